Source: an optimization exercise on an open RTL-to-GDS flow (aim: small area and a short achievable clock period). Production flows keep margins and buffers that such runs may drop.
Function was checked by simulation only, so behaviour that the tests miss may differ from the original.
Runs are listed by start time; runs that overlapped did not see each other's results, and the first one shown may already differ from the original design.
Some runs may be left out. An edit can pass the tests and still lose a function that they never use.

===== flow/config.mk =====
export PLATFORM = sky130hd
export DESIGN_NAME = TopProcessor
export DESIGN_NICKNAME = TopProcessor
export VERILOG_FILES = /design/flow/design.v
export SDC_FILE = /design/flow/constraint.sdc
export NUM_CORES = 4
export LEC_CHECK = 0
export CAP_MARGIN = 20
export CORE_MARGIN = 2
export CORE_UTILIZATION = 40
export SETUP_SLACK_MARGIN = 1.0
export SLEW_MARGIN = 20

===== flow/constraint.sdc =====
create_clock -name core_clock -period 24.0 [get_ports {Clk}]
set_input_delay 4.8000 -clock core_clock [delete_from_list [all_inputs] [get_ports {Clk}]]
set_output_delay 4.8000 -clock core_clock [all_outputs]
set_load 0.01 [all_outputs]

===== flow/design.v =====
`timescale 1ns / 1ps
module Controller(Instruction, ALUOp, ALUSrc, MemRead, MemWrite, MemtoReg, RegWrite, PCSrc, ALUSrc2, ReadReg1, ReadReg2, WriteReg, SEInstruction, Shmt);
	input [31:0] Instruction;
	output reg ALUSrc, MemRead, MemWrite, MemtoReg, RegWrite, PCSrc, ALUSrc2;
	output reg [3:0] ALUOp;
	output reg [4:0] ReadReg1, ReadReg2, WriteReg;
	output reg [15:0] SEInstruction;
	output reg [31:0] Shmt;
	always @(Instruction) begin
		SEInstruction <= Instruction[15:0];
		Shmt <= {27'd0, Instruction[10:6]};
		MemRead <= 0;
		MemWrite <= 0;
		MemtoReg <= 0;
		PCSrc <= 0;
		ALUSrc <= 0;
		ALUSrc2 <= 0;
		ALUOp <= 0;
		RegWrite <= 1;
		ReadReg1 <= Instruction[25:21]; 
		WriteReg <= Instruction[15:11];
		ReadReg2 <= Instruction[20:16]; 
		case (Instruction[31:26])
			6'd0: begin
				case (Instruction[5:0])
					6'b100000: begin
						ALUOp <= 0;
					end
					6'b100010: begin
						ALUOp <= 1;
					end
					6'b100100: begin
						ALUOp <= 3;
					end
					6'b100101: begin
						ALUOp <= 4;
					end
					6'b101010: begin
						ALUOp <= 5;
					end
					6'd0: begin
						ReadReg1 <= Instruction[20:16];
						ALUOp <= 8;
						ALUSrc2 <= 1;
					end
					6'd2: begin
						ReadReg1 <= Instruction[20:16];
						ALUOp <= 9;
						ALUSrc2 <= 1;
					end
					6'd6: begin
						ReadReg1 <= Instruction[20:16];
						ReadReg2 <= Instruction[25:21];
						ALUOp <= 10;
					end
					default: begin
						ALUOp <= 0;
					end
				endcase
			end
			6'd28: begin
				case (Instruction[5:0])
					6'b100001: begin
						ALUOp <= 11;
					end
					6'b100000: begin
						ALUOp <= 12;
					end
					6'b00010: begin
						ALUOp <= 2;
					end
					default: begin
						ALUOp <= 11;
					end
				endcase
			end
			6'd8: begin
				WriteReg <= Instruction[20:16];
				ALUSrc <= 1;
				ALUOp <= 0;
				ALUSrc2 <= 0;
			end
			6'd13: begin
				WriteReg <= Instruction[20:16];
				ALUSrc <= 1;
				ALUOp <= 4;
			end
			6'd35: begin
				WriteReg <= Instruction[20:16];
				ALUOp <= 0;
				ALUSrc <= 1;
				MemRead <= 1;
				MemtoReg <= 1;
			end
			6'd43: begin
				RegWrite <= 0;
				ALUOp <= 0;
				MemWrite <= 1;
				MemtoReg <= 1;
				ALUSrc <= 1;
			end
			6'd5: begin
				RegWrite <= 0;
				PCSrc <= 1;
				ALUOp <= 6;
			end
			default: begin
				ALUOp <= 0;
			end
		endcase
	end
endmodule
`timescale 1ns / 1ps
module ProgramCounter(Address, PCResult, Reset, Clk);
	input [31:0] Address;
	input Reset, Clk;
	output reg [31:0] PCResult;
	always @(posedge Clk) begin
		if (Reset == 1)
			PCResult <= 32'h0;
		else
			PCResult <= Address;
	end
endmodule
`timescale 1ns / 1ps
module PCAdder(PCResult, PCAddResult);
    input [31:0] PCResult;
    output reg [31:0] PCAddResult;
    always @(PCResult) begin
        PCAddResult <= PCResult + 4;
    end
endmodule
`timescale 1ns / 1ps
module SignExtension(in, out);
    input [15:0] in;
    output reg [31:0] out;    
    always @(in) begin
        if (in[15])
            out <= {16'b1111111111111111, in};
        else
            out <= {16'b0, in};
    end
endmodule
`timescale 1ns / 1ps
module Mux32Bit2To1(out, inA, inB, sel);
    output reg [31:0] out;
    input [31:0] inA;
    input [31:0] inB;
    input sel;
    always @(inA, inB, sel) begin
        if (sel)
            out <= inA;
        else
            out <= inB;
    end
endmodule
`timescale 1ns / 1ps
module ALU32Bit(ALUControl, A, B, ALUResult, Zero);
	input [3:0] ALUControl;  
	input [31:0] A, B;	     
	output reg [31:0] ALUResult;	 
	output Zero;	     
	reg [31:0] X;
	reg [4:0] lkIdx;
	reg [5:0] lkVal;
	always @(*) begin
		case (lkIdx)
			5'd0: lkVal = 6'd0;
			5'd1: lkVal = 6'd31;
			5'd2: lkVal = 6'd9;
			5'd3: lkVal = 6'd30;
			5'd4: lkVal = 6'd3;
			5'd5: lkVal = 6'd8;
			5'd6: lkVal = 6'd13;
			5'd7: lkVal = 6'd29;
			5'd8: lkVal = 6'd2;
			5'd9: lkVal = 6'd5;
			5'd10: lkVal = 6'd7;
			5'd11: lkVal = 6'd21;
			5'd12: lkVal = 6'd12;
			5'd13: lkVal = 6'd24;
			5'd14: lkVal = 6'd28;
			5'd15: lkVal = 6'd19;
			5'd16: lkVal = 6'd1;
			5'd17: lkVal = 6'd10;
			5'd18: lkVal = 6'd4;
			5'd19: lkVal = 6'd14;
			5'd20: lkVal = 6'd6;
			5'd21: lkVal = 6'd22;
			5'd22: lkVal = 6'd25;
			5'd23: lkVal = 6'd20;
			5'd24: lkVal = 6'd11;
			5'd25: lkVal = 6'd15;
			5'd26: lkVal = 6'd23;
			5'd27: lkVal = 6'd26;
			5'd28: lkVal = 6'd16;
			5'd29: lkVal = 6'd27;
			5'd30: lkVal = 6'd17;
			5'd31: lkVal = 6'd18;
			default: lkVal = 6'd0;
		endcase
	end
	always @(*) begin
		X = 32'h0;
		lkIdx = 5'd0;
		case (ALUControl)
			0: begin
				ALUResult = A + B;
			end
			1: begin
				ALUResult = A - B;
			end
			2: begin
				ALUResult = (A * B); 
			end
			3: begin
				ALUResult = A & B;
			end
			4: begin
				ALUResult = A | B;
			end
			5: begin
				ALUResult = (A < B)? 32'h1 : 32'h0;  
			end
			6: begin
				ALUResult = (A == B);
			end
			7: begin
				ALUResult = (A != B);
			end
			8: begin
				ALUResult = (A << B);
			end
			9: begin
				ALUResult = (A >> B);
			end
			10: begin
				ALUResult = ((A >> B) | (A << (32-B)));
			end
			11: begin
			    X = ~A;
			    X = X | (X >> 1);
			    X = X | (X >> 2);
			    X = X | (X >> 4);
			    X = X | (X >> 8);
			    X = X | (X >> 16);
			    X = X + 1;
			    X = X * 32'h076BE629;
			    lkIdx = X[31:27];
			    if ( A == 32'hFFFFFFFF) begin
			        ALUResult = 32;
			    end
			    else begin
			        ALUResult = {26'd0, lkVal};
			    end
			end
			12: begin
			    X = A;
			    X = X | (X >> 1);
			    X = X | (X >> 2);
			    X = X | (X >> 4);
			    X = X | (X >> 8);
			    X = X | (X >> 16);
			    X = X + 1;
			    X = X * 32'h076BE629;
			    lkIdx = X[31:27];
			    if ( A == 0) begin
			        ALUResult = 32;
			    end
			    else begin
			        ALUResult = {26'd0, lkVal};
			    end
			end
			default: begin
				ALUResult = 32'h0;
			end
		endcase
	end
	assign Zero = (ALUResult == 0);
endmodule
`timescale 1ns / 1ps
module RegisterFile(ReadRegister1, ReadRegister2, WriteRegister, WriteData, RegWrite, Clk, ReadData1, ReadData2);
	input RegWrite, Clk;
	input [4:0] ReadRegister1, ReadRegister2, WriteRegister;
	input [31:0] WriteData;
	output reg [31:0] ReadData1, ReadData2;
	reg [31:0] regFile [1:31];
	always @(posedge Clk) begin
		if (RegWrite && WriteRegister != 5'd0) begin
			regFile[WriteRegister] <= WriteData;
		end
	end
	always @(*) begin
		ReadData1 = (ReadRegister1 == 5'd0) ? 32'h0 : regFile[ReadRegister1];
		ReadData2 = (ReadRegister2 == 5'd0) ? 32'h0 : regFile[ReadRegister2];
	end
endmodule
`timescale 1ns / 1ps
module Datapath(Clk, Reset, ALUOp, ALUSrc, MemRead, MemWrite, MemtoReg, RegWrite, PCSrc, ReadReg1, ReadReg2, WriteReg, SEInstruction, Shmt, ALUSrc2, InstrAddr, DataAddr, DataWData, DataRData, WriteData);
	input Clk, Reset, ALUSrc, MemWrite, MemRead, MemtoReg, RegWrite, PCSrc, ALUSrc2;
	input [3:0] ALUOp;
	input [4:0] ReadReg1, ReadReg2, WriteReg;
	input [15:0] SEInstruction;
	input [31:0] Shmt;
	input [31:0] DataRData;
	output [31:0] InstrAddr, DataAddr, DataWData, WriteData;
	wire [31:0] ReadData1, ReadData2, ALUResult, ReadDataDM, PCount, PCnt4;
	wire [31:0] ALUMux1, ALUMux2, PCMux, DMMux, SE, SESL2, SESL2Add;
	wire ALUZero, PCALUZero, PCALUZero2, PCSrcandALUZ;
	ALU32Bit alu(ALUOp, ReadData1, ALUMux2, ALUResult, ALUZero);
	RegisterFile regFile(ReadReg1, ReadReg2, WriteReg, DMMux, RegWrite, Clk, ReadData1, ReadData2);
	assign DataAddr = ALUResult;
	assign DataWData = ReadData2;
	assign ReadDataDM = MemRead ? DataRData : 32'h0;
	Mux32Bit2To1 dmux(DMMux, ReadDataDM, ALUResult, MemtoReg);
	ProgramCounter pc(PCMux, PCount, Reset, Clk);
	PCAdder pcadd(PCount, PCnt4);
	assign InstrAddr = PCount;
	SignExtension se(SEInstruction, SE);
	Mux32Bit2To1 muxalu(ALUMux1, SE, ReadData2, ALUSrc);
	Mux32Bit2To1 muxalu2(ALUMux2, Shmt, ALUMux1, ALUSrc2);  
	assign SESL2 = { SE[29:0] , 2'b00 };
	assign SESL2Add = PCnt4 + SESL2;
	assign PCSrcandALUZ = PCSrc & ALUZero;
	Mux32Bit2To1 pcmux(PCMux, SESL2Add, PCnt4, PCSrcandALUZ);
	assign WriteData = DMMux;
endmodule
`timescale 1ns / 1ps
module TopProcessor(Clk, Reset, InstrAddr, Instruction, DataAddr, DataWData, MemWrite, MemRead, DataRData, WriteData);
	input Clk, Reset;
	input [31:0] Instruction;
	input [31:0] DataRData;
	output [31:0] InstrAddr, DataAddr, DataWData;
	output MemWrite, MemRead;
	output [31:0] WriteData;
	wire [3:0] ALUOp;
	wire ALUSrc, ALUSrc2, MemtoReg, RegWrite, PCSrc;
	wire [4:0] ReadReg1, ReadReg2, WriteReg;
	wire [15:0] SEInstruction;
	wire [31:0] Shmt;
	Controller controller(Instruction, ALUOp, ALUSrc, MemRead, MemWrite, MemtoReg, RegWrite, PCSrc, ALUSrc2, ReadReg1, ReadReg2, WriteReg, SEInstruction, Shmt);
	Datapath datapath(Clk, Reset, ALUOp, ALUSrc, MemRead, MemWrite, MemtoReg, RegWrite, PCSrc, ReadReg1, ReadReg2, WriteReg, SEInstruction, Shmt, ALUSrc2, InstrAddr, DataAddr, DataWData, DataRData, WriteData);
endmodule

===== flow/run.sh =====
#!/bin/bash
# synth_recipe.tcl (not shown) runs the flow's synth.tcl, then flattens the netlist and writes it again
# the make line also repeats each setting of config.mk as NAME=value (left out here)
make -C /OpenROAD-flow-scripts/flow DESIGN_CONFIG=/design/flow/config.mk WORK_HOME=/design/flow/orfs CLKGATE_MAP_FILE= SYNTH_SCRIPT=/design/flow/synth_recipe.tcl finish

==> results of run 1 <==
[cell usage in the layout (no fill, tap or decap), types with 51 or more instances in the layout]
| cell | n |
|---|---|
| clkbuf_16 | 105 |
| ha_1 | 618 |
| clkdlybuf4s50_1 | 184 |
| nand2_1 | 1513 |
| a31oi_1 | 110 |
| and3_1 | 111 |
| buf_12 | 61 |
| a21o_1 | 65 |
| fa_1 | 748 |
| nand3_1 | 351 |
| buf_4 | 710 |
| edfxtp_1 | 992 |
| xor2_1 | 51 |
| inv_1 | 1241 |
| nand4_1 | 89 |
| o21ai_0 | 216 |
| mux2i_1 | 625 |
| a21oi_1 | 345 |
| a32oi_1 | 83 |
| xnor2_1 | 177 |
| nor2_1 | 582 |
| a211oi_1 | 97 |
| nor3_1 | 105 |
| o22ai_1 | 69 |
[through the flow]
stage	util	hold slack, ps
5_1_grt	0.469	686
6_report	0.469	608
2_1_floorplan	-	589
3_3_place_gp	0.445	584
4_1_cts	0.464	608
3_5_place_dp	0.445	597
[worst max-delay path by stage]
stage	slack [ps]	startpoint	to
3_5_place_dp	-930	Instruction[31]	WriteData[1]
3_3_place_gp	-790	Instruction[26]	WriteData[1]
5_1_grt	830	Instruction[31]	WriteData[1]
6_report	1190	Instruction[1]	WriteData[31]
4_1_cts	980	Instruction[27]	WriteData[1]
2_1_floorplan	1120	Instruction[30]	WriteData[1]
[area by class of cell]
class	instances	area [um2]	area share
Clock inverter	62	798	0.00726
Tap cell	3150	3940	0.0358
Clock buffer	119	2550	0.0232
Antenna cell	15	37.5	0.000341
Timing Repair Buffer	1010	9260	0.0842
Sequential cell	1022	30400	0.276
Inverter	1267	4770	0.0433
Multi-Input combinational cell	6972	58300	0.530
[layer usage]
layer  global-route usage  vias to the layer above
li1                     -                    35100
met1                0.464                    42200
met2                0.586                     5711
met3               0.0872                     1578
met4                0.274                       20
met5                    0                        -
[sequential cells by signal, summed over array words and instances, names as in the netlist]
register and flops:
datapath.regFile.regFile 992, datapath.pc.PCResult 30
[worst max-delay path: cells and delay by family]
family	cells	cell delay, ps
fa+ha+maj	10	4290
buf+inv	14	3560
xor+xnor	1	190
mux	1	350
compound gates	11	2830
simple gates	7	1870
[timing repair]
action,in CTS,in global routing
resized for setup,136,117
endpoints found under the setup margin,20,16
gates cloned,4,5
pin swaps,29,40
hold buffers,0,0
setup buffers,49,36
[cells by family after synthesis]
family,after synthesis,synth area share
AND/OR/NAND/NOR,3097,0.144
buffers and inverters,1825,0.0770
AO/OA/AOI/OAI,1556,0.114
adder cells (fa/ha/maj),1377,0.243
flip-flops,1022,0.323
multiplexers,696,0.0775
XOR/XNOR,238,0.0223
other,2,0.0000798
==> flow_summary_export.csv, run 1 <==
group,metric,value,unit
synthesis,synth_largest_area_cell,"edfxtp_1",
sta,fin_crit,22810,ps
route,vias_per_cell,6.21,
placement,place_congestion,1.01,
global_routing,track_usage,0.379,
sta,final_max_slew_viol_count,0,
floorplan,fp.coreArea,235000,um2
synthesis,synth_ff_type,"edfxtp_1",
final_layout,area_growth,16.9,%
final_layout,fillCellCount,22000,
final_layout,stdcell_count,13600,
sta,layout_worst_path_cycle_share,0.950,
run_status,status,"complete, no violations",
sta,setup_tns,0,ps
clock_network,cts_buffers,99,
global_routing,grt_pass1_wl,640000,um
route,via_count,84600,
min_path,min_path_type,"reg2reg",
route,drtAntennaViolNets,0,
clock_network,clock_path_buffers,3,
placement,placed_area,104000,um2
synthesis,synth_seq_cells,1022,
worst_setup_path,rr_worst_depth,50,
clock_network,clk_latency,740,ps
synthesis,yosysTopAreaCellShare,0.316,
synthesis,synth_most_common_cell,"nand2_1",
min_path,hold_depth,3,
clock_network,htree_num_levels,3,
floorplan,rows,178,
sta,hold_violations,0,
route,drt-pass1-iter-count,7,
synthesis,syn_avg_cell_area,9.59,um2
final_layout,stdcell_area,110000,um2
clock_network,clock-sinks,1022,
placement,dp_hpwl,336000,um
placement,port_buffers,193,
worst_setup_path,worstPathArrival,18010,ps
synthesis,ys_warn_count,7,
worst_setup_path,max_stage_delay,630,ps
final_layout,layout.nets,11800,
min_path,min_to,"datapath.pc.PCResult[31]",
route,drtIter0Drc,11100,
worst_setup_path,crit_path_frequent_cell,"fa_1",
worst_setup_path,worstReg2RegEnd,"datapath.regFile.regFile[8][0]",
floorplan,initial_utilization,0.401,
worst_setup_path,r2r_setup_slack,12290,ps
sta,fmax,43.8,MHz
job,drv_cap,0,
synthesis,synth-edff-count,992,
worst_setup_path,worst-path-max-fanout,63,
route,top_layer,"met5",
route,wl_met2,203000,um
floorplan,ios,196,
route,wl_met3,50600,um
sta,slew_headroom,0.235,
route,routedWlPerCell,34.0,um
route,drc,0,
sta,rsz0062_at_grt,"true",
worst_setup_path,timing.rr.start,"datapath.regFile.regFile[2][28]",
global_routing,grt_pass1_vias,83700,
worst_setup_path,path_class,"in2out",
sta,fin_skew,34.6,ps
floorplan,dieArea,239000,um2
worst_setup_path,cp_slowest_cell,"clkdlybuf4s50_1",
floorplan,die_h,489,um
sta,setup_slack,1190,ps
worst_setup_path,worst_ep_required_time,19200,ps
floorplan,die_w,489,um
placement,dp_slack,-932,ps
global_routing,grt_max_degree,98,
global_routing,grt_antenna_before_repair,22,
synthesis,async_flop_share,0,
min_path,worstHoldStart,"datapath.pc.PCResult[31]",
synthesis,synthCells,9813,
global_routing,overflow,0,
clock_network,clk_pin_slew,60,ps
synthesis,synth_commonest_cells,"nand2_1, inv_1, edfxtp_1, fa_1, nor2_1",
sta,setup_viol,0,
route,drt_wl_total,463000,um
synthesis,ys_types,113,
worst_setup_path,cp-start-kind,"input pin",
route,met1_length,168000,um
worst_setup_path,crit_path_end_kind,"output pin",
synthesis,synth_area_leaders,"edfxtp_1, fa_1, ha_1, mux2i_1, nand2_1",
sta,tightest_slew,1140,ps
clock_network,cts_tree,"built",
synthesis,ys_seq_area_frac,0.323,
placement,dpl.cell_count,13300,
final_layout,drive_gt1_frac,0.128,
synthesis,mappedNetlistArea,94100,um2
clock_network,clockRootBuffer,"clkbuf_16",
Power of run 1 is not shown: the default activity estimate is doubtful for this run.
## Run 2: large edit since run 1, in outline
flow/design.v: 343 -> 3004 lines; modules unchanged: 0
  g_inv: new, 5 lines
  g_nand2: new, 5 lines
  g_nand3: new, 5 lines
  g_nand4: new, 5 lines
  g_nor2: new, 5 lines
  g_or3: new, 5 lines
  g_nor3: new, 5 lines
  g_o22ai: new, 5 lines
  g_and2: new, 5 lines
  g_xor2: new, 5 lines
  g_xnor2: new, 5 lines
  g_a21oi: new, 5 lines
  g_o21ai: new, 5 lines
  g_a21o: new, 5 lines
  g_a22oi: new, 5 lines
  g_a222oi: new, 5 lines
  g_fa: new, 5 lines
  g_ha: new, 5 lines
  ALU32Bit: edited, 123 -> 74 lines
  RFReadBit: new, 33 lines
  BoothMul32: new, 2713 lines, shown in part
  TopProcessor: edited, 15 -> 89 lines
  removed: Controller, ProgramCounter, PCAdder, SignExtension, Mux32Bit2To1, RegisterFile, Datapath
  code outside the modules changed too, not shown
==> module g_inv as of run 2 <==
module g_inv(A, Y);
	input A;
	output Y;
	assign Y = ~A;
endmodule
==> module g_nand2 as of run 2 <==
module g_nand2(A, B, Y);
	input A, B;
	output Y;
	assign Y = ~(A & B);
endmodule
==> module g_nand3 as of run 2 <==
module g_nand3(A, B, C, Y);
	input A, B, C;
	output Y;
	assign Y = ~(A & B & C);
endmodule
==> module g_nand4 as of run 2 <==
module g_nand4(A, B, C, D, Y);
	input A, B, C, D;
	output Y;
	assign Y = ~(A & B & C & D);
endmodule
==> module g_nor2 as of run 2 <==
module g_nor2(A, B, Y);
	input A, B;
	output Y;
	assign Y = ~(A | B);
endmodule
==> module g_or3 as of run 2 <==
module g_or3(A, B, C, Y);
	input A, B, C;
	output Y;
	assign Y = A | B | C;
endmodule
==> module g_nor3 as of run 2 <==
module g_nor3(A, B, C, Y);
	input A, B, C;
	output Y;
	assign Y = ~(A | B | C);
endmodule
==> module g_o22ai as of run 2 <==
module g_o22ai(A1, A2, B1, B2, Y);
	input A1, A2, B1, B2;
	output Y;
	assign Y = ~((A1 | A2) & (B1 | B2));
endmodule
==> module g_and2 as of run 2 <==
module g_and2(A, B, Y);
	input A, B;
	output Y;
	assign Y = A & B;
endmodule
==> module g_xor2 as of run 2 <==
module g_xor2(A, B, Y);
	input A, B;
	output Y;
	assign Y = A ^ B;
endmodule
==> module g_xnor2 as of run 2 <==
module g_xnor2(A, B, Y);
	input A, B;
	output Y;
	assign Y = ~(A ^ B);
endmodule
==> module g_a21oi as of run 2 <==
module g_a21oi(A1, A2, B1, Y);
	input A1, A2, B1;
	output Y;
	assign Y = ~((A1 & A2) | B1);
endmodule
==> module g_o21ai as of run 2 <==
module g_o21ai(A1, A2, B1, Y);
	input A1, A2, B1;
	output Y;
	assign Y = ~((A1 | A2) & B1);
endmodule
==> module g_a21o as of run 2 <==
module g_a21o(A1, A2, B1, Y);
	input A1, A2, B1;
	output Y;
	assign Y = (A1 & A2) | B1;
endmodule
==> module g_a22oi as of run 2 <==
module g_a22oi(A1, A2, B1, B2, Y);
	input A1, A2, B1, B2;
	output Y;
	assign Y = ~((A1 & A2) | (B1 & B2));
endmodule
==> module g_a222oi as of run 2 <==
module g_a222oi(A1, A2, B1, B2, C1, C2, Y);
	input A1, A2, B1, B2, C1, C2;
	output Y;
	assign Y = ~((A1 & A2) | (B1 & B2) | (C1 & C2));
endmodule
==> module g_fa as of run 2 <==
module g_fa(A, B, CI, S, CO);
	input A, B, CI;
	output S, CO;
	assign {CO, S} = A + B + CI;
endmodule
==> module g_ha as of run 2 <==
module g_ha(A, B, S, CO);
	input A, B;
	output S, CO;
	assign {CO, S} = A + B;
endmodule
==> module ALU32Bit as of run 2 <==
module ALU32Bit(NA, NB, Imm, Sh, UseImm, Sub, SelAdd, SelAnd, SelOr, SelSlt,
                SelShift, ShLeft, ShRot, SelCnt, CntOnes,
                ALUResult, Sum, NotEqual);
	input [31:0] NA, NB;         
	input [31:0] Imm;            
	input [4:0] Sh;              
	input UseImm;                
	input Sub;                   
	input SelAdd, SelAnd, SelOr, SelSlt, SelShift, SelCnt;
	input ShLeft;                
	input ShRot;                 
	input CntOnes;               
	output [31:0] ALUResult;
	output [31:0] Sum;           
	output NotEqual;             
	wire [31:0] A = ~NA;
	wire [31:0] B = ~NB;
	wire [31:0] Y = UseImm ? Imm : B;
	wire [32:0] AddOut = {1'b0, A} + {1'b0, Y ^ {32{Sub}}} + {32'd0, Sub};
	assign Sum = AddOut[31:0];
	wire Less = ~AddOut[32];     
	assign NotEqual = |AddOut[31:0];
	wire [31:0] AndOut = A & Y;
	wire [31:0] OrOut = A | Y;
	wire [4:0] ShNeg = 5'd0 - Sh;
	wire [4:0] Amt = ShRot ? A[4:0] : (ShLeft ? ShNeg : Sh);
	wire [63:0] BB = {B, B};
	wire [31:0] Rot = BB >> Amt;
	wire RotBig = (|A[31:6]) | (A[5] & (|A[4:0]));
	reg [31:0] Mask;
	integer k;
	always @(*) begin
		for (k = 0; k < 32; k = k + 1) begin
			if (ShRot)
				Mask[k] = ~RotBig;
			else if (ShLeft)
				Mask[k] = (k >= Sh);
			else
				Mask[k] = (k + Sh < 32);
		end
	end
	wire [31:0] ShOut = Rot & Mask;
	wire [31:0] C = A ^ {32{CntOnes}};
	wire [15:0] z1; wire [15:0] c1;
	genvar g;
	generate for (g = 0; g < 16; g = g + 1) begin : l1
		assign z1[g] = ~(C[2*g+1] | C[2*g]);
		assign c1[g] = ~C[2*g+1];
	end endgenerate
	wire [7:0] z2; wire [15:0] c2;
	generate for (g = 0; g < 8; g = g + 1) begin : l2
		assign z2[g] = z1[2*g+1] & z1[2*g];
		assign c2[2*g+1:2*g] = z1[2*g+1] ? {1'b1, c1[2*g]} : {1'b0, c1[2*g+1]};
	end endgenerate
	wire [3:0] z3; wire [11:0] c3;
	generate for (g = 0; g < 4; g = g + 1) begin : l3
		assign z3[g] = z2[2*g+1] & z2[2*g];
		assign c3[3*g+2:3*g] = z2[2*g+1] ? {1'b1, c2[4*g+1:4*g]} : {1'b0, c2[4*g+3:4*g+2]};
	end endgenerate
	wire [1:0] z4; wire [7:0] c4;
	generate for (g = 0; g < 2; g = g + 1) begin : l4
		assign z4[g] = z3[2*g+1] & z3[2*g];
		assign c4[4*g+3:4*g] = z3[2*g+1] ? {1'b1, c3[6*g+2:6*g]} : {1'b0, c3[6*g+5:6*g+3]};
	end endgenerate
	wire z5 = z4[1] & z4[0];
	wire [4:0] c5 = z4[1] ? {1'b1, c4[3:0]} : {1'b0, c4[7:4]};
	wire [5:0] CntOut = z5 ? 6'd32 : {1'b0, c5};
	assign ALUResult = ({32{SelAdd}} & Sum)
	                 | ({32{SelAnd}} & AndOut)
	                 | ({32{SelOr}} & OrOut)
	                 | {31'd0, SelSlt & Less}
	                 | ({32{SelShift}} & ShOut)
	                 | {26'd0, {6{SelCnt}} & CntOut};
endmodule
==> module RFReadBit as of run 2 <==
module RFReadBit(S, D, YN);
	input [30:0] S, D;
	output YN;
	wire n1;
	g_a222oi u1 (.A1(S[0]), .A2(D[0]), .B1(S[1]), .B2(D[1]), .C1(S[2]), .C2(D[2]), .Y(n1));
	wire n2;
	g_a222oi u2 (.A1(S[3]), .A2(D[3]), .B1(S[4]), .B2(D[4]), .C1(S[5]), .C2(D[5]), .Y(n2));
	wire n3;
	g_a222oi u3 (.A1(S[6]), .A2(D[6]), .B1(S[7]), .B2(D[7]), .C1(S[8]), .C2(D[8]), .Y(n3));
	wire n4;
	g_a222oi u4 (.A1(S[9]), .A2(D[9]), .B1(S[10]), .B2(D[10]), .C1(S[11]), .C2(D[11]), .Y(n4));
	wire n5;
	g_a222oi u5 (.A1(S[12]), .A2(D[12]), .B1(S[13]), .B2(D[13]), .C1(S[14]), .C2(D[14]), .Y(n5));
	wire n6;
	g_a222oi u6 (.A1(S[15]), .A2(D[15]), .B1(S[16]), .B2(D[16]), .C1(S[17]), .C2(D[17]), .Y(n6));
	wire n7;
	g_a222oi u7 (.A1(S[18]), .A2(D[18]), .B1(S[19]), .B2(D[19]), .C1(S[20]), .C2(D[20]), .Y(n7));
	wire n8;
	g_a222oi u8 (.A1(S[21]), .A2(D[21]), .B1(S[22]), .B2(D[22]), .C1(S[23]), .C2(D[23]), .Y(n8));
	wire n9;
	g_a222oi u9 (.A1(S[24]), .A2(D[24]), .B1(S[25]), .B2(D[25]), .C1(S[26]), .C2(D[26]), .Y(n9));
	wire n10;
	g_a222oi u10 (.A1(S[27]), .A2(D[27]), .B1(S[28]), .B2(D[28]), .C1(S[29]), .C2(D[29]), .Y(n10));
	wire n11;
	g_nand2 u11 (.A(S[30]), .B(D[30]), .Y(n11));
	wire n12;
	g_nand4 u12 (.A(n1), .B(n2), .C(n3), .D(n4), .Y(n12));
	wire n13;
	g_nand4 u13 (.A(n5), .B(n6), .C(n7), .D(n8), .Y(n13));
	wire n14;
	g_nand3 u14 (.A(n9), .B(n10), .C(n11), .Y(n14));
	g_nor3 uo (.A(n12), .B(n13), .C(n14), .Y(YN));
endmodule
==> module BoothMul32 as of run 2, first 66 of 2713 lines <==
module BoothMul32(NA, NB, P);
	input [31:0] NA, NB;
	output [31:0] P;
	wire n1;
	g_inv u1 (.A(NB[1]), .Y(n1));
	wire n2;
	g_nand2 u2 (.A(NB[0]), .B(n1), .Y(n2));
	wire n3;
	g_xnor2 u3 (.A(NB[2]), .B(NB[1]), .Y(n3));
	wire n4;
	g_xor2 u4 (.A(NB[3]), .B(NB[2]), .Y(n4));
	wire n5;
	g_nand2 u5 (.A(n3), .B(n4), .Y(n5));
	wire n6;
	g_xnor2 u6 (.A(NB[4]), .B(NB[3]), .Y(n6));
	wire n7;
	g_xor2 u7 (.A(NB[5]), .B(NB[4]), .Y(n7));
	wire n8;
	g_nand2 u8 (.A(n6), .B(n7), .Y(n8));
	wire n9;
	g_xnor2 u9 (.A(NB[6]), .B(NB[5]), .Y(n9));
	wire n10;
	g_xor2 u10 (.A(NB[7]), .B(NB[6]), .Y(n10));
	wire n11;
	g_nand2 u11 (.A(n9), .B(n10), .Y(n11));
	wire n12;
	g_xnor2 u12 (.A(NB[8]), .B(NB[7]), .Y(n12));
	wire n13;
	g_xor2 u13 (.A(NB[9]), .B(NB[8]), .Y(n13));
	wire n14;
	g_nand2 u14 (.A(n12), .B(n13), .Y(n14));
	wire n15;
	g_xnor2 u15 (.A(NB[10]), .B(NB[9]), .Y(n15));
	wire n16;
	g_xor2 u16 (.A(NB[11]), .B(NB[10]), .Y(n16));
	wire n17;
	g_nand2 u17 (.A(n15), .B(n16), .Y(n17));
	wire n18;
	g_xnor2 u18 (.A(NB[12]), .B(NB[11]), .Y(n18));
	wire n19;
	g_xor2 u19 (.A(NB[13]), .B(NB[12]), .Y(n19));
	wire n20;
	g_nand2 u20 (.A(n18), .B(n19), .Y(n20));
	wire n21;
	g_xnor2 u21 (.A(NB[14]), .B(NB[13]), .Y(n21));
	wire n22;
	g_xor2 u22 (.A(NB[15]), .B(NB[14]), .Y(n22));
	wire n23;
	g_nand2 u23 (.A(n21), .B(n22), .Y(n23));
	wire n24;
	g_xnor2 u24 (.A(NB[16]), .B(NB[15]), .Y(n24));
	wire n25;
	g_xor2 u25 (.A(NB[17]), .B(NB[16]), .Y(n25));
	wire n26;
	g_nand2 u26 (.A(n24), .B(n25), .Y(n26));
	wire n27;
	g_xnor2 u27 (.A(NB[18]), .B(NB[17]), .Y(n27));
	wire n28;
	g_xor2 u28 (.A(NB[19]), .B(NB[18]), .Y(n28));
	wire n29;
	g_nand2 u29 (.A(n27), .B(n28), .Y(n29));
	wire n30;
	g_xnor2 u30 (.A(NB[20]), .B(NB[19]), .Y(n30));
	wire n31;
	g_xor2 u31 (.A(NB[21]), .B(NB[20]), .Y(n31));
	wire n32;
==> module TopProcessor as of run 2 <==
module TopProcessor(Clk, Reset, InstrAddr, Instruction, DataAddr, DataWData, MemWrite, MemRead, DataRData, WriteData);
	input Clk, Reset;
	input [31:0] Instruction;
	input [31:0] DataRData;
	output [31:0] InstrAddr, DataAddr, DataWData;
	output MemWrite, MemRead;
	output [31:0] WriteData;
	wire [5:0] op = Instruction[31:26];
	wire [4:0] rs = Instruction[25:21];
	wire [4:0] rt = Instruction[20:16];
	wire [4:0] rd = Instruction[15:11];
	wire [4:0] sh = Instruction[10:6];
	wire [5:0] fn = Instruction[5:0];
	wire [31:0] imm = {{16{Instruction[15]}}, Instruction[15:0]};
	wire isR    = (op == 6'd0);
	wire isS    = (op == 6'd28);
	wire isAddi = (op == 6'd8);
	wire isOri  = (op == 6'd13);
	wire isLw   = (op == 6'd35);
	wire isSw   = (op == 6'd43);
	wire isBne  = (op == 6'd5);
	wire fSub = isR & (fn == 6'h22);
	wire fAnd = isR & (fn == 6'h24);
	wire fOr  = isR & (fn == 6'h25);
	wire fSlt = isR & (fn == 6'h2a);
	wire fSll = isR & (fn == 6'h00);
	wire fSrl = isR & (fn == 6'h02);
	wire fRot = isR & (fn == 6'h06);
	wire fMul = isS & (fn == 6'h02);
	wire fClz = isS & (fn == 6'h20);
	wire fCnt = isS & ~fMul;
	wire useImm = isAddi | isOri | isLw | isSw;
	wire selAnd = fAnd;
	wire selOr  = fOr | isOri;
	wire selSlt = fSlt;
	wire selShift = fSll | fSrl | fRot;
	wire selAdd = ~(selAnd | selOr | selSlt | selShift | isS);
	wire doSub = fSub | fSlt | isBne;
	wire regWrite = ~(isSw | isBne);
	wire [4:0] wreg = (isAddi | isOri | isLw) ? rt : rd;
	assign MemRead = isLw;
	assign MemWrite = isSw;
	reg [991:0] RF;
	integer i;
	always @(posedge Clk) begin
		for (i = 1; i < 32; i = i + 1)
			if (regWrite && wreg == i)
				RF[32*(i-1) +: 32] <= WriteData;
	end
	wire [30:0] sel1, sel2;
	genvar g, k;
	generate for (g = 1; g < 32; g = g + 1) begin : dec
		assign sel1[g-1] = (rs == g);
		assign sel2[g-1] = (rt == g);
	end endgenerate
	wire [31:0] NRA, NRB;        
	generate for (k = 0; k < 32; k = k + 1) begin : rd_port
		wire [30:0] col;
		for (g = 0; g < 31; g = g + 1) begin : c
			assign col[g] = RF[32*g + k];
		end
		RFReadBit p1 (.S(sel1), .D(col), .YN(NRA[k]));
		RFReadBit p2 (.S(sel2), .D(col), .YN(NRB[k]));
	end endgenerate
	wire [31:0] ALUOther, Sum, MulOut;
	wire NotEqual;
	ALU32Bit alu(.NA(NRA), .NB(NRB), .Imm(imm), .Sh(sh), .UseImm(useImm), .Sub(doSub),
	             .SelAdd(selAdd), .SelAnd(selAnd), .SelOr(selOr), .SelSlt(selSlt),
	             .SelShift(selShift), .ShLeft(fSll), .ShRot(fRot),
	             .SelCnt(fCnt), .CntOnes(~fClz),
	             .ALUResult(ALUOther), .Sum(Sum), .NotEqual(NotEqual));
	BoothMul32 mul(.NA(NRA), .NB(NRB), .P(MulOut));
	assign DataAddr = Sum;
	assign DataWData = ~NRB;
	wire [31:0] OtherW = isLw ? DataRData : ALUOther;
	generate for (k = 0; k < 32; k = k + 1) begin : wb
		g_a21o m (.A1(fMul), .A2(MulOut[k]), .B1(OtherW[k]), .Y(WriteData[k]));
	end endgenerate
	reg [31:2] PC;
	wire taken = isBne & NotEqual;
	wire [31:2] PCNext = PC + (taken ? imm[29:0] : 30'd0) + 30'd1;
	always @(posedge Clk) begin
		if (Reset)
			PC <= 30'd0;
		else
			PC <= PCNext;
	end
	assign InstrAddr = {PC, 2'b00};
endmodule
--- a/flow/config.mk
+++ b/flow/config.mk
@@ -8,5 +8,6 @@
 export CAP_MARGIN = 20
 export CORE_MARGIN = 2
 export CORE_UTILIZATION = 40
-export SETUP_SLACK_MARGIN = 1.0
+export SETUP_SLACK_MARGIN = 5
 export SLEW_MARGIN = 20
+export SYNTH_HIERARCHICAL = 1
==> flow_summary_export.csv, run 2 <==
group,metric,value,unit
global_routing,grt_antenna_before_repair,12,
sta,fin_crit,18780,ps
worst_setup_path,crit_end,"WriteData[31]",
placement,place_congestion,0.995,
final_layout,layout.nets,5728,
min_path,min_path_type,"reg2reg",
route,vias_per_cell,7.02,
route,drt-pass1-iter-count,13,
worst_setup_path,cp-start-kind,"input pin",
global_routing,grt_pass1_wl,365000,um
worst_setup_path,worst_ep_required_time,19200,ps
sta,setup_tns,0,ps
min_path,worstHoldStart,"PC[24]",
worst_setup_path,path_class,"in2out",
global_routing,grt_max_degree,59,
sta,setup_slack,5220,ps
worst_setup_path,worst-path-max-fanout,35,
synthesis,yosysTopAreaCellShare,0.487,
route,routedWlPerCell,35.2,um
synthesis,synth_most_common_cell,"edfxtp_1",
floorplan,die_h,395,um
floorplan,die_w,395,um
clock_network,clockRootBuffer,"clkbuf_16",
final_layout,fillCellCount,13500,
final_layout,final_cell_mix,"edfxtp_1, a222oi_1, nand2_1",
synthesis,ys_warn_count,8,
worst_setup_path,cp_slowest_cell,"buf_4",
worst_setup_path,timing.rr.start,"RF[485]",
worst_setup_path,r2r_setup_slack,14150,ps
route,via_count,52600,
placement,port_buffers,193,
synthesis,synth_commonest_cells,"edfxtp_1, a222oi_1, nand2_1, xnor2_1, o22ai_1",
sta,fin_skew,74.4,ps
clock_network,clock_path_buffers,3,
worst_setup_path,crit_path_end_kind,"output pin",
synthesis,synth-edff-count,992,
synthesis,synth_area_leaders,"edfxtp_1, a222oi_1, fa_1, xnor2_1, o22ai_1",
floorplan,ios,196,
floorplan,dieArea,156000,um2
worst_setup_path,worstReg2RegEnd,"PC[28]",
floorplan,fp.coreArea,152000,um2
worst_setup_path,crit_path_start,"Instruction[16]",
clock_network,clock-sinks,1022,
sta,slew_headroom,0.299,
final_layout,reg_top3,"RF (992), PC (30)",
run_status,status,"complete, no violations",
clock_network,cts_tree,"built",
worst_setup_path,crit_path_frequent_cell,"fa_1",
floorplan,rows,143,
synthesis,mappedNetlistArea,61100,um2
synthesis,ys_types,93,
clock_network,clk_pin_slew,60,ps
placement,dp_slack,3720,ps
global_routing,overflow,0,
final_layout,drive_gt1_frac,0.140,
sta,rsz0062_at_grt,"false",
synthesis,synth_largest_area_cell,"edfxtp_1",
synthesis,synthCells,4946,
clock_network,htree_num_levels,3,
job,drv_cap,0,
global_routing,track_usage,0.323,
route,drt_wl_total,263000,um
worst_setup_path,worstPathArrival,13980,ps
sta,layout_worst_path_cycle_share,0.783,
worst_setup_path,max_stage_delay,640,ps
final_layout,final_common_cell,"edfxtp_1",
sta,tightest_slew,1050,ps
clock_network,clk_latency,750,ps
synthesis,ys_seq_area_frac,0.497,
route,drtIter0Drc,9986,
sta,hold_violations,0,
sta,hold_slack,542,ps
sta,setup_viol,0,
placement,dp_hpwl,166000,um
final_layout,largest_reg_flops,992,
final_layout,top_register,"RF",
final_layout,area_growth,17.1,%
clock_network,cts_buffers,101,
worst_setup_path,rr_worst_depth,33,
route,drtAntennaViolNets,0,
sta,final_max_slew_viol_count,0,
sta,fmax,53.2,MHz
synthesis,syn_avg_cell_area,12.4,um2
floorplan,initial_utilization,0.402,
global_routing,grt_pass1_vias,50400,
route,drc,0,
synthesis,async_flop_share,0,
synthesis,synth_seq_cells,1022,
synthesis,synth_ff_type,"edfxtp_1",
## run 2: changes by cell type after synthesis, sizes merged, moves of 254 or more
cell,delta
nand2,-1173
inv,-1041
a222oi,+631
ha,-546
fa,-539
mux2i,-488
nor2,-408
nand3,-254
## run 2: cell type report
type                       instances  area, um2  share of cell area
clock inverter                    59        492             0.00687
sequential                      1022      30400               0.425
clock buffer                     119       2590              0.0363
inverter                         215        807              0.0113
timing repair buffer             458       4150              0.0579
tap                             2030       2540              0.0355
multi-input combinational       3572      30600               0.427
antenna                           11       27.5            0.000385
## run 2: critical path: cells and delay by family
family / cells / cell delay [ps]
simple gates: 8 / 1490
fa+ha+maj: 6 / 2840
buf+inv: 10 / 3150
compound gates: 3 / 810
xor+xnor: 3 / 780
## run 2: layer usage
metal  GRT usage  share of wire
met1       0.418           0.36
met5           0        0.00013
met2       0.466           0.42
met4       0.201          0.069
met3       0.108           0.15
## run 2: kinds of logic (layout without fill, tap and decap cells)
family	Yosys count	after routing	synth area share
other cells	1	13	0.0000614
mux	209	209	0.0390
flops	1022	1022	0.497
xor+xnor	437	438	0.0626
fa+ha+maj	292	292	0.0858
buf+inv	355	851	0.0246
compound gates	1512	1512	0.197
simple gates	1118	1119	0.0931
## run 2: per-stage QoR
step | util | instances | cell area (um2)
after floorplan | - | 4947 | 61200
after global placement | 0.446 | 7267 | 67700
final | 0.471 | 7486 | 71600
after CTS | 0.468 | 7461 | 71200
after detailed placement | 0.446 | 7267 | 67700
after global routing | 0.471 | 7477 | 71500
## run 2: how the worst min path moves through the flow
stage / slack (ps) / depth (start not counted) / end
2_1_floorplan: 540 / 2 / PC[24]
3_3_place_gp: 540 / 2 / PC[24]
3_5_place_dp: 530 / 2 / PC[24]
4_1_cts: 550 / 2 / PC[24]
5_1_grt: 570 / 2 / PC[24]
6_report: 540 / 2 / PC[24]
## run 2: modules after synthesis (local to each module, per instance), excerpt
module | area (um2) | cells inside | times used | flops+latches
g_o21ai | 5.00 | 1 | 71 | 0
g_o22ai | 6.26 | 1 | 256 | 0
g_inv | 3.75 | 1 | 83 | 0
g_nand3 | 5.00 | 1 | 64 | 0
g_a21o | 7.51 | 1 | 32 | 0
ALU32Bit | 7260 | 1100 | 1 | 0
g_nand4 | 6.26 | 1 | 128 | 0
g_a222oi | 10.0 | 1 | 640 | 0
g_nor2 | 3.75 | 1 | 39 | 0
## run 2: what timing repair did
action,4_1_cts,5_1_grt
setup endpoints to repair,21,16
setup buffers,15,11
pin swaps,17,27
gates cloned,1,3
hold buffers,0,0
resized for setup,56,62
Power of run 2 is not shown: default switching activity piles up to over one toggle a cycle in this logic, so the estimate is an artifact.
==> run 3: changes to the inputs <==
==> flow/flow/run.sh (new file) <==
#!/bin/bash
# Own layout flow: the standard synthesis unchanged, then ORFS from
# floorplan to finish with three knobs the flow settings cannot reach:
#  - a larger setup margin for the timing repair steps,
#  - repair of the worst path only (no total-negative-slack repair),
#  - buf_2 cells as the port buffers.
# Each step's full output goes to its own log in this folder.
set -euo pipefail
MARGIN=8
bash standard.sh synth > synth.log 2>&1
sed -e "s|\"\${@:-finish}\"|SETUP_SLACK_MARGIN=$MARGIN TNS_END_PERCENT=0 BUFFER_PORTS_ARGS='-buffer_cell sky130_fd_sc_hd__buf_2' \"\${@:-finish}\"|" standard.sh > layout.sh
bash layout.sh > layout.log 2>&1
==> flow/standard.sh (new file) <==
#!/bin/bash
# synth_recipe.tcl (not shown) runs the flow's synth.tcl, then flattens the netlist and writes it again
# the make line also repeats each setting of config.mk as NAME=value (left out here)
make -C /OpenROAD-flow-scripts/flow DESIGN_CONFIG=/design/flow/config.mk WORK_HOME=/design/flow/orfs CLKGATE_MAP_FILE= SYNTH_SCRIPT=/design/flow/synth_recipe.tcl "${@:-finish}"
--- a/flow/config.mk
+++ b/flow/config.mk
@@ -7,7 +7,7 @@
 export LEC_CHECK = 0
 export CAP_MARGIN = 20
 export CORE_MARGIN = 2
-export CORE_UTILIZATION = 40
+export CORE_UTILIZATION = 55
 export SETUP_SLACK_MARGIN = 5
 export SLEW_MARGIN = 20
 export SYNTH_HIERARCHICAL = 1
removed: flow/run.sh
==> flow_summary_export.csv, run 3 <==
group,metric,value,unit
run_status,status,"complete, no violations",
min_path,min_path_type,"reg2reg",
synthesis,synth_seq_cells,1022,
synthesis,ys_warn_count,8,
clock_network,clock_path_buffers,3,
clock_network,clockRootBuffer,"clkbuf_16",
worst_setup_path,cp_slowest_cell,"fa_2",
clock_network,cts_tree,"built",
route,vias_per_cell,7.69,
synthesis,synth-edff-count,992,
sta,fmax,58.5,MHz
worst_setup_path,cp-start-kind,"input pin",
worst_setup_path,path_class,"in2out",
worst_setup_path,r2r_setup_slack,14240,ps
route,drt_wl_total,272000,um
placement,dp_slack,4840,ps
worst_setup_path,worstPathArrival,12290,ps
route,via_count,54600,
synthesis,synthCells,4946,
synthesis,syn_avg_cell_area,12.4,um2
final_layout,largest_reg_flops,992,
floorplan,fp.coreArea,110000,um2
sta,fin_skew,49.6,ps
floorplan,rows,122,
synthesis,async_flop_share,0,
clock_network,clock-sinks,1022,
final_layout,drive_gt1_frac,0.219,
final_layout,reg_top3,"RF (992), PC (30)",
route,drc,0,
floorplan,die_w,337,um
placement,port_buffers,193,
sta,tightest_slew,1210,ps
final_layout,layout.nets,5865,
route,drtAntennaViolNets,0,
worst_setup_path,max_stage_delay,660,ps
synthesis,mappedNetlistArea,61100,um2
synthesis,synth_ff_type,"edfxtp_1",
job,drv_cap,0,
synthesis,synth_most_common_cell,"edfxtp_1",
global_routing,grt_max_degree,59,
sta,fin_crit,17090,ps
floorplan,ios,196,
final_layout,area_growth,20.5,%
clock_network,cts_buffers,104,
placement,place_congestion,0.983,
final_layout,fillCellCount,8208,
worst_setup_path,rr_worst_depth,32,
final_layout,final_common_cell,"edfxtp_1",
final_layout,utilization,0.667,
final_layout,final_cell_mix,"edfxtp_1, a222oi_1, nand2_1",
clock_network,holdBufCountCts,0,
sta,setup_slack,6910,ps
worst_setup_path,crit_path_start,"Instruction[19]",
route,drt-pass1-iter-count,13,
route,drtIter0Drc,11500,
sta,layout_worst_path_cycle_share,0.712,
global_routing,overflow,0,
placement,dp_hpwl,163000,um
worst_setup_path,crit_path_end_kind,"output pin",
worst_setup_path,worst-path-max-fanout,16,
sta,setup_viol,0,
worst_setup_path,worst_ep_required_time,19200,ps
synthesis,synth_area_leaders,"edfxtp_1, a222oi_1, fa_1, xnor2_1, o22ai_1",
floorplan,initial_utilization,0.554,
route,routedWlPerCell,38.3,um
synthesis,ys_types,93,
synthesis,ys_seq_area_frac,0.497,
clock_network,htree_num_levels,3,
floorplan,dieArea,114000,um2
floorplan,die_h,337,um
sta,rsz0062_at_grt,"true",
synthesis,synth_commonest_cells,"edfxtp_1, a222oi_1, nand2_1, xnor2_1, o22ai_1",
final_layout,stdcell_area,73600,um2
worst_setup_path,worstReg2RegEnd,"PC[28]",
placement,placed_area,66000,um2
worst_setup_path,crit_end,"WriteData[31]",
clock_network,clk_pin_slew,60,ps
synthesis,synth_largest_area_cell,"edfxtp_1",
clock_network,clk_latency,720,ps
sta,setup_tns,0,ps
sta,slew_headroom,0.188,
global_routing,grt_antenna_before_repair,14,
worst_setup_path,crit_path_frequent_cell,"buf_6",
global_routing,grt_pass1_wl,376000,um
final_layout,top_register,"RF",
global_routing,track_usage,0.470,
sta,final_max_slew_viol_count,0,
global_routing,grt_pass1_vias,51300,
worst_setup_path,timing.rr.start,"RF[301]",
synthesis,yosysTopAreaCellShare,0.487,
sta,hold_violations,0,
## run 3: cell count changes in the layout (fill, tap and decap cells not counted), sizes merged, moves of 6 or more
cell,previous run,this run
bufbuf,0,18
clkdlybuf4s50,187,0
clkinv,52,46
a21o,48,55
bufinv,3,15
buf,259,559
## run 3: how the worst min path moves through the flow
stage / start / end / cells after the start
5_1_grt: PC[24] / PC[24] / 2
2_1_floorplan: PC[24] / PC[24] / 2
4_1_cts: PC[24] / PC[24] / 2
6_report: PC[2] / PC[2] / 3
3_3_place_gp: PC[24] / PC[24] / 2
3_5_place_dp: PC[24] / PC[24] / 2
## run 3: what timing repair did
| action | 4_1_cts | 5_1_grt |
|---|---|---|
| resized for setup | 333 | 63 |
| setup buffers | 122 | 28 |
| pin swaps | 151 | 63 |
| cloned | 30 | 6 |
| setup endpoints to repair | 38 | 30 |
## run 3: worst max-delay path, delay by kind of cell
family          cells  cell delay [ps]
fa+ha+maj           5             2780
buf+inv            11             1450
compound gates      8             1260
simple gates        5             1210
xor+xnor            4              740
## run 3: cells by family (layout without fill, tap and decap cells)
logic type | count (synthesis) | in the layout | share of synthesized area
mux | 209 | 209 | 0.0390
buf+inv | 355 | 990 | 0.0246
flops | 1022 | 1022 | 0.497
xor+xnor | 437 | 439 | 0.0626
other cells | 1 | 12 | 0.0000614
compound gates | 1512 | 1519 | 0.197
simple gates | 1118 | 1122 | 0.0931
fa+ha+maj | 292 | 292 | 0.0858
## run 3: through the flow
stage                     cells  hold slack [ps]
after floorplan            4947              544
after detailed placement   6703              551
after CTS                  7049              563
final                      7093              567
after global routing       7083              578
after global placement     6702              545
## run 3: final cells by class
| cell class | instances | area, um2 | area share |
|---|---|---|---|
| Antenna cell | 10 | 25.0 | 0.000340 |
| Tap cell | 1488 | 1860 | 0.0253 |
| Timing Repair Buffer | 581 | 5390 | 0.0732 |
| Multi-Input combinational cell | 3583 | 31600 | 0.429 |
| Clock inverter | 67 | 851 | 0.0116 |
| Sequential cell | 1022 | 30400 | 0.413 |
| Inverter | 215 | 815 | 0.0111 |
| Clock buffer | 127 | 2730 | 0.0371 |
## run 3: per-layer routing
layer	share of wire	global-route usage	vias to the layer above	wire length, um
li1	-	-	21800	-
met1	0.33	0.580	26400	88700
met2	0.42	0.673	5153	113000
met3	0.16	0.159	1185	43000
met5	0.00028	0	-	76
met4	0.10	0.376	12	27300
## run 3: modules after synthesis, one instance, submodules excluded, excerpt
module   cells  cell area (um2)  times used  flops+latches
g_nor3       1             10.0          64              0
g_o22ai      1             6.26         256              0
g_nor2       1             3.75          39              0
g_fa         1             20.0         210              0
g_xor2       1             8.76          66              0
g_nand4      1             6.26         128              0
g_a21o       1             7.51          32              0
Power of run 3 is left out for the same reason.
==> run 4: changes to the inputs <==
--- a/flow/design.v
+++ b/flow/design.v
@@ -1,4 +1,459 @@
 `timescale 1ns / 1ps
+module AluAdder(A, B, CI, S, CO, NG, P);
+	input [31:0] A, B;
+	input CI;
+	output [31:0] S, NG, P;
+	output CO;
+	wire n1;
+	g_nand2 u1 (.A(A[0]), .B(B[0]), .Y(n1));
+	wire n2;
+	g_nand2 u2 (.A(A[1]), .B(B[1]), .Y(n2));
+	wire n3;
+	g_nand2 u3 (.A(A[2]), .B(B[2]), .Y(n3));
+	wire n4;
+	g_nand2 u4 (.A(A[3]), .B(B[3]), .Y(n4));
+	wire n5;
+	g_nand2 u5 (.A(A[4]), .B(B[4]), .Y(n5));
+	wire n6;
+	g_nand2 u6 (.A(A[5]), .B(B[5]), .Y(n6));
+	wire n7;
+	g_nand2 u7 (.A(A[6]), .B(B[6]), .Y(n7));
+	wire n8;
+	g_nand2 u8 (.A(A[7]), .B(B[7]), .Y(n8));
+	wire n9;
+	g_nand2 u9 (.A(A[8]), .B(B[8]), .Y(n9));
+	wire n10;
+	g_nand2 u10 (.A(A[9]), .B(B[9]), .Y(n10));
+	wire n11;
+	g_nand2 u11 (.A(A[10]), .B(B[10]), .Y(n11));
+	wire n12;
+	g_nand2 u12 (.A(A[11]), .B(B[11]), .Y(n12));
+	wire n13;
+	g_nand2 u13 (.A(A[12]), .B(B[12]), .Y(n13));
+	wire n14;
+	g_nand2 u14 (.A(A[13]), .B(B[13]), .Y(n14));
+	wire n15;
+	g_nand2 u15 (.A(A[14]), .B(B[14]), .Y(n15));
+	wire n16;
+	g_nand2 u16 (.A(A[15]), .B(B[15]), .Y(n16));
+	wire n17;
+	g_nand2 u17 (.A(A[16]), .B(B[16]), .Y(n17));
+	wire n18;
+	g_nand2 u18 (.A(A[17]), .B(B[17]), .Y(n18));
+	wire n19;
+	g_nand2 u19 (.A(A[18]), .B(B[18]), .Y(n19));
+	wire n20;
+	g_nand2 u20 (.A(A[19]), .B(B[19]), .Y(n20));
+	wire n21;
+	g_nand2 u21 (.A(A[20]), .B(B[20]), .Y(n21));
+	wire n22;
+	g_nand2 u22 (.A(A[21]), .B(B[21]), .Y(n22));
+	wire n23;
+	g_nand2 u23 (.A(A[22]), .B(B[22]), .Y(n23));
+	wire n24;
+	g_nand2 u24 (.A(A[23]), .B(B[23]), .Y(n24));
+	wire n25;
+	g_nand2 u25 (.A(A[24]), .B(B[24]), .Y(n25));
+	wire n26;
+	g_nand2 u26 (.A(A[25]), .B(B[25]), .Y(n26));
+	wire n27;
+	g_nand2 u27 (.A(A[26]), .B(B[26]), .Y(n27));
+	wire n28;
+	g_nand2 u28 (.A(A[27]), .B(B[27]), .Y(n28));
+	wire n29;
+	g_nand2 u29 (.A(A[28]), .B(B[28]), .Y(n29));
+	wire n30;
+	g_nand2 u30 (.A(A[29]), .B(B[29]), .Y(n30));
+	wire n31;
+	g_nand2 u31 (.A(A[30]), .B(B[30]), .Y(n31));
+	wire n32;
+	g_nand2 u32 (.A(A[31]), .B(B[31]), .Y(n32));
+	wire n33;
+	g_xor2 u33 (.A(A[0]), .B(B[0]), .Y(n33));
+	wire n34;
+	g_xor2 u34 (.A(A[1]), .B(B[1]), .Y(n34));
+	wire n35;
+	g_xor2 u35 (.A(A[2]), .B(B[2]), .Y(n35));
+	wire n36;
+	g_xor2 u36 (.A(A[3]), .B(B[3]), .Y(n36));
+	wire n37;
+	g_xor2 u37 (.A(A[4]), .B(B[4]), .Y(n37));
+	wire n38;
+	g_xor2 u38 (.A(A[5]), .B(B[5]), .Y(n38));
+	wire n39;
+	g_xor2 u39 (.A(A[6]), .B(B[6]), .Y(n39));
+	wire n40;
+	g_xor2 u40 (.A(A[7]), .B(B[7]), .Y(n40));
+	wire n41;
+	g_xor2 u41 (.A(A[8]), .B(B[8]), .Y(n41));
+	wire n42;
+	g_xor2 u42 (.A(A[9]), .B(B[9]), .Y(n42));
+	wire n43;
+	g_xor2 u43 (.A(A[10]), .B(B[10]), .Y(n43));
+	wire n44;
+	g_xor2 u44 (.A(A[11]), .B(B[11]), .Y(n44));
+	wire n45;
+	g_xor2 u45 (.A(A[12]), .B(B[12]), .Y(n45));
+	wire n46;
+	g_xor2 u46 (.A(A[13]), .B(B[13]), .Y(n46));
+	wire n47;
+	g_xor2 u47 (.A(A[14]), .B(B[14]), .Y(n47));
+	wire n48;
+	g_xor2 u48 (.A(A[15]), .B(B[15]), .Y(n48));
+	wire n49;
+	g_xor2 u49 (.A(A[16]), .B(B[16]), .Y(n49));
+	wire n50;
+	g_xor2 u50 (.A(A[17]), .B(B[17]), .Y(n50));
+	wire n51;
+	g_xor2 u51 (.A(A[18]), .B(B[18]), .Y(n51));
+	wire n52;
+	g_xor2 u52 (.A(A[19]), .B(B[19]), .Y(n52));
+	wire n53;
+	g_xor2 u53 (.A(A[20]), .B(B[20]), .Y(n53));
+	wire n54;
+	g_xor2 u54 (.A(A[21]), .B(B[21]), .Y(n54));
+	wire n55;
+	g_xor2 u55 (.A(A[22]), .B(B[22]), .Y(n55));
+	wire n56;
+	g_xor2 u56 (.A(A[23]), .B(B[23]), .Y(n56));
+	wire n57;
+	g_xor2 u57 (.A(A[24]), .B(B[24]), .Y(n57));
+	wire n58;
+	g_xor2 u58 (.A(A[25]), .B(B[25]), .Y(n58));
+	wire n59;
+	g_xor2 u59 (.A(A[26]), .B(B[26]), .Y(n59));
+	wire n60;
+	g_xor2 u60 (.A(A[27]), .B(B[27]), .Y(n60));
+	wire n61;
+	g_xor2 u61 (.A(A[28]), .B(B[28]), .Y(n61));
+	wire n62;
+	g_xor2 u62 (.A(A[29]), .B(B[29]), .Y(n62));
+	wire n63;
+	g_xor2 u63 (.A(A[30]), .B(B[30]), .Y(n63));
+	wire n64;
+	g_xor2 u64 (.A(A[31]), .B(B[31]), .Y(n64));
+	wire n65;
+	g_inv u65 (.A(n33), .Y(n65));
+	wire n66;
+	g_inv u66 (.A(CI), .Y(n66));
+	wire n67;
+	g_o21ai u67 (.A1(n65), .A2(n66), .B1(n1), .Y(n67));
+	wire n68;
+	g_inv u68 (.A(n34), .Y(n68));
+	wire n69;
+	g_inv u69 (.A(n67), .Y(n69));
+	wire n70;
+	g_o21ai u70 (.A1(n68), .A2(n69), .B1(n2), .Y(n70));
+	wire n71;
+	g_inv u71 (.A(n36), .Y(n71));
+	wire n72;
+	g_o21ai u72 (.A1(n71), .A2(n3), .B1(n4), .Y(n72));
+	wire n73;
+	g_inv u73 (.A(n35), .Y(n73));
+	wire n74;
+	g_nor2 u74 (.A(n71), .B(n73), .Y(n74));
+	wire n75;
+	g_inv u75 (.A(n38), .Y(n75));
+	wire n76;
+	g_o21ai u76 (.A1(n75), .A2(n5), .B1(n6), .Y(n76));
+	wire n77;
+	g_inv u77 (.A(n37), .Y(n77));
+	wire n78;
+	g_nor2 u78 (.A(n75), .B(n77), .Y(n78));
+	wire n79;
+	g_inv u79 (.A(n40), .Y(n79));
+	wire n80;
+	g_o21ai u80 (.A1(n79), .A2(n7), .B1(n8), .Y(n80));
+	wire n81;
+	g_inv u81 (.A(n39), .Y(n81));
+	wire n82;
+	g_nor2 u82 (.A(n79), .B(n81), .Y(n82));
+	wire n83;
+	g_inv u83 (.A(n42), .Y(n83));
+	wire n84;
+	g_o21ai u84 (.A1(n83), .A2(n9), .B1(n10), .Y(n84));
+	wire n85;
+	g_inv u85 (.A(n41), .Y(n85));
+	wire n86;
+	g_nor2 u86 (.A(n83), .B(n85), .Y(n86));
+	wire n87;
+	g_inv u87 (.A(n44), .Y(n87));
+	wire n88;
+	g_o21ai u88 (.A1(n87), .A2(n11), .B1(n12), .Y(n88));
+	wire n89;
+	g_inv u89 (.A(n43), .Y(n89));
+	wire n90;
+	g_nor2 u90 (.A(n87), .B(n89), .Y(n90));
+	wire n91;
+	g_inv u91 (.A(n46), .Y(n91));
+	wire n92;
+	g_o21ai u92 (.A1(n91), .A2(n13), .B1(n14), .Y(n92));
+	wire n93;
+	g_inv u93 (.A(n45), .Y(n93));
+	wire n94;
+	g_nor2 u94 (.A(n91), .B(n93), .Y(n94));
+	wire n95;
+	g_inv u95 (.A(n48), .Y(n95));
+	wire n96;
+	g_o21ai u96 (.A1(n95), .A2(n15), .B1(n16), .Y(n96));
+	wire n97;
+	g_inv u97 (.A(n47), .Y(n97));
+	wire n98;
+	g_nor2 u98 (.A(n95), .B(n97), .Y(n98));
+	wire n99;
+	g_inv u99 (.A(n50), .Y(n99));
+	wire n100;
+	g_o21ai u100 (.A1(n99), .A2(n17), .B1(n18), .Y(n100));
+	wire n101;
+	g_inv u101 (.A(n49), .Y(n101));
+	wire n102;
+	g_nor2 u102 (.A(n99), .B(n101), .Y(n102));
+	wire n103;
+	g_inv u103 (.A(n52), .Y(n103));
+	wire n104;
+	g_o21ai u104 (.A1(n103), .A2(n19), .B1(n20), .Y(n104));
+	wire n105;
+	g_inv u105 (.A(n51), .Y(n105));
+	wire n106;
+	g_nor2 u106 (.A(n103), .B(n105), .Y(n106));
+	wire n107;
+	g_inv u107 (.A(n54), .Y(n107));
+	wire n108;
+	g_o21ai u108 (.A1(n107), .A2(n21), .B1(n22), .Y(n108));
+	wire n109;
+	g_inv u109 (.A(n53), .Y(n109));
+	wire n110;
+	g_nor2 u110 (.A(n107), .B(n109), .Y(n110));
+	wire n111;
+	g_inv u111 (.A(n56), .Y(n111));
+	wire n112;
+	g_o21ai u112 (.A1(n111), .A2(n23), .B1(n24), .Y(n112));
+	wire n113;
+	g_inv u113 (.A(n55), .Y(n113));
+	wire n114;
+	g_nor2 u114 (.A(n111), .B(n113), .Y(n114));
+	wire n115;
+	g_inv u115 (.A(n58), .Y(n115));
+	wire n116;
+	g_o21ai u116 (.A1(n115), .A2(n25), .B1(n26), .Y(n116));
+	wire n117;
+	g_inv u117 (.A(n57), .Y(n117));
+	wire n118;
+	g_nor2 u118 (.A(n115), .B(n117), .Y(n118));
+	wire n119;
+	g_inv u119 (.A(n60), .Y(n119));
+	wire n120;
+	g_o21ai u120 (.A1(n119), .A2(n27), .B1(n28), .Y(n120));
+	wire n121;
+	g_inv u121 (.A(n59), .Y(n121));
+	wire n122;
+	g_nor2 u122 (.A(n119), .B(n121), .Y(n122));
+	wire n123;
+	g_inv u123 (.A(n62), .Y(n123));
+	wire n124;
+	g_o21ai u124 (.A1(n123), .A2(n29), .B1(n30), .Y(n124));
+	wire n125;
+	g_inv u125 (.A(n61), .Y(n125));
+	wire n126;
+	g_nor2 u126 (.A(n123), .B(n125), .Y(n126));
+	wire n127;
+	g_inv u127 (.A(n64), .Y(n127));
+	wire n128;
+	g_o21ai u128 (.A1(n127), .A2(n31), .B1(n32), .Y(n128));
+	wire n129;
+	g_inv u129 (.A(n63), .Y(n129));
+	wire n130;
+	g_nor2 u130 (.A(n127), .B(n129), .Y(n130));
+	wire n131;
+	g_a21oi u131 (.A1(n74), .A2(n70), .B1(n72), .Y(n131));
+	wire n132;
+	g_a21oi u132 (.A1(n82), .A2(n76), .B1(n80), .Y(n132));
+	wire n133;
+	g_nand2 u133 (.A(n82), .B(n78), .Y(n133));
+	wire n134;
+	g_a21oi u134 (.A1(n90), .A2(n84), .B1(n88), .Y(n134));
+	wire n135;
+	g_nand2 u135 (.A(n90), .B(n86), .Y(n135));
+	wire n136;
+	g_a21oi u136 (.A1(n98), .A2(n92), .B1(n96), .Y(n136));
+	wire n137;
+	g_nand2 u137 (.A(n98), .B(n94), .Y(n137));
+	wire n138;
+	g_a21oi u138 (.A1(n106), .A2(n100), .B1(n104), .Y(n138));
+	wire n139;
+	g_nand2 u139 (.A(n106), .B(n102), .Y(n139));
+	wire n140;
+	g_a21oi u140 (.A1(n114), .A2(n108), .B1(n112), .Y(n140));
+	wire n141;
+	g_nand2 u141 (.A(n114), .B(n110), .Y(n141));
+	wire n142;
+	g_a21oi u142 (.A1(n122), .A2(n116), .B1(n120), .Y(n142));
+	wire n143;
+	g_nand2 u143 (.A(n122), .B(n118), .Y(n143));
+	wire n144;
+	g_a21oi u144 (.A1(n130), .A2(n124), .B1(n128), .Y(n144));
+	wire n145;
+	g_nand2 u145 (.A(n130), .B(n126), .Y(n145));
+	wire n146;
+	g_o21ai u146 (.A1(n133), .A2(n131), .B1(n132), .Y(n146));
+	wire n147;
+	g_o21ai u147 (.A1(n137), .A2(n134), .B1(n136), .Y(n147));
+	wire n148;
+	g_nor2 u148 (.A(n137), .B(n135), .Y(n148));
+	wire n149;
+	g_o21ai u149 (.A1(n141), .A2(n138), .B1(n140), .Y(n149));
+	wire n150;
+	g_nor2 u150 (.A(n141), .B(n139), .Y(n150));
+	wire n151;
+	g_o21ai u151 (.A1(n145), .A2(n142), .B1(n144), .Y(n151));
+	wire n152;
+	g_nor2 u152 (.A(n145), .B(n143), .Y(n152));
+	wire n153;
+	g_a21oi u153 (.A1(n148), .A2(n146), .B1(n147), .Y(n153));
+	wire n154;
+	g_a21oi u154 (.A1(n152), .A2(n149), .B1(n151), .Y(n154));
+	wire n155;
+	g_nand2 u155 (.A(n152), .B(n150), .Y(n155));
+	wire n156;
+	g_o21ai u156 (.A1(n155), .A2(n153), .B1(n154), .Y(n156));
+	wire n157;
+	g_inv u157 (.A(n153), .Y(n157));
+	wire n158;
+	g_a21oi u158 (.A1(n150), .A2(n157), .B1(n149), .Y(n158));
+	wire n159;
+	g_inv u159 (.A(n146), .Y(n159));
+	wire n160;
+	g_o21ai u160 (.A1(n135), .A2(n159), .B1(n134), .Y(n160));
+	wire n161;
+	g_o21ai u161 (.A1(n139), .A2(n153), .B1(n138), .Y(n161));
+	wire n162;
+	g_o21ai u162 (.A1(n143), .A2(n158), .B1(n142), .Y(n162));
+	wire n163;
+	g_inv u163 (.A(n131), .Y(n163));
+	wire n164;
+	g_a21oi u164 (.A1(n78), .A2(n163), .B1(n76), .Y(n164));
+	wire n165;
+	g_a21oi u165 (.A1(n86), .A2(n146), .B1(n84), .Y(n165));
+	wire n166;
+	g_a21oi u166 (.A1(n94), .A2(n160), .B1(n92), .Y(n166));
+	wire n167;
+	g_a21oi u167 (.A1(n102), .A2(n157), .B1(n100), .Y(n167));
+	wire n168;
+	g_a21oi u168 (.A1(n110), .A2(n161), .B1(n108), .Y(n168));
+	wire n169;
+	g_inv u169 (.A(n158), .Y(n169));
+	wire n170;
+	g_a21oi u170 (.A1(n118), .A2(n169), .B1(n116), .Y(n170));
+	wire n171;
+	g_a21oi u171 (.A1(n126), .A2(n162), .B1(n124), .Y(n171));
+	wire n172;
+	g_inv u172 (.A(n70), .Y(n172));
+	wire n173;
+	g_o21ai u173 (.A1(n73), .A2(n172), .B1(n3), .Y(n173));
+	wire n174;
+	g_o21ai u174 (.A1(n77), .A2(n131), .B1(n5), .Y(n174));
+	wire n175;
+	g_o21ai u175 (.A1(n81), .A2(n164), .B1(n7), .Y(n175));
+	wire n176;
+	g_o21ai u176 (.A1(n85), .A2(n159), .B1(n9), .Y(n176));
+	wire n177;
+	g_o21ai u177 (.A1(n89), .A2(n165), .B1(n11), .Y(n177));
+	wire n178;
+	g_inv u178 (.A(n160), .Y(n178));
+	wire n179;
+	g_o21ai u179 (.A1(n93), .A2(n178), .B1(n13), .Y(n179));
+	wire n180;
+	g_o21ai u180 (.A1(n97), .A2(n166), .B1(n15), .Y(n180));
+	wire n181;
+	g_o21ai u181 (.A1(n101), .A2(n153), .B1(n17), .Y(n181));
+	wire n182;
+	g_o21ai u182 (.A1(n105), .A2(n167), .B1(n19), .Y(n182));
+	wire n183;
+	g_inv u183 (.A(n161), .Y(n183));
+	wire n184;
+	g_o21ai u184 (.A1(n109), .A2(n183), .B1(n21), .Y(n184));
+	wire n185;
+	g_o21ai u185 (.A1(n113), .A2(n168), .B1(n23), .Y(n185));
+	wire n186;
+	g_o21ai u186 (.A1(n117), .A2(n158), .B1(n25), .Y(n186));
+	wire n187;
+	g_o21ai u187 (.A1(n121), .A2(n170), .B1(n27), .Y(n187));
+	wire n188;
+	g_inv u188 (.A(n162), .Y(n188));
+	wire n189;
+	g_o21ai u189 (.A1(n125), .A2(n188), .B1(n29), .Y(n189));
+	wire n190;
+	g_o21ai u190 (.A1(n129), .A2(n171), .B1(n31), .Y(n190));
+	wire n191;
+	g_xor2 u191 (.A(n33), .B(CI), .Y(n191));
+	wire n192;
+	g_xor2 u192 (.A(n34), .B(n67), .Y(n192));
+	wire n193;
+	g_xor2 u193 (.A(n35), .B(n70), .Y(n193));
+	wire n194;
+	g_xor2 u194 (.A(n36), .B(n173), .Y(n194));
+	wire n195;
+	g_xnor2 u195 (.A(n37), .B(n131), .Y(n195));
+	wire n196;
+	g_xor2 u196 (.A(n38), .B(n174), .Y(n196));
+	wire n197;
+	g_xnor2 u197 (.A(n39), .B(n164), .Y(n197));
+	wire n198;
+	g_xor2 u198 (.A(n40), .B(n175), .Y(n198));
+	wire n199;
+	g_xor2 u199 (.A(n41), .B(n146), .Y(n199));
+	wire n200;
+	g_xor2 u200 (.A(n42), .B(n176), .Y(n200));
+	wire n201;
+	g_xnor2 u201 (.A(n43), .B(n165), .Y(n201));
+	wire n202;
+	g_xor2 u202 (.A(n44), .B(n177), .Y(n202));
+	wire n203;
+	g_xor2 u203 (.A(n45), .B(n160), .Y(n203));
+	wire n204;
+	g_xor2 u204 (.A(n46), .B(n179), .Y(n204));
+	wire n205;
+	g_xnor2 u205 (.A(n47), .B(n166), .Y(n205));
+	wire n206;
+	g_xor2 u206 (.A(n48), .B(n180), .Y(n206));
+	wire n207;
+	g_xnor2 u207 (.A(n49), .B(n153), .Y(n207));
+	wire n208;
+	g_xor2 u208 (.A(n50), .B(n181), .Y(n208));
+	wire n209;
+	g_xnor2 u209 (.A(n51), .B(n167), .Y(n209));
+	wire n210;
+	g_xor2 u210 (.A(n52), .B(n182), .Y(n210));
+	wire n211;
+	g_xor2 u211 (.A(n53), .B(n161), .Y(n211));
+	wire n212;
+	g_xor2 u212 (.A(n54), .B(n184), .Y(n212));
+	wire n213;
+	g_xnor2 u213 (.A(n55), .B(n168), .Y(n213));
+	wire n214;
+	g_xor2 u214 (.A(n56), .B(n185), .Y(n214));
+	wire n215;
+	g_xnor2 u215 (.A(n57), .B(n158), .Y(n215));
+	wire n216;
+	g_xor2 u216 (.A(n58), .B(n186), .Y(n216));
+	wire n217;
+	g_xnor2 u217 (.A(n59), .B(n170), .Y(n217));
+	wire n218;
+	g_xor2 u218 (.A(n60), .B(n187), .Y(n218));
+	wire n219;
+	g_xor2 u219 (.A(n61), .B(n162), .Y(n219));
+	wire n220;
+	g_xor2 u220 (.A(n62), .B(n189), .Y(n220));
+	wire n221;
+	g_xnor2 u221 (.A(n63), .B(n171), .Y(n221));
+	wire n222;
+	g_xor2 u222 (.A(n64), .B(n190), .Y(n222));
+	assign S = {n222, n221, n220, n219, n218, n217, n216, n215, n214, n213, n212, n211, n210, n209, n208, n207, n206, n205, n204, n203, n202, n201, n200, n199, n198, n197, n196, n195, n194, n193, n192, n191};
+	assign CO = n156;
+	assign NG = {n32, n31, n30, n29, n28, n27, n26, n25, n24, n23, n22, n21, n20, n19, n18, n17, n16, n15, n14, n13, n12, n11, n10, n9, n8, n7, n6, n5, n4, n3, n2, n1};
+	assign P = {n64, n63, n62, n61, n60, n59, n58, n57, n56, n55, n54, n53, n52, n51, n50, n49, n48, n47, n46, n45, n44, n43, n42, n41, n40, n39, n38, n37, n36, n35, n34, n33};
+endmodule
+`timescale 1ns / 1ps
 module g_inv(A, Y);
 	input A;
 	output Y;
@@ -107,13 +562,14 @@
 	output NotEqual;             
 	wire [31:0] A = ~NA;
 	wire [31:0] B = ~NB;
-	wire [31:0] Y = UseImm ? Imm : B;
-	wire [32:0] AddOut = {1'b0, A} + {1'b0, Y ^ {32{Sub}}} + {32'd0, Sub};
-	assign Sum = AddOut[31:0];
-	wire Less = ~AddOut[32];     
-	assign NotEqual = |AddOut[31:0];
-	wire [31:0] AndOut = A & Y;
-	wire [31:0] OrOut = A | Y;
+	wire [31:0] Yx = UseImm ? Imm : (B ^ {32{Sub}});
+	wire [31:0] AddNG, AddP;
+	wire AddCO;
+	AluAdder add(.A(A), .B(Yx), .CI(Sub), .S(Sum), .CO(AddCO), .NG(AddNG), .P(AddP));
+	wire Less = ~AddCO;          
+	assign NotEqual = ~&AddP;    
+	wire [31:0] AndOut = ~AddNG;
+	wire [31:0] OrOut = ~AddNG | AddP;
 	wire [4:0] ShNeg = 5'd0 - Sh;
 	wire [4:0] Amt = ShRot ? A[4:0] : (ShLeft ? ShNeg : Sh);
 	wire [63:0] BB = {B, B};
@@ -2139,778 +2595,668 @@
 	wire n1088;
 	g_nand2 u1088 (.A(n112), .B(n49), .Y(n1088));
 	wire n1089;
-	g_xor2 u1089 (.A(n112), .B(n49), .Y(n1089));
+	g_xnor2 u1089 (.A(n112), .B(n49), .Y(n1089));
 	wire n1090;
 	g_nand2 u1090 (.A(s1028), .B(n114), .Y(n1090));
 	wire n1091;
-	g_xor2 u1091 (.A(s1028), .B(n114), .Y(n1091));
+	g_xnor2 u1091 (.A(s1028), .B(n114), .Y(n1091));
 	wire n1092;
 	g_nand2 u1092 (.A(s1030), .B(c1029), .Y(n1092));
 	wire n1093;
-	g_xor2 u1093 (.A(s1030), .B(c1029), .Y(n1093));
+	g_xnor2 u1093 (.A(s1030), .B(c1029), .Y(n1093));
 	wire n1094;
 	g_nand2 u1094 (.A(s1032), .B(c1031), .Y(n1094));
 	wire n1095;
-	g_xor2 u1095 (.A(s1032), .B(c1031), .Y(n1095));
+	g_xnor2 u1095 (.A(s1032), .B(c1031), .Y(n1095));
 	wire n1096;
 	g_nand2 u1096 (.A(s1034), .B(c1033), .Y(n1096));
 	wire n1097;
-	g_xor2 u1097 (.A(s1034), .B(c1033), .Y(n1097));
+	g_xnor2 u1097 (.A(s1034), .B(c1033), .Y(n1097));
 	wire n1098;
 	g_nand2 u1098 (.A(s1036), .B(c1035), .Y(n1098));
 	wire n1099;
-	g_xor2 u1099 (.A(s1036), .B(c1035), .Y(n1099));
+	g_xnor2 u1099 (.A(s1036), .B(c1035), .Y(n1099));
 	wire n1100;
 	g_nand2 u1100 (.A(s1038), .B(c1037), .Y(n1100));
 	wire n1101;
-	g_xor2 u1101 (.A(s1038), .B(c1037), .Y(n1101));
+	g_xnor2 u1101 (.A(s1038), .B(c1037), .Y(n1101));
 	wire n1102;
 	g_nand2 u1102 (.A(s1040), .B(c1039), .Y(n1102));
 	wire n1103;
-	g_xor2 u1103 (.A(s1040), .B(c1039), .Y(n1103));
+	g_xnor2 u1103 (.A(s1040), .B(c1039), .Y(n1103));
 	wire n1104;
 	g_nand2 u1104 (.A(s1042), .B(c1041), .Y(n1104));
 	wire n1105;
-	g_xor2 u1105 (.A(s1042), .B(c1041), .Y(n1105));
+	g_xnor2 u1105 (.A(s1042), .B(c1041), .Y(n1105));
 	wire n1106;
 	g_nand2 u1106 (.A(s1044), .B(c1043), .Y(n1106));
 	wire n1107;
-	g_xor2 u1107 (.A(s1044), .B(c1043), .Y(n1107));
+	g_xnor2 u1107 (.A(s1044), .B(c1043), .Y(n1107));
 	wire n1108;
 	g_nand2 u1108 (.A(s1046), .B(c1045), .Y(n1108));
 	wire n1109;
-	g_xor2 u1109 (.A(s1046), .B(c1045), .Y(n1109));
+	g_xnor2 u1109 (.A(s1046), .B(c1045), .Y(n1109));
 	wire n1110;
 	g_nand2 u1110 (.A(s1048), .B(c1047), .Y(n1110));
 	wire n1111;
-	g_xor2 u1111 (.A(s1048), .B(c1047), .Y(n1111));
+	g_xnor2 u1111 (.A(s1048), .B(c1047), .Y(n1111));
 	wire n1112;
 	g_nand2 u1112 (.A(s1050), .B(c1049), .Y(n1112));
 	wire n1113;
-	g_xor2 u1113 (.A(s1050), .B(c1049), .Y(n1113));
+	g_xnor2 u1113 (.A(s1050), .B(c1049), .Y(n1113));
 	wire n1114;
 	g_nand2 u1114 (.A(s1052), .B(c1051), .Y(n1114));
 	wire n1115;
-	g_xor2 u1115 (.A(s1052), .B(c1051), .Y(n1115));
+	g_xnor2 u1115 (.A(s1052), .B(c1051), .Y(n1115));
 	wire n1116;
 	g_nand2 u1116 (.A(s1054), .B(c1053), .Y(n1116));
 	wire n1117;
-	g_xor2 u1117 (.A(s1054), .B(c1053), .Y(n1117));
+	g_xnor2 u1117 (.A(s1054), .B(c1053), .Y(n1117));
 	wire n1118;
 	g_nand2 u1118 (.A(s1056), .B(c1055), .Y(n1118));
 	wire n1119;
-	g_xor2 u1119 (.A(s1056), .B(c1055), .Y(n1119));
+	g_xnor2 u1119 (.A(s1056), .B(c1055), .Y(n1119));
 	wire n1120;
 	g_nand2 u1120 (.A(s1058), .B(c1057), .Y(n1120));
 	wire n1121;
-	g_xor2 u1121 (.A(s1058), .B(c1057), .Y(n1121));
+	g_xnor2 u1121 (.A(s1058), .B(c1057), .Y(n1121));
 	wire n1122;
 	g_nand2 u1122 (.A(s1060), .B(c1059), .Y(n1122));
 	wire n1123;
-	g_xor2 u1123 (.A(s1060), .B(c1059), .Y(n1123));
+	g_xnor2 u1123 (.A(s1060), .B(c1059), .Y(n1123));
 	wire n1124;
 	g_nand2 u1124 (.A(s1062), .B(c1061), .Y(n1124));
 	wire n1125;
-	g_xor2 u1125 (.A(s1062), .B(c1061), .Y(n1125));
+	g_xnor2 u1125 (.A(s1062), .B(c1061), .Y(n1125));
 	wire n1126;
 	g_nand2 u1126 (.A(s1064), .B(c1063), .Y(n1126));
 	wire n1127;
-	g_xor2 u1127 (.A(s1064), .B(c1063), .Y(n1127));
+	g_xnor2 u1127 (.A(s1064), .B(c1063), .Y(n1127));
 	wire n1128;
 	g_nand2 u1128 (.A(s1066), .B(c1065), .Y(n1128));
 	wire n1129;
-	g_xor2 u1129 (.A(s1066), .B(c1065), .Y(n1129));
+	g_xnor2 u1129 (.A(s1066), .B(c1065), .Y(n1129));
 	wire n1130;
 	g_nand2 u1130 (.A(s1068), .B(c1067), .Y(n1130));
 	wire n1131;
-	g_xor2 u1131 (.A(s1068), .B(c1067), .Y(n1131));
+	g_xnor2 u1131 (.A(s1068), .B(c1067), .Y(n1131));
 	wire n1132;
 	g_nand2 u1132 (.A(s1070), .B(c1069), .Y(n1132));
 	wire n1133;
-	g_xor2 u1133 (.A(s1070), .B(c1069), .Y(n1133));
+	g_xnor2 u1133 (.A(s1070), .B(c1069), .Y(n1133));
 	wire n1134;
 	g_nand2 u1134 (.A(s1072), .B(c1071), .Y(n1134));
 	wire n1135;
-	g_xor2 u1135 (.A(s1072), .B(c1071), .Y(n1135));
+	g_xnor2 u1135 (.A(s1072), .B(c1071), .Y(n1135));
 	wire n1136;
 	g_nand2 u1136 (.A(s1074), .B(c1073), .Y(n1136));
 	wire n1137;
-	g_xor2 u1137 (.A(s1074), .B(c1073), .Y(n1137));
+	g_xnor2 u1137 (.A(s1074), .B(c1073), .Y(n1137));
 	wire n1138;
 	g_nand2 u1138 (.A(s1076), .B(c1075), .Y(n1138));
 	wire n1139;
-	g_xor2 u1139 (.A(s1076), .B(c1075), .Y(n1139));
+	g_xnor2 u1139 (.A(s1076), .B(c1075), .Y(n1139));
 	wire n1140;
 	g_nand2 u1140 (.A(s1078), .B(c1077), .Y(n1140));
 	wire n1141;
-	g_xor2 u1141 (.A(s1078), .B(c1077), .Y(n1141));
+	g_xnor2 u1141 (.A(s1078), .B(c1077), .Y(n1141));
 	wire n1142;
 	g_nand2 u1142 (.A(s1080), .B(c1079), .Y(n1142));
 	wire n1143;
-	g_xor2 u1143 (.A(s1080), .B(c1079), .Y(n1143));
+	g_xnor2 u1143 (.A(s1080), .B(c1079), .Y(n1143));
 	wire n1144;
 	g_nand2 u1144 (.A(s1082), .B(c1081), .Y(n1144));
 	wire n1145;
-	g_xor2 u1145 (.A(s1082), .B(c1081), .Y(n1145));
+	g_xnor2 u1145 (.A(s1082), .B(c1081), .Y(n1145));
 	wire n1146;
 	g_nand2 u1146 (.A(s1084), .B(c1083), .Y(n1146));
 	wire n1147;
-	g_xor2 u1147 (.A(s1084), .B(c1083), .Y(n1147));
+	g_xnor2 u1147 (.A(s1084), .B(c1083), .Y(n1147));
 	wire n1148;
 	g_nand2 u1148 (.A(s1086), .B(c1085), .Y(n1148));
 	wire n1149;
-	g_xor2 u1149 (.A(s1086), .B(c1085), .Y(n1149));
+	g_xnor2 u1149 (.A(s1086), .B(c1085), .Y(n1149));
 	wire n1150;
 	g_inv u1150 (.A(n1088), .Y(n1150));
 	wire n1151;
 	g_nand2 u1151 (.A(n51), .B(n1150), .Y(n1151));
 	wire n1152;
-	g_nand2 u1152 (.A(n1091), .B(n51), .Y(n1152));
+	g_inv u1152 (.A(n51), .Y(n1152));
 	wire n1153;
-	g_inv u1153 (.A(n1093), .Y(n1153));
+	g_nor2 u1153 (.A(n1091), .B(n1152), .Y(n1153));
 	wire n1154;
-	g_o21ai u1154 (.A1(n1153), .A2(n1090), .B1(n1092), .Y(n1154));
+	g_inv u1154 (.A(n1153), .Y(n1154));
 	wire n1155;
-	g_nand2 u1155 (.A(n1093), .B(n1091), .Y(n1155));
+	g_o21ai u1155 (.A1(n1093), .A2(n1090), .B1(n1092), .Y(n1155));
 	wire n1156;
-	g_inv u1156 (.A(n1155), .Y(n1156));
+	g_nor2 u1156 (.A(n1093), .B(n1091), .Y(n1156));
 	wire n1157;
-	g_inv u1157 (.A(n1095), .Y(n1157));
+	g_o21ai u1157 (.A1(n1095), .A2(n1092), .B1(n1094), .Y(n1157));
 	wire n1158;
-	g_o21ai u1158 (.A1(n1157), .A2(n1092), .B1(n1094), .Y(n1158));
+	g_nor2 u1158 (.A(n1095), .B(n1093), .Y(n1158));
 	wire n1159;
-	g_nand2 u1159 (.A(n1095), .B(n1093), .Y(n1159));
+	g_o21ai u1159 (.A1(n1097), .A2(n1094), .B1(n1096), .Y(n1159));
 	wire n1160;
-	g_inv u1160 (.A(n1159), .Y(n1160));
+	g_nor2 u1160 (.A(n1097), .B(n1095), .Y(n1160));
 	wire n1161;
-	g_inv u1161 (.A(n1097), .Y(n1161));
+	g_o21ai u1161 (.A1(n1099), .A2(n1096), .B1(n1098), .Y(n1161));
 	wire n1162;
-	g_o21ai u1162 (.A1(n1161), .A2(n1094), .B1(n1096), .Y(n1162));
+	g_nor2 u1162 (.A(n1099), .B(n1097), .Y(n1162));
 	wire n1163;
-	g_nand2 u1163 (.A(n1097), .B(n1095), .Y(n1163));
+	g_o21ai u1163 (.A1(n1101), .A2(n1098), .B1(n1100), .Y(n1163));
 	wire n1164;
-	g_inv u1164 (.A(n1163), .Y(n1164));
+	g_nor2 u1164 (.A(n1101), .B(n1099), .Y(n1164));
 	wire n1165;
-	g_inv u1165 (.A(n1099), .Y(n1165));
+	g_o21ai u1165 (.A1(n1103), .A2(n1100), .B1(n1102), .Y(n1165));
 	wire n1166;
-	g_o21ai u1166 (.A1(n1165), .A2(n1096), .B1(n1098), .Y(n1166));
+	g_nor2 u1166 (.A(n1103), .B(n1101), .Y(n1166));
 	wire n1167;
-	g_nand2 u1167 (.A(n1099), .B(n1097), .Y(n1167));
+	g_o21ai u1167 (.A1(n1105), .A2(n1102), .B1(n1104), .Y(n1167));
 	wire n1168;
-	g_inv u1168 (.A(n1167), .Y(n1168));
+	g_nor2 u1168 (.A(n1105), .B(n1103), .Y(n1168));
 	wire n1169;
-	g_inv u1169 (.A(n1101), .Y(n1169));
+	g_o21ai u1169 (.A1(n1107), .A2(n1104), .B1(n1106), .Y(n1169));
 	wire n1170;
-	g_o21ai u1170 (.A1(n1169), .A2(n1098), .B1(n1100), .Y(n1170));
+	g_nor2 u1170 (.A(n1107), .B(n1105), .Y(n1170));
 	wire n1171;
-	g_nand2 u1171 (.A(n1101), .B(n1099), .Y(n1171));
+	g_o21ai u1171 (.A1(n1109), .A2(n1106), .B1(n1108), .Y(n1171));
 	wire n1172;
-	g_inv u1172 (.A(n1171), .Y(n1172));
+	g_nor2 u1172 (.A(n1109), .B(n1107), .Y(n1172));
 	wire n1173;
-	g_inv u1173 (.A(n1103), .Y(n1173));
+	g_o21ai u1173 (.A1(n1111), .A2(n1108), .B1(n1110), .Y(n1173));
 	wire n1174;
-	g_o21ai u1174 (.A1(n1173), .A2(n1100), .B1(n1102), .Y(n1174));
+	g_nor2 u1174 (.A(n1111), .B(n1109), .Y(n1174));
 	wire n1175;
-	g_nand2 u1175 (.A(n1103), .B(n1101), .Y(n1175));
+	g_o21ai u1175 (.A1(n1113), .A2(n1110), .B1(n1112), .Y(n1175));
 	wire n1176;
-	g_inv u1176 (.A(n1175), .Y(n1176));
+	g_nor2 u1176 (.A(n1113), .B(n1111), .Y(n1176));
 	wire n1177;
-	g_inv u1177 (.A(n1105), .Y(n1177));
+	g_o21ai u1177 (.A1(n1115), .A2(n1112), .B1(n1114), .Y(n1177));
 	wire n1178;
-	g_o21ai u1178 (.A1(n1177), .A2(n1102), .B1(n1104), .Y(n1178));
+	g_nor2 u1178 (.A(n1115), .B(n1113), .Y(n1178));
 	wire n1179;
-	g_nand2 u1179 (.A(n1105), .B(n1103), .Y(n1179));
+	g_o21ai u1179 (.A1(n1117), .A2(n1114), .B1(n1116), .Y(n1179));
 	wire n1180;
-	g_inv u1180 (.A(n1179), .Y(n1180));
+	g_nor2 u1180 (.A(n1117), .B(n1115), .Y(n1180));
 	wire n1181;
-	g_inv u1181 (.A(n1107), .Y(n1181));
+	g_o21ai u1181 (.A1(n1119), .A2(n1116), .B1(n1118), .Y(n1181));
 	wire n1182;
-	g_o21ai u1182 (.A1(n1181), .A2(n1104), .B1(n1106), .Y(n1182));
+	g_nor2 u1182 (.A(n1119), .B(n1117), .Y(n1182));
 	wire n1183;
-	g_nand2 u1183 (.A(n1107), .B(n1105), .Y(n1183));
+	g_o21ai u1183 (.A1(n1121), .A2(n1118), .B1(n1120), .Y(n1183));
 	wire n1184;
-	g_inv u1184 (.A(n1183), .Y(n1184));
+	g_nor2 u1184 (.A(n1121), .B(n1119), .Y(n1184));
 	wire n1185;
-	g_inv u1185 (.A(n1109), .Y(n1185));
+	g_o21ai u1185 (.A1(n1123), .A2(n1120), .B1(n1122), .Y(n1185));
 	wire n1186;
-	g_o21ai u1186 (.A1(n1185), .A2(n1106), .B1(n1108), .Y(n1186));
+	g_nor2 u1186 (.A(n1123), .B(n1121), .Y(n1186));
 	wire n1187;
-	g_nand2 u1187 (.A(n1109), .B(n1107), .Y(n1187));
+	g_o21ai u1187 (.A1(n1125), .A2(n1122), .B1(n1124), .Y(n1187));
 	wire n1188;
-	g_inv u1188 (.A(n1187), .Y(n1188));
+	g_nor2 u1188 (.A(n1125), .B(n1123), .Y(n1188));
 	wire n1189;
-	g_inv u1189 (.A(n1111), .Y(n1189));
+	g_o21ai u1189 (.A1(n1127), .A2(n1124), .B1(n1126), .Y(n1189));
 	wire n1190;
-	g_o21ai u1190 (.A1(n1189), .A2(n1108), .B1(n1110), .Y(n1190));
+	g_nor2 u1190 (.A(n1127), .B(n1125), .Y(n1190));
 	wire n1191;
-	g_nand2 u1191 (.A(n1111), .B(n1109), .Y(n1191));
+	g_o21ai u1191 (.A1(n1129), .A2(n1126), .B1(n1128), .Y(n1191));
 	wire n1192;
-	g_inv u1192 (.A(n1191), .Y(n1192));
+	g_nor2 u1192 (.A(n1129), .B(n1127), .Y(n1192));
 	wire n1193;
-	g_inv u1193 (.A(n1113), .Y(n1193));
+	g_o21ai u1193 (.A1(n1131), .A2(n1128), .B1(n1130), .Y(n1193));
 	wire n1194;
-	g_o21ai u1194 (.A1(n1193), .A2(n1110), .B1(n1112), .Y(n1194));
+	g_nor2 u1194 (.A(n1131), .B(n1129), .Y(n1194));
 	wire n1195;
-	g_nand2 u1195 (.A(n1113), .B(n1111), .Y(n1195));
+	g_o21ai u1195 (.A1(n1133), .A2(n1130), .B1(n1132), .Y(n1195));
 	wire n1196;
-	g_inv u1196 (.A(n1195), .Y(n1196));
+	g_nor2 u1196 (.A(n1133), .B(n1131), .Y(n1196));
 	wire n1197;
-	g_inv u1197 (.A(n1115), .Y(n1197));
+	g_o21ai u1197 (.A1(n1135), .A2(n1132), .B1(n1134), .Y(n1197));
 	wire n1198;
-	g_o21ai u1198 (.A1(n1197), .A2(n1112), .B1(n1114), .Y(n1198));
+	g_nor2 u1198 (.A(n1135), .B(n1133), .Y(n1198));
 	wire n1199;
-	g_nand2 u1199 (.A(n1115), .B(n1113), .Y(n1199));
+	g_o21ai u1199 (.A1(n1137), .A2(n1134), .B1(n1136), .Y(n1199));
 	wire n1200;
-	g_inv u1200 (.A(n1199), .Y(n1200));
+	g_nor2 u1200 (.A(n1137), .B(n1135), .Y(n1200));
 	wire n1201;
-	g_inv u1201 (.A(n1117), .Y(n1201));
+	g_o21ai u1201 (.A1(n1139), .A2(n1136), .B1(n1138), .Y(n1201));
 	wire n1202;
-	g_o21ai u1202 (.A1(n1201), .A2(n1114), .B1(n1116), .Y(n1202));
+	g_nor2 u1202 (.A(n1139), .B(n1137), .Y(n1202));
 	wire n1203;
-	g_nand2 u1203 (.A(n1117), .B(n1115), .Y(n1203));
+	g_o21ai u1203 (.A1(n1141), .A2(n1138), .B1(n1140), .Y(n1203));
 	wire n1204;
-	g_inv u1204 (.A(n1203), .Y(n1204));
+	g_nor2 u1204 (.A(n1141), .B(n1139), .Y(n1204));
 	wire n1205;
-	g_inv u1205 (.A(n1119), .Y(n1205));
+	g_o21ai u1205 (.A1(n1143), .A2(n1140), .B1(n1142), .Y(n1205));
 	wire n1206;
-	g_o21ai u1206 (.A1(n1205), .A2(n1116), .B1(n1118), .Y(n1206));
+	g_nor2 u1206 (.A(n1143), .B(n1141), .Y(n1206));
 	wire n1207;
-	g_nand2 u1207 (.A(n1119), .B(n1117), .Y(n1207));
+	g_o21ai u1207 (.A1(n1145), .A2(n1142), .B1(n1144), .Y(n1207));
 	wire n1208;
-	g_inv u1208 (.A(n1207), .Y(n1208));
+	g_nor2 u1208 (.A(n1145), .B(n1143), .Y(n1208));
 	wire n1209;
-	g_inv u1209 (.A(n1121), .Y(n1209));
+	g_o21ai u1209 (.A1(n1147), .A2(n1144), .B1(n1146), .Y(n1209));
 	wire n1210;
-	g_o21ai u1210 (.A1(n1209), .A2(n1118), .B1(n1120), .Y(n1210));
+	g_nor2 u1210 (.A(n1147), .B(n1145), .Y(n1210));
 	wire n1211;
-	g_nand2 u1211 (.A(n1121), .B(n1119), .Y(n1211));
+	g_o21ai u1211 (.A1(n1149), .A2(n1146), .B1(n1148), .Y(n1211));
 	wire n1212;
-	g_inv u1212 (.A(n1211), .Y(n1212));
+	g_nor2 u1212 (.A(n1149), .B(n1147), .Y(n1212));
 	wire n1213;
-	g_inv u1213 (.A(n1123), .Y(n1213));
+	g_o21ai u1213 (.A1(n1154), .A2(n1088), .B1(n1090), .Y(n1213));
 	wire n1214;
-	g_o21ai u1214 (.A1(n1213), .A2(n1120), .B1(n1122), .Y(n1214));
+	g_inv u1214 (.A(n1151), .Y(n1214));
 	wire n1215;
-	g_nand2 u1215 (.A(n1123), .B(n1121), .Y(n1215));
+	g_a21oi u1215 (.A1(n1156), .A2(n1214), .B1(n1155), .Y(n1215));
 	wire n1216;
-	g_inv u1216 (.A(n1215), .Y(n1216));
+	g_inv u1216 (.A(n1090), .Y(n1216));
 	wire n1217;
-	g_inv u1217 (.A(n1125), .Y(n1217));
+	g_a21oi u1217 (.A1(n1158), .A2(n1216), .B1(n1157), .Y(n1217));
 	wire n1218;
-	g_o21ai u1218 (.A1(n1217), .A2(n1122), .B1(n1124), .Y(n1218));
+	g_inv u1218 (.A(n1154), .Y(n1218));
 	wire n1219;
-	g_nand2 u1219 (.A(n1125), .B(n1123), .Y(n1219));
+	g_nand2 u1219 (.A(n1158), .B(n1218), .Y(n1219));
 	wire n1220;
-	g_inv u1220 (.A(n1219), .Y(n1220));
+	g_a21oi u1220 (.A1(n1160), .A2(n1155), .B1(n1159), .Y(n1220));
 	wire n1221;
-	g_inv u1221 (.A(n1127), .Y(n1221));
+	g_nand2 u1221 (.A(n1160), .B(n1156), .Y(n1221));
 	wire n1222;
-	g_o21ai u1222 (.A1(n1221), .A2(n1124), .B1(n1126), .Y(n1222));
+	g_a21oi u1222 (.A1(n1162), .A2(n1157), .B1(n1161), .Y(n1222));
 	wire n1223;
-	g_nand2 u1223 (.A(n1127), .B(n1125), .Y(n1223));
+	g_nand2 u1223 (.A(n1162), .B(n1158), .Y(n1223));
 	wire n1224;
-	g_inv u1224 (.A(n1223), .Y(n1224));
+	g_a21oi u1224 (.A1(n1164), .A2(n1159), .B1(n1163), .Y(n1224));
 	wire n1225;
-	g_inv u1225 (.A(n1129), .Y(n1225));
+	g_nand2 u1225 (.A(n1164), .B(n1160), .Y(n1225));
 	wire n1226;
-	g_o21ai u1226 (.A1(n1225), .A2(n1126), .B1(n1128), .Y(n1226));
+	g_a21oi u1226 (.A1(n1166), .A2(n1161), .B1(n1165), .Y(n1226));
 	wire n1227;
-	g_nand2 u1227 (.A(n1129), .B(n1127), .Y(n1227));
+	g_nand2 u1227 (.A(n1166), .B(n1162), .Y(n1227));
 	wire n1228;
-	g_inv u1228 (.A(n1227), .Y(n1228));
+	g_a21oi u1228 (.A1(n1168), .A2(n1163), .B1(n1167), .Y(n1228));
 	wire n1229;
-	g_inv u1229 (.A(n1131), .Y(n1229));
+	g_nand2 u1229 (.A(n1168), .B(n1164), .Y(n1229));
 	wire n1230;
-	g_o21ai u1230 (.A1(n1229), .A2(n1128), .B1(n1130), .Y(n1230));
+	g_a21oi u1230 (.A1(n1170), .A2(n1165), .B1(n1169), .Y(n1230));
 	wire n1231;
-	g_nand2 u1231 (.A(n1131), .B(n1129), .Y(n1231));
+	g_nand2 u1231 (.A(n1170), .B(n1166), .Y(n1231));
 	wire n1232;
-	g_inv u1232 (.A(n1231), .Y(n1232));
+	g_a21oi u1232 (.A1(n1172), .A2(n1167), .B1(n1171), .Y(n1232));
 	wire n1233;
-	g_inv u1233 (.A(n1133), .Y(n1233));
+	g_nand2 u1233 (.A(n1172), .B(n1168), .Y(n1233));
 	wire n1234;
-	g_o21ai u1234 (.A1(n1233), .A2(n1130), .B1(n1132), .Y(n1234));
+	g_a21oi u1234 (.A1(n1174), .A2(n1169), .B1(n1173), .Y(n1234));
 	wire n1235;
-	g_nand2 u1235 (.A(n1133), .B(n1131), .Y(n1235));
+	g_nand2 u1235 (.A(n1174), .B(n1170), .Y(n1235));
 	wire n1236;
-	g_inv u1236 (.A(n1235), .Y(n1236));
+	g_a21oi u1236 (.A1(n1176), .A2(n1171), .B1(n1175), .Y(n1236));
 	wire n1237;
-	g_inv u1237 (.A(n1135), .Y(n1237));
+	g_nand2 u1237 (.A(n1176), .B(n1172), .Y(n1237));
 	wire n1238;
-	g_o21ai u1238 (.A1(n1237), .A2(n1132), .B1(n1134), .Y(n1238));
+	g_a21oi u1238 (.A1(n1178), .A2(n1173), .B1(n1177), .Y(n1238));
 	wire n1239;
-	g_nand2 u1239 (.A(n1135), .B(n1133), .Y(n1239));
+	g_nand2 u1239 (.A(n1178), .B(n1174), .Y(n1239));
 	wire n1240;
-	g_inv u1240 (.A(n1239), .Y(n1240));
+	g_a21oi u1240 (.A1(n1180), .A2(n1175), .B1(n1179), .Y(n1240));
 	wire n1241;
-	g_inv u1241 (.A(n1137), .Y(n1241));
+	g_nand2 u1241 (.A(n1180), .B(n1176), .Y(n1241));
 	wire n1242;
-	g_o21ai u1242 (.A1(n1241), .A2(n1134), .B1(n1136), .Y(n1242));
+	g_a21oi u1242 (.A1(n1182), .A2(n1177), .B1(n1181), .Y(n1242));
 	wire n1243;
-	g_nand2 u1243 (.A(n1137), .B(n1135), .Y(n1243));
+	g_nand2 u1243 (.A(n1182), .B(n1178), .Y(n1243));
 	wire n1244;
-	g_inv u1244 (.A(n1243), .Y(n1244));
+	g_a21oi u1244 (.A1(n1184), .A2(n1179), .B1(n1183), .Y(n1244));
 	wire n1245;
-	g_inv u1245 (.A(n1139), .Y(n1245));
+	g_nand2 u1245 (.A(n1184), .B(n1180), .Y(n1245));
 	wire n1246;
-	g_o21ai u1246 (.A1(n1245), .A2(n1136), .B1(n1138), .Y(n1246));
+	g_a21oi u1246 (.A1(n1186), .A2(n1181), .B1(n1185), .Y(n1246));
 	wire n1247;
-	g_nand2 u1247 (.A(n1139), .B(n1137), .Y(n1247));
+	g_nand2 u1247 (.A(n1186), .B(n1182), .Y(n1247));
 	wire n1248;
-	g_inv u1248 (.A(n1247), .Y(n1248));
+	g_a21oi u1248 (.A1(n1188), .A2(n1183), .B1(n1187), .Y(n1248));
 	wire n1249;
-	g_inv u1249 (.A(n1141), .Y(n1249));
+	g_nand2 u1249 (.A(n1188), .B(n1184), .Y(n1249));
 	wire n1250;
-	g_o21ai u1250 (.A1(n1249), .A2(n1138), .B1(n1140), .Y(n1250));
+	g_a21oi u1250 (.A1(n1190), .A2(n1185), .B1(n1189), .Y(n1250));
 	wire n1251;
-	g_nand2 u1251 (.A(n1141), .B(n1139), .Y(n1251));
+	g_nand2 u1251 (.A(n1190), .B(n1186), .Y(n1251));
 	wire n1252;
-	g_inv u1252 (.A(n1251), .Y(n1252));
+	g_a21oi u1252 (.A1(n1192), .A2(n1187), .B1(n1191), .Y(n1252));
 	wire n1253;
-	g_inv u1253 (.A(n1143), .Y(n1253));
+	g_nand2 u1253 (.A(n1192), .B(n1188), .Y(n1253));
 	wire n1254;
-	g_o21ai u1254 (.A1(n1253), .A2(n1140), .B1(n1142), .Y(n1254));
+	g_a21oi u1254 (.A1(n1194), .A2(n1189), .B1(n1193), .Y(n1254));
 	wire n1255;
-	g_nand2 u1255 (.A(n1143), .B(n1141), .Y(n1255));
+	g_nand2 u1255 (.A(n1194), .B(n1190), .Y(n1255));
 	wire n1256;
-	g_inv u1256 (.A(n1255), .Y(n1256));
+	g_a21oi u1256 (.A1(n1196), .A2(n1191), .B1(n1195), .Y(n1256));
 	wire n1257;
-	g_inv u1257 (.A(n1145), .Y(n1257));
+	g_nand2 u1257 (.A(n1196), .B(n1192), .Y(n1257));
 	wire n1258;
-	g_o21ai u1258 (.A1(n1257), .A2(n1142), .B1(n1144), .Y(n1258));
+	g_a21oi u1258 (.A1(n1198), .A2(n1193), .B1(n1197), .Y(n1258));
 	wire n1259;
-	g_nand2 u1259 (.A(n1145), .B(n1143), .Y(n1259));
+	g_nand2 u1259 (.A(n1198), .B(n1194), .Y(n1259));
 	wire n1260;
-	g_inv u1260 (.A(n1259), .Y(n1260));
+	g_a21oi u1260 (.A1(n1200), .A2(n1195), .B1(n1199), .Y(n1260));
 	wire n1261;
-	g_inv u1261 (.A(n1147), .Y(n1261));
+	g_nand2 u1261 (.A(n1200), .B(n1196), .Y(n1261));
 	wire n1262;
-	g_o21ai u1262 (.A1(n1261), .A2(n1144), .B1(n1146), .Y(n1262));
+	g_a21oi u1262 (.A1(n1202), .A2(n1197), .B1(n1201), .Y(n1262));
 	wire n1263;
-	g_nand2 u1263 (.A(n1147), .B(n1145), .Y(n1263));
+	g_nand2 u1263 (.A(n1202), .B(n1198), .Y(n1263));
 	wire n1264;
-	g_inv u1264 (.A(n1263), .Y(n1264));
+	g_a21oi u1264 (.A1(n1204), .A2(n1199), .B1(n1203), .Y(n1264));
 	wire n1265;
-	g_inv u1265 (.A(n1149), .Y(n1265));
+	g_nand2 u1265 (.A(n1204), .B(n1200), .Y(n1265));
 	wire n1266;
-	g_o21ai u1266 (.A1(n1265), .A2(n1146), .B1(n1148), .Y(n1266));
+	g_a21oi u1266 (.A1(n1206), .A2(n1201), .B1(n1205), .Y(n1266));
 	wire n1267;
-	g_nand2 u1267 (.A(n1149), .B(n1147), .Y(n1267));
+	g_nand2 u1267 (.A(n1206), .B(n1202), .Y(n1267));
 	wire n1268;
-	g_inv u1268 (.A(n1267), .Y(n1268));
+	g_a21oi u1268 (.A1(n1208), .A2(n1203), .B1(n1207), .Y(n1268));
 	wire n1269;
-	g_o21ai u1269 (.A1(n1152), .A2(n1088), .B1(n1090), .Y(n1269));
+	g_nand2 u1269 (.A(n1208), .B(n1204), .Y(n1269));
 	wire n1270;
-	g_inv u1270 (.A(n1151), .Y(n1270));
+	g_a21oi u1270 (.A1(n1210), .A2(n1205), .B1(n1209), .Y(n1270));
 	wire n1271;
-	g_a21oi u1271 (.A1(n1156), .A2(n1270), .B1(n1154), .Y(n1271));
+	g_nand2 u1271 (.A(n1210), .B(n1206), .Y(n1271));
 	wire n1272;
-	g_inv u1272 (.A(n1090), .Y(n1272));
+	g_a21oi u1272 (.A1(n1212), .A2(n1207), .B1(n1211), .Y(n1272));
 	wire n1273;
-	g_a21oi u1273 (.A1(n1160), .A2(n1272), .B1(n1158), .Y(n1273));
+	g_nand2 u1273 (.A(n1212), .B(n1208), .Y(n1273));
 	wire n1274;
-	g_inv u1274 (.A(n1152), .Y(n1274));
+	g_o21ai u1274 (.A1(n1219), .A2(n1088), .B1(n1217), .Y(n1274));
 	wire n1275;
-	g_nand2 u1275 (.A(n1160), .B(n1274), .Y(n1275));
+	g_o21ai u1275 (.A1(n1221), .A2(n1151), .B1(n1220), .Y(n1275));
 	wire n1276;
-	g_a21oi u1276 (.A1(n1164), .A2(n1154), .B1(n1162), .Y(n1276));
+	g_inv u1276 (.A(n1213), .Y(n1276));
 	wire n1277;
-	g_nand2 u1277 (.A(n1164), .B(n1156), .Y(n1277));
+	g_o21ai u1277 (.A1(n1223), .A2(n1276), .B1(n1222), .Y(n1277));
 	wire n1278;
-	g_a21oi u1278 (.A1(n1168), .A2(n1158), .B1(n1166), .Y(n1278));
+	g_o21ai u1278 (.A1(n1225), .A2(n1215), .B1(n1224), .Y(n1278));
 	wire n1279;
-	g_nand2 u1279 (.A(n1168), .B(n1160), .Y(n1279));
+	g_o21ai u1279 (.A1(n1227), .A2(n1217), .B1(n1226), .Y(n1279));
 	wire n1280;
-	g_a21oi u1280 (.A1(n1172), .A2(n1162), .B1(n1170), .Y(n1280));
+	g_nor2 u1280 (.A(n1227), .B(n1219), .Y(n1280));
 	wire n1281;
-	g_nand2 u1281 (.A(n1172), .B(n1164), .Y(n1281));
+	g_o21ai u1281 (.A1(n1229), .A2(n1220), .B1(n1228), .Y(n1281));
 	wire n1282;
-	g_a21oi u1282 (.A1(n1176), .A2(n1166), .B1(n1174), .Y(n1282));
+	g_nor2 u1282 (.A(n1229), .B(n1221), .Y(n1282));
 	wire n1283;
-	g_nand2 u1283 (.A(n1176), .B(n1168), .Y(n1283));
+	g_o21ai u1283 (.A1(n1231), .A2(n1222), .B1(n1230), .Y(n1283));
 	wire n1284;
-	g_a21oi u1284 (.A1(n1180), .A2(n1170), .B1(n1178), .Y(n1284));
+	g_nor2 u1284 (.A(n1231), .B(n1223), .Y(n1284));
 	wire n1285;
-	g_nand2 u1285 (.A(n1180), .B(n1172), .Y(n1285));
+	g_o21ai u1285 (.A1(n1233), .A2(n1224), .B1(n1232), .Y(n1285));
 	wire n1286;
-	g_a21oi u1286 (.A1(n1184), .A2(n1174), .B1(n1182), .Y(n1286));
+	g_nor2 u1286 (.A(n1233), .B(n1225), .Y(n1286));
 	wire n1287;
-	g_nand2 u1287 (.A(n1184), .B(n1176), .Y(n1287));
+	g_o21ai u1287 (.A1(n1235), .A2(n1226), .B1(n1234), .Y(n1287));
 	wire n1288;
-	g_a21oi u1288 (.A1(n1188), .A2(n1178), .B1(n1186), .Y(n1288));
+	g_nor2 u1288 (.A(n1235), .B(n1227), .Y(n1288));
 	wire n1289;
-	g_nand2 u1289 (.A(n1188), .B(n1180), .Y(n1289));
+	g_o21ai u1289 (.A1(n1237), .A2(n1228), .B1(n1236), .Y(n1289));
 	wire n1290;
-	g_a21oi u1290 (.A1(n1192), .A2(n1182), .B1(n1190), .Y(n1290));
+	g_nor2 u1290 (.A(n1237), .B(n1229), .Y(n1290));
 	wire n1291;
-	g_nand2 u1291 (.A(n1192), .B(n1184), .Y(n1291));
+	g_o21ai u1291 (.A1(n1239), .A2(n1230), .B1(n1238), .Y(n1291));
 	wire n1292;
-	g_a21oi u1292 (.A1(n1196), .A2(n1186), .B1(n1194), .Y(n1292));
+	g_nor2 u1292 (.A(n1239), .B(n1231), .Y(n1292));
 	wire n1293;
-	g_nand2 u1293 (.A(n1196), .B(n1188), .Y(n1293));
+	g_o21ai u1293 (.A1(n1241), .A2(n1232), .B1(n1240), .Y(n1293));
 	wire n1294;
-	g_a21oi u1294 (.A1(n1200), .A2(n1190), .B1(n1198), .Y(n1294));
+	g_nor2 u1294 (.A(n1241), .B(n1233), .Y(n1294));
 	wire n1295;
-	g_nand2 u1295 (.A(n1200), .B(n1192), .Y(n1295));
+	g_o21ai u1295 (.A1(n1243), .A2(n1234), .B1(n1242), .Y(n1295));
 	wire n1296;
-	g_a21oi u1296 (.A1(n1204), .A2(n1194), .B1(n1202), .Y(n1296));
+	g_nor2 u1296 (.A(n1243), .B(n1235), .Y(n1296));
 	wire n1297;
-	g_nand2 u1297 (.A(n1204), .B(n1196), .Y(n1297));
+	g_o21ai u1297 (.A1(n1245), .A2(n1236), .B1(n1244), .Y(n1297));
 	wire n1298;
-	g_a21oi u1298 (.A1(n1208), .A2(n1198), .B1(n1206), .Y(n1298));
+	g_nor2 u1298 (.A(n1245), .B(n1237), .Y(n1298));
 	wire n1299;
-	g_nand2 u1299 (.A(n1208), .B(n1200), .Y(n1299));
+	g_o21ai u1299 (.A1(n1247), .A2(n1238), .B1(n1246), .Y(n1299));
 	wire n1300;
-	g_a21oi u1300 (.A1(n1212), .A2(n1202), .B1(n1210), .Y(n1300));
+	g_nor2 u1300 (.A(n1247), .B(n1239), .Y(n1300));
 	wire n1301;
-	g_nand2 u1301 (.A(n1212), .B(n1204), .Y(n1301));
+	g_o21ai u1301 (.A1(n1249), .A2(n1240), .B1(n1248), .Y(n1301));
 	wire n1302;
-	g_a21oi u1302 (.A1(n1216), .A2(n1206), .B1(n1214), .Y(n1302));
+	g_nor2 u1302 (.A(n1249), .B(n1241), .Y(n1302));
 	wire n1303;
-	g_nand2 u1303 (.A(n1216), .B(n1208), .Y(n1303));
+	g_o21ai u1303 (.A1(n1251), .A2(n1242), .B1(n1250), .Y(n1303));
 	wire n1304;
-	g_a21oi u1304 (.A1(n1220), .A2(n1210), .B1(n1218), .Y(n1304));
+	g_nor2 u1304 (.A(n1251), .B(n1243), .Y(n1304));
 	wire n1305;
-	g_nand2 u1305 (.A(n1220), .B(n1212), .Y(n1305));
+	g_o21ai u1305 (.A1(n1253), .A2(n1244), .B1(n1252), .Y(n1305));
 	wire n1306;
-	g_a21oi u1306 (.A1(n1224), .A2(n1214), .B1(n1222), .Y(n1306));
+	g_nor2 u1306 (.A(n1253), .B(n1245), .Y(n1306));
 	wire n1307;
-	g_nand2 u1307 (.A(n1224), .B(n1216), .Y(n1307));
+	g_o21ai u1307 (.A1(n1255), .A2(n1246), .B1(n1254), .Y(n1307));
 	wire n1308;
-	g_a21oi u1308 (.A1(n1228), .A2(n1218), .B1(n1226), .Y(n1308));
+	g_nor2 u1308 (.A(n1255), .B(n1247), .Y(n1308));
 	wire n1309;
-	g_nand2 u1309 (.A(n1228), .B(n1220), .Y(n1309));
+	g_o21ai u1309 (.A1(n1257), .A2(n1248), .B1(n1256), .Y(n1309));
 	wire n1310;
-	g_a21oi u1310 (.A1(n1232), .A2(n1222), .B1(n1230), .Y(n1310));
+	g_nor2 u1310 (.A(n1257), .B(n1249), .Y(n1310));
 	wire n1311;
-	g_nand2 u1311 (.A(n1232), .B(n1224), .Y(n1311));
+	g_o21ai u1311 (.A1(n1259), .A2(n1250), .B1(n1258), .Y(n1311));
 	wire n1312;
-	g_a21oi u1312 (.A1(n1236), .A2(n1226), .B1(n1234), .Y(n1312));
+	g_nor2 u1312 (.A(n1259), .B(n1251), .Y(n1312));
 	wire n1313;
-	g_nand2 u1313 (.A(n1236), .B(n1228), .Y(n1313));
+	g_o21ai u1313 (.A1(n1261), .A2(n1252), .B1(n1260), .Y(n1313));
 	wire n1314;
-	g_a21oi u1314 (.A1(n1240), .A2(n1230), .B1(n1238), .Y(n1314));
+	g_nor2 u1314 (.A(n1261), .B(n1253), .Y(n1314));
 	wire n1315;
-	g_nand2 u1315 (.A(n1240), .B(n1232), .Y(n1315));
+	g_o21ai u1315 (.A1(n1263), .A2(n1254), .B1(n1262), .Y(n1315));
 	wire n1316;
-	g_a21oi u1316 (.A1(n1244), .A2(n1234), .B1(n1242), .Y(n1316));
+	g_nor2 u1316 (.A(n1263), .B(n1255), .Y(n1316));
 	wire n1317;
-	g_nand2 u1317 (.A(n1244), .B(n1236), .Y(n1317));
+	g_o21ai u1317 (.A1(n1265), .A2(n1256), .B1(n1264), .Y(n1317));
 	wire n1318;
-	g_a21oi u1318 (.A1(n1248), .A2(n1238), .B1(n1246), .Y(n1318));
+	g_nor2 u1318 (.A(n1265), .B(n1257), .Y(n1318));
 	wire n1319;
-	g_nand2 u1319 (.A(n1248), .B(n1240), .Y(n1319));
+	g_o21ai u1319 (.A1(n1267), .A2(n1258), .B1(n1266), .Y(n1319));
 	wire n1320;
-	g_a21oi u1320 (.A1(n1252), .A2(n1242), .B1(n1250), .Y(n1320));
+	g_nor2 u1320 (.A(n1267), .B(n1259), .Y(n1320));
 	wire n1321;
-	g_nand2 u1321 (.A(n1252), .B(n1244), .Y(n1321));
+	g_o21ai u1321 (.A1(n1269), .A2(n1260), .B1(n1268), .Y(n1321));
 	wire n1322;
-	g_a21oi u1322 (.A1(n1256), .A2(n1246), .B1(n1254), .Y(n1322));
+	g_nor2 u1322 (.A(n1269), .B(n1261), .Y(n1322));
 	wire n1323;
-	g_nand2 u1323 (.A(n1256), .B(n1248), .Y(n1323));
+	g_o21ai u1323 (.A1(n1271), .A2(n1262), .B1(n1270), .Y(n1323));
 	wire n1324;
-	g_a21oi u1324 (.A1(n1260), .A2(n1250), .B1(n1258), .Y(n1324));
+	g_nor2 u1324 (.A(n1271), .B(n1263), .Y(n1324));
 	wire n1325;
-	g_nand2 u1325 (.A(n1260), .B(n1252), .Y(n1325));
+	g_o21ai u1325 (.A1(n1273), .A2(n1264), .B1(n1272), .Y(n1325));
 	wire n1326;
-	g_a21oi u1326 (.A1(n1264), .A2(n1254), .B1(n1262), .Y(n1326));
+	g_nor2 u1326 (.A(n1273), .B(n1265), .Y(n1326));
 	wire n1327;
-	g_nand2 u1327 (.A(n1264), .B(n1256), .Y(n1327));
+	g_a21oi u1327 (.A1(n1280), .A2(n1150), .B1(n1279), .Y(n1327));
 	wire n1328;
-	g_a21oi u1328 (.A1(n1268), .A2(n1258), .B1(n1266), .Y(n1328));
+	g_a21oi u1328 (.A1(n1282), .A2(n1214), .B1(n1281), .Y(n1328));
 	wire n1329;
-	g_nand2 u1329 (.A(n1268), .B(n1260), .Y(n1329));
+	g_a21oi u1329 (.A1(n1284), .A2(n1213), .B1(n1283), .Y(n1329));
 	wire n1330;
-	g_o21ai u1330 (.A1(n1275), .A2(n1088), .B1(n1273), .Y(n1330));
+	g_inv u1330 (.A(n1215), .Y(n1330));
 	wire n1331;
-	g_o21ai u1331 (.A1(n1277), .A2(n1151), .B1(n1276), .Y(n1331));
+	g_a21oi u1331 (.A1(n1286), .A2(n1330), .B1(n1285), .Y(n1331));
 	wire n1332;
-	g_inv u1332 (.A(n1269), .Y(n1332));
+	g_a21oi u1332 (.A1(n1288), .A2(n1274), .B1(n1287), .Y(n1332));
 	wire n1333;
-	g_o21ai u1333 (.A1(n1279), .A2(n1332), .B1(n1278), .Y(n1333));
+	g_a21oi u1333 (.A1(n1290), .A2(n1275), .B1(n1289), .Y(n1333));
 	wire n1334;
-	g_o21ai u1334 (.A1(n1281), .A2(n1271), .B1(n1280), .Y(n1334));
+	g_a21oi u1334 (.A1(n1292), .A2(n1277), .B1(n1291), .Y(n1334));
 	wire n1335;
-	g_o21ai u1335 (.A1(n1283), .A2(n1273), .B1(n1282), .Y(n1335));
+	g_a21oi u1335 (.A1(n1294), .A2(n1278), .B1(n1293), .Y(n1335));
 	wire n1336;
-	g_nor2 u1336 (.A(n1283), .B(n1275), .Y(n1336));
+	g_a21oi u1336 (.A1(n1296), .A2(n1279), .B1(n1295), .Y(n1336));
 	wire n1337;
-	g_o21ai u1337 (.A1(n1285), .A2(n1276), .B1(n1284), .Y(n1337));
+	g_nand2 u1337 (.A(n1296), .B(n1280), .Y(n1337));
 	wire n1338;
-	g_nor2 u1338 (.A(n1285), .B(n1277), .Y(n1338));
+	g_a21oi u1338 (.A1(n1298), .A2(n1281), .B1(n1297), .Y(n1338));
 	wire n1339;
-	g_o21ai u1339 (.A1(n1287), .A2(n1278), .B1(n1286), .Y(n1339));
+	g_nand2 u1339 (.A(n1298), .B(n1282), .Y(n1339));
 	wire n1340;
-	g_nor2 u1340 (.A(n1287), .B(n1279), .Y(n1340));
+	g_a21oi u1340 (.A1(n1300), .A2(n1283), .B1(n1299), .Y(n1340));
 	wire n1341;
-	g_o21ai u1341 (.A1(n1289), .A2(n1280), .B1(n1288), .Y(n1341));
+	g_nand2 u1341 (.A(n1300), .B(n1284), .Y(n1341));
 	wire n1342;
-	g_nor2 u1342 (.A(n1289), .B(n1281), .Y(n1342));
+	g_a21oi u1342 (.A1(n1302), .A2(n1285), .B1(n1301), .Y(n1342));
 	wire n1343;
-	g_o21ai u1343 (.A1(n1291), .A2(n1282), .B1(n1290), .Y(n1343));
+	g_nand2 u1343 (.A(n1302), .B(n1286), .Y(n1343));
 	wire n1344;
-	g_nor2 u1344 (.A(n1291), .B(n1283), .Y(n1344));
+	g_a21oi u1344 (.A1(n1304), .A2(n1287), .B1(n1303), .Y(n1344));
 	wire n1345;
-	g_o21ai u1345 (.A1(n1293), .A2(n1284), .B1(n1292), .Y(n1345));
+	g_nand2 u1345 (.A(n1304), .B(n1288), .Y(n1345));
 	wire n1346;
-	g_nor2 u1346 (.A(n1293), .B(n1285), .Y(n1346));
+	g_a21oi u1346 (.A1(n1306), .A2(n1289), .B1(n1305), .Y(n1346));
 	wire n1347;
-	g_o21ai u1347 (.A1(n1295), .A2(n1286), .B1(n1294), .Y(n1347));
+	g_nand2 u1347 (.A(n1306), .B(n1290), .Y(n1347));
 	wire n1348;
-	g_nor2 u1348 (.A(n1295), .B(n1287), .Y(n1348));
+	g_a21oi u1348 (.A1(n1308), .A2(n1291), .B1(n1307), .Y(n1348));
 	wire n1349;
-	g_o21ai u1349 (.A1(n1297), .A2(n1288), .B1(n1296), .Y(n1349));
+	g_nand2 u1349 (.A(n1308), .B(n1292), .Y(n1349));
 	wire n1350;
-	g_nor2 u1350 (.A(n1297), .B(n1289), .Y(n1350));
+	g_a21oi u1350 (.A1(n1310), .A2(n1293), .B1(n1309), .Y(n1350));
 	wire n1351;
-	g_o21ai u1351 (.A1(n1299), .A2(n1290), .B1(n1298), .Y(n1351));
+	g_nand2 u1351 (.A(n1310), .B(n1294), .Y(n1351));
 	wire n1352;
-	g_nor2 u1352 (.A(n1299), .B(n1291), .Y(n1352));
+	g_a21oi u1352 (.A1(n1312), .A2(n1295), .B1(n1311), .Y(n1352));
 	wire n1353;
-	g_o21ai u1353 (.A1(n1301), .A2(n1292), .B1(n1300), .Y(n1353));
+	g_nand2 u1353 (.A(n1312), .B(n1296), .Y(n1353));
 	wire n1354;
-	g_nor2 u1354 (.A(n1301), .B(n1293), .Y(n1354));
+	g_a21oi u1354 (.A1(n1314), .A2(n1297), .B1(n1313), .Y(n1354));
 	wire n1355;
-	g_o21ai u1355 (.A1(n1303), .A2(n1294), .B1(n1302), .Y(n1355));
+	g_nand2 u1355 (.A(n1314), .B(n1298), .Y(n1355));
 	wire n1356;
-	g_nor2 u1356 (.A(n1303), .B(n1295), .Y(n1356));
+	g_a21oi u1356 (.A1(n1316), .A2(n1299), .B1(n1315), .Y(n1356));
 	wire n1357;
-	g_o21ai u1357 (.A1(n1305), .A2(n1296), .B1(n1304), .Y(n1357));
+	g_nand2 u1357 (.A(n1316), .B(n1300), .Y(n1357));
 	wire n1358;
-	g_nor2 u1358 (.A(n1305), .B(n1297), .Y(n1358));
+	g_a21oi u1358 (.A1(n1318), .A2(n1301), .B1(n1317), .Y(n1358));
 	wire n1359;
-	g_o21ai u1359 (.A1(n1307), .A2(n1298), .B1(n1306), .Y(n1359));
+	g_nand2 u1359 (.A(n1318), .B(n1302), .Y(n1359));
 	wire n1360;
-	g_nor2 u1360 (.A(n1307), .B(n1299), .Y(n1360));
+	g_a21oi u1360 (.A1(n1320), .A2(n1303), .B1(n1319), .Y(n1360));
 	wire n1361;
-	g_o21ai u1361 (.A1(n1309), .A2(n1300), .B1(n1308), .Y(n1361));
+	g_nand2 u1361 (.A(n1320), .B(n1304), .Y(n1361));
 	wire n1362;
-	g_nor2 u1362 (.A(n1309), .B(n1301), .Y(n1362));
+	g_a21oi u1362 (.A1(n1322), .A2(n1305), .B1(n1321), .Y(n1362));
 	wire n1363;
-	g_o21ai u1363 (.A1(n1311), .A2(n1302), .B1(n1310), .Y(n1363));
+	g_nand2 u1363 (.A(n1322), .B(n1306), .Y(n1363));
 	wire n1364;
-	g_nor2 u1364 (.A(n1311), .B(n1303), .Y(n1364));
+	g_a21oi u1364 (.A1(n1324), .A2(n1307), .B1(n1323), .Y(n1364));
 	wire n1365;
-	g_o21ai u1365 (.A1(n1313), .A2(n1304), .B1(n1312), .Y(n1365));
+	g_nand2 u1365 (.A(n1324), .B(n1308), .Y(n1365));
 	wire n1366;
-	g_nor2 u1366 (.A(n1313), .B(n1305), .Y(n1366));
+	g_a21oi u1366 (.A1(n1326), .A2(n1309), .B1(n1325), .Y(n1366));
 	wire n1367;
-	g_o21ai u1367 (.A1(n1315), .A2(n1306), .B1(n1314), .Y(n1367));
+	g_nand2 u1367 (.A(n1326), .B(n1310), .Y(n1367));
 	wire n1368;
-	g_nor2 u1368 (.A(n1315), .B(n1307), .Y(n1368));
+	g_o21ai u1368 (.A1(n1337), .A2(n1088), .B1(n1336), .Y(n1368));
 	wire n1369;
-	g_o21ai u1369 (.A1(n1317), .A2(n1308), .B1(n1316), .Y(n1369));
+	g_o21ai u1369 (.A1(n1339), .A2(n1151), .B1(n1338), .Y(n1369));
 	wire n1370;
-	g_nor2 u1370 (.A(n1317), .B(n1309), .Y(n1370));
+	g_o21ai u1370 (.A1(n1341), .A2(n1276), .B1(n1340), .Y(n1370));
 	wire n1371;
-	g_o21ai u1371 (.A1(n1319), .A2(n1310), .B1(n1318), .Y(n1371));
+	g_o21ai u1371 (.A1(n1343), .A2(n1215), .B1(n1342), .Y(n1371));
 	wire n1372;
-	g_nor2 u1372 (.A(n1319), .B(n1311), .Y(n1372));
+	g_inv u1372 (.A(n1274), .Y(n1372));
 	wire n1373;
-	g_o21ai u1373 (.A1(n1321), .A2(n1312), .B1(n1320), .Y(n1373));
+	g_o21ai u1373 (.A1(n1345), .A2(n1372), .B1(n1344), .Y(n1373));
 	wire n1374;
-	g_nor2 u1374 (.A(n1321), .B(n1313), .Y(n1374));
+	g_inv u1374 (.A(n1275), .Y(n1374));
 	wire n1375;
-	g_o21ai u1375 (.A1(n1323), .A2(n1314), .B1(n1322), .Y(n1375));
+	g_o21ai u1375 (.A1(n1347), .A2(n1374), .B1(n1346), .Y(n1375));
 	wire n1376;
-	g_nor2 u1376 (.A(n1323), .B(n1315), .Y(n1376));
+	g_inv u1376 (.A(n1277), .Y(n1376));
 	wire n1377;
-	g_o21ai u1377 (.A1(n1325), .A2(n1316), .B1(n1324), .Y(n1377));
+	g_o21ai u1377 (.A1(n1349), .A2(n1376), .B1(n1348), .Y(n1377));
 	wire n1378;
-	g_nor2 u1378 (.A(n1325), .B(n1317), .Y(n1378));
+	g_inv u1378 (.A(n1278), .Y(n1378));
 	wire n1379;
-	g_o21ai u1379 (.A1(n1327), .A2(n1318), .B1(n1326), .Y(n1379));
+	g_o21ai u1379 (.A1(n1351), .A2(n1378), .B1(n1350), .Y(n1379));
 	wire n1380;
-	g_nor2 u1380 (.A(n1327), .B(n1319), .Y(n1380));
+	g_o21ai u1380 (.A1(n1353), .A2(n1327), .B1(n1352), .Y(n1380));
 	wire n1381;
-	g_o21ai u1381 (.A1(n1329), .A2(n1320), .B1(n1328), .Y(n1381));
+	g_o21ai u1381 (.A1(n1355), .A2(n1328), .B1(n1354), .Y(n1381));
 	wire n1382;
-	g_nor2 u1382 (.A(n1329), .B(n1321), .Y(n1382));
+	g_o21ai u1382 (.A1(n1357), .A2(n1329), .B1(n1356), .Y(n1382));
 	wire n1383;
-	g_a21oi u1383 (.A1(n1336), .A2(n1150), .B1(n1335), .Y(n1383));
+	g_o21ai u1383 (.A1(n1359), .A2(n1331), .B1(n1358), .Y(n1383));
 	wire n1384;
-	g_a21oi u1384 (.A1(n1338), .A2(n1270), .B1(n1337), .Y(n1384));
+	g_o21ai u1384 (.A1(n1361), .A2(n1332), .B1(n1360), .Y(n1384));
 	wire n1385;
-	g_a21oi u1385 (.A1(n1340), .A2(n1269), .B1(n1339), .Y(n1385));
+	g_o21ai u1385 (.A1(n1363), .A2(n1333), .B1(n1362), .Y(n1385));
 	wire n1386;
-	g_inv u1386 (.A(n1271), .Y(n1386));
+	g_o21ai u1386 (.A1(n1365), .A2(n1334), .B1(n1364), .Y(n1386));
 	wire n1387;
-	g_a21oi u1387 (.A1(n1342), .A2(n1386), .B1(n1341), .Y(n1387));
+	g_o21ai u1387 (.A1(n1367), .A2(n1335), .B1(n1366), .Y(n1387));
 	wire n1388;
-	g_a21oi u1388 (.A1(n1344), .A2(n1330), .B1(n1343), .Y(n1388));
+	g_inv u1388 (.A(n1089), .Y(n1388));
 	wire n1389;
-	g_a21oi u1389 (.A1(n1346), .A2(n1331), .B1(n1345), .Y(n1389));
+	g_xnor2 u1389 (.A(n51), .B(n1088), .Y(n1389));
 	wire n1390;
-	g_a21oi u1390 (.A1(n1348), .A2(n1333), .B1(n1347), .Y(n1390));
+	g_xor2 u1390 (.A(n1091), .B(n1151), .Y(n1390));
 	wire n1391;
-	g_a21oi u1391 (.A1(n1350), .A2(n1334), .B1(n1349), .Y(n1391));
+	g_xnor2 u1391 (.A(n1093), .B(n1213), .Y(n1391));
 	wire n1392;
-	g_a21oi u1392 (.A1(n1352), .A2(n1335), .B1(n1351), .Y(n1392));
+	g_xor2 u1392 (.A(n1095), .B(n1215), .Y(n1392));
 	wire n1393;
-	g_nand2 u1393 (.A(n1352), .B(n1336), .Y(n1393));
+	g_xnor2 u1393 (.A(n1097), .B(n1274), .Y(n1393));
 	wire n1394;
-	g_a21oi u1394 (.A1(n1354), .A2(n1337), .B1(n1353), .Y(n1394));
+	g_xnor2 u1394 (.A(n1099), .B(n1275), .Y(n1394));
 	wire n1395;
-	g_nand2 u1395 (.A(n1354), .B(n1338), .Y(n1395));
+	g_xnor2 u1395 (.A(n1101), .B(n1277), .Y(n1395));
 	wire n1396;
-	g_a21oi u1396 (.A1(n1356), .A2(n1339), .B1(n1355), .Y(n1396));
+	g_xnor2 u1396 (.A(n1103), .B(n1278), .Y(n1396));
 	wire n1397;
-	g_nand2 u1397 (.A(n1356), .B(n1340), .Y(n1397));
+	g_xor2 u1397 (.A(n1105), .B(n1327), .Y(n1397));
 	wire n1398;
-	g_a21oi u1398 (.A1(n1358), .A2(n1341), .B1(n1357), .Y(n1398));
+	g_xor2 u1398 (.A(n1107), .B(n1328), .Y(n1398));
 	wire n1399;
-	g_nand2 u1399 (.A(n1358), .B(n1342), .Y(n1399));
+	g_xor2 u1399 (.A(n1109), .B(n1329), .Y(n1399));
 	wire n1400;
-	g_a21oi u1400 (.A1(n1360), .A2(n1343), .B1(n1359), .Y(n1400));
+	g_xor2 u1400 (.A(n1111), .B(n1331), .Y(n1400));
 	wire n1401;
-	g_nand2 u1401 (.A(n1360), .B(n1344), .Y(n1401));
+	g_xor2 u1401 (.A(n1113), .B(n1332), .Y(n1401));
 	wire n1402;
-	g_a21oi u1402 (.A1(n1362), .A2(n1345), .B1(n1361), .Y(n1402));
+	g_xor2 u1402 (.A(n1115), .B(n1333), .Y(n1402));
 	wire n1403;
-	g_nand2 u1403 (.A(n1362), .B(n1346), .Y(n1403));
+	g_xor2 u1403 (.A(n1117), .B(n1334), .Y(n1403));
 	wire n1404;
-	g_a21oi u1404 (.A1(n1364), .A2(n1347), .B1(n1363), .Y(n1404));
+	g_xor2 u1404 (.A(n1119), .B(n1335), .Y(n1404));
 	wire n1405;
-	g_nand2 u1405 (.A(n1364), .B(n1348), .Y(n1405));
+	g_xnor2 u1405 (.A(n1121), .B(n1368), .Y(n1405));
 	wire n1406;
-	g_a21oi u1406 (.A1(n1366), .A2(n1349), .B1(n1365), .Y(n1406));
+	g_xnor2 u1406 (.A(n1123), .B(n1369), .Y(n1406));
 	wire n1407;
-	g_nand2 u1407 (.A(n1366), .B(n1350), .Y(n1407));
+	g_xnor2 u1407 (.A(n1125), .B(n1370), .Y(n1407));
 	wire n1408;
-	g_a21oi u1408 (.A1(n1368), .A2(n1351), .B1(n1367), .Y(n1408));
+	g_xnor2 u1408 (.A(n1127), .B(n1371), .Y(n1408));
 	wire n1409;
-	g_nand2 u1409 (.A(n1368), .B(n1352), .Y(n1409));
+	g_xnor2 u1409 (.A(n1129), .B(n1373), .Y(n1409));
 	wire n1410;
-	g_a21oi u1410 (.A1(n1370), .A2(n1353), .B1(n1369), .Y(n1410));
+	g_xnor2 u1410 (.A(n1131), .B(n1375), .Y(n1410));
 	wire n1411;
-	g_nand2 u1411 (.A(n1370), .B(n1354), .Y(n1411));
+	g_xnor2 u1411 (.A(n1133), .B(n1377), .Y(n1411));
 	wire n1412;
-	g_a21oi u1412 (.A1(n1372), .A2(n1355), .B1(n1371), .Y(n1412));
+	g_xnor2 u1412 (.A(n1135), .B(n1379), .Y(n1412));
 	wire n1413;
-	g_nand2 u1413 (.A(n1372), .B(n1356), .Y(n1413));
+	g_xnor2 u1413 (.A(n1137), .B(n1380), .Y(n1413));
 	wire n1414;
-	g_a21oi u1414 (.A1(n1374), .A2(n1357), .B1(n1373), .Y(n1414));
+	g_xnor2 u1414 (.A(n1139), .B(n1381), .Y(n1414));
 	wire n1415;
-	g_nand2 u1415 (.A(n1374), .B(n1358), .Y(n1415));
+	g_xnor2 u1415 (.A(n1141), .B(n1382), .Y(n1415));
 	wire n1416;
-	g_a21oi u1416 (.A1(n1376), .A2(n1359), .B1(n1375), .Y(n1416));
+	g_xnor2 u1416 (.A(n1143), .B(n1383), .Y(n1416));
 	wire n1417;
-	g_nand2 u1417 (.A(n1376), .B(n1360), .Y(n1417));
+	g_xnor2 u1417 (.A(n1145), .B(n1384), .Y(n1417));
 	wire n1418;
-	g_a21oi u1418 (.A1(n1378), .A2(n1361), .B1(n1377), .Y(n1418));
+	g_xnor2 u1418 (.A(n1147), .B(n1385), .Y(n1418));
 	wire n1419;
-	g_nand2 u1419 (.A(n1378), .B(n1362), .Y(n1419));
-	wire n1420;
-	g_a21oi u1420 (.A1(n1380), .A2(n1363), .B1(n1379), .Y(n1420));
-	wire n1421;
-	g_nand2 u1421 (.A(n1380), .B(n1364), .Y(n1421));
-	wire n1422;
-	g_a21oi u1422 (.A1(n1382), .A2(n1365), .B1(n1381), .Y(n1422));
-	wire n1423;
-	g_nand2 u1423 (.A(n1382), .B(n1366), .Y(n1423));
-	wire n1424;
-	g_o21ai u1424 (.A1(n1393), .A2(n1088), .B1(n1392), .Y(n1424));
-	wire n1425;
-	g_o21ai u1425 (.A1(n1395), .A2(n1151), .B1(n1394), .Y(n1425));
-	wire n1426;
-	g_o21ai u1426 (.A1(n1397), .A2(n1332), .B1(n1396), .Y(n1426));
-	wire n1427;
-	g_o21ai u1427 (.A1(n1399), .A2(n1271), .B1(n1398), .Y(n1427));
-	wire n1428;
-	g_inv u1428 (.A(n1330), .Y(n1428));
-	wire n1429;
-	g_o21ai u1429 (.A1(n1401), .A2(n1428), .B1(n1400), .Y(n1429));
-	wire n1430;
-	g_inv u1430 (.A(n1331), .Y(n1430));
-	wire n1431;
-	g_o21ai u1431 (.A1(n1403), .A2(n1430), .B1(n1402), .Y(n1431));
-	wire n1432;
-	g_inv u1432 (.A(n1333), .Y(n1432));
-	wire n1433;
-	g_o21ai u1433 (.A1(n1405), .A2(n1432), .B1(n1404), .Y(n1433));
-	wire n1434;
-	g_inv u1434 (.A(n1334), .Y(n1434));
-	wire n1435;
-	g_o21ai u1435 (.A1(n1407), .A2(n1434), .B1(n1406), .Y(n1435));
-	wire n1436;
-	g_o21ai u1436 (.A1(n1409), .A2(n1383), .B1(n1408), .Y(n1436));
-	wire n1437;
-	g_o21ai u1437 (.A1(n1411), .A2(n1384), .B1(n1410), .Y(n1437));
-	wire n1438;
-	g_o21ai u1438 (.A1(n1413), .A2(n1385), .B1(n1412), .Y(n1438));
-	wire n1439;
-	g_o21ai u1439 (.A1(n1415), .A2(n1387), .B1(n1414), .Y(n1439));
-	wire n1440;
-	g_o21ai u1440 (.A1(n1417), .A2(n1388), .B1(n1416), .Y(n1440));
-	wire n1441;
-	g_o21ai u1441 (.A1(n1419), .A2(n1389), .B1(n1418), .Y(n1441));
-	wire n1442;
-	g_o21ai u1442 (.A1(n1421), .A2(n1390), .B1(n1420), .Y(n1442));
-	wire n1443;
-	g_o21ai u1443 (.A1(n1423), .A2(n1391), .B1(n1422), .Y(n1443));
-	wire n1444;
-	g_xnor2 u1444 (.A(n51), .B(n1088), .Y(n1444));
-	wire n1445;
-	g_xnor2 u1445 (.A(n1091), .B(n1151), .Y(n1445));
-	wire n1446;
-	g_xor2 u1446 (.A(n1093), .B(n1269), .Y(n1446));
-	wire n1447;
-	g_xnor2 u1447 (.A(n1095), .B(n1271), .Y(n1447));
-	wire n1448;
-	g_xor2 u1448 (.A(n1097), .B(n1330), .Y(n1448));
-	wire n1449;
-	g_xor2 u1449 (.A(n1099), .B(n1331), .Y(n1449));
-	wire n1450;
-	g_xor2 u1450 (.A(n1101), .B(n1333), .Y(n1450));
-	wire n1451;
-	g_xor2 u1451 (.A(n1103), .B(n1334), .Y(n1451));
-	wire n1452;
-	g_xnor2 u1452 (.A(n1105), .B(n1383), .Y(n1452));
-	wire n1453;
-	g_xnor2 u1453 (.A(n1107), .B(n1384), .Y(n1453));
-	wire n1454;
-	g_xnor2 u1454 (.A(n1109), .B(n1385), .Y(n1454));
-	wire n1455;
-	g_xnor2 u1455 (.A(n1111), .B(n1387), .Y(n1455));
-	wire n1456;
-	g_xnor2 u1456 (.A(n1113), .B(n1388), .Y(n1456));
-	wire n1457;
-	g_xnor2 u1457 (.A(n1115), .B(n1389), .Y(n1457));
-	wire n1458;
-	g_xnor2 u1458 (.A(n1117), .B(n1390), .Y(n1458));
-	wire n1459;
-	g_xnor2 u1459 (.A(n1119), .B(n1391), .Y(n1459));
-	wire n1460;
-	g_xor2 u1460 (.A(n1121), .B(n1424), .Y(n1460));
-	wire n1461;
-	g_xor2 u1461 (.A(n1123), .B(n1425), .Y(n1461));
-	wire n1462;
-	g_xor2 u1462 (.A(n1125), .B(n1426), .Y(n1462));
-	wire n1463;
-	g_xor2 u1463 (.A(n1127), .B(n1427), .Y(n1463));
-	wire n1464;
-	g_xor2 u1464 (.A(n1129), .B(n1429), .Y(n1464));
-	wire n1465;
-	g_xor2 u1465 (.A(n1131), .B(n1431), .Y(n1465));
-	wire n1466;
-	g_xor2 u1466 (.A(n1133), .B(n1433), .Y(n1466));
-	wire n1467;
-	g_xor2 u1467 (.A(n1135), .B(n1435), .Y(n1467));
-	wire n1468;
-	g_xor2 u1468 (.A(n1137), .B(n1436), .Y(n1468));
-	wire n1469;
-	g_xor2 u1469 (.A(n1139), .B(n1437), .Y(n1469));
-	wire n1470;
-	g_xor2 u1470 (.A(n1141), .B(n1438), .Y(n1470));
-	wire n1471;
-	g_xor2 u1471 (.A(n1143), .B(n1439), .Y(n1471));
-	wire n1472;
-	g_xor2 u1472 (.A(n1145), .B(n1440), .Y(n1472));
-	wire n1473;
-	g_xor2 u1473 (.A(n1147), .B(n1441), .Y(n1473));
-	wire n1474;
-	g_xor2 u1474 (.A(n1149), .B(n1442), .Y(n1474));
-	assign P = {n1474, n1473, n1472, n1471, n1470, n1469, n1468, n1467, n1466, n1465, n1464, n1463, n1462, n1461, n1460, n1459, n1458, n1457, n1456, n1455, n1454, n1453, n1452, n1451, n1450, n1449, n1448, n1447, n1446, n1445, n1444, n1089};
+	g_xnor2 u1419 (.A(n1149), .B(n1386), .Y(n1419));
+	assign P = {n1419, n1418, n1417, n1416, n1415, n1414, n1413, n1412, n1411, n1410, n1409, n1408, n1407, n1406, n1405, n1404, n1403, n1402, n1401, n1400, n1399, n1398, n1397, n1396, n1395, n1394, n1393, n1392, n1391, n1390, n1389, n1388};
 endmodule
 `timescale 1ns / 1ps
 module TopProcessor(Clk, Reset, InstrAddr, Instruction, DataAddr, DataWData, MemWrite, MemRead, DataRData, WriteData);
==> flow/flow/run.sh (replaced) <==
#!/bin/bash
# Own layout flow: the standard synthesis unchanged, then ORFS from
# floorplan to finish with four knobs the flow settings cannot reach:
#  - a larger setup margin for the timing repair steps,
#  - repair of the worst path only (no total-negative-slack repair),
#  - buf_2 cells as the port buffers,
#  - sizing not held to the same cell footprint.
# Each step's full output goes to its own log in this folder.
set -euo pipefail
MARGIN=10
bash standard.sh synth > synth.log 2>&1
sed -e "s|\"\${@:-finish}\"|SETUP_SLACK_MARGIN=$MARGIN TNS_END_PERCENT=0 MATCH_CELL_FOOTPRINT=0 BUFFER_PORTS_ARGS='-buffer_cell sky130_fd_sc_hd__buf_2' \"\${@:-finish}\"|" standard.sh > layout.sh
bash layout.sh > layout.log 2>&1
==> flow_summary_export.csv, run 4 <==
group,metric,value,unit
run_status,status,"complete, no violations",
global_routing,grt_antenna_before_repair,9,
synthesis,syn_avg_cell_area,12.4,um2
synthesis,synth-edff-count,992,
sta,hold_slack,555,ps
clock_network,clockRootBuffer,"clkbuf_16",
sta,rsz0062_at_grt,"true",
worst_setup_path,worst_ep_required_time,19200,ps
synthesis,synth_compound_area_frac,0.199,
clock_network,cts_tree,"built",
route,drt_wl_total,274000,um
worst_setup_path,crit_path_start,"Instruction[24]",
placement,dpl.cell_count,6550,
route,drc,0,
worst_setup_path,timing.rr.start,"RF[486]",
final_layout,largest_reg_flops,992,
synthesis,yosysTopAreaCellShare,0.490,
sta,hold_violations,0,
worst_setup_path,cp-start-kind,"input pin",
placement,place_congestion,0.993,
clock_network,holdBufCountCts,0,
sta,slew_headroom,0.214,
route,drtAntennaViolNets,0,
sta,setup_viol,0,
synthesis,synth_seq_cells,1022,
clock_network,clk_latency,730,ps
final_layout,reg_top3,"RF (992), PC (30)",
floorplan,die_h,337,um
final_layout,stdcell_count,6978,
synthesis,synth_mux_area_frac,0.0268,
final_layout,drive_gt1_frac,0.235,
floorplan,fp.coreArea,109000,um2
route,vias_per_cell,7.71,
job,drv_cap,0,
synthesis,ys_warn_count,8,
sta,final_max_slew_viol_count,0,
global_routing,grt_pass1_wl,371000,um
sta,setup_slack,6990,ps
synthesis,synth_ff_type,"edfxtp_1",
floorplan,ios,196,
synthesis,synthCells,4892,
floorplan,dieArea,113000,um2
synthesis,synth_most_common_cell,"edfxtp_1",
worst_setup_path,r2r_setup_slack,16400,ps
synthesis,mappedNetlistArea,60800,um2
clock_network,clock-sinks,1022,
worst_setup_path,crit_path_end_kind,"output pin",
synthesis,synthAdderAreaFrac,0.0797,
route,drtIter0Drc,11800,
route,via_count,53800,
sta,fmax,58.8,MHz
clock_network,htree_num_levels,3,
sta,fin_crit,17010,ps
floorplan,initial_utilization,0.556,
synthesis,synth_commonest_cells,"edfxtp_1, a222oi_1, nand2_1, xnor2_1, o22ai_1",
sta,layout_worst_path_cycle_share,0.709,
final_layout,top_register,"RF",
final_layout,area_growth,20.0,%
synthesis,ys_seq_area_frac,0.500,
final_layout,layout.nets,5742,
sta,setup_tns,0,ps
route,routedWlPerCell,39.3,um
min_path,min_path_type,"reg2reg",
worst_setup_path,worstPathArrival,12210,ps
global_routing,grt_max_degree,65,
placement,dp_hpwl,160000,um
clock_network,clk_pin_slew,70,ps
clock_network,cts_buffers,103,
synthesis,synth_xor_area_frac,0.0686,
worst_setup_path,worst-path-max-fanout,32,
global_routing,grt_pass1_vias,50500,
global_routing,overflow,0,
floorplan,die_w,337,um
clock_network,clock_path_buffers,3,
synthesis,ys_types,89,
final_layout,final_cell_mix,"edfxtp_1, a222oi_1, nand2_1",
synthesis,async_flop_share,0,
worst_setup_path,path_class,"in2out",
synthesis,synth_top_family_by_area,"compound AO/OA/AOI/OAI gates",
synthesis,synth_largest_area_cell,"edfxtp_1",
placement,dp_slack,4870,ps
worst_setup_path,crit_end,"WriteData[23]",
global_routing,track_usage,0.467,
route,drt-pass1-iter-count,14,
placement,port_buffers,193,
worst_setup_path,worstReg2RegEnd,"RF[503]",
sta,fin_skew,76.4,ps
synthesis,synth_area_leaders,"edfxtp_1, a222oi_1, fa_1, xnor2_1, o22ai_1",
worst_setup_path,rr_worst_depth,25,
sta,tightest_slew,1180,ps
final_layout,final_common_cell,"edfxtp_1",
synthesis,synthSimpleGateAreaFrac,0.0924,
floorplan,rows,121,
min_path,hold_depth,2,
## run 4: cell types whose count changed after synthesis, sizes merged, moves of 19 or more
| cell | delta |
|---|---|
| xnor2 | +24 |
| nor2 | +19 |
| a21oi | -24 |
| inv | -47 |
| buf | +88 |
| ha | -30 |
| a22oi | +60 |
| o21ai | +22 |
| mux2i | -109 |
| a221o | +23 |
## run 4: stage by stage
stage               instance area (um2)   util
floorplan                         61100      -
global placement                  64900  0.594
detailed placement                64900  0.594
CTS                               71900  0.658
global route                      73000  0.668
finish                            73000  0.668
## run 4: per-module statistics from Yosys, one instance, submodules excluded, a selection
module | cells inside | flip-flops and latches | copies in the design
g_xnor2 | 1 | 0 | 349
g_o22ai | 1 | 0 | 256
g_nand3 | 1 | 0 | 64
g_a21o | 1 | 0 | 32
g_inv | 1 | 0 | 72
g_o21ai | 1 | 0 | 111
g_a21oi | 1 | 0 | 69
BoothMul32 | 32 | 0 | 1
g_nor3 | 1 | 0 | 64
g_fa | 1 | 0 | 210
g_xor2 | 1 | 0 | 79
g_ha | 1 | 0 | 30
TopProcessor | 1600 | 1022 | 1
g_nand2 | 1 | 0 | 193
ALU32Bit | 781 | 0 | 1
AluAdder | 96 | 0 | 1
## run 4: worst min-delay path by stage
| stage | endpoint | slack, ps | start |
|---|---|---|---|
| CTS | PC[24] | 560 | PC[24] |
| detailed placement | PC[24] | 540 | PC[24] |
| global placement | PC[24] | 540 | PC[24] |
| floorplan | PC[24] | 540 | PC[24] |
| global route | PC[24] | 590 | PC[24] |
| finish | PC[24] | 550 | PC[24] |
## run 4: metal layers
metal | share of wire | GRT usage | vias up
li1 | - | - | 21400
met2 | 0.41 | 0.664 | 5054
met1 | 0.33 | 0.573 | 26200
met3 | 0.16 | 0.177 | 1162
met5 | 0.000047 | 0.00894 | -
met4 | 0.098 | 0.360 | 2
## run 4: cell families (layout without fill, tap and decap cells)
family          count (synthesis)  after routing
compound gates               1507           1513
simple gates                 1116           1118
flops                        1022           1022
xor+xnor                      476            477
buf+inv                       393            987
fa+ha+maj                     261            261
mux                           116            116
other cells                     1              8
## run 4: area by class of cell
class	instances	area [um2]
multi-input combinational	3487	30700
fill	8096	36300
sequential	1022	30400
antenna	6	15.0
clock inverter	60	628
timing repair buffer	634	6050
tap	1476	1850
inverter	167	634
clock buffer	126	2740
## run 4: repair_timing
item	4_1_cts	5_1_grt
pin swaps	149	80
setup buffers	143	50
setup endpoints to repair	64	62
cloned	34	9
resized for setup	383	69
## run 4: critical path, cell delays in order
cell      delay [ps]
buf_2            150
nand2b_4         280
nor3_2            70
buf_4            320
a222oi_1         590
nand4_1          500
nor3_2           310
buf_4            400
o22ai_1          210
xnor2_1          180
fa_1             580
fa_1             450
fa_1             420
fa_1             530
fa_1             510
xnor2_4          270
o21ai_1          180
a21oi_2          190
o21ai_1          150
a21oi_2          120
o21ai_1          120
xnor2_1          290
a21o_1           300
buf_2            180
Power of run 4 is left out for the same reason.
==> run 5: too many edits to list; what changed since run 4 <==
flow/design.v: 3350 -> 3974 lines; modules unchanged: 22
  g_maj3: new, 5 lines
  g_mux2i: new, 5 lines
  BoothMul32: edited, 2603 -> 3217 lines, shown in part
==> module g_maj3 as of run 5 <==
module g_maj3(A, B, C, Y);
	input A, B, C;
	output Y;
	assign Y = (A & B) | (A & C) | (B & C);
endmodule
==> module g_mux2i as of run 5 <==
module g_mux2i(A0, A1, S, Y);
	input A0, A1, S;
	output Y;
	assign Y = ~(S ? A1 : A0);
endmodule
==> module BoothMul32, changes in run 5, first 46 of 4450 lines <==
@@ -98,7 +98,7 @@
 	wire n48;
 	g_nor2 u48 (.A(NB[0]), .B(NA[0]), .Y(n48));
 	wire n49;
-	g_xnor2 u49 (.A(n48), .B(NB[1]), .Y(n49));
+	g_nor2 u49 (.A(NB[1]), .B(n48), .Y(n49));
 	wire n50;
 	g_o22ai u50 (.A1(NB[0]), .A2(NA[1]), .B1(n2), .B2(NA[0]), .Y(n50));
 	wire n51;
@@ -224,2380 +224,2994 @@
 	wire n111;
 	g_xnor2 u111 (.A(n110), .B(NB[1]), .Y(n111));
 	wire n112;
-	g_inv u112 (.A(NB[1]), .Y(n112));
+	g_nor2 u112 (.A(n3), .B(NA[0]), .Y(n112));
 	wire n113;
-	g_nor2 u113 (.A(n3), .B(NA[0]), .Y(n113));
+	g_nor2 u113 (.A(NB[3]), .B(n112), .Y(n113));
 	wire n114;
-	g_xnor2 u114 (.A(n113), .B(NB[3]), .Y(n114));
+	g_o22ai u114 (.A1(n3), .A2(NA[1]), .B1(n5), .B2(NA[0]), .Y(n114));
 	wire n115;
-	g_o22ai u115 (.A1(n3), .A2(NA[1]), .B1(n5), .B2(NA[0]), .Y(n115));
+	g_xnor2 u115 (.A(n114), .B(NB[3]), .Y(n115));
 	wire n116;
-	g_xnor2 u116 (.A(n115), .B(NB[3]), .Y(n116));
+	g_o22ai u116 (.A1(n3), .A2(NA[2]), .B1(n5), .B2(NA[1]), .Y(n116));
 	wire n117;
-	g_o22ai u117 (.A1(n3), .A2(NA[2]), .B1(n5), .B2(NA[1]), .Y(n117));
+	g_xnor2 u117 (.A(n116), .B(NB[3]), .Y(n117));
 	wire n118;
-	g_xnor2 u118 (.A(n117), .B(NB[3]), .Y(n118));
+	g_o22ai u118 (.A1(n3), .A2(NA[3]), .B1(n5), .B2(NA[2]), .Y(n118));
 	wire n119;
-	g_o22ai u119 (.A1(n3), .A2(NA[3]), .B1(n5), .B2(NA[2]), .Y(n119));
+	g_xnor2 u119 (.A(n118), .B(NB[3]), .Y(n119));
 	wire n120;
-	g_xnor2 u120 (.A(n119), .B(NB[3]), .Y(n120));
+	g_o22ai u120 (.A1(n3), .A2(NA[4]), .B1(n5), .B2(NA[3]), .Y(n120));
 	wire n121;
-	g_o22ai u121 (.A1(n3), .A2(NA[4]), .B1(n5), .B2(NA[3]), .Y(n121));
+	g_xnor2 u121 (.A(n120), .B(NB[3]), .Y(n121));
 	wire n122;
-	g_xnor2 u122 (.A(n121), .B(NB[3]), .Y(n122));
+	g_o22ai u122 (.A1(n3), .A2(NA[5]), .B1(n5), .B2(NA[4]), .Y(n122));
 	wire n123;
--- a/flow/flow/run.sh
+++ b/flow/flow/run.sh
@@ -7,7 +7,7 @@
 #  - sizing not held to the same cell footprint.
 # Each step's full output goes to its own log in this folder.
 set -euo pipefail
-MARGIN=10
+MARGIN=7.5
 bash standard.sh synth > synth.log 2>&1
 sed -e "s|\"\${@:-finish}\"|SETUP_SLACK_MARGIN=$MARGIN TNS_END_PERCENT=0 MATCH_CELL_FOOTPRINT=0 BUFFER_PORTS_ARGS='-buffer_cell sky130_fd_sc_hd__buf_2' \"\${@:-finish}\"|" standard.sh > layout.sh
 bash layout.sh > layout.log 2>&1
--- a/flow/config.mk
+++ b/flow/config.mk
@@ -7,7 +7,7 @@
 export LEC_CHECK = 0
 export CAP_MARGIN = 20
 export CORE_MARGIN = 2
-export CORE_UTILIZATION = 55
+export CORE_UTILIZATION = 50
 export SETUP_SLACK_MARGIN = 5
 export SLEW_MARGIN = 20
 export SYNTH_HIERARCHICAL = 1
==> flow_summary_export.csv, run 5 <==
group,metric,value,unit
final_layout,multi_input_area,32900,um2
worst_setup_path,worst-path-max-fanout,29,
sta,slew_headroom,0.281,
synthesis,synth_seq_cells,1022,
final_layout,seqCellArea,30400,um2
worst_setup_path,path_class,"in2out",
sta,hold_violations,0,
synthesis,async_flop_share,0,
synthesis,synth_commonest_cells,"edfxtp_1, a222oi_1, xor2_1, xnor2_1, nand2_1",
route,drc,0,
clock_network,clock_path_buffers,3,
worst_setup_path,crit_path_end_kind,"output pin",
worst_setup_path,worst_ep_required_time,19200,ps
final_layout,fillCellCount,9767,
clock_network,cts_buffers,104,
worst_setup_path,path_buf_inv,10,
worst_setup_path,crit_path_frequent_cell,"buf_4",
final_layout,largest_reg_flops,992,
sta,final_max_slew_viol_count,0,
synthesis,synth_most_common_cell,"edfxtp_1",
final_layout,reg_top3,"RF (992), PC (30)",
synthesis,synth_area_leaders,"edfxtp_1, a222oi_1, xor2_1, xnor2_1, o22ai_1",
floorplan,die_h,356,um
synthesis,syn_avg_cell_area,11.7,um2
worst_setup_path,cp_slowest_cell,"nand4_1",
clock_network,cts_tree,"built",
synthesis,ys_seq_area_frac,0.489,
sta,rsz0062_at_grt,"true",
floorplan,initial_utilization,0.503,
final_layout,area_growth,22.2,%
final_layout,final_common_cell,"edfxtp_1",
sta,layout_worst_path_cycle_share,0.705,
floorplan,fp.coreArea,123000,um2
clock_network,clockRootBuffer,"clkbuf_16",
global_routing,grt_use_met2,0.583,
clock_network,clk_pin_slew,60,ps
synthesis,synth-edff-count,992,
global_routing,track_usage,0.413,
final_layout,layout.nets,6038,
sta,setup_tns,0,ps
global_routing,grt_pass1_vias,51400,
route,routedWlPerCell,36.1,um
global_routing,grt_max_degree,65,
synthesis,synth_ff_type,"edfxtp_1",
synthesis,mappedNetlistArea,62100,um2
run_status,status,"complete, no violations",
synthesis,ys_types,90,
sta,fin_crit,16910,ps
worst_setup_path,cp-start-kind,"input pin",
clock_network,htree_num_levels,3,
synthesis,synthCells,5300,
final_layout,top_register,"RF",
synthesis,yosysTopAreaCellShare,0.480,
synthesis,ys_warn_count,8,
floorplan,die_w,356,um
synthesis,synth_largest_area_cell,"edfxtp_1",
global_routing,grt_use_met3,0.118,
final_layout,drive_gt1_frac,0.270,
sta,fin_skew,106,ps
global_routing,overflow,0,
clock_network,clk_latency,760,ps
global_routing,grtUsageMet1,0.554,
route,vias_per_cell,7.35,
worst_setup_path,max_stage_delay,470,ps
route,drtAntennaViolNets,0,
floorplan,dieArea,127000,um2
clock_network,clock-sinks,1022,
sta,fmax,59.1,MHz
sta,setup_viol,0,
route,drt-pass1-iter-count,22,
final_layout,final_cell_mix,"edfxtp_1, a222oi_1, xor2_1",
global_routing,grt_antenna_before_repair,18,
sta,tightest_slew,1070,ps
min_path,min_path_type,"reg2reg",
job,drv_cap,0,
placement,port_buffers,193,
floorplan,rows,129,
placement,place_congestion,0.998,
worst_setup_path,worstPathArrival,12110,ps
worst_setup_path,critPathTopFamily,"XOR/XNOR gates",
global_routing,grt_pass1_wl,375000,um
global_routing,busiest_layer,"met2",
placement,dp_hpwl,164000,um
floorplan,ios,196,
clock_network,holdBufCountCts,0,
route,via_count,56300,
route,drt_wl_total,277000,um
route,drtIter0Drc,12300,
-- run 5: cell type report --
cell class | instances | area share
inverters | 200 | 0.0100
clock buffers | 129 | 0.0359
multi-input cells | 3867 | 0.433
repair buffers | 742 | 0.0851
well taps | 1637 | 0.0270
diodes | 6 | 0.000198
flip-flops and latches | 1022 | 0.400
clock inverters | 57 | 0.00857
-- run 5: metal layers --
layer	share of wire	wire [um]
met1	0.35	97700
met2	0.41	113000
met3	0.16	44000
met4	0.080	22000
met5	0.00030	84
-- run 5: per-module statistics from Yosys (local to each module, per instance), a selection --
module | copies in the design | cells inside | cell area [um2]
g_fa | 7 | 1 | 20.0
g_nand4 | 128 | 1 | 6.26
g_inv | 105 | 1 | 3.75
TopProcessor | 1 | 1600 | 33900
g_mux2i | 91 | 1 | 10.0
g_o22ai | 256 | 1 | 6.26
-- run 5: through the flow --
step	hold slack, ps	cell area (um2)	cells	utilization	worst slack, ps
global route	580	75900	7657	0.615	6960
global placement	536	66500	7120	0.538	5050
finish	553	75900	7660	0.615	7090
detailed placement	541	66500	7120	0.538	4870
floorplan	544	62500	5301	-	6340
CTS	550	73600	7543	0.596	7460
-- run 5: worst min-delay path: stages, from the launching register on --
cell     delay (ps)
dfxtp_1         310
inv_1            50
ha_1            120
nor2_1           40
-- run 5: cell families (layout without fill, tap and decap cells) --
family                     count (synthesis)  in the layout  synth area share
buffers and inverters                    426           1128            0.0349
other                                      1              8         0.0000604
xor gates and xnor gates                 873            875             0.123
muxes                                    207            207            0.0409
and+or+nand+nor                         1134           1135            0.0916
adders and majority gates                133            133            0.0258
DFF                                     1022           1022             0.489
AOI/OAI and AO/OA                       1504           1515             0.194
-- run 5: repair_timing --
item                       4_1_cts  5_1_grt
cloned                          25       12
pin swaps                      201      219
gates resized for setup        370      237
buffers inserted               212       99
setup endpoints to repair       26       23
-- run 5: final timing paths --
| kind | end | cells after the start | start | slack, ps |
|---|---|---|---|---|
| max reg2reg | PC[30] | 24 | RF[311] | 16240 |
| max | WriteData[31] | 36 | Instruction[19] | 7090 |
| min | PC[2] | 3 | PC[2] | 550 |
| min reg2reg | PC[2] | 3 | PC[2] | 550 |
Power of run 5 is left out for the same reason.
==> run 6: changes to the inputs <==
==> flow/design.v: back to that of run 4 <==
--- a/flow/flow/run.sh
+++ b/flow/flow/run.sh
@@ -7,7 +7,7 @@
 #  - sizing not held to the same cell footprint.
 # Each step's full output goes to its own log in this folder.
 set -euo pipefail
-MARGIN=7.5
+MARGIN=8.5
 bash standard.sh synth > synth.log 2>&1
 sed -e "s|\"\${@:-finish}\"|SETUP_SLACK_MARGIN=$MARGIN TNS_END_PERCENT=0 MATCH_CELL_FOOTPRINT=0 BUFFER_PORTS_ARGS='-buffer_cell sky130_fd_sc_hd__buf_2' \"\${@:-finish}\"|" standard.sh > layout.sh
 bash layout.sh > layout.log 2>&1
==> flow/config.mk (replaced) <==
export PLATFORM = sky130hd
export DESIGN_NAME = TopProcessor
export DESIGN_NICKNAME = TopProcessor
export VERILOG_FILES = /design/flow/design.v
export SDC_FILE = /design/flow/constraint.sdc
export NUM_CORES = 4
export LEC_CHECK = 0
export CAP_MARGIN = 10
export CORE_MARGIN = 2
export CORE_UTILIZATION = 55
export CTS_CLUSTER_DIAMETER = 80
export CTS_CLUSTER_SIZE = 20
export SETUP_SLACK_MARGIN = 5
export SLEW_MARGIN = 10
export SYNTH_HIERARCHICAL = 1
==> flow_summary_export.csv, run 6 <==
group,metric,value,unit
final_layout,drive_gt1_frac,0.212,
final_layout,reg_top3,"RF (992), PC (30)",
run_status,status,"complete, no violations",
final_layout,utilization,0.643,
worst_setup_path,cp_slowest_cell,"nand4_1",
route,drc,0,
placement,dp_hpwl,160000,um
sta,tightest_slew,1210,ps
sta,setup_tns,0,ps
floorplan,initial_utilization,0.556,
synthesis,async_flop_share,0,
sta,rsz0062_at_grt,"true",
floorplan,fp.coreArea,109000,um2
worst_setup_path,path_buf_inv,5,
worst_setup_path,worst_ep_required_time,19200,ps
placement,place_congestion,0.993,
worst_setup_path,critPathTopFamily,"adder cells",
clock_network,clk_latency,720,ps
clock_network,clockRootBuffer,"clkbuf_16",
sta,fin_skew,51.0,ps
synthesis,synth_largest_area_cell,"edfxtp_1",
synthesis,synth_ff_type,"edfxtp_1",
worst_setup_path,path_class,"in2out",
synthesis,synth_commonest_cells,"edfxtp_1, a222oi_1, nand2_1, xnor2_1, o22ai_1",
route,drt-pass1-iter-count,13,
global_routing,grt_pass1_wl,371000,um
final_layout,top_register,"RF",
clock_network,htree_num_levels,2,
clock_network,cts_tree,"built",
floorplan,die_h,337,um
synthesis,ys_warn_count,8,
synthesis,mappedNetlistArea,60800,um2
sta,setup_viol,0,
worst_setup_path,worstPathArrival,12160,ps
worst_setup_path,crit_path_frequent_cell,"fa_1",
worst_setup_path,cp-start-kind,"input pin",
worst_setup_path,crit_path_end_kind,"output pin",
floorplan,dieArea,113000,um2
synthesis,ys_seq_area_frac,0.500,
synthesis,syn_avg_cell_area,12.4,um2
route,routedWlPerCell,39.6,um
clock_network,cts_buffers,60,
clock_network,holdBufCountCts,0,
sta,slew_headroom,0.191,
final_layout,final_cell_mix,"edfxtp_1, a222oi_1, nand2_1",
sta,final_max_slew_viol_count,0,
route,via_count,53200,
synthesis,synthCells,4892,
synthesis,synth_most_common_cell,"edfxtp_1",
final_layout,largest_reg_flops,992,
synthesis,yosysTopAreaCellShare,0.490,
synthesis,synth_area_leaders,"edfxtp_1, a222oi_1, fa_1, xnor2_1, o22ai_1",
final_layout,layout.nets,5659,
floorplan,die_w,337,um
synthesis,synth_seq_cells,1022,
global_routing,track_usage,0.466,
synthesis,synth-edff-count,992,
sta,layout_worst_path_cycle_share,0.707,
worst_setup_path,max_stage_delay,620,ps
floorplan,rows,121,
global_routing,grt_pass1_vias,49600,
min_path,min_path_type,"reg2reg",
sta,fin_crit,16960,ps
route,drt_wl_total,271000,um
route,vias_per_cell,7.78,
global_routing,grt_max_degree,65,
placement,port_buffers,193,
clock_network,clk_pin_slew,80,ps
global_routing,overflow,0,
route,drtIter0Drc,11700,
worst_setup_path,worst-path-max-fanout,32,
synthesis,ys_types,89,
route,drtAntennaViolNets,0,
final_layout,final_common_cell,"edfxtp_1",
floorplan,ios,196,
sta,fmax,59.0,MHz
final_layout,fillCellCount,8440,
global_routing,grt_antenna_before_repair,14,
sta,hold_violations,0,
clock_network,clock-sinks,1022,
final_layout,area_growth,15.7,%
job,drv_cap,0,
clock_network,clock_path_buffers,3,
==> run 6: through the flow <==
step           instances  hold slack [ps]  setup slack, ps  area [um2]
4_1_cts             6819              564             7310       70100
6_report            6833              566             7040       70300
2_1_floorplan       4893              544             5820       61100
3_3_place_gp        6549              540             4820       64900
5_1_grt             6830              610             6980       70300
3_5_place_dp        6549              548             4810       64900
==> run 6: layer usage <==
metal / share of wire / global-route usage
met1: 0.33 / 0.585
met2: 0.41 / 0.672
met5: 0.00081 / 0
met3: 0.16 / 0.158
met4: 0.094 / 0.343
==> run 6: modules after synthesis (local to each module, per instance), a selection <==
module	cells inside	cell area (um2)	copies in the design	flip-flops and latches
ALU32Bit	781	5150	1	0
g_o22ai	1	6.26	256	0
TopProcessor	1600	33900	1	1022
g_a21o	1	7.51	32	0
g_xnor2	1	8.76	349	0
g_ha	1	12.5	30	0
g_nor3	1	10.0	64	0
==> run 6: repair_timing <==
action / 4_1_cts / 5_1_grt
buffers inserted: 160 / 4
gates cloned: 31 / 2
pin swaps: 153 / 16
endpoints found under the setup margin: 52 / 49
resized for setup: 360 / 26
==> run 6: cells by family (layout without fill, tap and decap cells) <==
| family | Yosys count | in the layout | synth area share |
|---|---|---|---|
| other | 1 | 10 | 0.0000617 |
| AO/OA/AOI/OAI | 1507 | 1513 | 0.199 |
| multiplexers | 116 | 116 | 0.0268 |
| flip-flops | 1022 | 1022 | 0.500 |
| XOR/XNOR | 476 | 477 | 0.0686 |
| buffers and inverters | 393 | 840 | 0.0337 |
| adder cells (fa/ha/maj) | 261 | 261 | 0.0797 |
| AND/OR/NAND/NOR | 1116 | 1118 | 0.0924 |
==> run 6: cell type report <==
class	instances	area, um2	area share
Tap cell	1476	1850	0.0263
Sequential cell	1022	30400	0.432
Inverter	167	632	0.00898
Antenna cell	8	20.0	0.000285
Timing Repair Buffer	594	5390	0.0766
Clock inverter	7	130	0.00185
Multi-Input combinational cell	3487	30400	0.432
Clock buffer	72	1570	0.0223
==> run 6: tightest hold or removal path, delay by kind of cell, from the launching register on <==
family | cells | cell delay [ps]
simple gates | 1 | 110
compound gates | 1 | 50
flops | 1 | 370
==> run 6: worst paths after layout <==
path | from | to | slack [ps] | cells after the start
hold reg to reg | PC[24] | PC[24] | 570 | 2
setup reg to reg | RF[21] | RF[605] | 16380 | 23
setup / recovery | Instruction[22] | WriteData[28] | 7040 | 25
hold / removal | PC[24] | PC[24] | 570 | 2
Power of run 6 is left out for the same reason.
==> run 7: changes to the inputs <==
==> flow/flow/run.sh (replaced) <==
#!/bin/bash
# Own layout flow: the standard synthesis unchanged, then ORFS from
# floorplan to finish with four knobs the flow settings cannot reach:
#  - a larger setup margin for the timing repair steps,
#  - repair of the worst path only (no total-negative-slack repair),
#  - buf_1 cells as the port buffers,
#  - sizing not held to the same cell footprint.
# Each step's full output goes to its own log in this folder.
set -euo pipefail
MARGIN=8.5
bash standard.sh synth > synth.log 2>&1
sed -e "s|\"\${@:-finish}\"|SETUP_SLACK_MARGIN=$MARGIN TNS_END_PERCENT=0 MATCH_CELL_FOOTPRINT=0 BUFFER_PORTS_ARGS='-buffer_cell sky130_fd_sc_hd__buf_1' \"\${@:-finish}\"|" standard.sh > layout.sh
bash layout.sh > layout.log 2>&1
--- a/flow/config.mk
+++ b/flow/config.mk
@@ -7,7 +7,7 @@
 export LEC_CHECK = 0
 export CAP_MARGIN = 10
 export CORE_MARGIN = 2
-export CORE_UTILIZATION = 55
+export CORE_UTILIZATION = 62
 export CTS_CLUSTER_DIAMETER = 80
 export CTS_CLUSTER_SIZE = 20
 export SETUP_SLACK_MARGIN = 5
==> flow_summary_export.csv, run 7 <==
group,metric,value,unit
run_status,status,"complete, no violations",
global_routing,track_usage,0.491,
final_layout,final_cell_mix,"edfxtp_1, a222oi_1, nand2_1",
clock_network,holdBufCountCts,0,
synthesis,ys_seq_area_frac,0.500,
final_layout,reg_top3,"RF (992), PC (30)",
synthesis,mappedNetlistArea,60800,um2
worst_setup_path,worst-path-max-fanout,27,
clock_network,clock_path_buffers,3,
worst_setup_path,cp_slowest_cell,"fa_1",
sta,setup_tns,0,ps
route,drt_wl_total,256000,um
sta,layout_worst_path_cycle_share,0.724,
placement,dp_hpwl,155000,um
synthesis,synth_seq_cells,1022,
sta,tightest_slew,1310,ps
synthesis,ys_warn_count,8,
synthesis,synth_commonest_cells,"edfxtp_1, a222oi_1, nand2_1, xnor2_1, o22ai_1",
worst_setup_path,worstPathArrival,12580,ps
worst_setup_path,crit_path_end_kind,"output pin",
synthesis,synth_largest_area_cell,"edfxtp_1",
clock_network,clk_latency,720,ps
clock_network,clockRootBuffer,"clkbuf_16",
synthesis,async_flop_share,0,
floorplan,rows,114,
sta,slew_headroom,0.121,
route,via_count,53600,
floorplan,die_h,317,um
route,drt-pass1-iter-count,14,
sta,fin_skew,55.1,ps
sta,rsz0062_at_grt,"true",
clock_network,htree_num_levels,2,
synthesis,synth-edff-count,992,
sta,hold_violations,0,
final_layout,fillCellCount,6830,
worst_setup_path,crit_path_frequent_cell,"fa_1",
synthesis,ys_types,89,
min_path,min_path_type,"reg2reg",
sta,final_max_slew_viol_count,0,
synthesis,synth_ff_type,"edfxtp_1",
placement,place_congestion,0.999,
clock_network,cts_buffers,59,
worst_setup_path,worst_ep_required_time,19200,ps
global_routing,grt_max_degree,65,
floorplan,initial_utilization,0.627,
final_layout,area_growth,13.8,%
global_routing,grt_pass1_vias,49400,
final_layout,largest_reg_flops,992,
clock_network,clk_pin_slew,80,ps
global_routing,overflow,0,
placement,port_buffers,193,
job,drv_cap,0,
route,routedWlPerCell,38.9,um
floorplan,dieArea,101000,um2
route,drtAntennaViolNets,0,
synthesis,syn_avg_cell_area,12.4,um2
floorplan,die_w,317,um
clock_network,cts_tree,"built",
route,drtIter0Drc,13200,
global_routing,grt_pass1_wl,350000,um
route,vias_per_cell,8.15,
synthesis,yosysTopAreaCellShare,0.490,
worst_setup_path,max_stage_delay,520,ps
route,drc,0,
floorplan,ios,196,
synthesis,synth_most_common_cell,"edfxtp_1",
final_layout,final_common_cell,"edfxtp_1",
worst_setup_path,timing.rr.start,"RF[578]",
final_layout,top_register,"RF",
min_path,worstHoldStart,"PC[2]",
final_layout,multi_input_area,30400,um2
synthesis,synth_area_leaders,"edfxtp_1, a222oi_1, fa_1, xnor2_1, o22ai_1",
floorplan,fp.coreArea,97000,um2
worst_setup_path,cp-start-kind,"input pin",
worst_setup_path,path_class,"in2out",
sta,fmax,57.5,MHz
synthesis,synthCells,4892,
worst_setup_path,crit_path_start,"Instruction[16]",
final_layout,layout.nets,5601,
final_layout,seqCellArea,30400,um2
global_routing,grt_antenna_before_repair,10,
sta,setup_viol,0,
sta,fin_crit,17380,ps
clock_network,clock-sinks,1022,
final_layout,drive_gt1_frac,0.174,
run 7: cell counts after synthesis:
Identical to the previous run, type by type.
run 7: cell type report:
cell class,instances,share of cell area
Antenna cell,10,0.000362
Clock buffer,70,0.0219
Clock inverter,8,0.00177
Inverter,167,0.00918
Multi-Input combinational cell,3484,0.440
Sequential cell,1022,0.439
Tap cell,1276,0.0231
Timing Repair Buffer,540,0.0648
run 7: logic make-up after synthesis:
kind of cell	Yosys count	synth area share
buf+inv	393	0.0337
mux	116	0.0268
simple gates	1116	0.0924
fa+ha+maj	261	0.0797
other cells	1	0.0000617
compound gates	1507	0.199
flops	1022	0.500
xor+xnor	476	0.0686
run 7: worst max-delay path: cells and delay by family:
family | cells | cell delay, ps
AO/OA/AOI/OAI | 8 | 1490
XOR/XNOR | 4 | 950
adder cells (fa/ha/maj) | 6 | 2770
buffers and inverters | 9 | 1350
AND/OR/NAND/NOR | 5 | 1110
run 7: final timing paths:
kind	end	slack, ps	depth (start not counted)
worst min register to register	PC[2]	570	3
worst max-delay path	WriteData[31]	6620	32
worst min-delay path	PC[2]	570	3
worst max register to register	RF[93]	16310	25
run 7: modules after synthesis (local to each module, per instance), excerpt:
module | flops+latches | cell area, um2 | cells | times used
g_inv | 0 | 3.75 | 1 | 72
g_a21oi | 0 | 8.76 | 1 | 69
g_nor2 | 0 | 3.75 | 1 | 86
g_nand3 | 0 | 5.00 | 1 | 64
g_o22ai | 0 | 6.26 | 1 | 256
g_o21ai | 0 | 5.00 | 1 | 111
AluAdder | 0 | 721 | 96 | 1
g_nor3 | 0 | 10.0 | 1 | 64
run 7: metal layers:
metal	vias up	GRT usage	share of wire
met2	5744	0.680	0.40
met4	14	0.361	0.098
li1	21000	-	-
met1	25600	0.616	0.32
met5	-	0.00710	0.0012
met3	1270	0.205	0.18
run 7: timing repair:
item,4_1_cts,5_1_grt
gates cloned,17,14
pin swaps,91,67
setup buffers,67,46
gates resized for setup,246,112
setup endpoints to repair,52,47
run 7: through the flow:
stage	utilization	worst slack, ps	instances	area [um2]	hold WS [ps]
floorplan	-	5820	4893	61100	544
global placement	0.663	4620	6344	64400	541
detailed placement	0.663	4490	6344	64400	556
CTS	0.700	7000	6506	67900	571
global route	0.713	6610	6571	69200	605
finish	0.714	6620	6577	69200	573
Power of run 7 is left out for the same reason.
==> run 8: changes to the inputs <==
==> flow/flow/run.sh (replaced) <==
#!/bin/bash
# Own layout flow: the standard synthesis unchanged, then ORFS from
# floorplan to finish with four knobs the flow settings cannot reach:
#  - a larger setup margin for the timing repair steps,
#  - repair of the worst path only (no total-negative-slack repair),
#  - buf_2 cells as the port buffers,
#  - sizing not held to the same cell footprint.
# Each step's full output goes to its own log in this folder.
set -euo pipefail
MARGIN=7.5
bash standard.sh synth > synth.log 2>&1
sed -e "s|\"\${@:-finish}\"|SETUP_SLACK_MARGIN=$MARGIN TNS_END_PERCENT=0 MATCH_CELL_FOOTPRINT=0 BUFFER_PORTS_ARGS='-buffer_cell sky130_fd_sc_hd__buf_2' \"\${@:-finish}\"|" standard.sh > layout.sh
bash layout.sh > layout.log 2>&1
--- a/flow/config.mk
+++ b/flow/config.mk
@@ -7,9 +7,9 @@
 export LEC_CHECK = 0
 export CAP_MARGIN = 10
 export CORE_MARGIN = 2
-export CORE_UTILIZATION = 62
-export CTS_CLUSTER_DIAMETER = 80
-export CTS_CLUSTER_SIZE = 20
+export CORE_UTILIZATION = 55
+export CTS_CLUSTER_DIAMETER = 90
+export CTS_CLUSTER_SIZE = 24
 export SETUP_SLACK_MARGIN = 5
 export SLEW_MARGIN = 10
 export SYNTH_HIERARCHICAL = 1
==> flow_summary_export.csv, run 8 <==
group,metric,value,unit
run_status,status,"complete, no violations",
global_routing,grt_use_met3,0.169,
sta,final_max_slew_viol_count,0,
clock_network,cts_tree,"built",
clock_network,cts_buffers,50,
final_layout,fillCellCount,8303,
final_layout,top_register,"RF",
sta,fin_crit,16940,ps
sta,slew_headroom,0.153,
floorplan,rows,121,
worst_setup_path,cp_slowest_cell,"fa_1",
final_layout,area_growth,17.4,%
worst_setup_path,crit_path_frequent_cell,"fa_1",
sta,fin_skew,49.6,ps
global_routing,grtUsageMet1,0.580,
sta,tightest_slew,1270,ps
synthesis,synth_commonest_cells,"edfxtp_1, a222oi_1, nand2_1, xnor2_1, o22ai_1",
synthesis,ys_seq_area_frac,0.500,
global_routing,overflow,0,
sta,setup_tns,0,ps
global_routing,track_usage,0.468,
placement,port_buffers,193,
worst_setup_path,cp-start-kind,"input pin",
floorplan,initial_utilization,0.556,
synthesis,async_flop_share,0,
sta,fmax,59.0,MHz
worst_setup_path,path_buf_inv,8,
route,drtIter0Drc,12000,
clock_network,holdBufCountCts,0,
floorplan,dieArea,113000,um2
global_routing,busiest_layer,"met2",
route,drt_wl_total,273000,um
route,drc,0,
synthesis,synth_seq_cells,1022,
synthesis,yosysTopAreaCellShare,0.490,
worst_setup_path,worstPathArrival,12140,ps
placement,dp_hpwl,160000,um
global_routing,grt_pass1_vias,49900,
sta,setup_viol,0,
route,drt-pass1-iter-count,13,
route,routedWlPerCell,39.6,um
synthesis,synthCells,4892,
sta,hold_violations,0,
clock_network,clockRootBuffer,"clkbuf_16",
floorplan,die_h,337,um
clock_network,clock-sinks,1022,
global_routing,grt_use_met2,0.667,
worst_setup_path,critPathTopFamily,"adder cells",
clock_network,clock_path_buffers,3,
synthesis,synth_most_common_cell,"edfxtp_1",
synthesis,mappedNetlistArea,60800,um2
route,via_count,53700,
global_routing,grt_pass1_wl,372000,um
synthesis,synth_ff_type,"edfxtp_1",
floorplan,ios,196,
final_layout,largest_reg_flops,992,
final_layout,drive_gt1_frac,0.237,
worst_setup_path,max_stage_delay,600,ps
final_layout,layout.nets,5720,
synthesis,syn_avg_cell_area,12.4,um2
global_routing,grt_max_degree,65,
final_layout,reg_top3,"RF (992), PC (30)",
synthesis,ys_warn_count,8,
floorplan,fp.coreArea,109000,um2
sta,rsz0062_at_grt,"true",
route,vias_per_cell,7.78,
clock_network,clk_pin_slew,100,ps
synthesis,synth_largest_area_cell,"edfxtp_1",
global_routing,grt_antenna_before_repair,20,
final_layout,final_cell_mix,"edfxtp_1, a222oi_1, nand2_1",
synthesis,synth-edff-count,992,
placement,place_congestion,0.993,
job,drv_cap,0,
final_layout,final_common_cell,"edfxtp_1",
min_path,min_path_type,"reg2reg",
synthesis,ys_types,89,
floorplan,die_w,337,um
worst_setup_path,path_class,"in2out",
worst_setup_path,worst-path-max-fanout,32,
synthesis,synth_area_leaders,"edfxtp_1, a222oi_1, fa_1, xnor2_1, o22ai_1",
clock_network,htree_num_levels,2,
clock_network,clk_latency,720,ps
route,drtAntennaViolNets,0,
sta,layout_worst_path_cycle_share,0.706,
worst_setup_path,worst_ep_required_time,19200,ps
worst_setup_path,crit_path_end_kind,"output pin",
## run 8: cell counts after synthesis
No cell type changed its count.
## run 8: kinds of logic (layout without fill, tap and decap cells)
logic type               count (synthesis)  count (layout)  synth area share
flip-flops                            1022            1022             0.500
buffers and inverters                  393             897            0.0337
XOR/XNOR                               476             477            0.0686
multiplexers                           116             116            0.0268
AND/OR/NAND/NOR                       1116            1119            0.0924
other                                    1              15         0.0000617
adder cells (fa/ha/maj)                261             261            0.0797
AO/OA/AOI/OAI                         1507            1513             0.199
## run 8: modules after synthesis (local to each module, per instance), excerpt
module        copies in the design  cells  flops+latches
ALU32Bit                         1    781              0
AluAdder                         1     96              0
BoothMul32                       1     32              0
TopProcessor                     1   1600           1022
g_a21o                          32      1              0
g_a21oi                         69      1              0
g_a222oi                       640      1              0
g_fa                           210      1              0
g_ha                            30      1              0
g_nand4                        128      1              0
g_nor2                          86      1              0
g_nor3                          64      1              0
g_o22ai                        256      1              0
g_xnor2                        349      1              0
## run 8: layer usage
layer | vias up | share of wire
li1 | 21200 | -
met1 | 26300 | 0.33
met2 | 4984 | 0.41
met3 | 1159 | 0.16
met4 | 12 | 0.095
met5 | - | 0.00029
## run 8: final cells by class
| class | instances | area (um2) | share of cell area |
|---|---|---|---|
| Antenna cell | 13 | 32.5 | 0.000456 |
| Sequential cell | 1022 | 30400 | 0.426 |
| Clock inverter | 6 | 118 | 0.00165 |
| Multi-Input combinational cell | 3488 | 30900 | 0.433 |
| Timing Repair Buffer | 664 | 6170 | 0.0863 |
| Clock buffer | 60 | 1340 | 0.0188 |
| Inverter | 167 | 632 | 0.00885 |
| Tap cell | 1476 | 1850 | 0.0259 |
## run 8: what timing repair did
action | in CTS | in global routing
cloned | 39 | 5
endpoints found under the setup margin | 28 | 23
pin swaps | 159 | 114
setup buffers | 179 | 45
gates resized for setup | 395 | 126
## run 8: stage by stage
step	std cells	util	cell area [um2]	hold slack, ps	worst slack [ps]
6_report	6896	0.653	71400	568	7060
5_1_grt	6888	0.653	71400	612	7000
4_1_cts	6833	0.643	70300	566	7390
3_5_place_dp	6549	0.594	64900	548	4810
3_3_place_gp	6549	0.594	64900	540	4820
2_1_floorplan	4893	-	61100	544	5820
## run 8: path summary, 6_finish.rpt
check,from,end,slack [ps],cells past startpoint
max,Instruction[19],WriteData[31],7060,31
min,PC[24],PC[24],570,2
max reg2reg,RF[590],RF[631],16420,25
min reg2reg,PC[24],PC[24],570,2
## run 8: worst register-to-register path, delay by kind of cell, from the launching register on
kind                     cells  cell delay [ps]
buffers and inverters        6             1190
flip-flops                   1              400
AO/OA/AOI/OAI                8             1460
AND/OR/NAND/NOR              2             1090
adder cells (fa/ha/maj)      5             2260
XOR/XNOR                     4              860
Power of run 8 is left out for the same reason.
## Run 9: large edit since run 8, in outline
flow/design.v: 3350 -> 3406 lines; modules unchanged: 21
  RFDecode: new, 8 lines
  g_nand2b: new, 5 lines
  BoothMul32: edited, 2603 -> 2645 lines, shown in part
  TopProcessor: edited, 89 -> 89 lines
  code outside the modules changed too, not shown
==> module RFDecode as of run 9 <==
module RFDecode(A, S);
	input [4:0] A;
	output [30:0] S;
	genvar g;
	generate for (g = 1; g < 32; g = g + 1) begin : dec
		assign S[g-1] = (A == g);
	end endgenerate
endmodule
==> module g_nand2b as of run 9 <==
module g_nand2b(AN, B, Y);
	input AN, B;
	output Y;
	assign Y = ~(~AN & B);
endmodule
==> module BoothMul32, changes in run 9, first 57 of 4309 lines <==
@@ -2,9 +2,9 @@
 	input [31:0] NA, NB;
 	output [31:0] P;
 	wire n1;
-	g_inv u1 (.A(NB[1]), .Y(n1));
+	g_nand2b u1 (.AN(NB[1]), .B(NB[0]), .Y(n1));
 	wire n2;
-	g_nand2 u2 (.A(NB[0]), .B(n1), .Y(n2));
+	g_nand2b u2 (.AN(NB[1]), .B(NB[0]), .Y(n2));
 	wire n3;
 	g_xnor2 u3 (.A(NB[2]), .B(NB[1]), .Y(n3));
 	wire n4;
@@ -12,2592 +12,2634 @@
 	wire n5;
 	g_nand2 u5 (.A(n3), .B(n4), .Y(n5));
 	wire n6;
-	g_xnor2 u6 (.A(NB[4]), .B(NB[3]), .Y(n6));
+	g_xnor2 u6 (.A(NB[2]), .B(NB[1]), .Y(n6));
 	wire n7;
-	g_xor2 u7 (.A(NB[5]), .B(NB[4]), .Y(n7));
+	g_xor2 u7 (.A(NB[3]), .B(NB[2]), .Y(n7));
 	wire n8;
 	g_nand2 u8 (.A(n6), .B(n7), .Y(n8));
 	wire n9;
-	g_xnor2 u9 (.A(NB[6]), .B(NB[5]), .Y(n9));
+	g_xnor2 u9 (.A(NB[4]), .B(NB[3]), .Y(n9));
 	wire n10;
-	g_xor2 u10 (.A(NB[7]), .B(NB[6]), .Y(n10));
+	g_xor2 u10 (.A(NB[5]), .B(NB[4]), .Y(n10));
 	wire n11;
 	g_nand2 u11 (.A(n9), .B(n10), .Y(n11));
 	wire n12;
-	g_xnor2 u12 (.A(NB[8]), .B(NB[7]), .Y(n12));
+	g_xnor2 u12 (.A(NB[4]), .B(NB[3]), .Y(n12));
 	wire n13;
-	g_xor2 u13 (.A(NB[9]), .B(NB[8]), .Y(n13));
+	g_xor2 u13 (.A(NB[5]), .B(NB[4]), .Y(n13));
 	wire n14;
 	g_nand2 u14 (.A(n12), .B(n13), .Y(n14));
 	wire n15;
-	g_xnor2 u15 (.A(NB[10]), .B(NB[9]), .Y(n15));
+	g_xnor2 u15 (.A(NB[6]), .B(NB[5]), .Y(n15));
 	wire n16;
-	g_xor2 u16 (.A(NB[11]), .B(NB[10]), .Y(n16));
+	g_xor2 u16 (.A(NB[7]), .B(NB[6]), .Y(n16));
 	wire n17;
 	g_nand2 u17 (.A(n15), .B(n16), .Y(n17));
 	wire n18;
-	g_xnor2 u18 (.A(NB[12]), .B(NB[11]), .Y(n18));
+	g_xnor2 u18 (.A(NB[6]), .B(NB[5]), .Y(n18));
 	wire n19;
-	g_xor2 u19 (.A(NB[13]), .B(NB[12]), .Y(n19));
+	g_xor2 u19 (.A(NB[7]), .B(NB[6]), .Y(n19));
 	wire n20;
 	g_nand2 u20 (.A(n18), .B(n19), .Y(n20));
 	wire n21;
-	g_xnor2 u21 (.A(NB[14]), .B(NB[13]), .Y(n21));
==> module TopProcessor, changes in run 9 <==
@@ -47,20 +47,20 @@
 			if (regWrite && wreg == i)
 				RF[32*(i-1) +: 32] <= WriteData;
 	end
-	wire [30:0] sel1, sel2;
+	wire [30:0] sel1lo, sel1hi, sel2lo, sel2hi;
+	RFDecode dec1lo (.A(rs), .S(sel1lo));
+	RFDecode dec1hi (.A(rs), .S(sel1hi));
+	RFDecode dec2lo (.A(rt), .S(sel2lo));
+	RFDecode dec2hi (.A(rt), .S(sel2hi));
 	genvar g, k;
-	generate for (g = 1; g < 32; g = g + 1) begin : dec
-		assign sel1[g-1] = (rs == g);
-		assign sel2[g-1] = (rt == g);
-	end endgenerate
 	wire [31:0] NRA, NRB;        
 	generate for (k = 0; k < 32; k = k + 1) begin : rd_port
 		wire [30:0] col;
 		for (g = 0; g < 31; g = g + 1) begin : c
 			assign col[g] = RF[32*g + k];
 		end
-		RFReadBit p1 (.S(sel1), .D(col), .YN(NRA[k]));
-		RFReadBit p2 (.S(sel2), .D(col), .YN(NRB[k]));
+		RFReadBit p1 (.S(k < 16 ? sel1lo : sel1hi), .D(col), .YN(NRA[k]));
+		RFReadBit p2 (.S(k < 16 ? sel2lo : sel2hi), .D(col), .YN(NRB[k]));
 	end endgenerate
 	wire [31:0] ALUOther, Sum, MulOut;
 	wire NotEqual;
--- a/flow/flow/run.sh
+++ b/flow/flow/run.sh
@@ -7,7 +7,7 @@
 #  - sizing not held to the same cell footprint.
 # Each step's full output goes to its own log in this folder.
 set -euo pipefail
-MARGIN=7.5
+MARGIN=8.5
 bash standard.sh synth > synth.log 2>&1
 sed -e "s|\"\${@:-finish}\"|SETUP_SLACK_MARGIN=$MARGIN TNS_END_PERCENT=0 MATCH_CELL_FOOTPRINT=0 BUFFER_PORTS_ARGS='-buffer_cell sky130_fd_sc_hd__buf_2' \"\${@:-finish}\"|" standard.sh > layout.sh
 bash layout.sh > layout.log 2>&1
--- a/flow/config.mk
+++ b/flow/config.mk
@@ -8,8 +8,8 @@
 export CAP_MARGIN = 10
 export CORE_MARGIN = 2
 export CORE_UTILIZATION = 55
-export CTS_CLUSTER_DIAMETER = 90
-export CTS_CLUSTER_SIZE = 24
+export CTS_CLUSTER_DIAMETER = 80
+export CTS_CLUSTER_SIZE = 20
 export SETUP_SLACK_MARGIN = 5
 export SLEW_MARGIN = 10
 export SYNTH_HIERARCHICAL = 1
==> flow_summary_export.csv, run 9 <==
group,metric,value,unit
run_status,status,"complete, no violations",
worst_setup_path,rr_worst_depth,22,
floorplan,die_w,338,um
worst_setup_path,crit_path_end_kind,"output pin",
sta,setup_tns,0,ps
final_layout,fillCellCount,8700,
final_layout,drive_gt1_frac,0.214,
sta,fin_crit,16840,ps
final_layout,stdcell_area,70300,um2
final_layout,final_cell_mix,"edfxtp_1, a222oi_1, nand2_1",
placement,placed_area,65300,um2
global_routing,track_usage,0.428,
synthesis,mappedNetlistArea,61200,um2
synthesis,yosysTopAreaCellShare,0.486,
floorplan,fp.coreArea,111000,um2
route,drtAntennaViolNets,0,
clock_network,clock_path_buffers,3,
synthesis,ys_seq_area_frac,0.496,
clock_network,clk_latency,720,ps
worst_setup_path,path_class,"in2out",
sta,layout_worst_path_cycle_share,0.702,
clock_network,cts_buffers,60,
sta,slew_headroom,0.0646,
worst_setup_path,cp-start-kind,"input pin",
route,drc,0,
sta,hold_slack,548,ps
worst_setup_path,worst-path-max-fanout,31,
synthesis,ys_warn_count,8,
sta,rsz0062_at_grt,"true",
clock_network,cts_tree,"built",
job,drv_cap,0,
floorplan,ios,196,
route,vias_per_cell,7.58,
sta,hold_violations,0,
clock_network,htree_num_levels,2,
final_layout,top_register,"RF",
placement,port_buffers,193,
synthesis,synth_commonest_cells,"edfxtp_1, a222oi_1, nand2_1, xnor2_1, nor2_1",
final_layout,final_common_cell,"edfxtp_1",
min_path,min_path_type,"reg2reg",
global_routing,grt_pass1_vias,49100,
worst_setup_path,r2r_setup_slack,16470,ps
worst_setup_path,worstReg2RegEnd,"PC[31]",
route,drt-pass1-iter-count,14,
global_routing,grt_max_degree,65,
final_layout,reg_top3,"RF (992), PC (30)",
worst_setup_path,timing.rr.start,"RF[399]",
clock_network,clockRootBuffer,"clkbuf_16",
sta,final_max_slew_viol_count,0,
synthesis,synth_most_common_cell,"edfxtp_1",
worst_setup_path,worstPathArrival,12040,ps
route,routedWlPerCell,36.2,um
synthesis,synth_area_leaders,"edfxtp_1, a222oi_1, fa_1, xnor2_1, o22ai_1",
synthesis,synth_largest_area_cell,"edfxtp_1",
synthesis,synth_ff_type,"edfxtp_1",
synthesis,synthCells,4981,
sta,fmax,59.4,MHz
synthesis,ys_types,90,
floorplan,initial_utilization,0.554,
synthesis,syn_avg_cell_area,12.3,um2
placement,dp_slack,5430,ps
placement,dp_hpwl,161000,um
clock_network,clock-sinks,1022,
worst_setup_path,crit_path_start,"Instruction[21]",
floorplan,die_h,338,um
final_layout,area_growth,14.7,%
clock_network,clk_pin_slew,70,ps
sta,fin_skew,40.2,ps
worst_setup_path,worst_ep_required_time,19200,ps
worst_setup_path,crit_end,"WriteData[30]",
route,via_count,52700,
placement,place_congestion,1.02,
final_layout,layout.nets,5774,
route,drt_wl_total,252000,um
floorplan,rows,122,
sta,tightest_slew,1400,ps
final_layout,largest_reg_flops,992,
synthesis,synth_seq_cells,1022,
global_routing,grt_antenna_before_repair,15,
final_layout,multi_input_area,30400,um2
synthesis,synth-edff-count,992,
synthesis,async_flop_share,0,
route,drtIter0Drc,10500,
global_routing,overflow,0,
final_layout,seqCellArea,30400,um2
sta,setup_slack,7160,ps
sta,setup_viol,0,
floorplan,dieArea,114000,um2
global_routing,grt_pass1_wl,347000,um
==> run 9: changes by cell type after synthesis, moves of 9 or more <==
cell and delta:
or3b_4 +11, and2_1 -9, nor2_1 +65, xor2_1 +12
nor3_1 -15, nand3b_1 +16, nand2_1 +14
==> run 9: logic make-up (layout without fill, tap and decap cells) <==
family                   count (synthesis)  in the layout  share of synthesized area
buffers and inverters                  394            873                     0.0336
multiplexers                           113            113                     0.0259
other                                    1              5                  0.0000612
adder cells (fa/ha/maj)                261            261                     0.0792
XOR/XNOR                               492            492                     0.0704
AND/OR/NAND/NOR                       1202           1204                     0.0986
AO/OA/AOI/OAI                         1496           1499                      0.196
flip-flops                            1022           1022                      0.496
==> run 9: cell type report <==
cell class	instances	share of cell area
clock buffers	72	0.0223
multi-input cells	3571	0.433
inverters	162	0.00869
well taps	1488	0.0265
diodes	3	0.000107
repair buffers	630	0.0747
flip-flops and latches	1022	0.433
clock inverters	9	0.00191
==> run 9: stage by stage <==
stage,std cells,utilization
floorplan,4982,-
global placement,6701,0.590
detailed placement,6701,0.590
CTS,6895,0.627
global route,6954,0.636
finish,6957,0.636
==> run 9: worst min path at each step <==
| stage | from | slack, ps | cells past startpoint | to |
|---|---|---|---|---|
| after floorplan | PC[31] | 550 | 2 | PC[31] |
| after global placement | PC[31] | 520 | 2 | PC[31] |
| after detailed placement | PC[31] | 530 | 2 | PC[31] |
| after CTS | PC[2] | 550 | 3 | PC[2] |
| after global routing | PC[2] | 610 | 3 | PC[2] |
| final | PC[31] | 550 | 2 | PC[31] |
==> run 9: critical path, cell delays in order <==
cell and delay [ps]:
buf_2 300, nand3b_1 280, nor2_2 70, buf_4 220
a222oi_1 460, nand4_1 540, nor3_4 340, buf_6 360
o22ai_1 180, xnor2_1 180, fa_1 650, fa_1 470
fa_1 450, fa_1 510, fa_1 460, xnor2_2 290
buf_4 180, nor2_2 50, a21oi_2 140, o21ai_1 90
a21oi_2 130, o21ai_2 80, xnor2_1 130, a21o_2 220
buf_12 160, buf_4 160
==> run 9: per-layer routing <==
layer / GRT usage / wire length (um)
met5: 0 / 85
met1: 0.576 / 89200
met2: 0.627 / 107000
met3: 0.124 / 39000
met4: 0.232 / 16400
==> run 9: Yosys stat by module (local to each module, per instance), excerpt <==
module / area (um2) / copies in the design / flops+latches / cells inside
g_xor2: 8.76 / 86 / 0 / 1
g_xnor2: 8.76 / 356 / 0 / 1
g_o22ai: 6.26 / 256 / 0 / 1
g_nand2: 3.75 / 199 / 0 / 1
g_a21oi: 8.76 / 69 / 0 / 1
g_nor3: 10.0 / 64 / 0 / 1
g_nor2: 3.75 / 86 / 0 / 1
TopProcessor: 33300 / 1 / 1022 / 1487
g_ha: 12.5 / 30 / 0 / 1
g_fa: 20.0 / 210 / 0 / 1
g_inv: 3.75 / 71 / 0 / 1
BoothMul32: 240 / 1 / 0 / 32
g_nand4: 6.26 / 128 / 0 / 1
RFDecode: 218 / 4 / 0 / 46
ALU32Bit: 5160 / 1 / 0 / 778
g_o21ai: 5.00 / 111 / 0 / 1
==> run 9: timing repair <==
item,CTS,global route
gates cloned,14,7
pin swaps,92,70
gates resized for setup,277,84
buffers inserted,99,52
endpoints found under the setup margin,32,44
hold buffers,0,0
Power of run 9 is left out for the same reason.
==> run 10: changes to the inputs <==
==> flow/design.v: back to that of run 4 <==
--- a/flow/flow/run.sh
+++ b/flow/flow/run.sh
@@ -7,7 +7,7 @@
 #  - sizing not held to the same cell footprint.
 # Each step's full output goes to its own log in this folder.
 set -euo pipefail
-MARGIN=8.5
+MARGIN=7.2
 bash standard.sh synth > synth.log 2>&1
 sed -e "s|\"\${@:-finish}\"|SETUP_SLACK_MARGIN=$MARGIN TNS_END_PERCENT=0 MATCH_CELL_FOOTPRINT=0 BUFFER_PORTS_ARGS='-buffer_cell sky130_fd_sc_hd__buf_2' \"\${@:-finish}\"|" standard.sh > layout.sh
 bash layout.sh > layout.log 2>&1
==> flow_summary_export.csv, run 10 <==
group,metric,value,unit
global_routing,overflow,0,
final_layout,top_register,"RF",
synthesis,syn_avg_cell_area,12.4,um2
synthesis,synth_most_common_cell,"edfxtp_1",
route,routedWlPerCell,39.3,um
worst_setup_path,worstPathArrival,12290,ps
final_layout,utilization,0.648,
clock_network,htree_num_levels,2,
floorplan,dieArea,113000,um2
worst_setup_path,worst_ep_required_time,19200,ps
synthesis,synthCells,4892,
worst_setup_path,worst-path-max-fanout,32,
floorplan,die_w,337,um
final_layout,reg_top3,"RF (992), PC (30)",
worst_setup_path,crit_path_frequent_cell,"fa_1",
run_status,status,"complete, no violations",
route,drc,0,
synthesis,synth_ff_type,"edfxtp_1",
final_layout,largest_reg_flops,992,
synthesis,synth_area_leaders,"edfxtp_1, a222oi_1, fa_1, xnor2_1, o22ai_1",
final_layout,layout.nets,5691,
route,drt_wl_total,270000,um
final_layout,drive_gt1_frac,0.222,
final_layout,final_common_cell,"edfxtp_1",
route,drtAntennaViolNets,0,
clock_network,clock-sinks,1022,
job,drv_cap,0,
clock_network,clockRootBuffer,"clkbuf_16",
global_routing,grt_max_degree,65,
route,drt-pass1-iter-count,15,
clock_network,cts_tree,"built",
sta,final_max_slew_viol_count,0,
worst_setup_path,cp_slowest_cell,"nand4_1",
worst_setup_path,path_class,"in2out",
floorplan,ios,196,
sta,fin_skew,50.7,ps
synthesis,ys_seq_area_frac,0.500,
route,vias_per_cell,7.75,
floorplan,rows,121,
floorplan,die_h,337,um
synthesis,async_flop_share,0,
sta,layout_worst_path_cycle_share,0.712,
worst_setup_path,cp-start-kind,"input pin",
sta,slew_headroom,0.159,
global_routing,grt_pass1_wl,361000,um
floorplan,fp.coreArea,109000,um2
clock_network,holdBufCountCts,0,
min_path,min_path_type,"reg2reg",
global_routing,track_usage,0.452,
clock_network,cts_buffers,60,
worst_setup_path,crit_path_end_kind,"output pin",
sta,rsz0062_at_grt,"true",
clock_network,clock_path_buffers,3,
synthesis,synth_commonest_cells,"edfxtp_1, a222oi_1, nand2_1, xnor2_1, o22ai_1",
sta,fin_crit,17090,ps
route,drtIter0Drc,12000,
synthesis,mappedNetlistArea,60800,um2
sta,setup_tns,0,ps
final_layout,area_growth,16.5,%
synthesis,synth-edff-count,992,
final_layout,final_cell_mix,"edfxtp_1, a222oi_1, nand2_1",
floorplan,initial_utilization,0.556,
placement,placed_area,64900,um2
sta,hold_violations,0,
sta,fmax,58.5,MHz
final_layout,fillCellCount,8379,
clock_network,clk_latency,730,ps
synthesis,yosysTopAreaCellShare,0.490,
synthesis,synth_largest_area_cell,"edfxtp_1",
placement,port_buffers,193,
placement,place_congestion,0.993,
placement,dp_hpwl,160000,um
sta,setup_viol,0,
synthesis,ys_warn_count,8,
sta,tightest_slew,1260,ps
clock_network,clk_pin_slew,80,ps
global_routing,grt_antenna_before_repair,16,
synthesis,synth_seq_cells,1022,
synthesis,ys_types,89,
final_layout,stdcell_area,70800,um2
route,via_count,53200,
global_routing,grt_pass1_vias,49100,
worst_setup_path,max_stage_delay,730,ps
run 10: logic make-up (layout without fill, tap and decap cells):
family	count (synthesis)	in the layout	share of synthesized area
simple gates	1116	1118	0.0924
flops	1022	1022	0.500
mux	116	116	0.0268
compound gates	1507	1512	0.199
other cells	1	7	0.0000617
buf+inv	393	873	0.0337
fa+ha+maj	261	261	0.0797
xor+xnor	476	477	0.0686
run 10: worst max-delay path: cells and delay by family:
| kind | cells | cell delay (ps) |
|---|---|---|
| adder cells (fa/ha/maj) | 6 | 2650 |
| AND/OR/NAND/NOR | 4 | 1430 |
| buffers and inverters | 8 | 1230 |
| AO/OA/AOI/OAI | 8 | 1230 |
| XOR/XNOR | 4 | 860 |
run 10: worst paths after layout:
path | slack, ps | to | from | depth (start not counted)
hold / removal | 570 | PC[24] | PC[24] | 2
hold reg to reg | 570 | PC[24] | PC[24] | 2
setup / recovery | 6910 | WriteData[31] | Instruction[16] | 30
setup reg to reg | 16210 | RF[279] | RF[590] | 25
run 10: area by class of cell:
cell class / instances / area, um2 / share of cell area
Antenna cell: 5 / 12.5 / 0.000177
Clock buffer: 72 / 1570 / 0.0221
Clock inverter: 7 / 130 / 0.00184
Inverter: 167 / 634 / 0.00896
Multi-Input combinational cell: 3486 / 30600 / 0.431
Sequential cell: 1022 / 30400 / 0.429
Tap cell: 1476 / 1850 / 0.0261
Timing Repair Buffer: 627 / 5690 / 0.0803
run 10: per-layer routing:
layer | part of all wire | global-route usage | vias up
li1 | - | - | 21200
met4 | 0.093 | 0.327 | 8
met5 | 0.00021 | 0.00170 | -
met3 | 0.16 | 0.150 | 1116
met2 | 0.41 | 0.655 | 5073
met1 | 0.33 | 0.569 | 25800
run 10: stage by stage:
| step | cells | hold WS, ps | worst slack [ps] |
|---|---|---|---|
| finish | 6862 | 567 | 6910 |
| global route | 6860 | 610 | 6950 |
| CTS | 6739 | 564 | 7110 |
| detailed placement | 6549 | 548 | 4810 |
| global placement | 6549 | 540 | 4820 |
| floorplan | 4893 | 544 | 5820 |
run 10: Yosys stat by module, one instance, submodules excluded, a selection:
module / flip-flops and latches / cells / copies in the design / area (um2)
g_nor3: 0 / 1 / 64 / 10.0
g_xor2: 0 / 1 / 79 / 8.76
TopProcessor: 1022 / 1600 / 1 / 33900
g_nand3: 0 / 1 / 64 / 5.00
g_o21ai: 0 / 1 / 111 / 5.00
g_nor2: 0 / 1 / 86 / 3.75
g_nand4: 0 / 1 / 128 / 6.26
BoothMul32: 0 / 32 / 1 / 240
g_nand2: 0 / 1 / 193 / 3.75
g_xnor2: 0 / 1 / 349 / 8.76
g_a222oi: 0 / 1 / 640 / 10.0
g_a21o: 0 / 1 / 32 / 7.51
g_ha: 0 / 1 / 30 / 12.5
run 10: timing repair:
| item | 4_1_cts | 5_1_grt |
|---|---|---|
| cloned | 18 | 15 |
| resized for setup | 222 | 198 |
| setup buffers | 93 | 103 |
| pin swaps | 82 | 144 |
| endpoints found under the hold margin | 0 | 0 |
| endpoints found under the setup margin | 26 | 23 |
Power of run 10 is left out for the same reason.

afterwards: timing with drivers on the ports:
The flow's constraints put no driver on any port. The routed layouts listed below were extracted and timed again, unchanged, in two steps.
Step 1, drivers: a clkbuf_16 drives Clk and a buf_2 each remaining input, both assumed.
Step 2, shift: input delay + t, output delay - t, t = (earliest + latest rising clock arrival at the registers) / 2. This alone moves slack from input paths to output paths.
a / b / c = ideal / step 1 / step 2; a / b = the first two.
run | shift t [ns] | setup WS [ns] | slew at the worst register clock pin (ns)
run 1 | 0.799 | 1.192 / 1.143 / 1.143 | 0.07 / 0.07
run 2 | 0.790 | 5.216 / 5.183 / 5.183 | 0.07 / 0.07
run 3 | 0.776 | 6.908 / 6.706 / 6.706 | 0.07 / 0.07
run 4 | 0.768 | 6.993 / 6.898 / 6.898 | 0.07 / 0.07
run 5 | 0.789 | 7.091 / 7.014 / 7.014 | 0.07 / 0.07
run 6 | 0.772 | 7.039 / 6.948 / 6.948 | 0.09 / 0.09
run 7 | 0.768 | 6.622 / 6.522 / 6.522 | 0.09 / 0.09
run 8 | 0.764 | 7.061 / 6.965 / 6.965 | 0.11 / 0.11
run 9 | 0.792 | 7.159 / 7.026 / 7.026 | 0.09 / 0.09
run 10 | 0.774 | 6.914 / 6.836 / 6.836 | 0.10 / 0.10
After both steps every run listed still meets setup and hold. The setup slack of run 3, which loses most, moves by -0.202 ns with the drivers and by -0.202 ns with both steps.
